Source: an optimization exercise on an open RTL-to-GDS flow (aim: small area). Production flows keep margins and buffers that such runs may drop.
Where RTL was checked, it was by simulation tests only, not by an equivalence proof against the original.
Runs are listed by start time; runs that overlapped did not see each other's results, and the first one shown may already differ from the original design.
The series may have gaps, and a smaller design here may also do less where the tests do not look.
Function not checked in runs 14, 15, 17 and 19: the RTL went through the layout flow alone.

===== flow/config.mk =====
export PLATFORM = sky130hd
export DESIGN_NAME = ResonantLowPassFilter
export DESIGN_NICKNAME = ResonantLowPassFilter
export VERILOG_FILES = /design/flow/design.v
export SDC_FILE = /design/flow/constraint.sdc
export NUM_CORES = 4
export LEC_CHECK = 0
export CAP_MARGIN = 20
export CORE_MARGIN = 2
export CORE_UTILIZATION = 40
export SLEW_MARGIN = 20

===== flow/constraint.sdc =====
create_clock -name core_clock -period 7.0 [get_ports {clk}]
set_input_delay 1.4000 -clock core_clock [delete_from_list [all_inputs] [get_ports {clk}]]
set_output_delay 1.4000 -clock core_clock [all_outputs]
set_load 0.01 [all_outputs]

===== flow/design.v =====
module ResonantLowPassFilter(
    input clk,
    input signed [15:0] audio_in,
    input signed [15:0] cutoff,
    input signed [15:0] resonance,
    input signed [15:0] gain,
    input reset_n,
    output reg signed [15:0] filtered_audio
);
    parameter [15:0] MAX_POS_VALUE = 16'h7FFF;
    parameter [15:0] MIN_NEG_VALUE = -16'h8000;
    reg signed [15:0] state;
    reg signed [15:0] feedback;
    reg signed [15:0] output_reg;
    reg signed [15:0] alpha;
    reg signed [15:0] beta;
    reg signed [15:0] gamma;
    wire signed [31:0] fb_prod  = $signed(state) * $signed(beta);
    wire signed [31:0] out_prod = $signed(state) * $signed(alpha);
    wire signed [16:0] fb_full  = fb_prod >>> 15;
    wire signed [16:0] out_full = out_prod >>> 15;
    wire signed [16:0] st_full  = $signed(audio_in) - $signed(feedback);
    wire signed [16:0] fa_full  = $signed(output_reg) + ($signed(gamma) >>> 1);
    function signed [15:0] sat17;
        input signed [16:0] v;
        begin
            if (v > $signed({MAX_POS_VALUE[15], MAX_POS_VALUE}))
                sat17 = $signed(MAX_POS_VALUE);
            else if (v < $signed({MIN_NEG_VALUE[15], MIN_NEG_VALUE}))
                sat17 = $signed(MIN_NEG_VALUE);
            else
                sat17 = v[15:0];
        end
    endfunction
    always @(posedge clk or negedge reset_n) begin
        if (!reset_n) begin
            state <= $signed(16'h0000);
            feedback <= $signed(16'h0000);
            output_reg <= $signed(16'h0000);
            alpha <= $signed(16'h0000);
            beta <= $signed(16'h0000);
            gamma <= $signed(16'h0000);
            filtered_audio <= $signed(16'h0000);
        end else begin
            alpha <= $signed(cutoff);
            beta <= $signed(resonance);
            gamma <= $signed(gain);
            feedback <= sat17(fb_full);
            state <= sat17(st_full);
            output_reg <= sat17(out_full);
            filtered_audio <= sat17(fa_full);  
        end
    end
endmodule

===== flow/run.sh =====
#!/bin/bash
# synth_recipe.tcl (not shown) runs the flow's synth.tcl, then flattens the netlist and writes it again
# the make line also repeats each setting of config.mk as NAME=value (left out here)
make -C /OpenROAD-flow-scripts/flow DESIGN_CONFIG=/design/flow/config.mk WORK_HOME=/design/flow/orfs CLKGATE_MAP_FILE= SYNTH_SCRIPT=/design/flow/synth_recipe.tcl finish

==> key figures, run 1 <==
Run status
  • Status: complete, no violations

STA
  • PnR worst setup slack: 0.338 ns
  • Clock skew: 0.0138 ns
  • Setup TNS Final: 0 ns
  • Final Cycle Share: 0.952
  • RSZ-0062 raised after global routing: no
  • Fin. Hold Viols: 0
  • Fmax: 0.150 GHz
  • Tmin final: 6.66 ns
  • Setup violations, final: 0
  • Slew @ Worst Pin: 0.992 ns
  • Max-slew violations: 0
  • Slew headroom: 0.325

Die
  • Die Area: 0.0609 mm^2
  • Initial Util: 0.407
  • Die Span Y: 247 um
  • Die X: 247 um
  • Core Area: 0.0579 mm^2
  • Rows: 88
  • IO Pins: 82

Critical path
  • RR Startpoint: alpha[4]
  • Crit-path cells: and2_1, fa_1, inv_1, fa_1, fa_1, inv_1, fa_1, fa_1, inv_1, fa_1, inv_1, ha_1, a211oi_1, nand2_1, a311oi_1, buf_4, nand2_1, a31oi_4, o21ai_1, mux2i_1, buf_12, a31o_2
  • Critical path depth in cells: 22
  • Worst EP required: 7.29 ns
  • R2r setup slk: 0.34 ns
  • CP Data Arrival Time: 6.96 ns
  • Critical path class: register to register
  • CP max FO: 14
  • Worst setup EP type: register
  • R2R Path End: output_reg[3]
  • Slowest stage cell, crit path: dfrtp_1
  • Top delay family on crit path: adder cells
  • Worst reg2reg path depth: 22
  • Most used cell, CP: fa_1
  • Startpoint type of the worst setup path: register
  • Crit-path max cell delay: 0.57 ns
  • CP bufs+invs: 6

CTS
  • Clock latency on the worst-skew pair: 0.40 ns
  • TritonCTS clock tree: yes
  • Post-CTS setup repair buffer count: 0
  • CTS clk-pin slew, worst paths: 0.09 ns
  • CTS H-Tree Depth: 3
  • Root Buffer: clkbuf_16
  • CTS Buf Count: 9
  • Clk sink count: 111
  • CTS Hold Bufs: 0
  • Clk buf depth: 2

Place
  • Placed cell count: 3,285
  • Pre-CTS setup slack: 0.141 ns
  • DP HPWL: 45,500 um
  • RD Place Congestion: 0.833
  • PortBufs: 80

Global route
  • Gr usage total: 0.195
  • Largest net degree at the start of global routing: 58
  • First-pass GRT wire length: 93,400 um
  • Initial antenna violation count: 0
  • Vias in the first global route: 18,100
  • Total grt overflow: 0

Yosys
  • FF+latch count, synth: 111
  • Top cells by area, synth: fa_1 (45%), dfrtp_1 (12%), ha_1 (10%)
  • Fraction of registers with async set/reset: 1.00
  • Number of flops mapped to enable cells by yosys: 0
  • Area leader, netlist: fa_1
  • Main synth FF type: dfrtp_1
  • Netlist cell types: 63
  • Seq/Total Area, Yosys: 0.118
  • Top cell type's share of synthesized area: 0.445
  • Syn avg cell area: 9.64 um^2
  • Post-Syn Area: 0.0236 mm^2
  • Syn. warnings: 1
  • Synthesized netlist cell count: 2,444

Routing
  • Via count: 16,200
  • WL/cell: 16.5 um
  • Initial drt markers: 824
  • Via density per instance: 4.90
  • DR pass1 iterations: 7
  • # DRC: 0
  • Post-route ant nets: 0
  • Drt total wl: 54,600 um

Final layout
  • Most common cell after layout, fill and taps aside: inv_1
  • Ant diodes: 0
  • Area grow syn2layout: 10.5%
  • Nets: 3,311
  • Most frequent cells in the layout: inv_1 (607), fa_1 (523), nand2_1 (265)
  • Share of cells above drive strength 1: 0.0576
  • Final core occ: 0.449
  • Filler-free cell count of the finished design: 3,301

Min path
  • Hold path depth: 3
  • Hold Path Class: register to register
  • Hold endpoint: filtered_audio[0]
  • Beginning of the worst hold path: gamma[1]

Run
  • Max cap viols: 0
## worst reg2reg max path, cell delays in order (launching register included)
cell	delay, ns
dfrtp_1	0.57
and2_1	0.29
fa_1	0.54
inv_1	0.05
fa_1	0.47
fa_1	0.52
inv_1	0.06
fa_1	0.46
fa_1	0.51
inv_1	0.05
fa_1	0.47
inv_1	0.04
ha_1	0.29
a211oi_1	0.29
nand2_1	0.16
a311oi_1	0.39
buf_4	0.20
nand2_1	0.11
a31oi_4	0.31
o21ai_1	0.21
mux2i_1	0.20
buf_12	0.18
a31o_2	0.21
## logic make-up after synthesis
kind of cell / count (synthesis) / share of synthesized area
flops: 111 / 0.118
simple gates: 633 / 0.134
xor+xnor: 69 / 0.0257
fa+ha+maj: 730 / 0.553
mux: 7 / 0.00324
compound gates: 199 / 0.0542
buf+inv: 695 / 0.112
## what timing repair did
action / 4_1_cts / 5_1_grt
resized for setup: 0 / 20
endpoints found under the setup margin: 0 / 32
endpoints found under the hold margin: 0 / 0
## worst max path at each step
stage / startpoint / to / slack, ns
global placement: state[14] / output_reg[14] / 0.22
finish: alpha[4] / output_reg[3] / 0.34
CTS: state[12] / output_reg[14] / 0.08
floorplan: state[15] / feedback[13] / 0.62
global route: alpha[1] / output_reg[14] / 0.005
detailed placement: state[14] / output_reg[3] / 0.14
## through the flow
stage,cell area [um^2],hold WS [ns]
2_1_floorplan,23600,0.549
3_3_place_gp,25700,0.594
3_5_place_dp,25700,0.615
4_1_cts,26000,0.648
5_1_grt,26000,0.706
6_report,26000,0.636
## per-layer routing
metal  vias to the layer above  routed length [um]  track usage
li1                       7381                   -            -
met1                      8442               23700        0.258
met2                       271               27900        0.340
met3                        73                1870       0.0220
met4                         0                1170       0.0505
met5                         -                   0            0
## Yosys cell counts (4+ instances only)
library cell and instances:
inv_1 607, fa_1 524, nand2_1 265, and2_1 244, ha_1 190, dfrtp_1 111
clkbuf_1 80, a21oi_1 72, nor2_1 51, xnor2_1 51, o21ai_0 36, xor2_1 18
nand3_1 17, o21a_1 17, nand2b_1 15, a211oi_1 9, maj3_2 9, o21bai_1 9
or3_1 8, maj3_1 7, o211ai_1 7, a21o_1 6, buf_2 6, a21boi_0 5
and3_1 5, nand4_1 5, nor2b_1 5, mux2i_1 4, o22ai_1 4, o31ai_1 4
## final cells by class
class / count / area (um^2)
Clock buffer: 9 / 225
Clock inverter: 7 / 80.1
Fill cell: 5622 / 31900
Inverter: 607 / 2280
Multi-Input combinational cell: 1638 / 18200
Sequential cell: 111 / 2800
Tap cell: 765 / 957
Timing Repair Buffer: 164 / 1520
Power of run 1 is not shown: default switching activity piles up to over one toggle a cycle in this logic, so the estimate is an artifact.
## Run 2: large edit since run 1, in outline
flow/design.v: 54 -> 2381 lines; modules unchanged: 0
  ResonantLowPassFilter: edited, 54 -> 2373 lines, shown in part
  rlpf_fa: new, 4 lines
  rlpf_ha: new, 4 lines
==> module ResonantLowPassFilter, changes in run 2, first 40 of 2401 lines <==
@@ -8,46 +8,2365 @@
     output reg signed [15:0] filtered_audio
 );
-    parameter [15:0] MAX_POS_VALUE = 16'h7FFF;
-    parameter [15:0] MIN_NEG_VALUE = -16'h8000;
-    reg signed [15:0] state;
-    reg signed [15:0] feedback;
-    reg signed [15:0] output_reg;
-    reg signed [15:0] alpha;
-    reg signed [15:0] beta;
-    reg signed [15:0] gamma;
-    wire signed [31:0] fb_prod  = $signed(state) * $signed(beta);
-    wire signed [31:0] out_prod = $signed(state) * $signed(alpha);
-    wire signed [16:0] fb_full  = fb_prod >>> 15;
-    wire signed [16:0] out_full = out_prod >>> 15;
-    wire signed [16:0] st_full  = $signed(audio_in) - $signed(feedback);
-    wire signed [16:0] fa_full  = $signed(output_reg) + ($signed(gamma) >>> 1);
+    reg signed [15:0] state, feedback, sum_reg;
+    reg signed [15:0] alpha, beta;
+    wire [16:0] sx = {state, 1'b0};
+    wire [7:0] neg, one, two, nz;
+    genvar i;
+    generate for (i = 0; i < 8; i = i + 1) begin : enc
+        assign neg[i] = sx[2*i+2];
+        assign one[i] = sx[2*i+1] ^ sx[2*i];
+        assign two[i] = (sx[2*i+2] & ~sx[2*i+1] & ~sx[2*i]) | (~sx[2*i+2] & sx[2*i+1] & sx[2*i]);
+        assign nz[i]  = one[i] | two[i];
+    end endgenerate
+    wire s_min = state[15] & ~|state[14:0];
+    wire ca = s_min & alpha[15] & ~|alpha[14:0];
+    wire cb = s_min & beta[15] & ~|beta[14:0];
+    wire ppbeta_1;
+    assign ppbeta_1 = (one[0] & beta[0]) ^ neg[0];
+    wire ppbeta_2;
+    assign ppbeta_2 = ((one[0] & beta[1]) | (two[0] & beta[0])) ^ neg[0];
+    wire ppbeta_3;
+    assign ppbeta_3 = ((one[0] & beta[2]) | (two[0] & beta[1])) ^ neg[0];
+    wire ppbeta_4;
+    assign ppbeta_4 = ((one[0] & beta[3]) | (two[0] & beta[2])) ^ neg[0];
+    wire ppbeta_5;
==> module rlpf_fa as of run 2 <==
module rlpf_fa(input a, input b, input c, output s, output co);
    assign s = a ^ b ^ c;
    assign co = (a & b) | (a & c) | (b & c);
endmodule
==> module rlpf_ha as of run 2 <==
module rlpf_ha(input a, input b, output s, output co);
    assign s = a ^ b;
    assign co = a & b;
endmodule
--- a/flow/config.mk
+++ b/flow/config.mk
@@ -6,6 +6,8 @@
 export NUM_CORES = 4
 export LEC_CHECK = 0
+export ABC_AREA = 1
 export CAP_MARGIN = 20
 export CORE_MARGIN = 2
 export CORE_UTILIZATION = 40
 export SLEW_MARGIN = 20
+export SYNTH_HIERARCHICAL = 1
==> key figures, run 2 <==
Run status
  • Status: complete, no violations

Global route
  • First-pass GRT wire length: 63,800 um (-32%)
  • Total grt overflow: 0 (unchanged)
  • Largest net degree at the start of global routing: 65 (+12%)
  • Initial antenna violation count: 0 (unchanged)
  • Vias in the first global route: 11,800 (-35%)
  • Gr usage total: 0.212 (+0.0168)

Critical path
  • CP max FO: 8 (-6)
  • Crit-path max cell delay: 0.59 ns (+0.02 ns)
  • Most used cell, CP: nand2_1
  • Worst EP required: 7.25 ns (-0.04 ns)
  • Slowest stage cell, crit path: fa_1
  • Critical path class: register to register
  • Startpoint type of the worst setup path: register
  • Worst setup EP type: register
  • R2r setup slk: 0.49 ns (+0.16 ns)
  • CP Data Arrival Time: 6.76 ns (-0.20 ns)

Yosys
  • Synth top cells by count: xor2_1 (272), o22ai_1 (238), fa_1 (219)
  • Syn. warnings: 7 (+6)
  • Fraction of registers with async set/reset: 0.667 (-0.333)
  • FF+latch count, synth: 96 (-14%)
  • Main synth FF type: dfrtp_1
  • Number of flops mapped to enable cells by yosys: 0 (unchanged)
  • Top cells by area, synth: fa_1 (30%), xor2_1 (16%), dfrtp_1 (11%)
  • Syn avg cell area: 9.55 um^2 (-0.98%)
  • Top-count cell post-synth: xor2_1
  • Synthesized netlist cell count: 1,530 (-37%)
  • Post-Syn Area: 0.0146 mm^2 (-38%)
  • Top cell type's share of synthesized area: 0.300 (-0.145)
  • Area leader, netlist: fa_1
  • Netlist cell types: 43 (-32%)
  • Seq/Total Area, Yosys: 0.154 (+0.0356)

Routing
  • Via density per instance: 5.59 (+14%)
  • Drt total wl: 38,500 um (-30%)
  • DR pass1 iterations: 8 (+1)
  • Post-route ant nets: 0 (unchanged)
  • WL/cell: 19.1 um (+15%)
  • Initial drt markers: 861 (+4.5%)
  • Via count: 11,300 (-30%)
  • # DRC: 0 (unchanged)

Final layout
  • Area grow syn2layout: 10.8%
  • Most common cell after layout, fill and taps aside: xor2_1
  • Share of cells above drive strength 1: 0.0661 (+0.00850)
  • Nets: 1,951 (-41%)
  • Ant diodes: 0 (unchanged)
  • Most frequent cells in the layout: xor2_1 (272), o22ai_1 (238), fa_1 (219)

CTS
  • CTS H-Tree Depth: 3 (unchanged)
  • CTS Buf Count: 9 (unchanged)
  • Post_cts resized: 0 (unchanged)
  • TritonCTS clock tree: yes
  • Clk buf depth: 2 (unchanged)
  • Clk sink count: 96 (-14%)
  • Root Buffer: clkbuf_16
  • Clock latency on the worst-skew pair: 0.39 ns (about the same)
  • CTS clk-pin slew, worst paths: 0.07 ns (-0.02 ns)
  • CTS Hold Bufs: 0 (unchanged)
  • Post-CTS setup repair buffer count: 0 (unchanged)

STA
  • Clock skew: 0.0171 ns (+0.00329 ns)
  • Slew @ Worst Pin: 0.850 ns (-0.142 ns)
  • Slew headroom: 0.433 (+0.108)
  • RSZ-0062 raised after global routing: no
  • Max-slew violations: 0 (unchanged)
  • Setup violations, final: 0 (unchanged)
  • Fmax: 0.154 GHz (+2.4%)
  • Tmin final: 6.51 ns (-0.157 ns)
  • Setup TNS Final: 0 ns (unchanged)
  • Fin. Hold Viols: 0 (unchanged)
  • Final Cycle Share: 0.929 (-0.0224)

Die
  • Rows: 69 (-22%)
  • Die X: 195 um (-21%)
  • IO Pins: 82 (unchanged)
  • Initial Util: 0.409 (+0.00183)
  • Die Area: 0.0381 mm^2 (-37%)
  • Die Span Y: 195 um (-21%)
  • Core Area: 0.0357 mm^2 (-38%)

Place
  • PortBufs: 80 (unchanged)
  • DP HPWL: 30,100 um (-34%)
  • RD Place Congestion: 0.881 (+5.7%)

Run
  • Max cap viols: 0 (unchanged)

Min path
  • Hold Path Class: register to register
-- run 2: cell types whose count changed after synthesis, moves of 47 or more --
cell     change
and2_1     -244
dfrtp_1     -47
fa_1       -305
ha_1        -78
inv_1      -469
nand2_1    -132
o22ai_1    +234
xor2_1     +254
-- run 2: through the flow --
stage	std cells	setup slack (ns)	util	cell area [um^2]	hold WS (ns)
after floorplan	1530	1.18	-	14600	0.331
after global placement	2004	0.296	0.445	15900	0.332
final	2020	0.494	0.453	16200	0.348
after global routing	2020	0.0180	0.453	16200	0.354
after detailed placement	2004	0.280	0.445	15900	0.335
after CTS	2020	0.375	0.452	16200	0.350
-- run 2: layer usage --
| layer | share of wire | global-route usage | vias to the layer above |
|---|---|---|---|
| li1 | - | - | 5166 |
| met1 | 0.44 | 0.295 | 5635 |
| met2 | 0.46 | 0.340 | 447 |
| met3 | 0.076 | 0.0380 | 47 |
| met4 | 0.019 | 0.0551 | 0 |
| met5 | 0 | 0 | - |
-- run 2: Yosys stat by module, one instance, submodules excluded --
| module | flops+latches | times used | area [um^2] | cells |
|---|---|---|---|---|
| rlpf_fa | 0 | 196 | 20.0 | 1 |
| rlpf_ha | 0 | 41 | 12.5 | 1 |
| ResonantLowPassFilter | 96 | 1 | 10200 | 1293 |
-- run 2: cells by family after synthesis --
kind of cell	count (synthesis)	share of synthesized area
and+or+nand+nor	234	0.0699
DFF	96	0.154
AOI/OAI and AO/OA	321	0.135
adders and majority gates	331	0.396
buffers and inverters	258	0.0701
xor gates and xnor gates	290	0.176
-- run 2: path summary, 6_finish.rpt --
path / cells after the start / endpoint / from
setup / recovery: 26 / sum_reg[9] / state[11]
hold / removal: 0 / filtered_audio[3] / sum_reg[3]
setup reg to reg: 26 / sum_reg[9] / state[11]
hold reg to reg: 0 / filtered_audio[3] / sum_reg[3]
max in group asynchronous: 1 / state[3] / reset_n
min in group asynchronous: 1 / filtered_audio[1] / reset_n
-- run 2: critical path: cells and delay by family (launching register included) --
kind | cells | cell delay (ns)
XOR/XNOR | 2 | 0.40
AND/OR/NAND/NOR | 15 | 2.46
adder cells (fa/ha/maj) | 6 | 2.71
flip-flops | 1 | 0.44
AO/OA/AOI/OAI | 1 | 0.12
buffers and inverters | 2 | 0.24
-- run 2: layout make-up --
cell class                 count  area, um^2
inverter                     143         546
timing repair buffer         128        1160
multi-input combinational   1176       11400
clock inverter                 6        51.3
fill                        3455       19600
sequential                    96        2250
clock buffer                  10         229
tap                          461         577
Power of run 2 is left out for the same reason.
==> run 3, diff against run 2 <==
--- a/flow/config.mk
+++ b/flow/config.mk
@@ -7,7 +7,8 @@
 export LEC_CHECK = 0
 export ABC_AREA = 1
-export CAP_MARGIN = 20
+export CAP_MARGIN = 0
 export CORE_MARGIN = 2
-export CORE_UTILIZATION = 40
-export SLEW_MARGIN = 20
+export CORE_UTILIZATION = 60
+export CTS_BUF_LIST = sky130_fd_sc_hd__clkbuf_4 sky130_fd_sc_hd__clkbuf_8
+export SLEW_MARGIN = 0
 export SYNTH_HIERARCHICAL = 1
==> key figures, run 3 <==
CTS
  • TritonCTS clock tree: yes
  • Root Buffer: clkbuf_8
  • CTS H-Tree Depth: 3 (unchanged)
  • Clock latency on the worst-skew pair: 0.39 ns (about the same)
  • CTS Buf Count: 9 (unchanged)
  • Clk sink count: 96 (unchanged)
  • CTS clk-pin slew, worst paths: 0.10 ns (+0.03 ns)
  • Clk buf depth: 2 (unchanged)

Global route
  • Vias in the first global route: 11,800 (+0.47%)
  • Total grt overflow: 0 (unchanged)
  • Initial antenna violation count: 0 (unchanged)
  • Largest net degree at the start of global routing: 65 (unchanged)
  • Gr usage total: 0.306 (+0.0940)
  • First-pass GRT wire length: 62,100 um (-2.6%)

Yosys
  • Syn. warnings: 7 (unchanged)
  • Main synth FF type: dfrtp_1
  • Synthesized netlist cell count: 1,530 (unchanged)
  • Netlist cell types: 43 (unchanged)
  • Top cells by area, synth: fa_1 (30%), xor2_1 (16%), dfrtp_1 (11%)
  • Area leader, netlist: fa_1
  • Fraction of registers with async set/reset: 0.667 (unchanged)
  • FF+latch count, synth: 96 (unchanged)
  • Synth top cells by count: xor2_1 (272), o22ai_1 (238), fa_1 (219)
  • Top-count cell post-synth: xor2_1
  • Top cell type's share of synthesized area: 0.300 (unchanged)
  • Seq/Total Area, Yosys: 0.154 (unchanged)
  • Syn avg cell area: 9.55 um^2 (unchanged)
  • Number of flops mapped to enable cells by yosys: 0 (unchanged)
  • Post-Syn Area: 0.0146 mm^2 (unchanged)

STA
  • Setup TNS Final: 0 ns (unchanged)
  • Slew @ Worst Pin: 0.948 ns (+0.0984 ns)
  • Fin. Hold Viols: 0 (unchanged)
  • Tmin final: 6.61 ns (+0.104 ns)
  • Clock skew: 0.0156 ns (-0.00154 ns)
  • Fmax: 0.151 GHz (-1.6%)
  • Max-slew violations: 0 (unchanged)
  • Final Cycle Share: 0.944 (+0.0149)
  • Setup violations, final: 0 (unchanged)
  • RSZ-0062 raised after global routing: no
  • Slew headroom: 0.368 (-0.0656)
  • PnR worst setup slack: 0.390 ns (-0.104 ns)

Final layout
  • Finished Cell Area: 0.0159 mm^2 (-1.5%)
  • Most common cell after layout, fill and taps aside: xor2_1
  • # fillers: 2,044 (-41%)
  • Filler-free cell count of the finished design: 1,881 (-6.9%)
  • Most frequent cells in the layout: xor2_1 (272), o22ai_1 (238), fa_1 (219)
  • Ant diodes: 0 (unchanged)
  • Share of cells above drive strength 1: 0.0649 (-0.00120)
  • Nets: 1,949 (-0.10%)
  • Area grow syn2layout: 9.11%

Place
  • PortBufs: 80 (unchanged)
  • RD Place Congestion: 0.883 (+0.28%)
  • Pre-CTS setup slack: 0.273 ns (-0.00669 ns)
  • Placed cell count: 1,862 (-7.1%)
  • DP HPWL: 28,600 um (-5.2%)
  • Cell area after placement: 0.0157 mm^2 (-1.3%)

Routing
  • Via density per instance: 6.07 (+8.5%)
  • DR pass1 iterations: 5 (-3)
  • Drt total wl: 37,400 um (-3.0%)
  • Initial drt markers: 1,054 (+22%)
  • Post-route ant nets: 0 (unchanged)
  • # DRC: 0 (unchanged)
  • WL/cell: 19.9 um (+4.2%)
  • Via count: 11,400 (+1.1%)

Critical path
  • Top delay family on crit path: adder cells
  • Critical path class: register to register
  • CP Data Arrival Time: 6.94 ns (+0.18 ns)
  • Crit-path max cell delay: 0.67 ns (+0.08 ns)
  • Slowest stage cell, crit path: dfrtp_2
  • Worst setup EP type: register
  • Worst EP required: 7.33 ns (+0.08 ns)
  • CP max FO: 16 (+8)
  • Most used cell, CP: nand2_1
  • Startpoint type of the worst setup path: register
  • CP bufs+invs: 3 (+1)

Run status
  • Status: complete, no violations

Die
  • Initial Util: 0.606 (+0.197)
  • IO Pins: 82 (unchanged)
  • Rows: 57 (-17%)
  • Die Area: 0.0256 mm^2 (-33%)
  • Die X: 160 um (-18%)
  • Core Area: 0.0241 mm^2 (-33%)
  • Die Span Y: 160 um (-18%)

Min path
  • Hold Path Class: register to register

Run
  • Max cap viols: 0 (unchanged)
run 3: worst register-to-register path, cell delays in order, from the launching register on:
cell and delay (ns):
dfrtp_2 0.67, inv_1 0.25, o21ai_2 0.61, o22ai_1 0.17, xor2_1 0.18, ha_1 0.35
fa_1 0.40, fa_1 0.60, fa_1 0.43, ha_1 0.34, inv_1 0.07, nor3_1 0.24
nand3_1 0.11, nand2_1 0.17, nand2_1 0.12, nand2_1 0.16, nand2_1 0.08, nand2_1 0.09
a21boi_0 0.12, fa_1 0.40, xnor2_1 0.23, xor2_2 0.31, nor2_4 0.10, inv_2 0.17
nand3_1 0.09, nand2_1 0.07
run 3: final timing paths:
| path | startpoint | to | slack, ns | cells after the start |
|---|---|---|---|---|
| min in group asynchronous | reset_n | state[1] | 1.12 | 1 |
| worst min-delay path | sum_reg[2] | filtered_audio[2] | 0.36 | 0 |
| worst max register to register | state[11] | sum_reg[0] | 0.39 | 25 |
| worst min register to register | sum_reg[2] | filtered_audio[2] | 0.36 | 0 |
| worst max-delay path | state[11] | sum_reg[0] | 0.39 | 25 |
| max in group asynchronous | reset_n | state[7] | 5.20 | 1 |
run 3: per-module statistics from Yosys, one instance, submodules excluded:
module / flip-flops and latches / copies in the design
ResonantLowPassFilter: 96 / 1
rlpf_fa: 0 / 196
rlpf_ha: 0 / 41
run 3: stage by stage:
step                 util  hold WS (ns)
floorplan               -         0.331
global placement    0.650         0.335
detailed placement  0.650         0.335
CTS                 0.660         0.359
global route        0.661         0.370
finish              0.661         0.358
run 3: logic make-up (layout without fill, tap and decap cells):
logic type | count (synthesis) | after routing | synth area share
flops | 96 | 96 | 0.154
buf+inv | 258 | 285 | 0.0701
xor+xnor | 290 | 290 | 0.176
simple gates | 234 | 234 | 0.0699
compound gates | 321 | 321 | 0.135
fa+ha+maj | 331 | 331 | 0.396
run 3: routing by layer:
layer | vias up | track usage | routed length [um] | share of wire
met4 | 0 | 0.101 | 1220 | 0.033
li1 | 5157 | - | - | -
met2 | 500 | 0.480 | 17400 | 0.47
met3 | 93 | 0.0447 | 2600 | 0.070
met5 | - | 0 | 0 | 0
met1 | 5665 | 0.440 | 16200 | 0.43
run 3: cell type report:
type / instances / area, um^2 / area share
Clock buffer: 10 / 138 / 0.00864
Clock inverter: 6 / 85.1 / 0.00534
Inverter: 143 / 542 / 0.0340
Multi-Input combinational cell: 1176 / 11400 / 0.714
Sequential cell: 96 / 2250 / 0.141
Tap cell: 324 / 405 / 0.0254
Timing Repair Buffer: 126 / 1140 / 0.0718
run 3: what timing repair did:
| item | 4_1_cts | 5_1_grt |
|---|---|---|
| hold buffers | 0 | 0 |
| setup endpoints to repair | 0 | 12 |
| buffers inserted | 0 | 3 |
| resized for setup | 0 | 3 |
Power of run 3 is left out for the same reason.
==> run 4, diff against run 3 <==
--- a/flow/config.mk
+++ b/flow/config.mk
@@ -7,8 +7,8 @@
 export LEC_CHECK = 0
 export ABC_AREA = 1
-export CAP_MARGIN = 0
+export CAP_MARGIN = 20
 export CORE_MARGIN = 2
 export CORE_UTILIZATION = 60
 export CTS_BUF_LIST = sky130_fd_sc_hd__clkbuf_4 sky130_fd_sc_hd__clkbuf_8
-export SLEW_MARGIN = 0
+export SLEW_MARGIN = 20
 export SYNTH_HIERARCHICAL = 1
==> key figures, run 4 <==
Global route
  • Largest net degree at the start of global routing: 65 (unchanged)
  • First-pass GRT wire length: 62,100 um (unchanged)
  • Vias in the first global route: 11,800 (unchanged)
  • Gr usage total: 0.306 (unchanged)
  • Total grt overflow: 0 (unchanged)
  • Initial antenna violation count: 0 (unchanged)

CTS
  • Root Buffer: clkbuf_8
  • Clock latency on the worst-skew pair: 0.39 ns (about the same)
  • CTS clk-pin slew, worst paths: 0.10 ns (about the same)
  • CTS Buf Count: 9 (unchanged)
  • Clk sink count: 96 (unchanged)
  • TritonCTS clock tree: yes
  • Clk buf depth: 2 (unchanged)
  • CTS Hold Bufs: 0 (unchanged)
  • CTS H-Tree Depth: 3 (unchanged)

Critical path
  • R2r setup slk: 0.39 ns (about the same)
  • CP Data Arrival Time: 6.94 ns (about the same)
  • Worst reg2reg path depth: 25 (unchanged)
  • Slowest stage cell, crit path: dfrtp_2
  • Most used cell, CP: nand2_1
  • RR Startpoint: state[11]
  • CP max FO: 16 (unchanged)
  • Critical path class: register to register
  • Worst EP required: 7.33 ns (about the same)
  • R2R Path End: sum_reg[0]
  • Crit-path max cell delay: 0.67 ns (about the same)
  • CP bufs+invs: 3 (unchanged)
  • Startpoint type of the worst setup path: register
  • Worst setup EP type: register
  • Top delay family on crit path: adder cells

Min path
  • Hold Path Class: register to register
  • Beginning of the worst hold path: sum_reg[2]
  • Hold path depth: 0 (unchanged)
  • Hold endpoint: filtered_audio[2]

Yosys
  • Synth top cells by count: xor2_1 (272), o22ai_1 (238), fa_1 (219)
  • Fraction of registers with async set/reset: 0.667 (unchanged)
  • Syn. warnings: 7 (unchanged)
  • Mux contribution to synthesized area: 0 (unchanged)
  • Netlist cell types: 43 (unchanged)
  • Number of flops mapped to enable cells by yosys: 0 (unchanged)
  • Complex-gate fraction of the synthesized area: 0.135 (unchanged)
  • Post-Syn Area: 0.0146 mm^2 (unchanged)
  • Synthesized netlist cell count: 1,530 (unchanged)
  • FF+latch count, synth: 96 (unchanged)
  • Adder-Cell Fraction of Synth Area: 0.396 (unchanged)
  • Top cells by area, synth: fa_1 (30%), xor2_1 (16%), dfrtp_1 (11%)
  • Syn avg cell area: 9.55 um^2 (unchanged)
  • Top cell type's share of synthesized area: 0.300 (unchanged)
  • Seq/Total Area, Yosys: 0.154 (unchanged)
  • Post-Synth Simple-Gate Area: 0.0699 (unchanged)
  • Xor/xnor share of the synthesized area: 0.176 (unchanged)
  • Main synth FF type: dfrtp_1
  • Largest family of logic cells by synthesized area: adder cells
  • Area leader, netlist: fa_1
  • Top-count cell post-synth: xor2_1

Place
  • PortBufs: 80 (unchanged)
  • RD Place Congestion: 0.883 (unchanged)
  • DP HPWL: 28,600 um (unchanged)

STA
  • Max-slew violations: 0 (unchanged)
  • Slew @ Worst Pin: 0.948 ns (unchanged)
  • RSZ-0062 raised after global routing: no
  • Setup violations, final: 0 (unchanged)
  • Slew headroom: 0.368 (unchanged)
  • Clock skew: 0.0156 ns (unchanged)
  • Tmin final: 6.61 ns (unchanged)
  • Fmax: 0.151 GHz (unchanged)
  • Setup TNS Final: 0 ns (unchanged)
  • Final Cycle Share: 0.944 (unchanged)
  • Fin. Hold Viols: 0 (unchanged)

Routing
  • Via density per instance: 6.07 (unchanged)
  • # DRC: 0 (unchanged)
  • WL/cell: 19.9 um (unchanged)
  • DR pass1 iterations: 5 (unchanged)
  • Initial drt markers: 1,054 (unchanged)
  • Post-route ant nets: 0 (unchanged)
  • Drt total wl: 37,400 um (unchanged)
  • Via count: 11,400 (unchanged)

Run status
  • Status: complete, no violations

Final layout
  • Share of cells above drive strength 1: 0.0649 (unchanged)
  • # fillers: 2,044 (unchanged)
  • Most common cell after layout, fill and taps aside: xor2_1
  • Area grow syn2layout: 9.11% (unchanged)
  • Most frequent cells in the layout: xor2_1 (272), o22ai_1 (238), fa_1 (219)
  • Ant diodes: 0 (unchanged)
  • Nets: 1,949 (unchanged)

Die
  • Core Area: 0.0241 mm^2 (unchanged)
  • Die X: 160 um (unchanged)
  • Initial Util: 0.606 (unchanged)
  • IO Pins: 82 (unchanged)
  • Die Area: 0.0256 mm^2 (unchanged)
  • Die Span Y: 160 um (unchanged)
  • Rows: 57 (unchanged)

Run
  • Max cap viols: 0 (unchanged)
## run 4: cell counts after synthesis
No cell type changed its count.
## run 4: cells by family after synthesis
logic type,after synthesis
buffers and inverters,258
DFF,96
AOI/OAI and AO/OA,321
and+or+nand+nor,234
xor gates and xnor gates,290
adders and majority gates,331
## run 4: worst max path at each step
stage                         start           to  slack, ns  cells past startpoint
after floorplan            state[3]   sum_reg[0]       1.18                     27
after global placement      gain[3]  sum_reg[13]       0.33                     21
after detailed placement    gain[3]   sum_reg[0]       0.27                     21
after CTS                  state[9]   sum_reg[5]       0.34                     26
after global routing      state[11]   sum_reg[3]       0.02                     25
final                     state[11]   sum_reg[0]       0.39                     25
## run 4: per-layer routing
metal | GRT usage | wire length, um | up-vias
met5 | 0 | 0 | -
met4 | 0.101 | 1220 | 0
met3 | 0.0447 | 2600 | 93
met2 | 0.480 | 17400 | 500
met1 | 0.440 | 16200 | 5665
li1 | - | - | 5157
## run 4: worst reg2reg max path, delay by kind of cell, from the launching register on
family	cells	cell delay (ns)
adders and majority gates	6	2.52
xor gates and xnor gates	3	0.72
AOI/OAI and AO/OA	3	0.90
and+or+nand+nor	10	1.23
DFF	1	0.67
buffers and inverters	3	0.49
## run 4: metrics by stage
| stage | instance area (um^2) | util | setup slack [ns] | cells | hold WS (ns) |
|---|---|---|---|---|---|
| 2_1_floorplan | 14600 | - | 1.18 | 1530 | 0.331 |
| 3_3_place_gp | 15700 | 0.650 | 0.331 | 1862 | 0.335 |
| 3_5_place_dp | 15700 | 0.650 | 0.273 | 1862 | 0.335 |
| 4_1_cts | 15900 | 0.660 | 0.343 | 1878 | 0.359 |
| 5_1_grt | 15900 | 0.661 | 0.0192 | 1881 | 0.370 |
| 6_report | 15900 | 0.661 | 0.390 | 1881 | 0.358 |
## run 4: layout make-up
type                            instances  area, um^2  area share
Timing Repair Buffer                  126        1140      0.0718
Inverter                              143         542      0.0340
Clock buffer                           10         138     0.00864
Multi-Input combinational cell       1176       11400       0.714
Sequential cell                        96        2250       0.141
Clock inverter                          6        85.1     0.00534
Tap cell                              324         405      0.0254
## run 4: timing repair
item,CTS,global route
buffers inserted,0,3
endpoints found under the setup margin,0,12
resized for setup,0,3
endpoints found under the hold margin,0,0
## run 4: Yosys stat by module (local to each module, per instance)
module | cells inside | times used | flip-flops and latches
rlpf_ha | 1 | 41 | 0
rlpf_fa | 1 | 196 | 0
ResonantLowPassFilter | 1293 | 1 | 96
Power of run 4 is left out for the same reason.
## Run 5: large edit since run 4, in outline
flow/design.v: 2381 -> 2326 lines; modules unchanged: 2
  ResonantLowPassFilter: edited, 2373 -> 2312 lines, shown in part
  rlpf_xnor: new, 3 lines
  rlpf_or: new, 3 lines
==> module ResonantLowPassFilter, changes in run 5, first 51 of 3100 lines <==
@@ -8,5 +8,5 @@
     output reg signed [15:0] filtered_audio
 );
-    reg signed [15:0] state, feedback, sum_reg;
+    reg signed [15:0] state, nfeedback, sum_reg;    
     reg signed [15:0] alpha, beta;
     wire [16:0] sx = {state, 1'b0};
@@ -296,2057 +296,1996 @@
     wire ng137;
     assign ng137 = neg[7] & ~cb;
-    wire inv138;
-    assign inv138 = ~ppbeta_17;
-    wire inv139;
-    assign inv139 = ~ppbeta_33;
-    wire inv140;
-    assign inv140 = ~ppbeta_50;
-    wire inv141;
-    assign inv141 = ~ppbeta_67;
-    wire inv142;
-    assign inv142 = ~ppbeta_84;
-    wire inv143;
-    assign inv143 = ~ppbeta_101;
-    wire inv144;
-    assign inv144 = ~ppbeta_118;
-    wire inv145;
-    assign inv145 = ~ppbeta_135;
+    wire fs138;
+    wire fc139;
+    rlpf_ha u_fs138 (.a(neg[5]), .b(ppbeta_11), .s(fs138), .co(fc139));
+    wire fs140;
+    wire fc141;
+    rlpf_ha u_fs140 (.a(ppbeta_12), .b(ppbeta_27), .s(fs140), .co(fc141));
+    wire fs142;
+    wire fc143;
+    rlpf_fa u_fs142 (.a(neg[6]), .b(ppbeta_13), .c(ppbeta_28), .s(fs142), .co(fc143));
+    wire fs144;
+    wire fc145;
+    rlpf_ha u_fs144 (.a(ppbeta_43), .b(ppbeta_58), .s(fs144), .co(fc145));
     wire fs146;
     wire fc147;
-    rlpf_ha u_fs146 (.a(neg[5]), .b(ppbeta_11), .s(fs146), .co(fc147));
+    rlpf_fa u_fs146 (.a(ppbeta_14), .b(ppbeta_29), .c(ppbeta_44), .s(fs146), .co(fc147));
     wire fs148;
     wire fc149;
-    rlpf_ha u_fs148 (.a(ppbeta_12), .b(ppbeta_27), .s(fs148), .co(fc149));
+    rlpf_ha u_fs148 (.a(ppbeta_59), .b(ppbeta_74), .s(fs148), .co(fc149));
     wire fs150;
     wire fc151;
-    rlpf_fa u_fs150 (.a(neg[6]), .b(ppbeta_13), .c(ppbeta_28), .s(fs150), .co(fc151));
+    rlpf_fa u_fs150 (.a(ppbeta_15), .b(ppbeta_30), .c(ppbeta_45), .s(fs150), .co(fc151));
     wire fs152;
==> module rlpf_xnor as of run 5 <==
module rlpf_xnor(input a, input b, output y);
    assign y = ~(a ^ b);
endmodule
==> module rlpf_or as of run 5 <==
module rlpf_or(input a, input b, output y);
    assign y = a | b;
endmodule
==> key figures, run 5 <==
Run status
  • Status: complete, no violations

Routing
  • Drt total wl: 37,200 um (-0.44%)
  • Via density per instance: 6.13 (+1.0%)
  • Via count: 11,500 (+1.1%)
  • # DRC: 0 (unchanged)
  • Post-route ant nets: 0 (unchanged)
  • Initial drt markers: 1,201 (+14%)
  • DR pass1 iterations: 6 (+1)
  • WL/cell: 19.8 um (-0.54%)

STA
  • Slew headroom: 0.463 (+0.0954)
  • PnR worst setup slack: 0.557 ns (+0.167 ns)
  • Clock skew: 0.0190 ns (+0.00345 ns)
  • Final Cycle Share: 0.920 (-0.0238)
  • RSZ-0062 raised after global routing: no
  • Max-slew violations: 0 (unchanged)
  • Setup violations, final: 0 (unchanged)
  • Slew @ Worst Pin: 0.805 ns (-0.143 ns)
  • Hold slack: 0.357 ns (-0.000839 ns)
  • Fin. Hold Viols: 0 (unchanged)
  • Tmin final: 6.44 ns (-0.167 ns)
  • Setup TNS Final: 0 ns (unchanged)
  • Fmax: 0.155 GHz (+2.6%)

Die
  • Die X: 158 um (-1.4%)
  • Rows: 56 (-1.8%)
  • IO Pins: 82 (unchanged)
  • Initial Util: 0.609 (+0.00281)
  • Die Span Y: 158 um (-1.4%)
  • Core Area: 0.0233 mm^2 (-3.2%)
  • Die Area: 0.0249 mm^2 (-2.7%)

Min path
  • Hold endpoint: filtered_audio[8]
  • Hold Path Class: register to register
  • Hold path depth: 0 (unchanged)
  • Beginning of the worst hold path: sum_reg[8]

Global route
  • First-pass GRT wire length: 60,300 um (-2.9%)
  • Total grt overflow: 0 (unchanged)
  • Met2 usage: 0.498 (+0.0182)
  • Met1 GRT Util: 0.441 (+0.00113)
  • Gr usage total: 0.311 (+0.00587)
  • Met3 usage: 0.0402 (-0.00443)
  • GRT Max-Usage Layer: met2
  • Initial antenna violation count: 0 (unchanged)
  • Largest net degree at the start of global routing: 65 (unchanged)
  • Vias in the first global route: 11,200 (-5.1%)

Critical path
  • CP max FO: 9 (-7)
  • Critical path class: input pin to register
  • RR Startpoint: state[3]
  • Worst reg2reg path depth: 26 (+4.0%)
  • Startpoint type of the worst setup path: input pin
  • R2R Path End: sum_reg[3]
  • Worst setup EP type: register
  • Worst EP required: 7.26 ns (-0.07 ns)
  • R2r setup slk: 0.62 ns (+0.23 ns)
  • CP Data Arrival Time: 6.71 ns (-0.23 ns)

Final layout
  • Register area: 0.00227 mm^2 (+0.95%)
  • Most common cell after layout, fill and taps aside: xor2_1
  • Ant diodes: 0 (unchanged)
  • Area grow syn2layout: 8.96%
  • Most frequent cells in the layout: xor2_1 (287), o22ai_1 (239), fa_1 (190)
  • Area of the multi-input gates: 0.0110 mm^2 (-3.1%)
  • Final core occ: 0.663 (+0.00217)
  • # fillers: 1,993 (-2.5%)
  • Share of cells above drive strength 1: 0.0793 (+0.0144)
  • Nets: 1,928 (-1.1%)

Yosys
  • Post-Syn Area: 0.0142 mm^2 (-2.8%)
  • Top cell type's share of synthesized area: 0.268 (-0.0324)
  • Top-count cell post-synth: xor2_1
  • Seq/Total Area, Yosys: 0.159 (+0.00576)
  • Syn. warnings: 7 (unchanged)
  • Synth top cells by count: xor2_1 (287), o22ai_1 (239), fa_1 (190)
  • Number of flops mapped to enable cells by yosys: 0 (unchanged)
  • FF+latch count, synth: 96 (unchanged)
  • Syn avg cell area: 9.23 um^2 (-3.3%)
  • Synthesized netlist cell count: 1,539 (+0.59%)
  • Netlist cell types: 39 (-9.3%)
  • Main synth FF type: dfrtp_1
  • Fraction of registers with async set/reset: 0.667 (unchanged)
  • Top cells by area, synth: fa_1 (27%), xor2_1 (18%), o22ai_1 (11%)
  • Area leader, netlist: fa_1

Place
  • RD Place Congestion: 0.888 (+0.59%)
  • Pre-CTS setup slack: -0.0973 ns (-0.370 ns)
  • DP HPWL: 28,300 um (-0.75%)
  • PortBufs: 80 (unchanged)

CTS
  • CTS clk-pin slew, worst paths: 0.10 ns (about the same)
  • Clock latency on the worst-skew pair: 0.40 ns (about the same)
  • CTS Buf Count: 9 (unchanged)
  • Clk buf depth: 2 (unchanged)
  • Clk sink count: 96 (unchanged)
  • TritonCTS clock tree: yes
  • CTS H-Tree Depth: 3 (unchanged)
  • CTS Hold Bufs: 0 (unchanged)
  • Root Buffer: clkbuf_8

Run
  • Max cap viols: 0 (unchanged)
[run 5: worst max path at each step]
stage / start / to / slack [ns]
6_report: gain[2] / sum_reg[3] / 0.56
3_5_place_dp: gain[2] / sum_reg[3] / -0.1
5_1_grt: gain[2] / sum_reg[3] / 0.21
3_3_place_gp: gain[2] / sum_reg[3] / -0.01
2_1_floorplan: state[9] / sum_reg[11] / 1.34
4_1_cts: gain[2] / sum_reg[3] / 0.31
[run 5: cell type report]
type | count | share of cell area
Clock buffer | 10 | 0.00849
Clock inverter | 6 | 0.00348
Inverter | 130 | 0.0319
Multi-Input combinational cell | 1200 | 0.712
Sequential cell | 96 | 0.147
Tap cell | 319 | 0.0258
Timing Repair Buffer | 122 | 0.0718
[run 5: metal layers]
layer	up-vias	share of wire
met4	0	0.031
met5	-	0
met2	574	0.47
met1	5662	0.42
li1	5223	-
met3	84	0.078
[run 5: cells by family after synthesis]
kind of cell / Yosys count / share of synthesized area
xor gates and xnor gates: 287 / 0.177
adders and majority gates: 303 / 0.367
buffers and inverters: 243 / 0.0669
AOI/OAI and AO/OA: 331 / 0.143
and+or+nand+nor: 279 / 0.0869
DFF: 96 / 0.159
[run 5: per-module statistics from Yosys (local to each module, per instance)]
module	flip-flops and latches	cell area, um^2	copies in the design	cells
rlpf_fa	0	20.0	190	1
rlpf_ha	0	12.5	83	1
ResonantLowPassFilter	96	9360	1	1266
[run 5: worst max-delay path: stages]
cell and delay, ns:
clkdlybuf4s50_1 0.56, inv_1 0.10, fa_1 0.51, fa_1 0.46
fa_1 0.53, fa_1 0.41, ha_1 0.34, a21oi_1 0.20
nor2_1 0.06, a211oi_1 0.29, o221a_2 0.26, nand2_2 0.08
nand2_1 0.08, nand2_2 0.06, nand2_1 0.07, nand2_1 0.05
ha_1 0.17, nor2_1 0.13, xor2_1 0.12, nor2_2 0.37
inv_1 0.28, nand2_1 0.13, nand2_1 0.06
[run 5: timing repair]
item | in CTS | in global routing
resized for setup | 0 | 1
setup endpoints to repair | 0 | 7
setup buffers | 0 | 0
[run 5: metrics by stage]
stage                     instance area, um^2  cells
after CTS                               15500   1883
after floorplan                         14200   1539
after global routing                    15500   1883
after detailed placement                15300   1867
after global placement                  15300   1867
final                                   15500   1883
Power of run 5 is left out for the same reason.
==> run 6, diff against run 5 <==
==> flow/flow/run.sh (new file) <==
#!/bin/bash
# The standard layout, with the smallest buffer on the ports.
set -euo pipefail
bash standard.sh "BUFFER_PORTS_ARGS=-buffer_cell sky130_fd_sc_hd__buf_1" finish > standard_flow.log 2>&1
==> flow/standard.sh (new file) <==
#!/bin/bash
# synth_recipe.tcl (not shown) runs the flow's synth.tcl, then flattens the netlist and writes it again
# the make line also repeats each setting of config.mk as NAME=value (left out here)
make -C /OpenROAD-flow-scripts/flow DESIGN_CONFIG=/design/flow/config.mk WORK_HOME=/design/flow/orfs CLKGATE_MAP_FILE= SYNTH_SCRIPT=/design/flow/synth_recipe.tcl "${@:-finish}"
removed: flow/run.sh
==> key figures, run 6 <==
Yosys
  • Syn avg cell area: 9.23 um^2 (unchanged)
  • Synth top cells by count: xor2_1 (287), o22ai_1 (239), fa_1 (190)
  • Post-Syn Area: 0.0142 mm^2 (unchanged)
  • Synthesized netlist cell count: 1,539 (unchanged)
  • Top cells by area, synth: fa_1 (27%), xor2_1 (18%), o22ai_1 (11%)
  • Netlist cell types: 39 (unchanged)
  • Top cell type's share of synthesized area: 0.268 (unchanged)
  • Area leader, netlist: fa_1
  • FF+latch count, synth: 96 (unchanged)
  • Fraction of registers with async set/reset: 0.667 (unchanged)
  • Number of flops mapped to enable cells by yosys: 0 (unchanged)
  • Main synth FF type: dfrtp_1
  • Top-count cell post-synth: xor2_1
  • Syn. warnings: 7 (unchanged)
  • Seq/Total Area, Yosys: 0.159 (unchanged)

Global route
  • Largest net degree at the start of global routing: 65 (unchanged)
  • Total grt overflow: 0 (unchanged)
  • Vias in the first global route: 11,200 (-0.018%)
  • Initial antenna violation count: 0 (unchanged)
  • Gr usage total: 0.312 (about the same)
  • First-pass GRT wire length: 60,300 um (unchanged)

Die
  • Core Area: 0.0233 mm^2 (unchanged)
  • Rows: 56 (unchanged)
  • Die X: 158 um (unchanged)
  • Die Span Y: 158 um (unchanged)
  • IO Pins: 82 (unchanged)
  • Die Area: 0.0249 mm^2 (unchanged)
  • Initial Util: 0.609 (unchanged)

STA
  • Final Cycle Share: 0.924 (+0.00374)
  • RSZ-0062 raised after global routing: no
  • Tmin final: 6.47 ns (+0.0262 ns)
  • Max-slew violations: 0 (unchanged)
  • Fmax: 0.155 GHz (-0.41%)
  • Slew @ Worst Pin: 0.824 ns (+0.0185 ns)
  • Slew headroom: 0.451 (-0.0123)
  • Fin. Hold Viols: 0 (unchanged)
  • Clock skew: 0.0234 ns (+0.00439 ns)
  • Setup violations, final: 0 (unchanged)
  • Setup TNS Final: 0 ns (unchanged)

Critical path
  • Crit-path max cell delay: 0.74 ns (+0.18 ns)
  • R2r setup slk: 0.53 ns (-0.09 ns)
  • Startpoint type of the worst setup path: register
  • CP max FO: 32 (+23)
  • R2R Path End: sum_reg[14]
  • RR Startpoint: state[1]
  • Critical path class: register to register
  • Most used cell, CP: nand2_1
  • Critical path depth in cells: 24 (+4.3%)
  • Worst setup EP type: register
  • CP bufs+invs: 1 (-2)
  • Slowest stage cell, crit path: dfrtp_1
  • Top delay family on crit path: adder cells
  • Crit-path cells: nand2_2, nand2_4, inv_2, o21ai_0, xor2_1, fa_1, fa_1, fa_1, fa_1, ha_1, nand2_1, nor2_1, a211oi_1, o221a_2, nand2_2, nand2_1, nand2_2, nand2_1, nand2_1, ha_1, nor2_1, xor2_1, nand2_1, o21ai_0
  • Worst reg2reg path depth: 24 (-7.7%)
  • CP Data Arrival Time: 6.79 ns (+0.08 ns)
  • Worst EP required: 7.32 ns (+0.06 ns)

CTS
  • Clock latency on the worst-skew pair: 0.40 ns (about the same)
  • CTS Hold Bufs: 0 (unchanged)
  • Root Buffer: clkbuf_8
  • CTS Buf Count: 9 (unchanged)
  • TritonCTS clock tree: yes
  • Clk sink count: 96 (unchanged)
  • Post-CTS setup repair buffer count: 0 (unchanged)
  • Post_cts resized: 0 (unchanged)
  • CTS H-Tree Depth: 3 (unchanged)
  • Clk buf depth: 2 (unchanged)
  • CTS clk-pin slew, worst paths: 0.12 ns (+0.02 ns)

Final layout
  • Share of cells above drive strength 1: 0.0733 (-0.00597)
  • Nets: 1,919 (-0.47%)
  • Area grow syn2layout: 5.23%
  • Most frequent cells in the layout: xor2_1 (287), o22ai_1 (239), fa_1 (190)
  • Ant diodes: 0 (unchanged)
  • Most common cell after layout, fill and taps aside: xor2_1

Routing
  • DR pass1 iterations: 5 (-1)
  • Drt total wl: 36,900 um (-0.84%)
  • Via count: 11,200 (-2.5%)
  • WL/cell: 19.7 um (-0.37%)
  • Via density per instance: 6.00 (-2.1%)
  • Post-route ant nets: 0 (unchanged)
  • Initial drt markers: 945 (-21%)
  • # DRC: 0 (unchanged)

Min path
  • Hold Path Class: register to register
  • Hold path depth: 0 (unchanged)
  • Hold endpoint: filtered_audio[1]
  • Beginning of the worst hold path: sum_reg[1]

Place
  • PortBufs: 80 (unchanged)
  • DP HPWL: 28,300 um (-0.34%)
  • RD Place Congestion: 0.875 (-1.5%)

Run status
  • Status: complete, no violations

Run
  • Max cap viols: 0 (unchanged)
==> run 6: cell counts after synthesis <==
No cell type changed its count.
==> run 6: worst max-delay path by stage <==
| stage | from | endpoint | slack, ns |
|---|---|---|---|
| after floorplan | state[9] | sum_reg[11] | 1.34 |
| after global placement | state[1] | sum_reg[14] | 0.69 |
| after detailed placement | state[1] | sum_reg[2] | 0.61 |
| after CTS | state[1] | sum_reg[2] | 0.57 |
| after global routing | state[1] | sum_reg[2] | 0.05 |
| final | state[1] | sum_reg[14] | 0.53 |
==> run 6: per-stage QoR <==
stage                     utilization  hold WS [ns]  std cells  area, um^2  setup WS, ns
after global routing            0.641         0.368       1874       14900        0.0481
after CTS                       0.641         0.361       1874       14900         0.570
after global placement          0.631         0.331       1858       14700         0.687
final                           0.641         0.359       1874       14900         0.530
after floorplan                     -         0.331       1539       14200          1.34
after detailed placement        0.631         0.336       1858       14700         0.609
==> run 6: area by class of cell <==
type	instances	area (um^2)
clock buffer	9	124
tap	319	399
sequential	96	2270
clock inverter	7	96.3
fill	2016	8390
inverter	130	493
timing repair buffer	113	549
multi-input combinational	1200	11000
==> run 6: cell families (layout without fill, tap and decap cells) <==
logic type      count (synthesis)  in the layout  synth area share
compound gates                331            331             0.143
xor+xnor                      287            287             0.177
fa+ha+maj                     303            303             0.367
buf+inv                       243            259            0.0669
flops                          96             96             0.159
simple gates                  279            279            0.0869
==> run 6: routing by layer <==
| layer | up-vias | GRT usage | share of wire |
|---|---|---|---|
| met5 | - | 0 | 0 |
| met4 | 0 | 0.108 | 0.033 |
| met3 | 86 | 0.0506 | 0.067 |
| met2 | 459 | 0.479 | 0.46 |
| met1 | 5507 | 0.449 | 0.44 |
| li1 | 5197 | - | - |
==> run 6: modules after synthesis (local to each module, per instance) <==
module	area [um^2]	cells inside	flops+latches	times used
ResonantLowPassFilter	9360	1266	96	1
rlpf_fa	20.0	1	0	190
rlpf_ha	12.5	1	0	83
Power of run 6 is left out for the same reason.
==> run 7, diff against run 6 <==
==> flow/flow/run.sh (replaced) <==
#!/bin/bash
# The standard layout, with the smallest buffer on the ports and power (size) recovery after global routing.
set -euo pipefail
bash standard.sh "BUFFER_PORTS_ARGS=-buffer_cell sky130_fd_sc_hd__buf_1" RECOVER_POWER=100 finish > standard_flow.log 2>&1
--- a/flow/config.mk
+++ b/flow/config.mk
@@ -9,5 +9,5 @@
 export CAP_MARGIN = 20
 export CORE_MARGIN = 2
-export CORE_UTILIZATION = 60
+export CORE_UTILIZATION = 75
 export CTS_BUF_LIST = sky130_fd_sc_hd__clkbuf_4 sky130_fd_sc_hd__clkbuf_8
 export SLEW_MARGIN = 20
==> key figures, run 7 <==
Run status
  • Status: failed layout checks
  • SO Faults: capacitance limit, slew limit

Final layout
  • Ant diodes: 0 (unchanged)
  • Most frequent cells in the layout: xor2_1 (287), o22ai_1 (239), fa_1 (190)
  • Register area: 0.00227 mm^2 (unchanged)
  • Area of the multi-input gates: 0.0110 mm^2 (-0.41%)
  • Most common cell after layout, fill and taps aside: xor2_1
  • Area grow syn2layout: 4.00%
  • Share of cells above drive strength 1: 0.0649 (-0.00844)
  • Nets: 1,921 (+0.10%)
  • Filler-free cell count of the finished design: 1,791 (-4.4%)
  • # fillers: 1,309 (-35%)

Min path
  • Hold path depth: 0 (unchanged)
  • Hold Path Class: register to register

Global route
  • Initial antenna violation count: 0 (unchanged)
  • First-pass GRT wire length: 61,100 um (+1.2%)
  • Gr usage total: 0.388 (+0.0763)
  • Largest net degree at the start of global routing: 65 (unchanged)
  • Vias in the first global route: 12,000 (+7.0%)
  • Total grt overflow: 0 (unchanged)

STA
  • Slew headroom: -1.28 (-1.73)
  • Tmin final: 6.48 ns (+0.0107 ns)
  • Hold slack: 0.356 ns (-0.00277 ns)
  • Clock skew: 0.0145 ns (-0.00886 ns)
  • Max-slew violations: 65 (+65)
  • PnR worst setup slack: 0.520 ns (-0.0107 ns)
  • Slew @ Worst Pin: 3.41 ns (+2.59 ns)
  • Fmax: 0.154 GHz (-0.17%)
  • RSZ-0062 raised after global routing: no
  • Final Cycle Share: 0.926 (+0.00153)
  • Setup TNS Final: 0 ns (unchanged)
  • Fin. Hold Viols: 0 (unchanged)
  • Setup violations, final: 0 (unchanged)

Die
  • Initial Util: 0.762 (+0.153)
  • Die Span Y: 142 um (-10%)
  • IO Pins: 82 (unchanged)
  • Die X: 142 um (-10%)
  • Rows: 50 (-11%)
  • Core Area: 0.0186 mm^2 (-20%)
  • Die Area: 0.0201 mm^2 (-20%)

Routing
  • DR pass1 iterations: 6 (+1)
  • # DRC: 0 (unchanged)
  • Post-route ant nets: 0 (unchanged)
  • Via density per instance: 6.70 (+12%)
  • WL/cell: 20.9 um (+6.4%)
  • Via count: 12,000 (+6.7%)
  • Initial drt markers: 1,341 (+42%)
  • Drt total wl: 37,500 um (+1.7%)

Yosys
  • Top-count cell post-synth: xor2_1
  • Seq/Total Area, Yosys: 0.159 (unchanged)
  • Synthesized netlist cell count: 1,539 (unchanged)
  • Fraction of registers with async set/reset: 0.667 (unchanged)
  • Main synth FF type: dfrtp_1
  • Area leader, netlist: fa_1
  • Top cells by area, synth: fa_1 (27%), xor2_1 (18%), o22ai_1 (11%)
  • Post-Syn Area: 0.0142 mm^2 (unchanged)
  • Synth top cells by count: xor2_1 (287), o22ai_1 (239), fa_1 (190)
  • Netlist cell types: 39 (unchanged)
  • Syn avg cell area: 9.23 um^2 (unchanged)
  • Number of flops mapped to enable cells by yosys: 0 (unchanged)
  • FF+latch count, synth: 96 (unchanged)
  • Syn. warnings: 7 (unchanged)
  • Top cell type's share of synthesized area: 0.268 (unchanged)

Critical path
  • CP max FO: 17 (-47%)
  • Critical path class: register to register
  • Critical path depth in cells: 25 (+4.2%)
  • Worst setup EP type: register
  • Top delay family on crit path: adder cells
  • Slowest stage cell, crit path: dfrtp_2
  • Most used cell, CP: nand2_1
  • Startpoint type of the worst setup path: register
  • CP Data Arrival Time: 6.75 ns (-0.04 ns)
  • Crit-path max cell delay: 0.63 ns (-0.11 ns)
  • Worst reg2reg path depth: 25 (+4.2%)
  • CP bufs+invs: 2 (+1)
  • Worst EP required: 7.27 ns (-0.05 ns)

Place
  • DP HPWL: 27,500 um (-2.7%)
  • Placed cell count: 1,775 (-4.5%)
  • Pre-CTS setup slack: 0.164 ns (-0.445 ns)
  • PortBufs: 80 (unchanged)
  • RD Place Congestion: 0.941 (+7.6%)

CTS
  • Clk buf depth: 2 (unchanged)
  • Post_cts resized: 0 (unchanged)
  • Root Buffer: clkbuf_8
  • CTS H-Tree Depth: 3 (unchanged)
  • CTS Buf Count: 9 (unchanged)
  • Post-CTS setup repair buffer count: 0 (unchanged)
  • CTS Hold Bufs: 0 (unchanged)
  • CTS clk-pin slew, worst paths: 0.11 ns (about the same)
  • Clk sink count: 96 (unchanged)
  • Clock latency on the worst-skew pair: 0.40 ns (about the same)
  • TritonCTS clock tree: yes

Run
  • Max cap viols: 1 (+1)
[run 7: cell counts after synthesis]
Identical to the previous run, type by type.
[run 7: cells by family after synthesis]
kind of cell	share of synthesized area
flip-flops	0.159
XOR/XNOR	0.177
buffers and inverters	0.0669
AO/OA/AOI/OAI	0.143
adder cells (fa/ha/maj)	0.367
AND/OR/NAND/NOR	0.0869
[run 7: layout make-up]
cell class	instances	area share
Clock buffer	10	0.00889
Clock inverter	6	0.00364
Inverter	130	0.0334
Multi-Input combinational cell	1200	0.743
Sequential cell	96	0.154
Tap cell	234	0.0198
Timing Repair Buffer	115	0.0380
[run 7: Yosys stat by module, one instance, submodules excluded]
module / area, um^2 / flops+latches / copies in the design
rlpf_fa: 20.0 / 0 / 190
rlpf_ha: 12.5 / 0 / 83
ResonantLowPassFilter: 9360 / 96 / 1
[run 7: metal layers]
layer	track usage	vias up	routed length (um)
met1	0.528	5766	14300
met5	0	-	0
met3	0.0850	178	4140
met4	0.158	0	1730
li1	-	5215	-
met2	0.611	846	17400
[run 7: worst paths after layout]
check / to / slack (ns) / startpoint
max in group asynchronous: state[9] / 2.55 / reset_n
setup / recovery: sum_reg[13] / 0.52 / state[13]
hold / removal: filtered_audio[2] / 0.36 / sum_reg[2]
min in group asynchronous: filtered_audio[1] / 2.24 / reset_n
setup reg to reg: sum_reg[13] / 0.52 / state[13]
hold reg to reg: filtered_audio[2] / 0.36 / sum_reg[2]
[run 7: through the flow]
stage          utilization  area [um^2]
6_report             0.792        14800
5_1_grt              0.792        14800
3_3_place_gp         0.785        14600
2_1_floorplan            -        14200
4_1_cts              0.795        14800
3_5_place_dp         0.785        14600
Power of run 7 is left out for the same reason.
==> run 8, diff against run 7 <==
--- a/flow/config.mk
+++ b/flow/config.mk
@@ -9,5 +9,5 @@
 export CAP_MARGIN = 20
 export CORE_MARGIN = 2
-export CORE_UTILIZATION = 75
+export CORE_UTILIZATION = 60
 export CTS_BUF_LIST = sky130_fd_sc_hd__clkbuf_4 sky130_fd_sc_hd__clkbuf_8
 export SLEW_MARGIN = 20
==> key figures, run 8 <==
Run status
  • Status: failed layout checks
  • SO Faults: capacitance limit, slew limit

Global route
  • First-pass GRT wire length: 60,300 um (-1.2%)
  • Largest net degree at the start of global routing: 65 (unchanged)
  • Total grt overflow: 0 (unchanged)
  • Gr usage total: 0.312 (-0.0763)
  • Vias in the first global route: 11,200 (-6.5%)
  • Initial antenna violation count: 0 (unchanged)

CTS
  • Post_cts resized: 0 (unchanged)
  • Post-CTS setup repair buffer count: 0 (unchanged)
  • Root Buffer: clkbuf_8
  • TritonCTS clock tree: yes
  • CTS H-Tree Depth: 3 (unchanged)
  • Clk buf depth: 2 (unchanged)
  • Clock latency on the worst-skew pair: 0.40 ns (about the same)
  • CTS Buf Count: 9 (unchanged)
  • CTS clk-pin slew, worst paths: 0.12 ns (about the same)
  • CTS Hold Bufs: 0 (unchanged)
  • Clk sink count: 96 (unchanged)

Critical path
  • Crit-path cells: nand2_2, nand2_4, inv_2, o21ai_0, xor2_1, fa_1, fa_1, fa_1, fa_1, ha_1, nand2_1, nor2_1, a211oi_1, o221a_2, nand2_2, nand2_1, nand2_1, nand2_1, nand2_1, ha_1, nor2_1, xor2_1, nand2_1, o21ai_0
  • Crit-path max cell delay: 0.75 ns (+0.12 ns)
  • R2R Path End: sum_reg[2]
  • R2r setup slk: 0.51 ns (about the same)
  • CP Data Arrival Time: 6.81 ns (+0.06 ns)
  • Worst setup path endpoint: sum_reg[2]
  • Critical path class: register to register
  • Crit path from: state[1]
  • Worst setup EP type: register
  • Slowest stage cell, crit path: dfrtp_1
  • Worst EP required: 7.31 ns (+0.04 ns)
  • Top delay family on crit path: adder cells
  • Most used cell, CP: nand2_1
  • Startpoint type of the worst setup path: register
  • Worst reg2reg path depth: 24 (-4.0%)
  • Critical path depth in cells: 24 (-4.0%)
  • CP max FO: 32 (+15)
  • CP bufs+invs: 1 (-1)
  • RR Startpoint: state[1]

STA
  • Slew @ Worst Pin: 3.42 ns (+0.00357 ns)
  • Setup TNS Final: 0 ns (unchanged)
  • Fmax: 0.154 GHz (-0.22%)
  • Clock skew: 0.0224 ns (+0.00781 ns)
  • Tmin final: 6.49 ns (+0.0140 ns)
  • Hold slack: 0.357 ns (+0.00163 ns)
  • Fin. Hold Viols: 0 (unchanged)
  • Max-slew violations: 65 (unchanged)
  • RSZ-0062 raised after global routing: no
  • Setup violations, final: 0 (unchanged)
  • Final Cycle Share: 0.928 (+0.00201)
  • Slew headroom: -1.28 (-0.00238)

Routing
  • Via density per instance: 5.98 (-11%)
  • WL/cell: 19.7 um (-6.1%)
  • Initial drt markers: 863 (-36%)
  • Via count: 11,200 (-6.7%)
  • Drt total wl: 36,800 um (-1.8%)
  • Post-route ant nets: 0 (unchanged)
  • DR pass1 iterations: 5 (-1)
  • # DRC: 0 (unchanged)

Die
  • Rows: 56 (+12%)
  • Initial Util: 0.609 (-0.153)
  • Die Area: 0.0249 mm^2 (+24%)
  • Core Area: 0.0233 mm^2 (+25%)
  • Die Span Y: 158 um (+11%)
  • IO Pins: 82 (unchanged)
  • Die X: 158 um (+11%)

Final layout
  • Share of cells above drive strength 1: 0.0630 (-0.00185)
  • Final core occ: 0.638 (-0.155)
  • Filler-free cell count of the finished design: 1,874 (+4.6%)
  • Area grow syn2layout: 4.77%
  • Most frequent cells in the layout: xor2_1 (287), o22ai_1 (239), fa_1 (190)
  • Nets: 1,919 (-0.10%)
  • Most common cell after layout, fill and taps aside: xor2_1
  • Ant diodes: 0 (unchanged)

Yosys
  • Top cells by area, synth: fa_1 (27%), xor2_1 (18%), o22ai_1 (11%)
  • Syn. warnings: 7 (unchanged)
  • Number of flops mapped to enable cells by yosys: 0 (unchanged)
  • Post-Syn Area: 0.0142 mm^2 (unchanged)
  • Main synth FF type: dfrtp_1
  • Area leader, netlist: fa_1
  • Top-count cell post-synth: xor2_1
  • Synthesized netlist cell count: 1,539 (unchanged)
  • Syn avg cell area: 9.23 um^2 (unchanged)
  • Fraction of registers with async set/reset: 0.667 (unchanged)
  • Top cell type's share of synthesized area: 0.268 (unchanged)
  • Synth top cells by count: xor2_1 (287), o22ai_1 (239), fa_1 (190)
  • Netlist cell types: 39 (unchanged)
  • Seq/Total Area, Yosys: 0.159 (unchanged)
  • FF+latch count, synth: 96 (unchanged)

Place
  • Placed cell count: 1,858 (+4.7%)
  • DP HPWL: 28,300 um (+2.8%)
  • RD Place Congestion: 0.875 (-7.0%)
  • PortBufs: 80 (unchanged)

Min path
  • Hold Path Class: register to register

Run
  • Max cap viols: 1 (unchanged)
[run 8: per-layer routing]
layer | share of wire | vias up | global-route usage
met5 | 0 | - | 0
met4 | 0.033 | 0 | 0.108
met3 | 0.067 | 83 | 0.0506
met2 | 0.46 | 453 | 0.479
met1 | 0.44 | 5466 | 0.449
li1 | - | 5197 | -
[run 8: metrics by stage]
stage	worst slack [ns]	instance area, um^2
3_3_place_gp	0.687	14700
6_report	0.506	14900
3_5_place_dp	0.609	14700
5_1_grt	0.0345	14900
4_1_cts	0.570	14900
2_1_floorplan	1.34	14200
[run 8: cell type report]
| class | count | area (um^2) |
|---|---|---|
| inverter | 130 | 493 |
| sequential | 96 | 2270 |
| tap | 319 | 399 |
| fill | 2027 | 8450 |
| timing repair buffer | 113 | 542 |
| clock inverter | 7 | 96.3 |
| multi-input combinational | 1200 | 11000 |
| clock buffer | 9 | 124 |
[run 8: Yosys stat by module, one instance, submodules excluded]
module / area, um^2 / flip-flops and latches
rlpf_fa: 20.0 / 0
ResonantLowPassFilter: 9360 / 96
rlpf_ha: 12.5 / 0
[run 8: how the worst min path moves through the flow]
stage | from | depth (start not counted) | to | slack, ns
global placement | sum_reg[4] | 0 | filtered_audio[4] | 0.33
global route | sum_reg[5] | 0 | filtered_audio[5] | 0.37
CTS | sum_reg[1] | 0 | filtered_audio[1] | 0.36
detailed placement | sum_reg[2] | 0 | filtered_audio[2] | 0.34
floorplan | sum_reg[0] | 0 | filtered_audio[0] | 0.33
finish | sum_reg[1] | 0 | filtered_audio[1] | 0.36
[run 8: kinds of logic after synthesis]
family	count (synthesis)	share of synthesized area
AO/OA/AOI/OAI	331	0.143
buffers and inverters	243	0.0669
adder cells (fa/ha/maj)	303	0.367
AND/OR/NAND/NOR	279	0.0869
XOR/XNOR	287	0.177
flip-flops	96	0.159
[run 8: worst register-to-register path: stages, from the launching register on]
cell and delay, ns:
dfrtp_1 0.75, nand2_2 0.19, nand2_4 0.36, inv_2 0.10, o21ai_0 0.25, xor2_1 0.35
fa_1 0.51, fa_1 0.45, fa_1 0.53, fa_1 0.42, ha_1 0.35, nand2_1 0.08
nor2_1 0.04, a211oi_1 0.29, o221a_2 0.26, nand2_2 0.08, nand2_1 0.07, nand2_1 0.08
nand2_1 0.07, nand2_1 0.06, ha_1 0.18, nor2_1 0.13, xor2_1 0.24, nand2_1 0.36
o21ai_0 0.21
Power of run 8 is left out for the same reason.
==> run 9, diff against run 8 <==
==> flow/flow/run.sh (replaced) <==
#!/bin/bash
# The standard layout, with the smallest buffer on the ports.
set -euo pipefail
bash standard.sh "BUFFER_PORTS_ARGS=-buffer_cell sky130_fd_sc_hd__buf_1" finish > standard_flow.log 2>&1
--- a/flow/config.mk
+++ b/flow/config.mk
@@ -9,5 +9,5 @@
 export CAP_MARGIN = 20
 export CORE_MARGIN = 2
-export CORE_UTILIZATION = 60
+export CORE_UTILIZATION = 75
 export CTS_BUF_LIST = sky130_fd_sc_hd__clkbuf_4 sky130_fd_sc_hd__clkbuf_8
 export SLEW_MARGIN = 20
==> key figures, run 9 <==
Run status
  • Status: complete, no violations

STA
  • Slew headroom: 0.450 (+1.73)
  • Max-slew violations: 0 (-100%)
  • Clock skew: 0.0149 ns (-0.00747 ns)
  • Fmax: 0.155 GHz (+0.58%)
  • Setup TNS Final: 0 ns (unchanged)
  • Fin. Hold Viols: 0 (unchanged)
  • Slew @ Worst Pin: 0.825 ns (-2.59 ns)
  • Final Cycle Share: 0.922 (-0.00537)
  • RSZ-0062 raised after global routing: no
  • Setup violations, final: 0 (unchanged)
  • Tmin final: 6.46 ns (-0.0376 ns)

Critical path
  • RR Startpoint: state[13]
  • Critical path class: register to register
  • Worst EP required: 7.27 ns (-0.04 ns)
  • Worst setup EP type: register
  • R2R Path End: sum_reg[13]
  • CP Data Arrival Time: 6.73 ns (-0.08 ns)
  • Worst reg2reg path depth: 25 (+4.2%)
  • R2r setup slk: 0.54 ns (+0.04 ns)
  • CP max FO: 17 (-47%)
  • Startpoint type of the worst setup path: register

Global route
  • Initial antenna violation count: 0 (unchanged)
  • First-pass GRT wire length: 61,100 um (+1.2%)
  • Vias in the first global route: 12,000 (+7.0%)
  • Total grt overflow: 0 (unchanged)
  • Largest net degree at the start of global routing: 65 (unchanged)
  • Gr usage total: 0.388 (+0.0763)

Min path
  • Hold endpoint: filtered_audio[2]
  • Hold path depth: 0 (unchanged)
  • Hold Path Class: register to register
  • Beginning of the worst hold path: sum_reg[2]

Routing
  • Initial drt markers: 1,386 (+61%)
  • Via count: 12,000 (+6.9%)
  • Drt total wl: 37,500 um (+1.8%)
  • WL/cell: 20.9 um (+6.6%)
  • Via density per instance: 6.69 (+12%)
  • DR pass1 iterations: 6 (+1)
  • Post-route ant nets: 0 (unchanged)
  • # DRC: 0 (unchanged)

CTS
  • Root Buffer: clkbuf_8
  • CTS clk-pin slew, worst paths: 0.11 ns (about the same)
  • Clk sink count: 96 (unchanged)
  • TritonCTS clock tree: yes
  • Clock latency on the worst-skew pair: 0.40 ns (about the same)
  • Post-CTS setup repair buffer count: 0 (unchanged)
  • Clk buf depth: 2 (unchanged)
  • CTS Buf Count: 9 (unchanged)
  • CTS H-Tree Depth: 3 (unchanged)

Die
  • Initial Util: 0.762 (+0.153)
  • Die X: 142 um (-10%)
  • IO Pins: 82 (unchanged)
  • Die Span Y: 142 um (-10%)
  • Core Area: 0.0186 mm^2 (-20%)
  • Die Area: 0.0201 mm^2 (-20%)
  • Rows: 50 (-11%)

Yosys
  • Fraction of registers with async set/reset: 0.667 (unchanged)
  • Top cells by area, synth: fa_1 (27%), xor2_1 (18%), o22ai_1 (11%)
  • Mux contribution to synthesized area: 0 (unchanged)
  • Main synth FF type: dfrtp_1
  • Largest family of logic cells by synthesized area: adder cells
  • Post-Synth Simple-Gate Area: 0.0869 (unchanged)
  • Synthesized netlist cell count: 1,539 (unchanged)
  • Xor/xnor share of the synthesized area: 0.177 (unchanged)
  • Number of flops mapped to enable cells by yosys: 0 (unchanged)
  • Top-count cell post-synth: xor2_1
  • Seq/Total Area, Yosys: 0.159 (unchanged)
  • Adder-Cell Fraction of Synth Area: 0.367 (unchanged)
  • FF+latch count, synth: 96 (unchanged)
  • Synth top cells by count: xor2_1 (287), o22ai_1 (239), fa_1 (190)
  • Area leader, netlist: fa_1
  • Complex-gate fraction of the synthesized area: 0.143 (unchanged)
  • Post-Syn Area: 0.0142 mm^2 (unchanged)
  • Syn avg cell area: 9.23 um^2 (unchanged)
  • Netlist cell types: 39 (unchanged)
  • Top cell type's share of synthesized area: 0.268 (unchanged)
  • Syn. warnings: 7 (unchanged)

Final layout
  • Most common cell after layout, fill and taps aside: xor2_1
  • Nets: 1,921 (+0.10%)
  • Ant diodes: 0 (unchanged)
  • Most frequent cells in the layout: xor2_1 (287), o22ai_1 (239), fa_1 (190)
  • Area grow syn2layout: 4.41%
  • Share of cells above drive strength 1: 0.0751 (+0.0121)

Place
  • RD Place Congestion: 0.941 (+7.6%)
  • DP HPWL: 27,500 um (-2.7%)
  • PortBufs: 80 (unchanged)

Run
  • Max cap viols: 0 (-1)
==> run 9: cell counts after synthesis <==
Identical to the previous run, type by type.
==> run 9: kinds of logic (layout without fill, tap and decap cells) <==
kind of cell	count (synthesis)	after routing
XOR/XNOR	287	287
AND/OR/NAND/NOR	279	279
adder cells (fa/ha/maj)	303	303
AO/OA/AOI/OAI	331	331
buffers and inverters	243	261
flip-flops	96	96
==> run 9: worst max-delay path by stage <==
| stage | endpoint | from |
|---|---|---|
| 3_3_place_gp | sum_reg[13] | gain[2] |
| 3_5_place_dp | sum_reg[13] | state[13] |
| 5_1_grt | sum_reg[13] | state[13] |
| 6_report | sum_reg[13] | state[13] |
| 2_1_floorplan | sum_reg[11] | state[9] |
| 4_1_cts | sum_reg[13] | state[13] |
==> run 9: layout make-up <==
type / instances / area, um^2
inverters: 130 / 493
fillers: 1288 / 3810
clock inverters: 6 / 53.8
repair buffers: 115 / 564
well taps: 234 / 293
flip-flops and latches: 96 / 2270
clock buffers: 10 / 131
multi-input cells: 1200 / 11000
==> run 9: modules after synthesis, one instance, submodules excluded <==
module / cell area, um^2 / copies in the design
ResonantLowPassFilter: 9360 / 1
rlpf_fa: 20.0 / 190
rlpf_ha: 12.5 / 83
==> run 9: routing by layer <==
layer  vias up  track usage  part of all wire  routed length (um)
met1      5720        0.528              0.38               14200
met5         -            0                 0                   0
met3       159       0.0850              0.11                4140
met4         0        0.158             0.041                1560
li1       5211            -                 -                   -
met2       884        0.611              0.47               17600
==> run 9: metrics by stage <==
step	setup WS [ns]	utilization	hold slack [ns]	instance area, um^2	std cells
4_1_cts	0.132	0.795	0.359	14800	1791
3_5_place_dp	0.164	0.785	0.336	14600	1775
3_3_place_gp	0.360	0.785	0.331	14600	1775
6_report	0.543	0.795	0.356	14800	1791
5_1_grt	0.199	0.795	0.363	14800	1791
2_1_floorplan	1.34	-	0.331	14200	1539
==> run 9: critical path, stage by stage (launching register included) <==
cell and delay (ns):
dfrtp_2 0.63, inv_1 0.19, o21ai_4 0.49, o22ai_1 0.16
xor2_1 0.20, fa_1 0.49, fa_1 0.42, fa_1 0.54
fa_1 0.41, ha_1 0.34, a21oi_1 0.21, nor2_1 0.06
a211oi_1 0.33, o221a_2 0.27, nand2_2 0.08, nand2_1 0.08
nand2_2 0.06, nand2_1 0.06, nand2_1 0.05, ha_1 0.17
nor2_1 0.14, xor2_1 0.12, nor2_2 0.37, inv_1 0.27
nand2_1 0.11, nand2_1 0.07
==> run 9: timing repair <==
item / 4_1_cts / 5_1_grt
hold buffers: 0 / 0
gates resized for setup: 0 / 2
setup endpoints to repair: 0 / 7
Power of run 9 is left out for the same reason.
==> run 10, diff against run 9 <==
--- a/flow/config.mk
+++ b/flow/config.mk
@@ -9,6 +9,7 @@
 export CAP_MARGIN = 20
 export CORE_MARGIN = 2
-export CORE_UTILIZATION = 75
+export CORE_UTILIZATION = 60
 export CTS_BUF_LIST = sky130_fd_sc_hd__clkbuf_4 sky130_fd_sc_hd__clkbuf_8
+export CTS_CLUSTER_SIZE = 10
 export SLEW_MARGIN = 20
 export SYNTH_HIERARCHICAL = 1
==> key figures, run 10 <==
Run status
  • Status: complete, no violations

Critical path
  • Startpoint type of the worst setup path: register
  • CP Data Arrival Time: 6.79 ns (+0.06 ns)
  • Critical path class: register to register
  • RR Startpoint: state[1]
  • Worst EP required: 7.32 ns (+0.05 ns)
  • Crit path from: state[1]
  • Worst setup EP type: register
  • Worst setup path endpoint: sum_reg[14]
  • Worst reg2reg path depth: 24 (-4.0%)
  • CP max FO: 32 (+15)
  • R2r setup slk: 0.53 ns (about the same)
  • R2R Path End: sum_reg[14]

Die
  • Die Area: 0.0249 mm^2 (+24%)
  • Die Span Y: 158 um (+11%)
  • Rows: 56 (+12%)
  • IO Pins: 82 (unchanged)
  • Die X: 158 um (+11%)
  • Initial Util: 0.609 (-0.153)
  • Core Area: 0.0233 mm^2 (+25%)

Place
  • Placed cell count: 1,858 (+4.7%)
  • PortBufs: 80 (unchanged)
  • DP HPWL: 28,300 um (+2.8%)
  • RD Place Congestion: 0.875 (-7.0%)
  • Pre-CTS setup slack: 0.609 ns (+0.445 ns)

STA
  • Fin. Hold Viols: 0 (unchanged)
  • Tmin final: 6.47 ns (+0.0128 ns)
  • Max-slew violations: 0 (unchanged)
  • Fmax: 0.155 GHz (-0.20%)
  • Setup violations, final: 0 (unchanged)
  • RSZ-0062 raised after global routing: no
  • Hold slack: 0.359 ns (+0.00264 ns)
  • PnR worst setup slack: 0.530 ns (-0.0128 ns)
  • Slew headroom: 0.451 (+0.000965)
  • Slew @ Worst Pin: 0.824 ns (-0.00145 ns)
  • Setup TNS Final: 0 ns (unchanged)
  • Clock skew: 0.0234 ns (+0.00851 ns)
  • Final Cycle Share: 0.924 (+0.00183)

Final layout
  • Most frequent cells in the layout: xor2_1 (287), o22ai_1 (239), fa_1 (190)
  • Nets: 1,919 (-0.10%)
  • Filler-free cell count of the finished design: 1,874 (+4.6%)
  • Register area: 0.00227 mm^2 (unchanged)
  • # fillers: 2,016 (+57%)
  • Area grow syn2layout: 5.23%
  • Share of cells above drive strength 1: 0.0733 (-0.00183)
  • Ant diodes: 0 (unchanged)
  • Most common cell after layout, fill and taps aside: xor2_1
  • Area of the multi-input gates: 0.0110 mm^2 (about the same)

Global route
  • Total grt overflow: 0 (unchanged)
  • Initial antenna violation count: 0 (unchanged)
  • Gr usage total: 0.312 (-0.0763)
  • Vias in the first global route: 11,200 (-6.5%)
  • Largest net degree at the start of global routing: 65 (unchanged)
  • First-pass GRT wire length: 60,300 um (-1.2%)

Run
  • Max cap viols: 0 (unchanged)

Yosys
  • Top-count cell post-synth: xor2_1
  • Post-Syn Area: 0.0142 mm^2 (unchanged)
  • FF+latch count, synth: 96 (unchanged)
  • Top cell type's share of synthesized area: 0.268 (unchanged)
  • Main synth FF type: dfrtp_1
  • Netlist cell types: 39 (unchanged)
  • Top cells by area, synth: fa_1 (27%), xor2_1 (18%), o22ai_1 (11%)
  • Synth top cells by count: xor2_1 (287), o22ai_1 (239), fa_1 (190)
  • Synthesized netlist cell count: 1,539 (unchanged)
  • Number of flops mapped to enable cells by yosys: 0 (unchanged)
  • Area leader, netlist: fa_1
  • Syn. warnings: 7 (unchanged)
  • Syn avg cell area: 9.23 um^2 (unchanged)
  • Seq/Total Area, Yosys: 0.159 (unchanged)
  • Fraction of registers with async set/reset: 0.667 (unchanged)

CTS
  • CTS Buf Count: 9 (unchanged)
  • CTS H-Tree Depth: 3 (unchanged)
  • CTS clk-pin slew, worst paths: 0.12 ns (about the same)
  • CTS Hold Bufs: 0 (unchanged)
  • Clock latency on the worst-skew pair: 0.40 ns (about the same)
  • Post-CTS setup repair buffer count: 0 (unchanged)
  • Root Buffer: clkbuf_8
  • Clk buf depth: 2 (unchanged)
  • TritonCTS clock tree: yes
  • Post_cts resized: 0 (unchanged)
  • Clk sink count: 96 (unchanged)

Routing
  • Drt total wl: 36,900 um (-1.7%)
  • Via density per instance: 6.00 (-10%)
  • # DRC: 0 (unchanged)
  • Via count: 11,200 (-6.1%)
  • WL/cell: 19.7 um (-6.1%)
  • DR pass1 iterations: 5 (-1)
  • Initial drt markers: 945 (-32%)
  • Post-route ant nets: 0 (unchanged)

Min path
  • Hold Path Class: register to register
  • Hold path depth: 0 (unchanged)
==> run 10: cell counts after synthesis <==
Identical to the previous run, type by type.
==> run 10: area by class of cell <==
class / count / share of cell area
Clock buffer: 9 / 0.00829
Clock inverter: 7 / 0.00645
Inverter: 130 / 0.0330
Multi-Input combinational cell: 1200 / 0.737
Sequential cell: 96 / 0.152
Tap cell: 319 / 0.0267
Timing Repair Buffer: 113 / 0.0368
==> run 10: metal layers <==
metal | up-vias | GRT usage | part of all wire
met4 | 0 | 0.108 | 0.033
met3 | 86 | 0.0506 | 0.067
met1 | 5507 | 0.449 | 0.44
li1 | 5197 | - | -
met2 | 459 | 0.479 | 0.46
met5 | - | 0 | 0
==> run 10: kinds of logic (layout without fill, tap and decap cells) <==
logic type | after synthesis | count (layout) | synth area share
compound gates | 331 | 331 | 0.143
xor+xnor | 287 | 287 | 0.177
fa+ha+maj | 303 | 303 | 0.367
buf+inv | 243 | 259 | 0.0669
flops | 96 | 96 | 0.159
simple gates | 279 | 279 | 0.0869
==> run 10: worst max-delay path: stages (launching register included) <==
cell and delay [ns]:
dfrtp_1 0.74, nand2_2 0.18, nand2_4 0.36, inv_2 0.09, o21ai_0 0.25, xor2_1 0.36, fa_1 0.51, fa_1 0.45
fa_1 0.53, fa_1 0.42, ha_1 0.35, nand2_1 0.08, nor2_1 0.04, a211oi_1 0.29, o221a_2 0.26, nand2_2 0.08
nand2_1 0.08, nand2_2 0.06, nand2_1 0.06, nand2_1 0.06, ha_1 0.18, nor2_1 0.13, xor2_1 0.24, nand2_1 0.35
o21ai_0 0.21
==> run 10: how the worst min path moves through the flow <==
stage / from / endpoint / slack, ns
floorplan: sum_reg[0] / filtered_audio[0] / 0.33
CTS: sum_reg[1] / filtered_audio[1] / 0.36
finish: sum_reg[1] / filtered_audio[1] / 0.36
detailed placement: sum_reg[2] / filtered_audio[2] / 0.34
global route: sum_reg[5] / filtered_audio[5] / 0.37
global placement: sum_reg[4] / filtered_audio[4] / 0.33
==> run 10: per-stage QoR <==
stage	utilization	cell area [um^2]
floorplan	-	14200
global route	0.641	14900
finish	0.641	14900
detailed placement	0.631	14700
CTS	0.641	14900
global placement	0.631	14700
==> run 10: per-module statistics from Yosys, one instance, submodules excluded <==
module | cells | area [um^2]
ResonantLowPassFilter | 1266 | 9360
rlpf_fa | 1 | 20.0
rlpf_ha | 1 | 12.5
Power of run 10 is left out for the same reason.
==> run 11, diff against run 10 <==
==> flow/flow/run.sh (replaced) <==
#!/bin/bash
# The standard layout, with the smallest buffer on the ports and a clock
# tree without dummy loads.
set -euo pipefail
bash standard.sh \
  "BUFFER_PORTS_ARGS=-buffer_cell sky130_fd_sc_hd__buf_1" \
  "CTS_ARGS=-sink_clustering_enable -repair_clock_nets -dont_use_dummy_load -buf_list {sky130_fd_sc_hd__clkbuf_4 sky130_fd_sc_hd__clkbuf_8}" \
  finish > standard_flow.log 2>&1
--- a/flow/config.mk
+++ b/flow/config.mk
@@ -10,6 +10,6 @@
 export CORE_MARGIN = 2
 export CORE_UTILIZATION = 60
-export CTS_BUF_LIST = sky130_fd_sc_hd__clkbuf_4 sky130_fd_sc_hd__clkbuf_8
-export CTS_CLUSTER_SIZE = 10
+export GPL_ROUTABILITY_DRIVEN = 0
+export GPL_TIMING_DRIVEN = 0
 export SLEW_MARGIN = 20
 export SYNTH_HIERARCHICAL = 1
==> key figures, run 11 <==
Run status
  • Status: complete, no violations

Yosys
  • Seq/Total Area, Yosys: 0.159 (unchanged)
  • Top cell type's share of synthesized area: 0.268 (unchanged)
  • Synth top cells by count: xor2_1 (287), o22ai_1 (239), fa_1 (190)
  • Netlist cell types: 39 (unchanged)
  • Post-Syn Area: 0.0142 mm^2 (unchanged)
  • Fraction of registers with async set/reset: 0.667 (unchanged)
  • Main synth FF type: dfrtp_1
  • Area leader, netlist: fa_1
  • Number of flops mapped to enable cells by yosys: 0 (unchanged)
  • Top cells by area, synth: fa_1 (27%), xor2_1 (18%), o22ai_1 (11%)
  • FF+latch count, synth: 96 (unchanged)
  • Synthesized netlist cell count: 1,539 (unchanged)
  • Syn. warnings: 7 (unchanged)
  • Top-count cell post-synth: xor2_1
  • Syn avg cell area: 9.23 um^2 (unchanged)

Global route
  • Total grt overflow: 0 (unchanged)
  • Vias in the first global route: 11,800 (+5.1%)
  • Gr usage total: 0.341 (+0.0293)
  • Initial antenna violation count: 0 (unchanged)
  • First-pass GRT wire length: 64,400 um (+6.7%)
  • Largest net degree at the start of global routing: 32 (-51%)

STA
  • Tmin final: 6.53 ns (+0.0565 ns)
  • Fin. Hold Viols: 0 (unchanged)
  • Max-slew violations: 0 (unchanged)
  • Slew headroom: 0.401 (-0.0496)
  • Hold slack: 0.339 ns (-0.0194 ns)
  • Final Cycle Share: 0.932 (+0.00807)
  • Clock skew: 0.0354 ns (+0.0120 ns)
  • Fmax: 0.153 GHz (-0.86%)
  • RSZ-0062 raised after global routing: no
  • Setup violations, final: 0 (unchanged)
  • Slew @ Worst Pin: 0.898 ns (+0.0744 ns)

Place
  • Placed cell count: 1,940 (+4.4%)
  • DP HPWL: 33,400 um (+18%)
  • Cell area after placement: 0.0149 mm^2 (+1.5%)
  • PortBufs: 80 (unchanged)

Routing
  • Via density per instance: 6.01 (about the same)
  • Via count: 11,700 (+4.0%)
  • WL/cell: 20.6 um (+4.7%)
  • Initial drt markers: 1,158 (+23%)
  • DR pass1 iterations: 8 (+3)
  • # DRC: 0 (unchanged)
  • Post-route ant nets: 0 (unchanged)
  • Drt total wl: 40,100 um (+8.8%)

Critical path
  • Most used cell, CP: nand2_1
  • CP max FO: 10 (-69%)
  • Worst setup EP type: register
  • Startpoint type of the worst setup path: register
  • CP Data Arrival Time: 6.80 ns (about the same)
  • Critical path class: register to register
  • Crit-path max cell delay: 0.52 ns (-0.22 ns)
  • Slowest stage cell, crit path: fa_1
  • R2r setup slk: 0.47 ns (-0.06 ns)
  • Worst EP required: 7.27 ns (-0.05 ns)

Final layout
  • Ant diodes: 0 (unchanged)
  • Nets: 1,999 (+4.2%)
  • Most common cell after layout, fill and taps aside: xor2_1
  • Share of cells above drive strength 1: 0.0651 (-0.00820)
  • Area grow syn2layout: 6.55%
  • # fillers: 2,009 (-0.35%)
  • Finished Cell Area: 0.0151 mm^2 (+1.3%)
  • Final core occ: 0.649 (+0.00804)
  • Filler-free cell count of the finished design: 1,947 (+3.9%)
  • Most frequent cells in the layout: xor2_1 (284), o22ai_1 (239), fa_1 (190)

Die
  • Initial Util: 0.609 (unchanged)
  • Core Area: 0.0233 mm^2 (unchanged)
  • Die X: 158 um (unchanged)
  • IO Pins: 82 (unchanged)
  • Die Span Y: 158 um (unchanged)
  • Rows: 56 (unchanged)
  • Die Area: 0.0249 mm^2 (unchanged)

CTS
  • CTS Buf Count: 9 (unchanged)
  • Clock latency on the worst-skew pair: 0.39 ns (about the same)
  • CTS H-Tree Depth: 3 (unchanged)
  • TritonCTS clock tree: yes
  • CTS Hold Bufs: 0 (unchanged)
  • Clk buf depth: 2 (unchanged)
  • Clk sink count: 96 (unchanged)
  • Root Buffer: clkbuf_8
  • CTS clk-pin slew, worst paths: 0.12 ns (about the same)

Min path
  • Hold Path Class: register to register

Run
  • Max cap viols: 0 (unchanged)
[run 11: changes by cell type in the layout (fill, tap and decap cells not counted), moves of 3 or more]
cell      before  now
o21ai_1        4   10
clkbuf_1       0   65
o21ai_2       13    7
xor2_1       287  284
clkbuf_2       0    8
xor2_2         0    3
inv_8          3    0
buf_2          1   17
buf_4         33    1
buf_1         79   96
[run 11: cells by family after synthesis]
family          Yosys count  synth area share
compound gates          331             0.143
fa+ha+maj               303             0.367
xor+xnor                287             0.177
simple gates            279            0.0869
buf+inv                 243            0.0669
flops                    96             0.159
[run 11: per-stage QoR]
stage	worst slack, ns	setup TNS, ns
floorplan	1.34	0
global placement	-0.271	-1.68
detailed placement	-0.304	-2.05
CTS	0.0190	0
global route	0.0128	0
finish	0.474	0
[run 11: cell type report]
type / instances / area [um^2] / area share
Multi-Input combinational cell: 1200 / 11000 / 0.729
Sequential cell: 96 / 2270 / 0.150
Inverter: 130 / 493 / 0.0326
Buffer: 110 / 465 / 0.0308
Tap cell: 319 / 399 / 0.0264
Timing Repair Buffer: 83 / 349 / 0.0231
Clock buffer: 9 / 124 / 0.00819
[run 11: worst paths after layout]
check / startpoint / to / depth (start not counted)
worst min register to register: sum_reg[12] / filtered_audio[12] / 0
worst max-delay path: state[13] / sum_reg[11] / 31
min in group asynchronous: reset_n / filtered_audio[4] / 1
worst max register to register: state[13] / sum_reg[11] / 31
worst min-delay path: sum_reg[12] / filtered_audio[12] / 0
max in group asynchronous: reset_n / nfeedback[1] / 3
[run 11: modules after synthesis, one instance, submodules excluded]
module / flops+latches / cells inside / copies in the design / area, um^2
ResonantLowPassFilter: 96 / 1266 / 1 / 9360
rlpf_fa: 0 / 1 / 190 / 20.0
rlpf_ha: 0 / 1 / 83 / 12.5
[run 11: layer usage]
layer  part of all wire  global-route usage  wire (um)
met1               0.41               0.470      16600
met2               0.46               0.536      18300
met3              0.093              0.0704       3750
met4              0.037               0.121       1500
met5                  0                   0          0
[run 11: worst max-delay path: cells and delay by family (launching register included)]
kind,cells,cell delay (ns)
adder cells (fa/ha/maj),6,2.38
AND/OR/NAND/NOR,16,1.82
buffers and inverters,5,0.99
flip-flops,1,0.50
AO/OA/AOI/OAI,2,0.37
XOR/XNOR,2,0.36
[run 11: what timing repair did]
| item | CTS | global route |
|---|---|---|
| buffers inserted | 0 | 1 |
| endpoints found under the setup margin | 10 | 15 |
| pin swaps | 0 | 1 |
| hold endpoints to repair | 0 | 0 |
| resized for setup | 6 | 36 |
Power of run 11 is left out for the same reason.
==> run 12, diff against run 11 <==
--- a/flow/config.mk
+++ b/flow/config.mk
@@ -10,5 +10,4 @@
 export CORE_MARGIN = 2
 export CORE_UTILIZATION = 60
-export GPL_ROUTABILITY_DRIVEN = 0
 export GPL_TIMING_DRIVEN = 0
 export SLEW_MARGIN = 20
==> key figures, run 12 <==
Final layout
  • Ant diodes: 0 (unchanged)
  • Most common cell after layout, fill and taps aside: xor2_1
  • Area of the multi-input gates: 0.0110 mm^2 (about the same)
  • Share of cells above drive strength 1: 0.0633 (-0.00184)
  • # fillers: 2,061 (+2.6%)
  • Register area: 0.00227 mm^2 (about the same)
  • Nets: 1,999 (unchanged)
  • Most frequent cells in the layout: xor2_1 (285), o22ai_1 (239), fa_1 (190)
  • Area grow syn2layout: 6.45% (about the same)
  • Final core occ: 0.648 (about the same)

Yosys
  • FF+latch count, synth: 96 (unchanged)
  • Synth top cells by count: xor2_1 (287), o22ai_1 (239), fa_1 (190)
  • Number of flops mapped to enable cells by yosys: 0 (unchanged)
  • Main synth FF type: dfrtp_1
  • Synthesized netlist cell count: 1,539 (unchanged)
  • Top cells by area, synth: fa_1 (27%), xor2_1 (18%), o22ai_1 (11%)
  • Area leader, netlist: fa_1
  • Syn avg cell area: 9.23 um^2 (unchanged)
  • Netlist cell types: 39 (unchanged)
  • Post-Syn Area: 0.0142 mm^2 (unchanged)
  • Fraction of registers with async set/reset: 0.667 (unchanged)
  • Seq/Total Area, Yosys: 0.159 (unchanged)
  • Top cell type's share of synthesized area: 0.268 (unchanged)
  • Top-count cell post-synth: xor2_1
  • Syn. warnings: 7 (unchanged)

Die
  • Die Area: 0.0249 mm^2 (unchanged)
  • Initial Util: 0.609 (unchanged)
  • Core Area: 0.0233 mm^2 (unchanged)
  • Rows: 56 (unchanged)
  • Die X: 158 um (unchanged)
  • Die Span Y: 158 um (unchanged)
  • IO Pins: 82 (unchanged)

CTS
  • Clk buf depth: 2 (unchanged)
  • Clk sink count: 96 (unchanged)
  • Clock latency on the worst-skew pair: 0.41 ns (+0.02 ns)
  • CTS Buf Count: 9 (unchanged)
  • CTS H-Tree Depth: 3 (unchanged)
  • CTS Hold Bufs: 0 (unchanged)
  • Root Buffer: clkbuf_8
  • TritonCTS clock tree: yes
  • CTS clk-pin slew, worst paths: 0.12 ns (about the same)
  • Post-CTS setup repair buffer count: 0 (unchanged)

Global route
  • Initial antenna violation count: 0 (unchanged)
  • Gr usage total: 0.343 (+0.00260)
  • Vias in the first global route: 11,900 (+0.39%)
  • First-pass GRT wire length: 64,900 um (+0.73%)
  • Total grt overflow: 0 (unchanged)
  • Largest net degree at the start of global routing: 31 (-3.1%)

STA
  • Fin. Hold Viols: 0 (unchanged)
  • RSZ-0062 raised after global routing: no
  • Max-slew violations: 0 (unchanged)
  • Clock skew: 0.0470 ns (+0.0115 ns)
  • Fmax: 0.152 GHz (-1.1%)
  • PnR worst setup slack: 0.400 ns (-0.0738 ns)
  • Setup violations, final: 0 (unchanged)
  • Final Cycle Share: 0.943 (+0.0105)
  • Slew headroom: 0.383 (-0.0180)
  • Tmin final: 6.60 ns (+0.0738 ns)
  • Slew @ Worst Pin: 0.925 ns (+0.0270 ns)

Critical path
  • CP Data Arrival Time: 6.92 ns (+0.12 ns)
  • Slowest stage cell, crit path: clkbuf_1
  • Worst EP required: 7.32 ns (+0.05 ns)
  • Crit-path max cell delay: 0.57 ns (+0.05 ns)
  • Critical path class: register to register
  • Worst setup EP type: register
  • Most used cell, CP: nand2_1
  • CP max FO: 10 (unchanged)
  • Startpoint type of the worst setup path: register

Routing
  • Via count: 11,800 (+0.68%)
  • Via density per instance: 6.05 (+0.68%)
  • # DRC: 0 (unchanged)
  • WL/cell: 21.0 um (+2.0%)
  • Drt total wl: 40,900 um (+2.0%)
  • Post-route ant nets: 0 (unchanged)
  • Initial drt markers: 1,224 (+5.7%)
  • DR pass1 iterations: 6 (-2)

Place
  • PortBufs: 80 (unchanged)
  • Pre-CTS setup slack: -0.394 ns (-0.0901 ns)
  • DP HPWL: 34,100 um (+1.8%)
  • RD Place Congestion: 0.971

Min path
  • Hold Path Class: register to register

Run
  • Max cap viols: 0 (unchanged)

Run status
  • Status: complete, no violations
## run 12: cell types whose count changed in the layout (fill, tap and decap cells not counted), sizes merged
cell / change
clkbuf: +3
buf: -3
## run 12: final cells by class
| cell class | count | area share |
|---|---|---|
| tap | 319 | 0.0264 |
| clock buffer | 9 | 0.00819 |
| buffer | 111 | 0.0309 |
| timing repair buffer | 82 | 0.0226 |
| multi-input combinational | 1200 | 0.729 |
| inverter | 130 | 0.0326 |
| sequential | 96 | 0.150 |
## run 12: worst max-delay path, delay by kind of cell (launching register included)
kind	cells	cell delay (ns)
XOR/XNOR	2	0.45
adder cells (fa/ha/maj)	6	2.26
flip-flops	1	0.50
AO/OA/AOI/OAI	1	0.14
AND/OR/NAND/NOR	16	1.92
buffers and inverters	5	1.25
## run 12: cell families after synthesis
family                   after synthesis  share of synthesized area
AO/OA/AOI/OAI                        331                      0.143
XOR/XNOR                             287                      0.177
buffers and inverters                243                     0.0669
adder cells (fa/ha/maj)              303                      0.367
AND/OR/NAND/NOR                      279                     0.0869
flip-flops                            96                      0.159
## run 12: Yosys stat by module (local to each module, per instance)
module                 area (um^2)  copies in the design  flops+latches  cells inside
rlpf_fa                       20.0                   190              0             1
rlpf_ha                       12.5                    83              0             1
ResonantLowPassFilter         9360                     1             96          1266
## run 12: final timing paths
kind / start / slack (ns) / endpoint / cells after the start
max: state[13] / 0.40 / sum_reg[13] / 30
min: sum_reg[13] / 0.35 / filtered_audio[13] / 0
max reg2reg: state[13] / 0.40 / sum_reg[13] / 30
min reg2reg: sum_reg[13] / 0.35 / filtered_audio[13] / 0
max in group asynchronous: reset_n / 5.43 / nfeedback[2] / 3
min in group asynchronous: reset_n / 0.84 / filtered_audio[1] / 1
## run 12: timing repair
item	in CTS	in global routing
endpoints found under the hold margin	0	0
resized for setup	9	22
pin swaps	0	0
endpoints found under the setup margin	15	15
## run 12: per-stage QoR
stage	setup TNS (ns)	instances	hold WS, ns	cell area (um^2)
after floorplan	0	1539	0.331	14200
after global placement	-1.95	1938	0.332	14900
after detailed placement	-2.82	1940	0.336	14900
after CTS	0	1947	0.350	15100
after global routing	0	1947	0.353	15100
final	0	1947	0.352	15100
## run 12: per-layer routing
layer,up-vias,GRT usage,part of all wire
met5,-,0,0
met4,0,0.112,0.034
met3,94,0.0602,0.090
met2,595,0.548,0.47
met1,5719,0.477,0.41
li1,5367,-,-
Power of run 12 is left out for the same reason.
==> run 13, diff against run 12 <==
--- a/flow/config.mk
+++ b/flow/config.mk
@@ -10,5 +10,5 @@
 export CORE_MARGIN = 2
 export CORE_UTILIZATION = 60
-export GPL_TIMING_DRIVEN = 0
+export CTS_BUF_LIST = sky130_fd_sc_hd__clkbuf_4 sky130_fd_sc_hd__clkbuf_8
 export SLEW_MARGIN = 20
 export SYNTH_HIERARCHICAL = 1
==> key figures, run 13 <==
Routing
  • Initial drt markers: 934 (-24%)
  • Via density per instance: 6.00 (-0.86%)
  • Via count: 11,200 (-4.9%)
  • WL/cell: 19.7 um (-6.4%)
  • Post-route ant nets: 0 (unchanged)
  • # DRC: 0 (unchanged)
  • Drt total wl: 36,700 um (-10%)
  • DR pass1 iterations: 5 (-1)

Place
  • PortBufs: 80 (unchanged)
  • RD Place Congestion: 0.875 (-9.9%)
  • DP HPWL: 28,300 um (-17%)

Yosys
  • Adder-Cell Fraction of Synth Area: 0.367 (unchanged)
  • Synth top cells by count: xor2_1 (287), o22ai_1 (239), fa_1 (190)
  • Xor/xnor share of the synthesized area: 0.177 (unchanged)
  • Top cells by area, synth: fa_1 (27%), xor2_1 (18%), o22ai_1 (11%)
  • FF+latch count, synth: 96 (unchanged)
  • Syn avg cell area: 9.23 um^2 (unchanged)
  • Top-count cell post-synth: xor2_1
  • Seq/Total Area, Yosys: 0.159 (unchanged)
  • Complex-gate fraction of the synthesized area: 0.143 (unchanged)
  • Number of flops mapped to enable cells by yosys: 0 (unchanged)
  • Top cell type's share of synthesized area: 0.268 (unchanged)
  • Fraction of registers with async set/reset: 0.667 (unchanged)
  • Largest family of logic cells by synthesized area: adder cells
  • Main synth FF type: dfrtp_1
  • Synthesized netlist cell count: 1,539 (unchanged)
  • Syn. warnings: 7 (unchanged)
  • Area leader, netlist: fa_1
  • Post-Syn Area: 0.0142 mm^2 (unchanged)
  • Netlist cell types: 39 (unchanged)
  • Post-Synth Simple-Gate Area: 0.0869 (unchanged)
  • Mux contribution to synthesized area: 0 (unchanged)

Run
  • Max cap viols: 0 (unchanged)

Final layout
  • Share of cells above drive strength 1: 0.0691 (+0.00585)
  • Ant diodes: 0 (unchanged)
  • Most frequent cells in the layout: xor2_1 (287), o22ai_1 (239), fa_1 (190)
  • Nets: 1,919 (-4.0%)
  • Area grow syn2layout: 4.55%
  • # fillers: 2,032 (-1.4%)
  • Most common cell after layout, fill and taps aside: xor2_1

Critical path
  • Worst EP required: 7.29 ns (-0.03 ns)
  • Critical path class: register to register
  • Worst setup EP type: register
  • RR Startpoint: state[1]
  • Startpoint type of the worst setup path: register
  • CP max FO: 32 (+22)
  • CP Data Arrival Time: 6.76 ns (-0.16 ns)
  • Crit path from: state[1]

Global route
  • Gr usage total: 0.311 (-0.0321)
  • Vias in the first global route: 11,200 (-5.4%)
  • First-pass GRT wire length: 60,300 um (-7.1%)
  • Initial antenna violation count: 0 (unchanged)
  • Total grt overflow: 0 (unchanged)
  • Largest net degree at the start of global routing: 65 (+110%)

STA
  • Final Cycle Share: 0.924 (-0.0189)
  • Setup violations, final: 0 (unchanged)
  • Setup TNS Final: 0 ns (unchanged)
  • Clock skew: 0.0467 ns (-0.000294 ns)
  • Max-slew violations: 0 (unchanged)
  • Tmin final: 6.47 ns (-0.132 ns)
  • Slew @ Worst Pin: 0.829 ns (-0.0960 ns)
  • Slew headroom: 0.447 (+0.0640)
  • Fin. Hold Viols: 0 (unchanged)
  • RSZ-0062 raised after global routing: no
  • Fmax: 0.155 GHz (+2.0%)

CTS
  • Clk sink count: 96 (unchanged)
  • CTS Hold Bufs: 0 (unchanged)
  • Post-CTS setup repair buffer count: 0 (unchanged)
  • CTS H-Tree Depth: 3 (unchanged)
  • Clock latency on the worst-skew pair: 0.40 ns (about the same)
  • CTS Buf Count: 9 (unchanged)
  • Root Buffer: clkbuf_8
  • Post_cts resized: 0 (-9)
  • TritonCTS clock tree: yes
  • CTS clk-pin slew, worst paths: 0.11 ns (about the same)
  • Clk buf depth: 2 (unchanged)

Die
  • Die Span Y: 158 um (unchanged)
  • IO Pins: 82 (unchanged)
  • Initial Util: 0.609 (unchanged)
  • Core Area: 0.0233 mm^2 (unchanged)
  • Die Area: 0.0249 mm^2 (unchanged)
  • Rows: 56 (unchanged)
  • Die X: 158 um (unchanged)

Min path
  • Hold Path Class: register to register
  • Beginning of the worst hold path: sum_reg[1]

Run status
  • Status: complete, no violations
[run 13: cell types whose count changed in the layout (fill, tap and decap cells not counted), sizes merged]
| cell | before | now |
|---|---|---|
| clkbuf | 87 | 9 |
| buf | 115 | 113 |
[run 13: cell families (layout without fill, tap and decap cells)]
kind of cell,after synthesis,count (layout)
fa+ha+maj,303,303
xor+xnor,287,287
flops,96,96
buf+inv,243,252
simple gates,279,279
compound gates,331,331
[run 13: final timing paths]
kind	endpoint	slack [ns]	depth (start not counted)
setup / recovery	sum_reg[2]	0.53	24
hold / removal	filtered_audio[1]	0.35	0
setup reg to reg	sum_reg[2]	0.53	24
hold reg to reg	filtered_audio[1]	0.35	0
max in group asynchronous	state[3]	5.21	2
min in group asynchronous	sum_reg[11]	1.18	2
[run 13: through the flow]
stage                     hold slack [ns]   util  cells  setup slack, ns  cell area (um^2)
after floorplan                     0.331      -   1539             1.34             14200
after global placement              0.331  0.631   1858            0.687             14700
after detailed placement            0.336  0.631   1858            0.609             14700
after CTS                           0.357  0.636   1867            0.565             14800
after global routing                0.364  0.636   1867           0.0448             14800
final                               0.354  0.636   1867            0.532             14800
[run 13: critical path, cell delays in order (launching register included)]
cell and delay [ns]:
dfrtp_1 0.75, nand2_2 0.19, nand2_4 0.36, inv_2 0.09, o21ai_0 0.25, xor2_1 0.35
fa_1 0.51, fa_1 0.45, fa_1 0.53, fa_1 0.42, ha_1 0.35, nand2_1 0.08
nor2_1 0.04, a211oi_1 0.29, o221a_2 0.26, nand2_2 0.08, nand2_1 0.08, nand2_2 0.06
nand2_1 0.06, nand2_1 0.06, ha_1 0.18, nor2_1 0.13, xor2_1 0.24, nand2_1 0.35
o21ai_0 0.20
[run 13: final cells by class]
cell class / instances / area (um^2) / share of cell area
well taps: 319 / 399 / 0.0269
repair buffers: 113 / 549 / 0.0370
clock buffers: 9 / 124 / 0.00834
multi-input cells: 1200 / 11000 / 0.742
flip-flops and latches: 96 / 2270 / 0.153
inverters: 130 / 493 / 0.0332
[run 13: Yosys stat by module (local to each module, per instance)]
module / copies in the design / area, um^2 / cells
ResonantLowPassFilter: 1 / 9360 / 1266
rlpf_ha: 83 / 12.5 / 1
rlpf_fa: 190 / 20.0 / 1
[run 13: per-layer routing]
metal / wire length [um] / vias to the layer above / global-route usage
met4: 1320 / 0 / 0.113
li1: - / 5190 / -
met5: 0 / - / 0
met2: 16800 / 444 / 0.475
met3: 2600 / 81 / 0.0512
met1: 16000 / 5479 / 0.448
Power of run 13 is left out for the same reason.
==> run 14, diff against run 13 <==
--- a/flow/design.v
+++ b/flow/design.v
@@ -8,9 +8,10 @@
     output reg signed [15:0] filtered_audio
 );
-    reg signed [15:0] state, nfeedback, sum_reg;    
+    reg signed [15:0] state, nfeedback;    
+    reg signed [16:0] sum_reg;    
     reg signed [15:0] alpha, beta;
+    genvar i;
     wire [16:0] sx = {state, 1'b0};
     wire [7:0] neg, one, two, nz;
-    genvar i;
     generate for (i = 0; i < 8; i = i + 1) begin : enc
         assign neg[i] = sx[2*i+2];
@@ -2301,11 +2302,11 @@
             state <= 16'sd0;
             nfeedback <= 16'hffff;
-            sum_reg <= 16'sd0;
+            sum_reg <= 17'sd0;
             filtered_audio <= 16'sd0;
         end else begin
             nfeedback <= nfb_new;
             state <= sat17(st_full);
-            sum_reg <= sat17(fa_full);
-            filtered_audio <= sum_reg;
+            sum_reg <= fa_full;
+            filtered_audio <= sat17(sum_reg);
         end
     end
==> flow/flow/run.sh (replaced) <==
#!/bin/bash
# The standard layout, with the smallest buffer on the ports and a clock
# tree without dummy loads.
set -euo pipefail
bash standard.sh \
  "BUFFER_PORTS_ARGS=-buffer_cell sky130_fd_sc_hd__buf_1" \
  "CTS_ARGS=-sink_clustering_enable -repair_clock_nets -dont_use_dummy_load -buf_list {sky130_fd_sc_hd__clkbuf_8 sky130_fd_sc_hd__clkbuf_16}" \
  finish > standard_flow.log 2>&1
==> key figures, run 14 <==
STA
  • PnR worst setup slack: 1.16 ns (+0.626 ns)
  • RSZ-0062 raised after global routing: no
  • Fmax: 0.171 GHz (+11%)
  • Tmin final: 5.84 ns (-0.626 ns)
  • Fin. Hold Viols: 0 (unchanged)
  • Final Cycle Share: 0.835 (-0.0895)
  • Setup violations, final: 0 (unchanged)
  • Slew headroom: 0.421 (-0.0266)
  • Clock skew: 0.0275 ns (-0.0192 ns)
  • Setup TNS Final: 0 ns (unchanged)
  • Slew @ Worst Pin: 0.869 ns (+0.0398 ns)
  • Max-slew violations: 0 (unchanged)

Yosys
  • Netlist cell types: 42 (+7.7%)
  • Post-Syn Area: 0.0142 mm^2 (+0.28%)
  • Synth top cells by count: xor2_1 (281), o22ai_1 (240), fa_1 (190)
  • Seq/Total Area, Yosys: 0.161 (+0.00131)
  • Number of flops mapped to enable cells by yosys: 0 (unchanged)
  • Synthesized netlist cell count: 1,553 (+0.91%)
  • Top cell type's share of synthesized area: 0.267 (-0.000753)
  • Main synth FF type: dfrtp_1
  • FF+latch count, synth: 97 (+1.0%)
  • Top cells by area, synth: fa_1 (27%), xor2_1 (17%), o22ai_1 (11%)
  • Top-count cell post-synth: xor2_1
  • Fraction of registers with async set/reset: 0.670 (+0.00344)
  • Area leader, netlist: fa_1
  • Syn avg cell area: 9.17 um^2 (-0.62%)
  • Syn. warnings: 7 (unchanged)

Global route
  • Total grt overflow: 0 (unchanged)
  • First-pass GRT wire length: 60,100 um (-0.24%)
  • Largest net degree at the start of global routing: 66 (+1.5%)
  • Gr usage total: 0.312 (+0.000665)
  • Initial antenna violation count: 0 (unchanged)
  • Vias in the first global route: 11,300 (+0.58%)

Critical path
  • CP max FO: 18 (-44%)
  • Worst EP required: 7.29 ns (about the same)
  • Critical path class: register to register
  • CP Data Arrival Time: 6.14 ns (-0.62 ns)
  • Startpoint type of the worst setup path: register
  • Worst reg2reg path depth: 22 (-8.3%)
  • Worst setup EP type: register

Final layout
  • Nets: 1,934 (+0.78%)
  • Most common cell after layout, fill and taps aside: xor2_1
  • Share of cells above drive strength 1: 0.0653 (-0.00378)
  • Ant diodes: 0 (unchanged)
  • Most frequent cells in the layout: xor2_1 (281), o22ai_1 (240), fa_1 (190)
  • Max reg flops: 17
  • Area grow syn2layout: 5.39%

Place
  • RD Place Congestion: 0.913 (+4.4%)
  • Pre-CTS setup slack: 1.23 ns (+0.617 ns)
  • PortBufs: 80 (unchanged)
  • DP HPWL: 28,000 um (-0.91%)

Die
  • Initial Util: 0.609 (about the same)
  • Rows: 56 (unchanged)
  • Die Span Y: 158 um (+0.14%)
  • Die X: 158 um (+0.14%)
  • Die Area: 0.0250 mm^2 (+0.28%)
  • Core Area: 0.0234 mm^2 (+0.30%)
  • IO Pins: 82 (unchanged)

CTS
  • CTS clk-pin slew, worst paths: 0.09 ns (-0.02 ns)
  • TritonCTS clock tree: yes
  • Root Buffer: clkbuf_16
  • CTS H-Tree Depth: 3 (unchanged)
  • Post_cts resized: 0 (unchanged)
  • Post-CTS setup repair buffer count: 0 (unchanged)
  • Clock latency on the worst-skew pair: 0.37 ns (-0.03 ns)
  • Clk sink count: 97 (+1.0%)
  • CTS Hold Bufs: 0 (unchanged)
  • Clk buf depth: 2 (unchanged)
  • CTS Buf Count: 9 (unchanged)

Routing
  • Via count: 11,300 (+1.3%)
  • Via density per instance: 6.03 (+0.62%)
  • DR pass1 iterations: 6 (+1)
  • Initial drt markers: 986 (+5.6%)
  • Post-route ant nets: 0 (unchanged)
  • # DRC: 0 (unchanged)
  • WL/cell: 19.8 um (+0.54%)
  • Drt total wl: 37,200 um (+1.2%)

Run
  • Max cap viols: 0 (unchanged)

Min path
  • Hold path depth: 2 (+2)
  • Hold Path Class: register to register

Run status
  • Status: complete, no violations
[run 14: changes by cell type after synthesis, sizes merged, moves of 3 or more]
cell and delta:
o21ai -5, clkbuf +3, nand3 -3, inv -4, xor2 -6, xnor2 +7
nand2 +11, nor2 -4, clkinv +7
[run 14: cells by family after synthesis]
logic type,share of synthesized area
xor+xnor,0.177
buf+inv,0.0676
flops,0.161
simple gates,0.0864
fa+ha+maj,0.368
compound gates,0.140
[run 14: routing by layer]
metal  share of wire  global-route usage  wire length (um)
met5               0                   0                 0
met4           0.025               0.100               948
met1            0.42               0.426             15700
met3           0.084              0.0641              3110
met2            0.47               0.500             17400
[run 14: final cells by class]
cell class | count | area (um^2)
clock buffer | 9 | 225
fill | 2023 | 8390
multi-input combinational | 1208 | 11000
tap | 319 | 399
sequential | 97 | 2300
timing repair buffer | 114 | 572
inverter | 133 | 499
[run 14: path summary, 6_finish.rpt]
check / slack (ns) / start / to
worst min register to register: 0.44 / sum_reg[5] / filtered_audio[5]
worst max-delay path: 1.16 / state[7] / sum_reg[16]
worst min-delay path: 0.44 / sum_reg[5] / filtered_audio[5]
worst max register to register: 1.16 / state[7] / sum_reg[16]
max in group asynchronous: 5.09 / reset_n / state[5]
min in group asynchronous: 1.25 / reset_n / sum_reg[3]
[run 14: critical path: stages (launching register included)]
cell and delay [ns]:
dfrtp_2 0.61, nor2_1 0.13, inv_1 0.09, nand2_1 0.41
o22ai_1 0.37, xor2_1 0.26, fa_1 0.49, fa_1 0.43
fa_1 0.54, fa_1 0.42, ha_1 0.35, a21oi_1 0.24
nor2_1 0.06, a211oi_1 0.31, o221a_2 0.27, nand2_2 0.09
nand2_1 0.09, nand2_2 0.06, nand2_1 0.06, nand2_1 0.06
ha_1 0.17, nor2_1 0.12, xnor2_1 0.13
[run 14: per-module statistics from Yosys, one instance, submodules excluded]
module	area, um^2	flip-flops and latches	copies in the design	cells
rlpf_fa	20.0	0	190	1
ResonantLowPassFilter	9400	97	1	1280
rlpf_ha	12.5	0	83	1
[run 14: metrics by stage]
step / cells / cell area, um^2 / utilization / hold slack (ns)
finish: 1880 / 15000 / 0.641 / 0.441
detailed placement: 1871 / 14800 / 0.632 / 0.435
CTS: 1880 / 15000 / 0.641 / 0.438
global route: 1880 / 15000 / 0.641 / 0.454
global placement: 1871 / 14800 / 0.632 / 0.431
floorplan: 1553 / 14200 / - / 0.423
Power of run 14 is left out for the same reason.
==> run 15, diff against run 14 <==
==> flow/flow/run.sh (replaced) <==
#!/bin/bash
# The standard layout, with the smallest buffer on the ports and a clock
# tree without dummy loads.
set -euo pipefail
bash standard.sh \
  "BUFFER_PORTS_ARGS=-buffer_cell sky130_fd_sc_hd__buf_1" \
  "CTS_ARGS=-sink_clustering_enable -repair_clock_nets -dont_use_dummy_load -buf_list {sky130_fd_sc_hd__clkbuf_4 sky130_fd_sc_hd__clkbuf_8 sky130_fd_sc_hd__clkbuf_16}" \
  finish > standard_flow.log 2>&1
==> key figures, run 15 <==
Run status
  • Status: complete, no violations

Critical path
  • Slowest stage cell, crit path: dfrtp_2
  • Startpoint type of the worst setup path: register
  • Worst EP required: 7.29 ns (about the same)
  • Top delay family on crit path: adder cells
  • Critical path class: register to register
  • Worst setup EP type: register
  • CP Data Arrival Time: 6.14 ns (about the same)
  • Crit-path max cell delay: 0.61 ns (about the same)
  • CP max FO: 18 (unchanged)
  • Crit-path cells: nor2_1, inv_1, nand2_1, o22ai_1, xor2_1, fa_1, fa_1, fa_1, fa_1, ha_1, a21oi_1, nor2_1, a211oi_1, o221a_2, nand2_2, nand2_1, nand2_2, nand2_1, nand2_1, ha_1, nor2_1, xnor2_1
  • CP bufs+invs: 1 (unchanged)

CTS
  • CTS Hold Bufs: 0 (unchanged)
  • TritonCTS clock tree: yes
  • Post_cts resized: 0 (unchanged)
  • CTS clk-pin slew, worst paths: 0.09 ns (about the same)
  • Clk sink count: 97 (unchanged)
  • CTS H-Tree Depth: 3 (unchanged)
  • Clk buf depth: 2 (unchanged)
  • Clock latency on the worst-skew pair: 0.37 ns (about the same)
  • Root Buffer: clkbuf_16
  • Post-CTS setup repair buffer count: 0 (unchanged)
  • CTS Buf Count: 9 (unchanged)

Routing
  • Via density per instance: 6.03 (unchanged)
  • Post-route ant nets: 0 (unchanged)
  • WL/cell: 19.8 um (unchanged)
  • DR pass1 iterations: 6 (unchanged)
  • Initial drt markers: 986 (unchanged)
  • Drt total wl: 37,200 um (unchanged)
  • # DRC: 0 (unchanged)
  • Via count: 11,300 (unchanged)

STA
  • Clock skew: 0.0275 ns (unchanged)
  • Final Cycle Share: 0.835 (unchanged)
  • Slew @ Worst Pin: 0.869 ns (unchanged)
  • Setup violations, final: 0 (unchanged)
  • Slew headroom: 0.421 (unchanged)
  • RSZ-0062 raised after global routing: no
  • Fin. Hold Viols: 0 (unchanged)
  • Fmax: 0.171 GHz (unchanged)
  • Tmin final: 5.84 ns (unchanged)
  • Setup TNS Final: 0 ns (unchanged)
  • Max-slew violations: 0 (unchanged)

Yosys
  • Number of flops mapped to enable cells by yosys: 0 (unchanged)
  • Top cells by area, synth: fa_1 (27%), xor2_1 (17%), o22ai_1 (11%)
  • Post-Synth Simple-Gate Area: 0.0864 (unchanged)
  • Netlist cell types: 42 (unchanged)
  • Largest family of logic cells by synthesized area: adder cells
  • Post-Syn Area: 0.0142 mm^2 (unchanged)
  • Top-count cell post-synth: xor2_1
  • Xor/xnor share of the synthesized area: 0.177 (unchanged)
  • Syn. warnings: 7 (unchanged)
  • Mux contribution to synthesized area: 0 (unchanged)
  • Main synth FF type: dfrtp_1
  • Synthesized netlist cell count: 1,553 (unchanged)
  • Synth top cells by count: xor2_1 (281), o22ai_1 (240), fa_1 (190)
  • Complex-gate fraction of the synthesized area: 0.140 (unchanged)
  • Syn avg cell area: 9.17 um^2 (unchanged)
  • Adder-Cell Fraction of Synth Area: 0.368 (unchanged)
  • Seq/Total Area, Yosys: 0.161 (unchanged)
  • Area leader, netlist: fa_1
  • FF+latch count, synth: 97 (unchanged)
  • Fraction of registers with async set/reset: 0.670 (unchanged)
  • Top cell type's share of synthesized area: 0.267 (unchanged)

Final layout
  • Most frequent cells in the layout: xor2_1 (281), o22ai_1 (240), fa_1 (190)
  • Area grow syn2layout: 5.39% (unchanged)
  • Ant diodes: 0 (unchanged)
  • Share of cells above drive strength 1: 0.0653 (unchanged)
  • Finished Cell Area: 0.0150 mm^2 (unchanged)
  • Max reg flops: 17 (unchanged)
  • Most common cell after layout, fill and taps aside: xor2_1
  • Nets: 1,934 (unchanged)

Global route
  • First-pass GRT wire length: 60,100 um (unchanged)
  • Vias in the first global route: 11,300 (unchanged)
  • Initial antenna violation count: 0 (unchanged)
  • Largest net degree at the start of global routing: 66 (unchanged)
  • Total grt overflow: 0 (unchanged)
  • Gr usage total: 0.312 (unchanged)

Die
  • Die Area: 0.0250 mm^2 (unchanged)
  • Rows: 56 (unchanged)
  • Die Span Y: 158 um (unchanged)
  • Core Area: 0.0234 mm^2 (unchanged)
  • IO Pins: 82 (unchanged)
  • Initial Util: 0.609 (unchanged)
  • Die X: 158 um (unchanged)

Run
  • Max cap viols: 0 (unchanged)

Place
  • RD Place Congestion: 0.913 (unchanged)
  • DP HPWL: 28,000 um (unchanged)
  • PortBufs: 80 (unchanged)
  • Cell area after placement: 0.0148 mm^2 (unchanged)

Min path
  • Hold Path Class: register to register
run 15: cell counts in the layout (fill, tap and decap cells not counted):
Identical to the previous run, type by type.
run 15: area by class of cell:
cell class                 instances  area, um^2
fill                            2023        8390
clock buffer                       9         225
sequential                        97        2300
tap                              319         399
multi-input combinational       1208       11000
timing repair buffer             114         572
inverter                         133         499
run 15: cells by family (layout without fill, tap and decap cells):
kind of cell / count (synthesis) / after routing
buffers and inverters: 248 / 256
DFF: 97 / 97
and+or+nand+nor: 286 / 286
AOI/OAI and AO/OA: 329 / 329
adders and majority gates: 305 / 305
xor gates and xnor gates: 288 / 288
run 15: modules after synthesis (local to each module, per instance):
| module | copies in the design | cells | cell area, um^2 | flip-flops and latches |
|---|---|---|---|---|
| ResonantLowPassFilter | 1 | 1280 | 9400 | 97 |
| rlpf_fa | 190 | 1 | 20.0 | 0 |
| rlpf_ha | 83 | 1 | 12.5 | 0 |
run 15: layer usage:
metal | GRT usage | part of all wire | up-vias
met2 | 0.500 | 0.47 | 479
met5 | 0 | 0 | -
met1 | 0.426 | 0.42 | 5559
met3 | 0.0641 | 0.084 | 77
li1 | - | - | 5227
met4 | 0.100 | 0.025 | 0
run 15: metrics by stage:
step           utilization  cells  hold WS, ns  worst slack, ns
5_1_grt              0.641   1880        0.454            0.848
4_1_cts              0.641   1880        0.438             1.22
2_1_floorplan            -   1553        0.423             1.94
3_5_place_dp         0.632   1871        0.435             1.23
3_3_place_gp         0.632   1871        0.431             1.29
6_report             0.641   1880        0.441             1.16
run 15: tightest hold or removal path: stages, from the launching register on:
cell and delay [ns]:
dfrtp_1 0.32, nand2_1 0.05, nand2_1 0.05
run 15: worst paths after layout:
| path | cells past startpoint | endpoint | slack, ns | start |
|---|---|---|---|---|
| max | 22 | sum_reg[16] | 1.16 | state[7] |
| max reg2reg | 22 | sum_reg[16] | 1.16 | state[7] |
| min reg2reg | 2 | filtered_audio[5] | 0.44 | sum_reg[5] |
| min | 2 | filtered_audio[5] | 0.44 | sum_reg[5] |
| max in group asynchronous | 2 | state[5] | 5.09 | reset_n |
| min in group asynchronous | 2 | sum_reg[3] | 1.25 | reset_n |
Power of run 15 is left out for the same reason.
--- run 16: outline of the changes from run 15 ---
flow/design.v: 2327 -> 2316 lines; modules unchanged: 4
  ResonantLowPassFilter: edited, 2313 -> 2302 lines, shown in part
==> module ResonantLowPassFilter, changes in run 16, first 41 of 3481 lines <==
@@ -9,5 +9,5 @@
 );
     reg signed [15:0] state, nfeedback;    
-    reg signed [16:0] sum_reg;    
+    reg signed [15:0] sum_reg;
     reg signed [15:0] alpha, beta;
     genvar i;
@@ -24,5 +24,5 @@
     wire cb = s_min & beta[15] & ~|beta[14:0];
     wire ppbeta_1;
-    assign ppbeta_1 = (one[0] & beta[0]) ^ neg[0];
+    assign ppbeta_1 = one[0] & beta[0];
     wire ppbeta_2;
     assign ppbeta_2 = ((one[0] & beta[1]) | (two[0] & beta[0])) ^ neg[0];
@@ -57,829 +57,836 @@
     wire ppbeta_17;
     assign ppbeta_17 = ~((nz[0] & beta[15]) ^ neg[0]);
-    wire ppbeta_18;
-    assign ppbeta_18 = (one[1] & beta[0]) ^ neg[1];
+    wire nc18;
+    assign nc18 = neg[0] & ~(one[0] & beta[0]);
     wire ppbeta_19;
-    assign ppbeta_19 = ((one[1] & beta[1]) | (two[1] & beta[0])) ^ neg[1];
+    assign ppbeta_19 = one[1] & beta[0];
     wire ppbeta_20;
-    assign ppbeta_20 = ((one[1] & beta[2]) | (two[1] & beta[1])) ^ neg[1];
+    assign ppbeta_20 = ((one[1] & beta[1]) | (two[1] & beta[0])) ^ neg[1];
     wire ppbeta_21;
-    assign ppbeta_21 = ((one[1] & beta[3]) | (two[1] & beta[2])) ^ neg[1];
+    assign ppbeta_21 = ((one[1] & beta[2]) | (two[1] & beta[1])) ^ neg[1];
     wire ppbeta_22;
-    assign ppbeta_22 = ((one[1] & beta[4]) | (two[1] & beta[3])) ^ neg[1];
+    assign ppbeta_22 = ((one[1] & beta[3]) | (two[1] & beta[2])) ^ neg[1];
     wire ppbeta_23;
-    assign ppbeta_23 = ((one[1] & beta[5]) | (two[1] & beta[4])) ^ neg[1];
+    assign ppbeta_23 = ((one[1] & beta[4]) | (two[1] & beta[3])) ^ neg[1];
     wire ppbeta_24;
-    assign ppbeta_24 = ((one[1] & beta[6]) | (two[1] & beta[5])) ^ neg[1];
+    assign ppbeta_24 = ((one[1] & beta[5]) | (two[1] & beta[4])) ^ neg[1];
     wire ppbeta_25;
-    assign ppbeta_25 = ((one[1] & beta[7]) | (two[1] & beta[6])) ^ neg[1];
==> flow/flow/run.sh (replaced) <==
#!/bin/bash
# The standard layout, with the smallest buffer on the ports, upsized
# synthesis cells downsized after floorplan, and a clock tree without dummy
# loads.
set -euo pipefail
bash standard.sh \
  "BUFFER_PORTS_ARGS=-buffer_cell sky130_fd_sc_hd__buf_1" \
  "POST_FLOORPLAN_TCL=$PWD/flow/downsize.tcl" \
  "CTS_ARGS=-sink_clustering_enable -repair_clock_nets -dont_use_dummy_load -buf_list {sky130_fd_sc_hd__clkbuf_8 sky130_fd_sc_hd__clkbuf_16}" \
  finish > standard_flow.log 2>&1
==> flow/flow/downsize.tcl (new file) <==
# After floorplan: give every combinational cell that synthesis upsized the
# smallest drive strength of its kind; the later repair steps upsize again
# wherever slew, capacitance or timing needs it.
set db [ord::get_db]
set n 0
foreach inst [[ord::get_db_block] getInsts] {
  set name [[$inst getMaster] getName]
  if {![regexp {^(sky130_fd_sc_hd__[a-z0-9]+)_([0-9]+)$} $name -> base size]} { continue }
  if {$size <= 1} { continue }
  if {[regexp {__(df|dl|sdf|edf|clk|tap|fill|decap|conb|buf|lpflow|probe)} $base]} { continue }
  foreach s {0 1} {
    set m [$db findMaster ${base}_$s]
    if {$m != "NULL" && $m != ""} {
      $inst swapMaster $m
      incr n
      break
    }
  }
}
puts "downsize.tcl: downsized $n cells"
--- a/flow/config.mk
+++ b/flow/config.mk
@@ -10,5 +10,4 @@
 export CORE_MARGIN = 2
 export CORE_UTILIZATION = 60
-export CTS_BUF_LIST = sky130_fd_sc_hd__clkbuf_4 sky130_fd_sc_hd__clkbuf_8
 export SLEW_MARGIN = 20
 export SYNTH_HIERARCHICAL = 1
==> key figures, run 16 <==
Run status
  • Status: complete, no violations

Routing
  • # DRC: 0 (unchanged)
  • Via count: 11,300 (-0.78%)
  • Drt total wl: 36,400 um (-2.2%)
  • DR pass1 iterations: 5 (-1)
  • Via density per instance: 6.17 (+2.2%)
  • WL/cell: 19.9 um (+0.73%)
  • Initial drt markers: 1,230 (+25%)
  • Post-route ant nets: 0 (unchanged)

STA
  • Setup TNS Final: 0 ns (unchanged)
  • RSZ-0062 raised after global routing: no
  • Slew @ Worst Pin: 0.860 ns (-0.00931 ns)
  • Clock skew: 0.0255 ns (-0.00195 ns)
  • Setup violations, final: 0 (unchanged)
  • Max-slew violations: 0 (unchanged)
  • Fmax: 0.155 GHz (-9.6%)
  • Tmin final: 6.46 ns (+0.622 ns)
  • Fin. Hold Viols: 0 (unchanged)
  • Slew headroom: 0.427 (+0.00621)
  • Final Cycle Share: 0.923 (+0.0888)

Global route
  • Largest net degree at the start of global routing: 65 (-1.5%)
  • Total grt overflow: 0 (unchanged)
  • Gr usage total: 0.312 (-0.000345)
  • Initial antenna violation count: 0 (unchanged)
  • Vias in the first global route: 11,500 (+1.5%)
  • First-pass GRT wire length: 59,700 um (-0.74%)

Yosys
  • Number of flops mapped to enable cells by yosys: 0 (unchanged)
  • Synth top cells by count: xor2_1 (265), o22ai_1 (237), fa_1 (189)
  • Area leader, netlist: fa_1
  • Main synth FF type: dfrtp_1
  • Top cells by area, synth: fa_1 (27%), xor2_1 (17%), o22ai_1 (11%)
  • Top cell type's share of synthesized area: 0.272 (+0.00473)
  • Post-Syn Area: 0.0139 mm^2 (-2.3%)
  • Seq/Total Area, Yosys: 0.163 (+0.00191)
  • Netlist cell types: 47 (+12%)
  • Top-count cell post-synth: xor2_1
  • Fraction of registers with async set/reset: 0.667 (-0.00344)
  • FF+latch count, synth: 96 (-1.0%)
  • Syn. warnings: 7 (unchanged)
  • Syn avg cell area: 9.13 um^2 (-0.40%)
  • Synthesized netlist cell count: 1,524 (-1.9%)

Place
  • PortBufs: 80 (unchanged)
  • RD Place Congestion: 0.912 (-0.21%)
  • DP HPWL: 27,400 um (-2.3%)

Final layout
  • Most frequent cells in the layout: xor2_1 (266), o22ai_1 (237), fa_1 (189)
  • Most common cell after layout, fill and taps aside: xor2_1
  • Area grow syn2layout: 5.09%
  • Ant diodes: 0 (unchanged)
  • Share of cells above drive strength 1: 0.0500 (-0.0153)
  • # fillers: 1,988 (-1.7%)
  • Nets: 1,899 (-1.8%)

CTS
  • CTS clk-pin slew, worst paths: 0.08 ns (about the same)
  • Clk sink count: 96 (-1.0%)
  • CTS H-Tree Depth: 3 (unchanged)
  • TritonCTS clock tree: yes
  • Root Buffer: clkbuf_16
  • Clk buf depth: 2 (unchanged)
  • CTS Buf Count: 9 (unchanged)
  • Clock latency on the worst-skew pair: 0.36 ns (about the same)
  • Post-CTS setup repair buffer count: 0 (unchanged)

Critical path
  • Crit path from: state[7]
  • CP Data Arrival Time: 6.66 ns (+0.52 ns)
  • Critical path class: register to register
  • Worst EP required: 7.20 ns (-0.09 ns)
  • RR Startpoint: state[7]
  • Worst setup EP type: register
  • Startpoint type of the worst setup path: register
  • CP max FO: 22 (+4)

Die
  • Die Area: 0.0244 mm^2 (-2.2%)
  • Die Span Y: 156 um (-1.1%)
  • Die X: 156 um (-1.1%)
  • Core Area: 0.0227 mm^2 (-3.0%)
  • Initial Util: 0.613 (+0.00442)
  • Rows: 55 (-1.8%)
  • IO Pins: 82 (unchanged)

Min path
  • Beginning of the worst hold path: sum_reg[13]
  • Hold Path Class: register to register

Run
  • Max cap viols: 0 (unchanged)
run 16: layout make-up:
cell class / instances / area (um^2) / share of cell area
multi-input combinational: 1177 / 10700 / 0.728
sequential: 96 / 2260 / 0.155
tap: 285 / 357 / 0.0244
inverter: 136 / 510 / 0.0349
timing repair buffer: 122 / 617 / 0.0422
clock buffer: 9 / 225 / 0.0154
run 16: kinds of logic after synthesis:
group | after synthesis | synth area share
AO/OA/AOI/OAI | 339 | 0.148
flip-flops | 96 | 0.163
AND/OR/NAND/NOR | 275 | 0.0839
XOR/XNOR | 272 | 0.172
buffers and inverters | 251 | 0.0699
adder cells (fa/ha/maj) | 291 | 0.363
run 16: Yosys stat by module (local to each module, per instance):
module / area, um^2 / times used / flip-flops and latches
rlpf_ha: 12.5 / 71 / 0
ResonantLowPassFilter: 9250 / 1 / 96
rlpf_fa: 20.0 / 189 / 0
run 16: repair_timing:
action / CTS / global route
hold buffers: 0 / 0
gates resized for setup: 0 / 1
endpoints found under the setup margin: 0 / 7
run 16: stage by stage:
stage | setup slack (ns) | hold WS (ns) | cell area (um^2) | util | std cells
2_1_floorplan | 1.27 | 0.331 | 13900 | - | 1524
3_3_place_gp | 0.334 | 0.333 | 14400 | 0.634 | 1816
3_5_place_dp | 0.227 | 0.335 | 14400 | 0.634 | 1816
4_1_cts | 0.330 | 0.343 | 14600 | 0.644 | 1825
5_1_grt | 0.0770 | 0.349 | 14600 | 0.644 | 1825
6_report | 0.537 | 0.337 | 14600 | 0.644 | 1825
run 16: metal layers:
layer	GRT usage	routed length (um)	vias to the layer above
met1	0.443	16000	5551
met5	0	0	-
met2	0.497	17000	477
li1	-	-	5142
met3	0.0346	2220	84
met4	0.110	1100	0
run 16: worst paths after layout:
| path | endpoint | slack, ns | depth (start not counted) |
|---|---|---|---|
| max in group asynchronous | state[9] | 5.15 | 2 |
| setup reg to reg | sum_reg[1] | 0.54 | 26 |
| hold / removal | filtered_audio[13] | 0.34 | 0 |
| hold reg to reg | filtered_audio[13] | 0.34 | 0 |
| min in group asynchronous | sum_reg[14] | 1.23 | 2 |
| setup / recovery | sum_reg[1] | 0.54 | 26 |
run 16: worst max-delay path, stage by stage (launching register included):
cell      delay [ns]
dfrtp_1         0.39
buf_4           0.31
nand2_1         0.12
nand2_1         0.26
buf_4           0.38
o22ai_1         0.14
xor2_1          0.20
fa_1            0.51
fa_1            0.41
fa_1            0.51
fa_1            0.42
ha_1            0.35
a21oi_1         0.23
o21bai_1        0.08
a221oi_1        0.25
nand2_1         0.17
nand2_1         0.10
nand2_1         0.08
nand2_1         0.07
nand2_1         0.05
ha_1            0.17
nor2_1          0.12
xor2_1          0.12
nor2_2          0.38
inv_1           0.29
nand2_1         0.12
nand2_1         0.07
Power of run 16 is left out for the same reason.
==> run 17, diff against run 16 <==
--- a/flow/design.v
+++ b/flow/design.v
@@ -340,6 +340,5 @@
     wire fs163;
     wire fc164;
-    assign fs163 = ~(ppbeta_17 ^ ppbeta_33);
-    assign fc164 = ppbeta_17 | ppbeta_33;
+    rlpf_fa u_fs163 (.a(ppbeta_17), .b(ppbeta_33), .c(1'b1), .s(fs163), .co(fc164));
     wire fs165;
     wire fc166;
@@ -350,6 +349,5 @@
     wire fs169;
     wire fc170;
-    assign fs169 = ~(ppbeta_34 ^ ppbeta_50);
-    assign fc170 = ppbeta_34 | ppbeta_50;
+    rlpf_fa u_fs169 (.a(ppbeta_34), .b(ppbeta_50), .c(1'b1), .s(fs169), .co(fc170));
     wire fs171;
     wire fc172;
@@ -366,6 +364,5 @@
     wire fs179;
     wire fc180;
-    assign fs179 = ~(ppbeta_52 ^ ppbeta_68);
-    assign fc180 = ppbeta_52 | ppbeta_68;
+    rlpf_fa u_fs179 (.a(ppbeta_52), .b(ppbeta_68), .c(1'b1), .s(fs179), .co(fc180));
     wire fs181;
     wire fc182;
@@ -470,6 +467,5 @@
     wire fs247;
     wire fc248;
-    assign fs247 = ~(ppbeta_88 ^ ppbeta_104);
-    assign fc248 = ppbeta_88 | ppbeta_104;
+    rlpf_fa u_fs247 (.a(ppbeta_88), .b(ppbeta_104), .c(1'b1), .s(fs247), .co(fc248));
     wire fs249;
     wire fc250;
@@ -928,6 +924,5 @@
     wire os501;
     wire oc502;
-    assign os501 = ~(gain[2] ^ ppalpha_371);
-    assign oc502 = gain[2] | ppalpha_371;
+    rlpf_fa u_os501 (.a(gain[2]), .b(ppalpha_371), .c(1'b1), .s(os501), .co(oc502));
     wire os503;
     wire oc504;
@@ -990,6 +985,5 @@
     wire os541;
     wire oc542;
-    assign os541 = ~(gain[5] ^ ppalpha_406);
-    assign oc542 = gain[5] | ppalpha_406;
+    rlpf_fa u_os541 (.a(gain[5]), .b(ppalpha_406), .c(1'b1), .s(os541), .co(oc542));
     wire os543;
     wire oc544;
@@ -1006,6 +1000,5 @@
     wire os551;
     wire oc552;
-    assign os551 = ~(gain[7] ^ ppalpha_424);
-    assign oc552 = gain[7] | ppalpha_424;
+    rlpf_fa u_os551 (.a(gain[7]), .b(ppalpha_424), .c(1'b1), .s(os551), .co(oc552));
     wire os553;
     wire oc554;
@@ -1122,6 +1115,5 @@
     wire os627;
     wire oc628;
-    assign os627 = ~(gain[11] ^ ppalpha_460);
-    assign oc628 = gain[11] | ppalpha_460;
+    rlpf_fa u_os627 (.a(gain[11]), .b(ppalpha_460), .c(1'b1), .s(os627), .co(oc628));
     wire os629;
     wire oc630;
==> key figures, run 17 <==
CTS
  • CTS H-Tree Depth: 3 (unchanged)
  • CTS clk-pin slew, worst paths: 0.08 ns (about the same)
  • Clock latency on the worst-skew pair: 0.37 ns (about the same)
  • Root Buffer: clkbuf_16
  • TritonCTS clock tree: yes
  • Clk buf depth: 2 (unchanged)
  • CTS Buf Count: 9 (unchanged)
  • Clk sink count: 96 (unchanged)

Critical path
  • Startpoint type of the worst setup path: register
  • RR Startpoint: state[1]
  • Most used cell, CP: nand2_1
  • Worst EP required: 7.28 ns (+0.08 ns)
  • Worst setup EP type: register
  • CP Data Arrival Time: 6.77 ns (+0.11 ns)
  • R2r setup slk: 0.51 ns (-0.02 ns)
  • R2R Path End: sum_reg[1]
  • Critical path class: register to register
  • Worst reg2reg path depth: 26 (unchanged)
  • Crit-path max cell delay: 0.52 ns (about the same)
  • CP max FO: 17 (-23%)
  • Slowest stage cell, crit path: dfrtp_1

Final layout
  • Nets: 1,887 (-0.63%)
  • Most common cell after layout, fill and taps aside: xor2_1
  • Most frequent cells in the layout: xor2_1 (266), o22ai_1 (238), fa_1 (197)
  • Area grow syn2layout: 5.85%
  • Register area: 0.00227 mm^2 (+0.22%)
  • # fillers: 1,973 (-0.75%)
  • Area of the multi-input gates: 0.0107 mm^2 (+0.83%)
  • Share of cells above drive strength 1: 0.0596 (+0.00955)

Yosys
  • Seq/Total Area, Yosys: 0.163 (+0.000439)
  • Syn. warnings: 7 (unchanged)
  • Top cell type's share of synthesized area: 0.284 (+0.0123)
  • Netlist cell types: 46 (-2.1%)
  • Fraction of registers with async set/reset: 0.667 (unchanged)
  • Top-count cell post-synth: xor2_1
  • Synthesized netlist cell count: 1,497 (-1.8%)
  • FF+latch count, synth: 96 (unchanged)
  • Main synth FF type: dfrtp_1
  • Synth top cells by count: xor2_1 (265), o22ai_1 (238), fa_1 (197)
  • Area leader, netlist: fa_1
  • Syn avg cell area: 9.27 um^2 (+1.5%)
  • Number of flops mapped to enable cells by yosys: 0 (unchanged)
  • Post-Syn Area: 0.0139 mm^2 (-0.27%)
  • Top cells by area, synth: fa_1 (28%), xor2_1 (17%), o22ai_1 (11%)

Run status
  • Status: complete, no violations

Global route
  • Largest net degree at the start of global routing: 57 (-12%)
  • Total grt overflow: 0 (unchanged)
  • Gr usage total: 0.319 (+0.00746)
  • First-pass GRT wire length: 60,200 um (+0.88%)
  • Vias in the first global route: 11,200 (-2.2%)
  • Initial antenna violation count: 0 (unchanged)

Die
  • Core Area: 0.0227 mm^2 (unchanged)
  • Die Span Y: 156 um (-0.13%)
  • Initial Util: 0.611 (-0.00165)
  • Rows: 55 (unchanged)
  • Die X: 156 um (-0.13%)
  • Die Area: 0.0244 mm^2 (-0.26%)
  • IO Pins: 82 (unchanged)

Routing
  • Drt total wl: 37,000 um (+1.6%)
  • DR pass1 iterations: 6 (+1)
  • # DRC: 0 (unchanged)
  • Via count: 11,100 (-1.3%)
  • Post-route ant nets: 0 (unchanged)
  • Initial drt markers: 948 (-23%)
  • Via density per instance: 6.12 (-0.73%)
  • WL/cell: 20.4 um (+2.2%)

STA
  • Fin. Hold Viols: 0 (unchanged)
  • RSZ-0062 raised after global routing: no
  • Slew @ Worst Pin: 0.795 ns (-0.0645 ns)
  • Max-slew violations: 0 (unchanged)
  • Final Cycle Share: 0.927 (+0.00353)
  • Slew headroom: 0.470 (+0.0430)
  • Fmax: 0.154 GHz (-0.38%)
  • Clock skew: 0.0223 ns (-0.00325 ns)
  • Tmin final: 6.49 ns (+0.0247 ns)
  • Hold slack: 0.328 ns (-0.00966 ns)
  • Setup violations, final: 0 (unchanged)

Min path
  • Beginning of the worst hold path: sum_reg[13]
  • Hold Path Class: register to register
  • Hold endpoint: filtered_audio[13]
  • Hold path depth: 0 (unchanged)

Run
  • Max cap viols: 0 (unchanged)

Place
  • PortBufs: 80 (unchanged)
  • DP HPWL: 27,700 um (+1.4%)
  • RD Place Congestion: 0.894 (-1.9%)
## run 17: kinds of logic after synthesis
family,synth area share
xor+xnor,0.172
flops,0.163
compound gates,0.150
simple gates,0.0824
buf+inv,0.0638
other cells,0.000270
fa+ha+maj,0.369
## run 17: metal layers
| metal | track usage | up-vias | share of wire |
|---|---|---|---|
| met5 | 0 | - | 0 |
| met2 | 0.500 | 441 | 0.46 |
| met4 | 0.0970 | 0 | 0.028 |
| met3 | 0.0594 | 78 | 0.078 |
| li1 | - | 5119 | - |
| met1 | 0.454 | 5466 | 0.43 |
## run 17: how the worst max path moves through the flow
stage / startpoint / endpoint / cells after the start
6_report: state[1] / sum_reg[1] / 26
5_1_grt: state[1] / sum_reg[1] / 26
4_1_cts: state[7] / sum_reg[5] / 26
3_5_place_dp: gain[2] / sum_reg[1] / 23
3_3_place_gp: gain[2] / sum_reg[1] / 23
2_1_floorplan: gain[2] / sum_reg[11] / 22
## run 17: area by class of cell
type / instances / area share
Multi-Input combinational cell: 1181 / 0.731
Sequential cell: 96 / 0.154
Timing Repair Buffer: 130 / 0.0461
Inverter: 112 / 0.0286
Tap cell: 285 / 0.0243
Clock buffer: 9 / 0.0153
Antenna cell: 1 / 0.000170
## run 17: stage by stage
stage               setup TNS [ns]  cells  setup WS, ns  cell area (um^2)   util
floorplan                        0   1504          1.02             13900      -
global route                     0   1813        0.0254             14700  0.647
detailed placement           -1.43   1804        -0.218             14500  0.637
finish                           0   1814         0.512             14700  0.647
global placement            -0.583   1804       -0.0923             14500  0.637
CTS                              0   1813         0.283             14700  0.647
## run 17: Yosys stat by module (local to each module, per instance)
module                 cell area [um^2]  cells  flops+latches  times used
ResonantLowPassFilter              9050   1229             96           1
rlpf_fa                            20.0      1              0         197
rlpf_ha                            12.5      1              0          71
## run 17: worst max-delay path: cells and delay by family (launching register included)
kind	cells	cell delay [ns]
buf+inv	2	0.62
simple gates	11	1.17
fa+ha+maj	7	2.60
compound gates	4	1.02
xor+xnor	2	0.47
flops	1	0.52
## run 17: repair_timing
action	4_1_cts	5_1_grt
hold buffers	0	0
pin swaps	0	0
buffers inserted	0	0
gates resized for setup	1	3
setup endpoints to repair	2	15
Power of run 17 is left out for the same reason.
==> run 18, diff against run 17 <==
--- a/flow/design.v
+++ b/flow/design.v
@@ -340,5 +340,6 @@
     wire fs163;
     wire fc164;
-    rlpf_fa u_fs163 (.a(ppbeta_17), .b(ppbeta_33), .c(1'b1), .s(fs163), .co(fc164));
+    assign fs163 = ~(ppbeta_17 ^ ppbeta_33);
+    assign fc164 = ppbeta_17 | ppbeta_33;
     wire fs165;
     wire fc166;
@@ -349,5 +350,6 @@
     wire fs169;
     wire fc170;
-    rlpf_fa u_fs169 (.a(ppbeta_34), .b(ppbeta_50), .c(1'b1), .s(fs169), .co(fc170));
+    assign fs169 = ~(ppbeta_34 ^ ppbeta_50);
+    assign fc170 = ppbeta_34 | ppbeta_50;
     wire fs171;
     wire fc172;
@@ -364,5 +366,6 @@
     wire fs179;
     wire fc180;
-    rlpf_fa u_fs179 (.a(ppbeta_52), .b(ppbeta_68), .c(1'b1), .s(fs179), .co(fc180));
+    assign fs179 = ~(ppbeta_52 ^ ppbeta_68);
+    assign fc180 = ppbeta_52 | ppbeta_68;
     wire fs181;
     wire fc182;
@@ -467,5 +470,6 @@
     wire fs247;
     wire fc248;
-    rlpf_fa u_fs247 (.a(ppbeta_88), .b(ppbeta_104), .c(1'b1), .s(fs247), .co(fc248));
+    assign fs247 = ~(ppbeta_88 ^ ppbeta_104);
+    assign fc248 = ppbeta_88 | ppbeta_104;
     wire fs249;
     wire fc250;
@@ -924,5 +928,6 @@
     wire os501;
     wire oc502;
-    rlpf_fa u_os501 (.a(gain[2]), .b(ppalpha_371), .c(1'b1), .s(os501), .co(oc502));
+    assign os501 = ~(gain[2] ^ ppalpha_371);
+    assign oc502 = gain[2] | ppalpha_371;
     wire os503;
     wire oc504;
@@ -985,5 +990,6 @@
     wire os541;
     wire oc542;
-    rlpf_fa u_os541 (.a(gain[5]), .b(ppalpha_406), .c(1'b1), .s(os541), .co(oc542));
+    assign os541 = ~(gain[5] ^ ppalpha_406);
+    assign oc542 = gain[5] | ppalpha_406;
     wire os543;
     wire oc544;
@@ -1000,5 +1006,6 @@
     wire os551;
     wire oc552;
-    rlpf_fa u_os551 (.a(gain[7]), .b(ppalpha_424), .c(1'b1), .s(os551), .co(oc552));
+    assign os551 = ~(gain[7] ^ ppalpha_424);
+    assign oc552 = gain[7] | ppalpha_424;
     wire os553;
     wire oc554;
@@ -1115,5 +1122,6 @@
     wire os627;
     wire oc628;
-    rlpf_fa u_os627 (.a(gain[11]), .b(ppalpha_460), .c(1'b1), .s(os627), .co(oc628));
+    assign os627 = ~(gain[11] ^ ppalpha_460);
+    assign oc628 = gain[11] | ppalpha_460;
     wire os629;
     wire oc630;
==> flow/flow/run.sh (replaced) <==
#!/bin/bash
# The standard layout, with the smallest buffer on the ports, upsized
# synthesis cells downsized after floorplan, and a clock tree without dummy
# loads.
set -euo pipefail
bash standard.sh \
  "BUFFER_PORTS_ARGS=-buffer_cell sky130_fd_sc_hd__buf_1" \
  "POST_FLOORPLAN_TCL=$PWD/flow/downsize.tcl" \
  "CTS_ARGS=-sink_clustering_enable -repair_clock_nets -dont_use_dummy_load -buf_list {sky130_fd_sc_hd__clkbuf_4 sky130_fd_sc_hd__clkbuf_8}" \
  finish > standard_flow.log 2>&1
--- a/flow/config.mk
+++ b/flow/config.mk
@@ -9,5 +9,5 @@
 export CAP_MARGIN = 20
 export CORE_MARGIN = 2
-export CORE_UTILIZATION = 60
+export CORE_UTILIZATION = 70
 export SLEW_MARGIN = 20
 export SYNTH_HIERARCHICAL = 1
==> key figures, run 18 <==
STA
  • RSZ-0062 raised after global routing: no
  • Setup violations, final: 0 (unchanged)
  • Slew @ Worst Pin: 0.855 ns (+0.0596 ns)
  • Max-slew violations: 0 (unchanged)
  • Tmin final: 6.50 ns (+0.00958 ns)
  • Slew headroom: 0.430 (-0.0397)
  • Fin. Hold Viols: 0 (unchanged)
  • Final Cycle Share: 0.928 (+0.00137)
  • Setup TNS Final: 0 ns (unchanged)
  • Fmax: 0.154 GHz (-0.15%)
  • Clock skew: 0.0332 ns (+0.0109 ns)

Final layout
  • Register area: 0.00226 mm^2 (-0.28%)
  • Most frequent cells in the layout: xor2_1 (266), o22ai_1 (237), fa_1 (189)
  • Nets: 1,899 (+0.64%)
  • Most common cell after layout, fill and taps aside: xor2_1
  • Area of the multi-input gates: 0.0107 mm^2 (-0.83%)
  • Area grow syn2layout: 4.17%
  • Share of cells above drive strength 1: 0.0494 (-0.0102)
  • # fillers: 1,539 (-22%)
  • Ant diodes: 0 (-1)

Critical path
  • Worst EP required: 7.23 ns (-0.05 ns)
  • Most used cell, CP: nand2_1
  • Startpoint type of the worst setup path: register
  • R2r setup slk: 0.50 ns (about the same)
  • Critical path class: register to register
  • CP max FO: 18 (+1)
  • Top delay family on crit path: adder cells
  • CP bufs+invs: 3 (+1)
  • Worst setup EP type: register
  • Crit-path max cell delay: 0.53 ns (about the same)
  • CP Data Arrival Time: 6.73 ns (-0.04 ns)
  • Slowest stage cell, crit path: fa_1

Global route
  • Initial antenna violation count: 0 (unchanged)
  • First-pass GRT wire length: 58,900 um (-2.2%)
  • Gr usage total: 0.347 (+0.0282)
  • Total grt overflow: 0 (unchanged)
  • Largest net degree at the start of global routing: 65 (+14%)
  • Vias in the first global route: 11,600 (+3.3%)

Die
  • Die Area: 0.0210 mm^2 (-14%)
  • Die Span Y: 145 um (-7.1%)
  • Core Area: 0.0195 mm^2 (-14%)
  • Die X: 145 um (-7.1%)
  • IO Pins: 82 (unchanged)
  • Rows: 51 (-7.3%)
  • Initial Util: 0.715 (+0.104)

CTS
  • CTS clk-pin slew, worst paths: 0.10 ns (+0.02 ns)
  • CTS Hold Bufs: 0 (unchanged)
  • CTS Buf Count: 9 (unchanged)
  • CTS H-Tree Depth: 3 (unchanged)
  • TritonCTS clock tree: yes
  • Clk sink count: 96 (unchanged)
  • Clk buf depth: 2 (unchanged)
  • Clock latency on the worst-skew pair: 0.39 ns (+0.02 ns)
  • Root Buffer: clkbuf_8

Routing
  • WL/cell: 19.6 um (-3.5%)
  • # DRC: 0 (unchanged)
  • Via density per instance: 6.37 (+4.0%)
  • Post-route ant nets: 0 (unchanged)
  • Via count: 11,500 (+3.5%)
  • Initial drt markers: 1,088 (+15%)
  • Drt total wl: 35,500 um (-4.0%)
  • DR pass1 iterations: 7 (+1)

Yosys
  • Number of flops mapped to enable cells by yosys: 0 (unchanged)
  • Main synth FF type: dfrtp_1
  • Syn avg cell area: 9.13 um^2 (-1.5%)
  • Top-count cell post-synth: xor2_1
  • Top cells by area, synth: fa_1 (27%), xor2_1 (17%), o22ai_1 (11%)
  • Synth top cells by count: xor2_1 (265), o22ai_1 (237), fa_1 (189)
  • Synthesized netlist cell count: 1,524 (+1.8%)
  • Top cell type's share of synthesized area: 0.272 (-0.0123)
  • Syn. warnings: 7 (unchanged)
  • Fraction of registers with async set/reset: 0.667 (unchanged)
  • Area leader, netlist: fa_1
  • Post-Syn Area: 0.0139 mm^2 (+0.27%)
  • Netlist cell types: 47 (+2.2%)
  • FF+latch count, synth: 96 (unchanged)
  • Seq/Total Area, Yosys: 0.163 (-0.000439)

Run status
  • Status: complete, no violations

Place
  • PortBufs: 80 (unchanged)
  • RD Place Congestion: 0.915 (+2.3%)
  • DP HPWL: 27,100 um (-2.5%)

Min path
  • Hold Path Class: register to register

Run
  • Max cap viols: 0 (unchanged)
run 18: cell count changes after synthesis, sizes merged, moves of 2 or more:
cell,previous run,this run
buf,14,12
clkbuf,101,103
fa,197,189
ha,94,102
inv,110,134
nand2,149,154
nand3,26,28
nor2,69,66
nor3,5,7
o21bai,2,5
run 18: layout make-up:
cell class | count | share of cell area
inverter | 136 | 0.0352
timing repair buffer | 122 | 0.0425
clock buffer | 9 | 0.00854
multi-input combinational | 1177 | 0.735
sequential | 96 | 0.156
tap | 265 | 0.0229
run 18: logic make-up after synthesis:
| family | count (synthesis) | synth area share |
|---|---|---|
| DFF | 96 | 0.163 |
| xor gates and xnor gates | 272 | 0.172 |
| buffers and inverters | 251 | 0.0699 |
| adders and majority gates | 291 | 0.363 |
| AOI/OAI and AO/OA | 339 | 0.148 |
| and+or+nand+nor | 275 | 0.0839 |
run 18: per-layer routing:
layer,routed length [um],global-route usage
met5,0,0
met4,1260,0.116
met3,3080,0.0654
met2,16900,0.555
met1,14200,0.482
run 18: repair_timing:
item	4_1_cts	5_1_grt
resized for setup	0	1
setup endpoints to repair	0	7
buffers inserted	0	0
run 18: path summary, 6_finish.rpt:
| check | from | endpoint | depth (start not counted) |
|---|---|---|---|
| worst max-delay path | state[7] | sum_reg[5] | 26 |
| max in group asynchronous | reset_n | state[9] | 2 |
| min in group asynchronous | reset_n | filtered_audio[8] | 2 |
| worst min-delay path | sum_reg[12] | filtered_audio[12] | 0 |
| worst min register to register | sum_reg[12] | filtered_audio[12] | 0 |
| worst max register to register | state[7] | sum_reg[5] | 26 |
run 18: through the flow:
step                      worst slack, ns   util  instances  area [um^2]  hold slack, ns
after floorplan                      1.27      -       1524        13900           0.331
after global placement              0.393  0.739       1796        14400           0.331
after detailed placement            0.286  0.739       1796        14400           0.335
after CTS                           0.341  0.745       1805        14500           0.349
after global routing                0.144  0.745       1805        14500           0.358
final                               0.502  0.745       1805        14500           0.350
run 18: per-module statistics from Yosys (local to each module, per instance):
module / copies in the design / cells / cell area (um^2) / flip-flops and latches
rlpf_ha: 71 / 1 / 12.5 / 0
ResonantLowPassFilter: 1 / 1264 / 9250 / 96
rlpf_fa: 189 / 1 / 20.0 / 0
Power of run 18 is left out for the same reason.
==> run 19, diff against run 18 <==
--- a/flow/design.v
+++ b/flow/design.v
@@ -340,6 +340,5 @@
     wire fs163;
     wire fc164;
-    assign fs163 = ~(ppbeta_17 ^ ppbeta_33);
-    assign fc164 = ppbeta_17 | ppbeta_33;
+    rlpf_fa u_fs163 (.a(ppbeta_17), .b(ppbeta_33), .c(1'b1), .s(fs163), .co(fc164));
     wire fs165;
     wire fc166;
@@ -350,6 +349,5 @@
     wire fs169;
     wire fc170;
-    assign fs169 = ~(ppbeta_34 ^ ppbeta_50);
-    assign fc170 = ppbeta_34 | ppbeta_50;
+    rlpf_fa u_fs169 (.a(ppbeta_34), .b(ppbeta_50), .c(1'b1), .s(fs169), .co(fc170));
     wire fs171;
     wire fc172;
@@ -366,6 +364,5 @@
     wire fs179;
     wire fc180;
-    assign fs179 = ~(ppbeta_52 ^ ppbeta_68);
-    assign fc180 = ppbeta_52 | ppbeta_68;
+    rlpf_fa u_fs179 (.a(ppbeta_52), .b(ppbeta_68), .c(1'b1), .s(fs179), .co(fc180));
     wire fs181;
     wire fc182;
@@ -470,6 +467,5 @@
     wire fs247;
     wire fc248;
-    assign fs247 = ~(ppbeta_88 ^ ppbeta_104);
-    assign fc248 = ppbeta_88 | ppbeta_104;
+    rlpf_fa u_fs247 (.a(ppbeta_88), .b(ppbeta_104), .c(1'b1), .s(fs247), .co(fc248));
     wire fs249;
     wire fc250;
@@ -928,6 +924,5 @@
     wire os501;
     wire oc502;
-    assign os501 = ~(gain[2] ^ ppalpha_371);
-    assign oc502 = gain[2] | ppalpha_371;
+    rlpf_fa u_os501 (.a(gain[2]), .b(ppalpha_371), .c(1'b1), .s(os501), .co(oc502));
     wire os503;
     wire oc504;
@@ -990,6 +985,5 @@
     wire os541;
     wire oc542;
-    assign os541 = ~(gain[5] ^ ppalpha_406);
-    assign oc542 = gain[5] | ppalpha_406;
+    rlpf_fa u_os541 (.a(gain[5]), .b(ppalpha_406), .c(1'b1), .s(os541), .co(oc542));
     wire os543;
     wire oc544;
@@ -1006,6 +1000,5 @@
     wire os551;
     wire oc552;
-    assign os551 = ~(gain[7] ^ ppalpha_424);
-    assign oc552 = gain[7] | ppalpha_424;
+    rlpf_fa u_os551 (.a(gain[7]), .b(ppalpha_424), .c(1'b1), .s(os551), .co(oc552));
     wire os553;
     wire oc554;
@@ -1122,6 +1115,5 @@
     wire os627;
     wire oc628;
-    assign os627 = ~(gain[11] ^ ppalpha_460);
-    assign oc628 = gain[11] | ppalpha_460;
+    rlpf_fa u_os627 (.a(gain[11]), .b(ppalpha_460), .c(1'b1), .s(os627), .co(oc628));
     wire os629;
     wire oc630;
==> key figures, run 19 <==
Run status
  • Status: complete, no violations

Yosys
  • Synth top cells by count: xor2_1 (265), o22ai_1 (238), fa_1 (197)
  • Netlist cell types: 46 (-2.1%)
  • Number of flops mapped to enable cells by yosys: 0 (unchanged)
  • Fraction of registers with async set/reset: 0.667 (unchanged)
  • Main synth FF type: dfrtp_1
  • Area leader, netlist: fa_1
  • Top cell type's share of synthesized area: 0.284 (+0.0123)
  • Post-Syn Area: 0.0139 mm^2 (-0.27%)
  • Syn. warnings: 7 (unchanged)
  • Seq/Total Area, Yosys: 0.163 (+0.000439)
  • Synthesized netlist cell count: 1,497 (-1.8%)
  • Syn avg cell area: 9.27 um^2 (+1.5%)
  • Top cells by area, synth: fa_1 (28%), xor2_1 (17%), o22ai_1 (11%)
  • FF+latch count, synth: 96 (unchanged)
  • Top-count cell post-synth: xor2_1

Global route
  • Initial antenna violation count: 0 (unchanged)
  • Total grt overflow: 0 (unchanged)
  • Largest net degree at the start of global routing: 65 (unchanged)
  • Gr usage total: 0.363 (+0.0152)
  • First-pass GRT wire length: 58,200 um (-1.2%)
  • Vias in the first global route: 11,200 (-3.2%)

Place
  • RD Place Congestion: 0.946 (+3.4%)
  • PortBufs: 80 (unchanged)
  • DP HPWL: 26,900 um (-0.66%)
  • Placed cell count: 1,777 (-1.1%)

CTS
  • TritonCTS clock tree: yes
  • Clk buf depth: 2 (unchanged)
  • CTS clk-pin slew, worst paths: 0.07 ns (-0.03 ns)
  • Root Buffer: clkbuf_8
  • CTS Buf Count: 9 (unchanged)
  • Clk sink count: 96 (unchanged)
  • CTS H-Tree Depth: 3 (unchanged)
  • Clock latency on the worst-skew pair: 0.40 ns (about the same)

Routing
  • Drt total wl: 36,500 um (+2.9%)
  • Post-route ant nets: 0 (unchanged)
  • DR pass1 iterations: 5 (-2)
  • Via density per instance: 6.38 (+0.21%)
  • WL/cell: 20.4 um (+4.0%)
  • Via count: 11,400 (-0.84%)
  • # DRC: 0 (unchanged)
  • Initial drt markers: 1,175 (+8.0%)

Critical path
  • Critical path class: register to register
  • Slowest stage cell, crit path: dfrtp_2
  • Worst EP required: 7.30 ns (+0.07 ns)
  • Startpoint type of the worst setup path: register
  • Worst setup EP type: register
  • R2R Path End: sum_reg[3]
  • CP Data Arrival Time: 6.79 ns (+0.06 ns)
  • RR Startpoint: state[11]
  • R2r setup slk: 0.51 ns (about the same)
  • CP max FO: 16 (-2)
  • Worst reg2reg path depth: 26 (unchanged)
  • Crit-path max cell delay: 0.64 ns (+0.11 ns)
  • Most used cell, CP: nand2_1

STA
  • Setup violations, final: 0 (unchanged)
  • Fin. Hold Viols: 0 (unchanged)
  • Slew @ Worst Pin: 0.832 ns (-0.0225 ns)
  • Final Cycle Share: 0.928 (about the same)
  • Clock skew: 0.0337 ns (+0.000534 ns)
  • Fmax: 0.154 GHz (about the same)
  • Slew headroom: 0.445 (+0.0150)
  • RSZ-0062 raised after global routing: no
  • Tmin final: 6.49 ns (-0.00509 ns)
  • Max-slew violations: 0 (unchanged)

Die
  • IO Pins: 82 (unchanged)
  • Rows: 51 (unchanged)
  • Die X: 145 um (-0.13%)
  • Initial Util: 0.713 (-0.00193)
  • Die Area: 0.0210 mm^2 (-0.26%)
  • Die Span Y: 145 um (-0.13%)
  • Core Area: 0.0195 mm^2 (unchanged)

Final layout
  • Nets: 1,880 (-1.0%)
  • Most common cell after layout, fill and taps aside: xor2_1
  • Ant diodes: 0 (unchanged)
  • Filler-free cell count of the finished design: 1,786 (-1.1%)
  • Area grow syn2layout: 4.60%
  • Most frequent cells in the layout: xor2_1 (266), o22ai_1 (238), fa_1 (197)
  • Share of cells above drive strength 1: 0.0546 (+0.00522)

Min path
  • Hold Path Class: register to register
  • Hold path depth: 0 (unchanged)
  • Hold endpoint: filtered_audio[1]
  • Beginning of the worst hold path: sum_reg[1]

Run
  • Max cap viols: 0 (unchanged)
==> run 19: cell count changes in the layout (fill, tap and decap cells not counted), sizes merged, moves of 2 or more <==
cell / previous run / this run
nand2: 154 / 149
ha: 102 / 94
nor2: 66 / 69
fa: 189 / 197
nor3: 7 / 5
o21bai: 5 / 2
nand3: 28 / 26
conb: 0 / 8
inv: 134 / 110
==> run 19: worst max path at each step <==
stage               startpoint           to  slack, ns
finish               state[11]   sum_reg[3]       0.51
global route         state[11]   sum_reg[7]       0.03
CTS                  state[11]   sum_reg[3]       0.13
detailed placement     gain[2]   sum_reg[3]      -0.11
global placement       gain[2]  sum_reg[13]     -0.003
floorplan              gain[2]  sum_reg[11]       1.02
==> run 19: critical path, delay by kind of cell, from the launching register on <==
family / cells / cell delay, ns
AOI/OAI and AO/OA: 4 / 1.08
xor gates and xnor gates: 2 / 0.69
adders and majority gates: 6 / 2.35
buffers and inverters: 2 / 0.37
DFF: 1 / 0.64
and+or+nand+nor: 12 / 1.28
==> run 19: cell families after synthesis <==
| logic type | after synthesis | synth area share |
|---|---|---|
| other | 1 | 0.000270 |
| adder cells (fa/ha/maj) | 291 | 0.369 |
| buffers and inverters | 227 | 0.0638 |
| AND/OR/NAND/NOR | 270 | 0.0824 |
| AO/OA/AOI/OAI | 340 | 0.150 |
| XOR/XNOR | 272 | 0.172 |
| flip-flops | 96 | 0.163 |
==> run 19: through the flow <==
stage           TNS, ns  setup slack [ns]   util  area (um^2)  hold slack [ns]
2_1_floorplan         0              1.02      -        13900            0.331
3_3_place_gp   -0.00343          -0.00343  0.739        14400            0.332
3_5_place_dp     -0.635            -0.109  0.739        14400            0.335
4_1_cts               0             0.130  0.745        14500            0.353
5_1_grt               0            0.0332  0.746        14500            0.360
6_report              0             0.507  0.746        14500            0.350
==> run 19: layer usage <==
layer / part of all wire / wire length, um / global-route usage
met5: 0 / 0 / 0
met3: 0.094 / 3420 / 0.0724
met2: 0.46 / 16700 / 0.557
met1: 0.41 / 15000 / 0.508
met4: 0.037 / 1350 / 0.146
==> run 19: repair_timing <==
item                                    4_1_cts  5_1_grt
gates resized for setup                       0        5
hold buffers                                  0        0
endpoints found under the setup margin        0       15
setup buffers                                 0        0
==> run 19: per-module statistics from Yosys, one instance, submodules excluded <==
module / flip-flops and latches / times used
rlpf_ha: 0 / 71
ResonantLowPassFilter: 96 / 1
rlpf_fa: 0 / 197
==> run 19: final cells by class <==
class / instances / area, um^2
Clock buffer: 9 / 124
Fill cell: 1484 / 4940
Inverter: 112 / 420
Multi-Input combinational cell: 1181 / 10700
Sequential cell: 96 / 2270
Tap cell: 265 / 332
Timing Repair Buffer: 123 / 624
Power of run 19 is left out for the same reason.
==> run 20, diff against run 19 <==
--- a/flow/design.v
+++ b/flow/design.v
@@ -340,5 +340,6 @@
     wire fs163;
     wire fc164;
-    rlpf_fa u_fs163 (.a(ppbeta_17), .b(ppbeta_33), .c(1'b1), .s(fs163), .co(fc164));
+    assign fs163 = ~(ppbeta_17 ^ ppbeta_33);
+    assign fc164 = ppbeta_17 | ppbeta_33;
     wire fs165;
     wire fc166;
@@ -349,5 +350,6 @@
     wire fs169;
     wire fc170;
-    rlpf_fa u_fs169 (.a(ppbeta_34), .b(ppbeta_50), .c(1'b1), .s(fs169), .co(fc170));
+    assign fs169 = ~(ppbeta_34 ^ ppbeta_50);
+    assign fc170 = ppbeta_34 | ppbeta_50;
     wire fs171;
     wire fc172;
@@ -364,5 +366,6 @@
     wire fs179;
     wire fc180;
-    rlpf_fa u_fs179 (.a(ppbeta_52), .b(ppbeta_68), .c(1'b1), .s(fs179), .co(fc180));
+    assign fs179 = ~(ppbeta_52 ^ ppbeta_68);
+    assign fc180 = ppbeta_52 | ppbeta_68;
     wire fs181;
     wire fc182;
@@ -467,5 +470,6 @@
     wire fs247;
     wire fc248;
-    rlpf_fa u_fs247 (.a(ppbeta_88), .b(ppbeta_104), .c(1'b1), .s(fs247), .co(fc248));
+    assign fs247 = ~(ppbeta_88 ^ ppbeta_104);
+    assign fc248 = ppbeta_88 | ppbeta_104;
     wire fs249;
     wire fc250;
@@ -924,5 +928,6 @@
     wire os501;
     wire oc502;
-    rlpf_fa u_os501 (.a(gain[2]), .b(ppalpha_371), .c(1'b1), .s(os501), .co(oc502));
+    assign os501 = ~(gain[2] ^ ppalpha_371);
+    assign oc502 = gain[2] | ppalpha_371;
     wire os503;
     wire oc504;
@@ -985,5 +990,6 @@
     wire os541;
     wire oc542;
-    rlpf_fa u_os541 (.a(gain[5]), .b(ppalpha_406), .c(1'b1), .s(os541), .co(oc542));
+    assign os541 = ~(gain[5] ^ ppalpha_406);
+    assign oc542 = gain[5] | ppalpha_406;
     wire os543;
     wire oc544;
@@ -1000,5 +1006,6 @@
     wire os551;
     wire oc552;
-    rlpf_fa u_os551 (.a(gain[7]), .b(ppalpha_424), .c(1'b1), .s(os551), .co(oc552));
+    assign os551 = ~(gain[7] ^ ppalpha_424);
+    assign oc552 = gain[7] | ppalpha_424;
     wire os553;
     wire oc554;
@@ -1115,5 +1122,6 @@
     wire os627;
     wire oc628;
-    rlpf_fa u_os627 (.a(gain[11]), .b(ppalpha_460), .c(1'b1), .s(os627), .co(oc628));
+    assign os627 = ~(gain[11] ^ ppalpha_460);
+    assign oc628 = gain[11] | ppalpha_460;
     wire os629;
     wire oc630;
--- a/flow/flow/run.sh
+++ b/flow/flow/run.sh
@@ -7,4 +7,5 @@
   "BUFFER_PORTS_ARGS=-buffer_cell sky130_fd_sc_hd__buf_1" \
   "POST_FLOORPLAN_TCL=$PWD/flow/downsize.tcl" \
+  "POST_RESIZE_TCL=$PWD/flow/bufdown.tcl" \
   "CTS_ARGS=-sink_clustering_enable -repair_clock_nets -dont_use_dummy_load -buf_list {sky130_fd_sc_hd__clkbuf_4 sky130_fd_sc_hd__clkbuf_8}" \
   finish > standard_flow.log 2>&1
==> flow/flow/bufdown.tcl (new file) <==
# After the placement repair: try the smallest buffer in place of each
# buffer that repair inserted, then repair slew and capacitance again.
set db [ord::get_db]
set b1 [$db findMaster sky130_fd_sc_hd__buf_1]
set n 0
foreach inst [[ord::get_db_block] getInsts] {
  set name [[$inst getMaster] getName]
  if {[string match "place*" [$inst getName]] && [regexp {^sky130_fd_sc_hd__buf_[2-9]} $name]} {
    $inst swapMaster $b1
    incr n
  }
}
puts "bufdown.tcl: downsized $n buffers"
estimate_parasitics -placement
repair_design -slew_margin 20 -cap_margin 20
==> key figures, run 20 <==
Run status
  • Status: complete, no violations

STA
  • Final Cycle Share: 0.945 (+0.0179)
  • Setup violations, final: 0 (unchanged)
  • Fmax: 0.151 GHz (-1.9%)
  • RSZ-0062 raised after global routing: yes
  • Max-slew violations: 0 (unchanged)
  • Fin. Hold Viols: 0 (unchanged)
  • Slew headroom: 0.257 (-0.188)
  • Clock skew: 0.0224 ns (-0.0113 ns)
  • Tmin final: 6.62 ns (+0.125 ns)
  • Slew @ Worst Pin: 1.11 ns (+0.281 ns)

Yosys
  • Netlist cell types: 47 (+2.2%)
  • Top cell type's share of synthesized area: 0.272 (-0.0123)
  • Number of flops mapped to enable cells by yosys: 0 (unchanged)
  • Top cells by area, synth: fa_1 (27%), xor2_1 (17%), o22ai_1 (11%)
  • Synthesized netlist cell count: 1,524 (+1.8%)
  • Syn avg cell area: 9.13 um^2 (-1.5%)
  • Syn. warnings: 7 (unchanged)
  • Main synth FF type: dfrtp_1
  • Post-Syn Area: 0.0139 mm^2 (+0.27%)
  • Top-count cell post-synth: xor2_1
  • Synth top cells by count: xor2_1 (265), o22ai_1 (237), fa_1 (189)
  • Area leader, netlist: fa_1
  • Seq/Total Area, Yosys: 0.163 (-0.000439)
  • FF+latch count, synth: 96 (unchanged)
  • Fraction of registers with async set/reset: 0.667 (unchanged)

Critical path
  • R2r setup slk: 0.38 ns (-0.13 ns)
  • CP max FO: 17 (+1)
  • Critical path class: register to register
  • Crit-path max cell delay: 0.73 ns (+0.09 ns)
  • Worst EP required: 7.31 ns (about the same)
  • Startpoint type of the worst setup path: register
  • Crit-path cells: nor2_1, inv_1, nand2_1, buf_1, buf_1, o22ai_1, xor2_1, fa_1, fa_1, fa_1, fa_1, ha_1, a21oi_1, nor2_1, a211oi_1, o221a_1, nand2_1, nand2_1, nand2_1, ha_1, nor2_1, xor2_1
  • Slowest stage cell, crit path: buf_1
  • Worst setup EP type: register
  • CP Data Arrival Time: 6.93 ns (+0.14 ns)

Die
  • Die X: 145 um (+0.13%)
  • Rows: 51 (unchanged)
  • Core Area: 0.0195 mm^2 (unchanged)
  • Die Area: 0.0210 mm^2 (+0.26%)
  • Initial Util: 0.715 (+0.00193)
  • IO Pins: 82 (unchanged)
  • Die Span Y: 145 um (+0.13%)

CTS
  • Clk sink count: 96 (unchanged)
  • Clock latency on the worst-skew pair: 0.40 ns (about the same)
  • CTS H-Tree Depth: 3 (unchanged)
  • Clk buf depth: 2 (unchanged)
  • TritonCTS clock tree: yes
  • CTS clk-pin slew, worst paths: 0.10 ns (+0.03 ns)
  • CTS Buf Count: 9 (unchanged)
  • Root Buffer: clkbuf_8

Routing
  • Via count: 11,500 (+0.68%)
  • DR pass1 iterations: 5 (unchanged)
  • Drt total wl: 35,500 um (-2.7%)
  • WL/cell: 19.7 um (-3.8%)
  • # DRC: 0 (unchanged)
  • Post-route ant nets: 0 (unchanged)
  • Initial drt markers: 1,130 (-3.8%)
  • Via density per instance: 6.35 (-0.55%)

Global route
  • Largest net degree at the start of global routing: 52 (-20%)
  • First-pass GRT wire length: 58,300 um (+0.17%)
  • Total grt overflow: 0 (unchanged)
  • Gr usage total: 0.346 (-0.0166)
  • Initial antenna violation count: 0 (unchanged)
  • Vias in the first global route: 11,500 (+2.6%)

Final layout
  • Nets: 1,902 (+1.2%)
  • Ant diodes: 0 (unchanged)
  • Share of cells above drive strength 1: 0.0376 (-0.0170)
  • Most common cell after layout, fill and taps aside: xor2_1
  • Most frequent cells in the layout: xor2_1 (266), o22ai_1 (237), fa_1 (189)
  • Final core occ: 0.744 (-0.00244)
  • Area grow syn2layout: 3.97%

Place
  • RD Place Congestion: 0.915 (-3.3%)
  • DP HPWL: 27,200 um (+1.1%)
  • PortBufs: 80 (unchanged)

Run
  • Max cap viols: 0 (unchanged)

Min path
  • Hold Path Class: register to register
[run 20: cell types whose count changed in the layout (fill, tap and decap cells not counted), moves of 8 or more]
cell / delta
inv_1: +24
buf_4: -43
clkbuf_2: +15
buf_1: +23
fa_1: -8
conb_1: -8
ha_1: +8
[run 20: per-stage QoR]
stage	hold WS [ns]	instances	instance area (um^2)	TNS, ns	worst slack (ns)
3_3_place_gp	0.331	1796	14400	0	0.393
2_1_floorplan	0.331	1524	13900	0	1.27
4_1_cts	0.350	1808	14500	0	0.0680
6_report	0.345	1808	14500	0	0.382
5_1_grt	0.355	1808	14500	-0.0202	-0.0202
3_5_place_dp	0.337	1799	14300	-5.29	-0.538
[run 20: Yosys stat by module, one instance, submodules excluded]
module,cells inside,flip-flops and latches
rlpf_ha,1,0
rlpf_fa,1,0
ResonantLowPassFilter,1264,96
[run 20: layout make-up]
cell class	count	area, um^2
Multi-Input combinational cell	1177	10700
Fill cell	1513	4990
Sequential cell	96	2260
Timing Repair Buffer	125	579
Inverter	136	510
Tap cell	265	332
Clock buffer	9	124
[run 20: what timing repair did]
item | 4_1_cts | 5_1_grt
hold buffers | 0 | 0
setup buffers | 0 | 0
endpoints found under the setup margin | 15 | 22
gates resized for setup | 7 | 18
[run 20: path summary, 6_finish.rpt]
check	start	to	cells past startpoint
hold / removal	sum_reg[9]	filtered_audio[9]	0
setup / recovery	state[9]	nfeedback[14]	22
max in group asynchronous	reset_n	nfeedback[0]	3
setup reg to reg	state[9]	nfeedback[14]	22
hold reg to reg	sum_reg[9]	filtered_audio[9]	0
min in group asynchronous	reset_n	filtered_audio[8]	2
[run 20: routing by layer]
layer,routed length (um),global-route usage
met5,0,0
met4,1390,0.133
met3,3020,0.0635
met2,16800,0.549
met1,14300,0.477
[run 20: logic make-up (layout without fill, tap and decap cells)]
group,count (synthesis),after routing,synth area share
and+or+nand+nor,275,275,0.0839
xor gates and xnor gates,272,272,0.172
DFF,96,96,0.163
buffers and inverters,251,270,0.0699
AOI/OAI and AO/OA,339,339,0.148
adders and majority gates,291,291,0.363
[run 20: worst max-delay path, delay by kind of cell, from the launching register on]
| kind | cells | cell delay (ns) |
|---|---|---|
| buf+inv | 3 | 1.19 |
| flops | 1 | 0.46 |
| xor+xnor | 2 | 0.42 |
| compound gates | 4 | 0.98 |
| simple gates | 7 | 1.06 |
| fa+ha+maj | 6 | 2.44 |
Power of run 20 is left out for the same reason.
==> run 21, diff against run 20 <==
--- a/flow/design.v
+++ b/flow/design.v
@@ -2130,151 +2130,148 @@
     rlpf_ha u_skp1181 (.a(audio_in[15]), .b(nfeedback[15]), .s(skp1181), .co(skg1180));
     wire skg1182;
-    wire skp1183;
-    rlpf_ha u_skp1183 (.a(audio_in[15]), .b(nfeedback[15]), .s(skp1183), .co(skg1182));
-    wire skg1184;
-    assign skg1184 = skg1150 | (skp1151 & 1'b1);
+    assign skg1182 = skg1150 | (skp1151 & 1'b1);
+    wire skG1183;
+    wire skP1184;
+    assign skG1183 = skg1152 | (skp1153 & skg1182);
+    assign skP1184 = skp1153 & skp1151;
     wire skG1185;
     wire skP1186;
-    assign skG1185 = skg1152 | (skp1153 & skg1184);
-    assign skP1186 = skp1153 & skp1151;
+    assign skG1185 = skg1156 | (skp1157 & skg1154);
+    assign skP1186 = skp1157 & skp1155;
     wire skG1187;
     wire skP1188;
-    assign skG1187 = skg1156 | (skp1157 & skg1154);
-    assign skP1188 = skp1157 & skp1155;
+    assign skG1187 = skg1160 | (skp1161 & skg1158);
+    assign skP1188 = skp1161 & skp1159;
     wire skG1189;
     wire skP1190;
-    assign skG1189 = skg1160 | (skp1161 & skg1158);
-    assign skP1190 = skp1161 & skp1159;
+    assign skG1189 = skg1164 | (skp1165 & skg1162);
+    assign skP1190 = skp1165 & skp1163;
     wire skG1191;
     wire skP1192;
-    assign skG1191 = skg1164 | (skp1165 & skg1162);
-    assign skP1192 = skp1165 & skp1163;
+    assign skG1191 = skg1168 | (skp1169 & skg1166);
+    assign skP1192 = skp1169 & skp1167;
     wire skG1193;
     wire skP1194;
-    assign skG1193 = skg1168 | (skp1169 & skg1166);
-    assign skP1194 = skp1169 & skp1167;
+    assign skG1193 = skg1172 | (skp1173 & skg1170);
+    assign skP1194 = skp1173 & skp1171;
     wire skG1195;
     wire skP1196;
-    assign skG1195 = skg1172 | (skp1173 & skg1170);
-    assign skP1196 = skp1173 & skp1171;
+    assign skG1195 = skg1176 | (skp1177 & skg1174);
+    assign skP1196 = skp1177 & skp1175;
     wire skG1197;
     wire skP1198;
-    assign skG1197 = skg1176 | (skp1177 & skg1174);
-    assign skP1198 = skp1177 & skp1175;
+    assign skG1197 = skg1180 | (skp1181 & skg1178);
+    assign skP1198 = skp1181 & skp1179;
     wire skG1199;
     wire skP1200;
-    assign skG1199 = skg1180 | (skp1181 & skg1178);
-    assign skP1200 = skp1181 & skp1179;
+    assign skG1199 = skG1185 | (skP1186 & skG1183);
+    assign skP1200 = skP1186 & skP1184;
     wire skG1201;
     wire skP1202;
-    assign skG1201 = skG1187 | (skP1188 & skG1185);
-    assign skP1202 = skP1188 & skP1186;
+    assign skG1201 = skG1189 | (skP1190 & skG1187);
+    assign skP1202 = skP1190 & skP1188;
     wire skG1203;
     wire skP1204;
-    assign skG1203 = skG1191 | (skP1192 & skG1189);
-    assign skP1204 = skP1192 & skP1190;
+    assign skG1203 = skG1193 | (skP1194 & skG1191);
+    assign skP1204 = skP1194 & skP1192;
     wire skG1205;
     wire skP1206;
-    assign skG1205 = skG1195 | (skP1196 & skG1193);
-    assign skP1206 = skP1196 & skP1194;
+    assign skG1205 = skG1197 | (skP1198 & skG1195);
+    assign skP1206 = skP1198 & skP1196;
     wire skG1207;
     wire skP1208;
-    assign skG1207 = skG1199 | (skP1200 & skG1197);
-    assign skP1208 = skP1200 & skP1198;
+    assign skG1207 = skG1201 | (skP1202 & skG1199);
+    assign skP1208 = skP1202 & skP1200;
     wire skG1209;
     wire skP1210;
-    assign skG1209 = skG1203 | (skP1204 & skG1201);
-    assign skP1210 = skP1204 & skP1202;
+    assign skG1209 = skG1205 | (skP1206 & skG1203);
+    assign skP1210 = skP1206 & skP1204;
     wire skG1211;
     wire skP1212;
-    assign skG1211 = skG1207 | (skP1208 & skG1205);
-    assign skP1212 = skP1208 & skP1206;
+    assign skG1211 = skG1209 | (skP1210 & skG1207);
+    assign skP1212 = skP1210 & skP1208;
     wire skG1213;
     wire skP1214;
-    assign skG1213 = skG1211 | (skP1212 & skG1209);
-    assign skP1214 = skP1212 & skP1210;
+    assign skG1213 = skG1203 | (skP1204 & skG1207);
+    assign skP1214 = skP1204 & skP1208;
     wire skG1215;
     wire skP1216;
-    assign skG1215 = skG1205 | (skP1206 & skG1209);
-    assign skP1216 = skP1206 & skP1210;
+    assign skG1215 = skG1187 | (skP1188 & skG1199);
+    assign skP1216 = skP1188 & skP1200;
     wire skG1217;
     wire skP1218;
-    assign skG1217 = skG1189 | (skP1190 & skG1201);
-    assign skP1218 = skP1190 & skP1202;
+    assign skG1217 = skG1191 | (skP1192 & skG1207);
+    assign skP1218 = skP1192 & skP1208;
     wire skG1219;
     wire skP1220;
-    assign skG1219 = skG1193 | (skP1194 & skG1209);
-    assign skP1220 = skP1194 & skP1210;
+    assign skG1219 = skG1195 | (skP1196 & skG1213);
+    assign skP1220 = skP1196 & skP1214;
     wire skG1221;
     wire skP1222;
-    assign skG1221 = skG1197 | (skP1198 & skG1215);
-    assign skP1222 = skP1198 & skP1216;
+    assign skG1221 = skg1154 | (skp1155 & skG1183);
+    assign skP1222 = skp1155 & skP1184;
     wire skG1223;
     wire skP1224;
-    assign skG1223 = skg1154 | (skp1155 & skG1185);
-    assign skP1224 = skp1155 & skP1186;
+    assign skG1223 = skg1158 | (skp1159 & skG1199);
+    assign skP1224 = skp1159 & skP1200;
     wire skG1225;
     wire skP1226;
-    assign skG1225 = skg1158 | (skp1159 & skG1201);
-    assign skP1226 = skp1159 & skP1202;
+    assign skG1225 = skg1162 | (skp1163 & skG1215);
+    assign skP1226 = skp1163 & skP1216;
     wire skG1227;
     wire skP1228;
-    assign skG1227 = skg1162 | (skp1163 & skG1217);
-    assign skP1228 = skp1163 & skP1218;
+    assign skG1227 = skg1166 | (skp1167 & skG1207);
+    assign skP1228 = skp1167 & skP1208;
     wire skG1229;
     wire skP1230;
-    assign skG1229 = skg1166 | (skp1167 & skG1209);
-    assign skP1230 = skp1167 & skP1210;
+    assign skG1229 = skg1170 | (skp1171 & skG1217);
+    assign skP1230 = skp1171 & skP1218;
     wire skG1231;
     wire skP1232;
-    assign skG1231 = skg1170 | (skp1171 & skG1219);
-    assign skP1232 = skp1171 & skP1220;
+    assign skG1231 = skg1174 | (skp1175 & skG1213);
+    assign skP1232 = skp1175 & skP1214;
     wire skG1233;
     wire skP1234;
-    assign skG1233 = skg1174 | (skp1175 & skG1215);
-    assign skP1234 = skp1175 & skP1216;
+    assign skG1233 = skg1178 | (skp1179 & skG1219);
+    assign skP1234 = skp1179 & skP1220;
     wire skG1235;
     wire skP1236;
-    assign skG1235 = skg1178 | (skp1179 & skG1221);
-    assign skP1236 = skp1179 & skP1222;
-    wire skG1237;
-    wire skP1238;
-    assign skG1237 = skg1182 | (skp1183 & skG1213);
-    assign skP1238 = skp1183 & skP1214;
+    assign skG1235 = skg1180 | (skp1181 & skG1211);
+    assign skP1236 = skp1181 & skP1212;
+    wire sks1237;
+    assign sks1237 = skp1151 ^ 1'b1;
+    wire sks1238;
+    assign sks1238 = skp1153 ^ skg1182;
     wire sks1239;
-    assign sks1239 = skp1151 ^ 1'b1;
+    assign sks1239 = skp1155 ^ skG1183;
     wire sks1240;
-    assign sks1240 = skp1153 ^ skg1184;
+    assign sks1240 = skp1157 ^ skG1221;
     wire sks1241;
-    assign sks1241 = skp1155 ^ skG1185;
+    assign sks1241 = skp1159 ^ skG1199;
     wire sks1242;
-    assign sks1242 = skp1157 ^ skG1223;
+    assign sks1242 = skp1161 ^ skG1223;
     wire sks1243;
-    assign sks1243 = skp1159 ^ skG1201;
+    assign sks1243 = skp1163 ^ skG1215;
     wire sks1244;
-    assign sks1244 = skp1161 ^ skG1225;
+    assign sks1244 = skp1165 ^ skG1225;
     wire sks1245;
-    assign sks1245 = skp1163 ^ skG1217;
+    assign sks1245 = skp1167 ^ skG1207;
     wire sks1246;
-    assign sks1246 = skp1165 ^ skG1227;
+    assign sks1246 = skp1169 ^ skG1227;
     wire sks1247;
-    assign sks1247 = skp1167 ^ skG1209;
+    assign sks1247 = skp1171 ^ skG1217;
     wire sks1248;
-    assign sks1248 = skp1169 ^ skG1229;
+    assign sks1248 = skp1173 ^ skG1229;
     wire sks1249;
-    assign sks1249 = skp1171 ^ skG1219;
+    assign sks1249 = skp1175 ^ skG1213;
     wire sks1250;
-    assign sks1250 = skp1173 ^ skG1231;
+    assign sks1250 = skp1177 ^ skG1231;
     wire sks1251;
-    assign sks1251 = skp1175 ^ skG1215;
+    assign sks1251 = skp1179 ^ skG1219;
     wire sks1252;
-    assign sks1252 = skp1177 ^ skG1233;
+    assign sks1252 = skp1181 ^ skG1233;
     wire sks1253;
-    assign sks1253 = skp1179 ^ skG1221;
-    wire sks1254;
-    assign sks1254 = skp1181 ^ skG1235;
-    wire sks1255;
-    assign sks1255 = skp1183 ^ skG1213;
-    wire signed [16:0] st_full = {sks1255, sks1254, sks1253, sks1252, sks1251, sks1250, sks1249, sks1248, sks1247, sks1246, sks1245, sks1244, sks1243, sks1242, sks1241, sks1240, sks1239};
+    assign sks1253 = skp1181 ^ skG1211;
+    wire signed [16:0] st_full = {sks1253, sks1252, sks1251, sks1250, sks1249, sks1248, sks1247, sks1246, sks1245, sks1244, sks1243, sks1242, sks1241, sks1240, sks1239, sks1238, sks1237};
     wire signed [15:0] nfb_new = ~fsum[30:15];
     wire [16:0] fa_full = osum[31:15];
--- a/flow/flow/run.sh
+++ b/flow/flow/run.sh
@@ -2,5 +2,6 @@
 # The standard layout, with the smallest buffer on the ports, upsized
 # synthesis cells downsized after floorplan, and a clock tree without dummy
-# loads.
+# loads; buffers that placement repair inserted are retried at the
+# smallest size before slew and capacitance are repaired again.
 set -euo pipefail
 bash standard.sh \
==> key figures, run 21 <==
Run status
  • Status: complete, no violations

Yosys
  • Synth top cells by count: xor2_1 (270), o22ai_1 (234), fa_1 (189)
  • Syn avg cell area: 9.08 um^2 (-0.63%)
  • Synthesized netlist cell count: 1,537 (+0.85%)
  • Area leader, netlist: fa_1
  • Top cell type's share of synthesized area: 0.271 (-0.000585)
  • Syn. warnings: 7 (unchanged)
  • Fraction of registers with async set/reset: 0.667 (unchanged)
  • Post-Syn Area: 0.0140 mm^2 (+0.22%)
  • Top-count cell post-synth: xor2_1
  • Netlist cell types: 40 (-15%)
  • Number of flops mapped to enable cells by yosys: 0 (unchanged)
  • Seq/Total Area, Yosys: 0.162 (-0.000350)
  • Top cells by area, synth: fa_1 (27%), xor2_1 (17%), o22ai_1 (10%)
  • Main synth FF type: dfrtp_1
  • FF+latch count, synth: 96 (unchanged)

Run
  • Max cap viols: 0 (unchanged)

Critical path
  • RR Startpoint: alpha[15]
  • R2r setup slk: 0.48 ns (+0.09 ns)
  • Startpoint type of the worst setup path: register
  • Worst reg2reg path depth: 28 (+27%)
  • CP bufs+invs: 6 (+3)
  • Worst setup EP type: register
  • Top delay family on crit path: adder cells
  • CP max FO: 15 (-2)
  • Crit-path max cell delay: 0.57 ns (-0.16 ns)
  • Worst EP required: 7.23 ns (-0.08 ns)
  • Crit path from: alpha[15]
  • CP Data Arrival Time: 6.75 ns (-0.18 ns)
  • R2R Path End: sum_reg[8]
  • Critical path class: register to register
  • Most used cell, CP: nand2_1
  • Slowest stage cell, crit path: dfxtp_1

Routing
  • Initial drt markers: 1,216 (+7.6%)
  • # DRC: 0 (unchanged)
  • Drt total wl: 36,300 um (+2.3%)
  • WL/cell: 19.9 um (+1.2%)
  • DR pass1 iterations: 8 (+3)
  • Via density per instance: 6.37 (+0.35%)
  • Via count: 11,600 (+1.4%)
  • Post-route ant nets: 0 (unchanged)

Die
  • Die Span Y: 145 um (+0.11%)
  • IO Pins: 82 (unchanged)
  • Core Area: 0.0195 mm^2 (+0.33%)
  • Die X: 145 um (+0.11%)
  • Initial Util: 0.714 (-0.000800)
  • Rows: 51 (unchanged)
  • Die Area: 0.0211 mm^2 (+0.21%)

Global route
  • Total grt overflow: 0 (unchanged)
  • Initial antenna violation count: 0 (unchanged)
  • Vias in the first global route: 11,700 (+1.8%)
  • Largest net degree at the start of global routing: 38 (-27%)
  • First-pass GRT wire length: 59,600 um (+2.2%)
  • Gr usage total: 0.353 (+0.00703)

Min path
  • Hold Path Class: register to register
  • Hold path depth: 0 (unchanged)
  • Beginning of the worst hold path: sum_reg[11]
  • Hold endpoint: filtered_audio[11]

CTS
  • Clk sink count: 96 (unchanged)
  • Root Buffer: clkbuf_8
  • Clk buf depth: 2 (unchanged)
  • CTS Buf Count: 9 (unchanged)
  • CTS clk-pin slew, worst paths: 0.11 ns (about the same)
  • Clock latency on the worst-skew pair: 0.39 ns (about the same)
  • CTS Hold Bufs: 0 (unchanged)
  • CTS H-Tree Depth: 3 (unchanged)
  • TritonCTS clock tree: yes

Final layout
  • Most common cell after layout, fill and taps aside: xor2_1
  • # fillers: 1,484 (-1.9%)
  • Most frequent cells in the layout: xor2_1 (270), o22ai_1 (234), fa_1 (189)
  • Share of cells above drive strength 1: 0.0384 (+0.000848)
  • Area grow syn2layout: 4.39%
  • Ant diodes: 0 (unchanged)
  • Nets: 1,919 (+0.89%)

STA
  • Slew @ Worst Pin: 1.14 ns (+0.0261 ns)
  • Tmin final: 6.52 ns (-0.0932 ns)
  • Final Cycle Share: 0.932 (-0.0133)
  • Slew headroom: 0.240 (-0.0174)
  • Clock skew: 0.0389 ns (+0.0165 ns)
  • Fin. Hold Viols: 0 (unchanged)
  • Max-slew violations: 0 (unchanged)
  • Hold slack: 0.348 ns (+0.00335 ns)
  • Fmax: 0.153 GHz (+1.4%)
  • Setup violations, final: 0 (unchanged)
  • RSZ-0062 raised after global routing: no

Place
  • DP HPWL: 27,400 um (+0.84%)
  • RD Place Congestion: 0.923 (+0.87%)
  • PortBufs: 80 (unchanged)
[run 21: changes by cell type after synthesis, sizes merged, moves of 4 or more]
cell and change:
buf +7, clkbuf -10, inv +5, nor2 +6
o21ai +14, xnor2 -5, xor2 +4
[run 21: per-module statistics from Yosys (local to each module, per instance)]
| module | cells inside | cell area (um^2) | flip-flops and latches | times used |
|---|---|---|---|---|
| rlpf_ha | 1 | 12.5 | 0 | 70 |
| ResonantLowPassFilter | 1278 | 9290 | 96 | 1 |
| rlpf_fa | 1 | 20.0 | 0 | 189 |
[run 21: cell type report]
type | instances | area [um^2] | share of cell area
clock buffers | 9 | 124 | 0.00851
inverters | 142 | 533 | 0.0366
well taps | 265 | 332 | 0.0228
flip-flops and latches | 96 | 2260 | 0.155
repair buffers | 127 | 638 | 0.0438
multi-input cells | 1187 | 10700 | 0.733
[run 21: worst max path at each step]
stage	endpoint	slack (ns)	cells past startpoint
after floorplan	sum_reg[10]	1.18	25
after global placement	sum_reg[2]	0.42	26
after detailed placement	sum_reg[2]	-0.22	27
after CTS	sum_reg[8]	0.02	28
after global routing	sum_reg[2]	0.009	27
final	sum_reg[8]	0.48	28
[run 21: metrics by stage]
step	instances	util	area [um^2]	setup TNS, ns	setup slack, ns
after floorplan	1537	-	14000	0	1.18
after global placement	1812	0.738	14400	0	0.419
after detailed placement	1817	0.737	14400	-1.48	-0.217
after CTS	1826	0.744	14500	0	0.0175
after global routing	1826	0.746	14600	0	0.00899
final	1826	0.746	14600	0	0.475
[run 21: cells by family after synthesis]
| kind of cell | share of synthesized area |
|---|---|
| fa+ha+maj | 0.362 |
| xor+xnor | 0.170 |
| flops | 0.162 |
| compound gates | 0.149 |
| simple gates | 0.0869 |
| buf+inv | 0.0701 |
[run 21: metal layers]
| layer | up-vias | track usage | share of wire |
|---|---|---|---|
| met3 | 112 | 0.0487 | 0.087 |
| met4 | 0 | 0.149 | 0.037 |
| met1 | 5629 | 0.494 | 0.41 |
| met2 | 684 | 0.558 | 0.47 |
| met5 | - | 0 | 0 |
| li1 | 5206 | - | - |
[run 21: what timing repair did]
action,4_1_cts,5_1_grt
gates resized for setup,7,22
setup endpoints to repair,13,15
setup buffers,0,0
Power of run 21 is left out for the same reason.
==> run 22, diff against run 21 <==
==> flow/design.v: back to that of run 16 <==
==> flow/flow/run.sh (replaced) <==
#!/bin/bash
# The standard layout, with the smallest buffer on the ports, upsized
# synthesis cells downsized after floorplan, and a clock tree without dummy
# loads.
set -euo pipefail
bash standard.sh \
  "BUFFER_PORTS_ARGS=-buffer_cell sky130_fd_sc_hd__buf_1" \
  "POST_FLOORPLAN_TCL=$PWD/flow/downsize.tcl" \
  "CTS_ARGS=-sink_clustering_enable -repair_clock_nets -dont_use_dummy_load -buf_list {sky130_fd_sc_hd__clkbuf_4 sky130_fd_sc_hd__clkbuf_8}" \
  finish > standard_flow.log 2>&1
--- a/flow/config.mk
+++ b/flow/config.mk
@@ -10,4 +10,5 @@
 export CORE_MARGIN = 2
 export CORE_UTILIZATION = 70
+export PLACE_DENSITY_LB_ADDON = 0.2
 export SLEW_MARGIN = 20
 export SYNTH_HIERARCHICAL = 1
removed: flow/flow/bufdown.tcl
==> key figures, run 22 <==
Final layout
  • Nets: 1,898 (-1.1%)
  • Finished Cell Area: 0.0145 mm^2 (-0.36%)
  • Ant diodes: 0 (unchanged)
  • Area of the multi-input gates: 0.0107 mm^2 (about the same)
  • # fillers: 1,439 (-3.0%)
  • Register area: 0.00226 mm^2 (unchanged)
  • Area grow syn2layout: 4.24%
  • Most common cell after layout, fill and taps aside: xor2_1
  • Filler-free cell count of the finished design: 1,804 (-1.2%)
  • Share of cells above drive strength 1: 0.0500 (+0.0116)
  • Most frequent cells in the layout: xor2_1 (266), o22ai_1 (237), fa_1 (189)

STA
  • Tmin final: 6.49 ns (-0.0387 ns)
  • Max-slew violations: 0 (unchanged)
  • Fmax: 0.154 GHz (+0.60%)
  • RSZ-0062 raised after global routing: no
  • Fin. Hold Viols: 0 (unchanged)
  • Final Cycle Share: 0.927 (-0.00552)
  • PnR worst setup slack: 0.514 ns (+0.0387 ns)
  • Slew @ Worst Pin: 0.823 ns (-0.317 ns)
  • Setup TNS Final: 0 ns (unchanged)
  • Clock skew: 0.0360 ns (-0.00293 ns)
  • Slew headroom: 0.451 (+0.211)
  • Setup violations, final: 0 (unchanged)

Routing
  • Drt total wl: 35,900 um (-1.2%)
  • WL/cell: 19.9 um (about the same)
  • Post-route ant nets: 0 (unchanged)
  • DR pass1 iterations: 8 (unchanged)
  • Via density per instance: 6.52 (+2.3%)
  • Initial drt markers: 1,420 (+17%)
  • # DRC: 0 (unchanged)
  • Via count: 11,800 (+1.1%)

Min path
  • Hold path depth: 0 (unchanged)
  • Hold endpoint: filtered_audio[6]
  • Hold Path Class: register to register
  • Beginning of the worst hold path: sum_reg[6]

Yosys
  • Top-count cell post-synth: xor2_1
  • Synthesized netlist cell count: 1,524 (-0.85%)
  • Netlist cell types: 47 (+18%)
  • Syn avg cell area: 9.13 um^2 (+0.64%)
  • Number of flops mapped to enable cells by yosys: 0 (unchanged)
  • Synth top cells by count: xor2_1 (265), o22ai_1 (237), fa_1 (189)
  • Area leader, netlist: fa_1
  • Top cells by area, synth: fa_1 (27%), xor2_1 (17%), o22ai_1 (11%)
  • Fraction of registers with async set/reset: 0.667 (unchanged)
  • Syn. warnings: 7 (unchanged)
  • FF+latch count, synth: 96 (unchanged)
  • Top cell type's share of synthesized area: 0.272 (+0.000585)
  • Main synth FF type: dfrtp_1
  • Seq/Total Area, Yosys: 0.163 (+0.000350)
  • Post-Syn Area: 0.0139 mm^2 (-0.22%)

Critical path
  • R2r setup slk: 0.51 ns (+0.04 ns)
  • Startpoint type of the worst setup path: register
  • RR Startpoint: state[9]
  • CP Data Arrival Time: 6.76 ns (about the same)
  • Worst reg2reg path depth: 24 (-14%)
  • Worst EP required: 7.28 ns (+0.05 ns)
  • CP max FO: 20 (+5)
  • Critical path class: register to register
  • Worst setup EP type: register
  • R2R Path End: sum_reg[6]

CTS
  • CTS Buf Count: 9 (unchanged)
  • Root Buffer: clkbuf_8
  • Clk buf depth: 2 (unchanged)
  • CTS clk-pin slew, worst paths: 0.10 ns (about the same)
  • CTS H-Tree Depth: 3 (unchanged)
  • Post-CTS setup repair buffer count: 0 (unchanged)
  • Clk sink count: 96 (unchanged)
  • CTS Hold Bufs: 0 (unchanged)
  • Clock latency on the worst-skew pair: 0.39 ns (about the same)
  • TritonCTS clock tree: yes

Die
  • Core Area: 0.0195 mm^2 (-0.33%)
  • Die Span Y: 145 um (-0.11%)
  • IO Pins: 82 (unchanged)
  • Die Area: 0.0210 mm^2 (-0.21%)
  • Rows: 51 (unchanged)
  • Initial Util: 0.715 (+0.000800)
  • Die X: 145 um (-0.11%)

Global route
  • Total grt overflow: 0 (unchanged)
  • Largest net degree at the start of global routing: 65 (+71%)
  • First-pass GRT wire length: 59,900 um (+0.65%)
  • Initial antenna violation count: 0 (unchanged)
  • Vias in the first global route: 12,100 (+2.9%)
  • Gr usage total: 0.353 (about the same)

Place
  • Pre-CTS setup slack: 0.165 ns (+0.381 ns)
  • Placed cell count: 1,795 (-1.2%)
  • PortBufs: 80 (unchanged)
  • RD Place Congestion: 0.939 (+1.8%)
  • DP HPWL: 26,800 um (-2.4%)
  • Cell area after placement: 0.0144 mm^2 (-0.14%)

Run status
  • Status: complete, no violations

Run
  • Max cap viols: 0 (unchanged)
[run 22: cell types whose count changed after synthesis, moves of 4 or more]
cell      previous run  this run
xnor2_1              1         6
nand2_1            137       149
nand2_2             18         5
clkbuf_1            93       103
xor2_1             270       265
nor2_1              70        64
nand3_1             29        25
buf_2               12         4
o21ai_0             67        54
[run 22: worst max path at each step]
stage                  start          end  slack [ns]  depth (start not counted)
finish              state[9]   sum_reg[6]        0.51                         24
global route        state[9]   sum_reg[2]        0.05                         26
CTS                 state[9]   sum_reg[5]        0.15                         25
detailed placement  state[9]   sum_reg[7]        0.16                         25
global placement     gain[2]   sum_reg[1]        0.42                         24
floorplan           state[9]  sum_reg[11]        1.27                         26
[run 22: metrics by stage]
stage | hold WS (ns) | util
3_5_place_dp | 0.336 | 0.738
5_1_grt | 0.331 | 0.746
4_1_cts | 0.323 | 0.745
6_report | 0.325 | 0.746
3_3_place_gp | 0.334 | 0.738
2_1_floorplan | 0.331 | -
[run 22: cell families after synthesis]
group           count (synthesis)  synth area share
simple gates                  275            0.0839
flops                          96             0.163
xor+xnor                      272             0.172
buf+inv                       251            0.0699
fa+ha+maj                     291             0.363
compound gates                339             0.148
[run 22: area by class of cell]
cell class / count / share of cell area
Multi-Input combinational cell: 1177 / 0.735
Timing Repair Buffer: 121 / 0.0420
Sequential cell: 96 / 0.156
Clock buffer: 9 / 0.00854
Inverter: 136 / 0.0352
Tap cell: 265 / 0.0228
[run 22: repair_timing]
action / CTS / global route
endpoints found under the setup margin: 0 / 11
gates resized for setup: 0 / 6
hold endpoints to repair: 0 / 0
[run 22: critical path: stages (launching register included)]
cell      delay (ns)
dfrtp_1         0.38
buf_4           0.30
inv_1           0.15
o21ai_2         0.41
buf_4           0.37
o22ai_1         0.13
xor2_1          0.20
fa_1            0.51
fa_1            0.40
fa_1            0.51
fa_1            0.42
ha_1            0.35
a21oi_1         0.21
o21bai_1        0.08
a221oi_1        0.28
nand2_1         0.17
nand2_1         0.10
nand2_1         0.07
nand2_1         0.07
nand2_1         0.05
ha_1            0.17
nor2_1          0.14
xor2_1          0.33
nand2_1         0.40
o21ai_0         0.19
[run 22: modules after synthesis (local to each module, per instance)]
module                 area [um^2]  times used  cells
ResonantLowPassFilter         9250           1   1264
rlpf_ha                       12.5          71      1
rlpf_fa                       20.0         189      1
[run 22: routing by layer]
layer,vias to the layer above,GRT usage,wire length (um)
li1,5146,-,-
met1,5698,0.479,14200
met2,742,0.568,16900
met3,172,0.0607,3270
met4,0,0.141,1570
met5,-,0,0
Power of run 22 is left out for the same reason.
==> run 23, diff against run 22 <==
--- a/flow/config.mk
+++ b/flow/config.mk
@@ -9,6 +9,5 @@
 export CAP_MARGIN = 20
 export CORE_MARGIN = 2
-export CORE_UTILIZATION = 70
-export PLACE_DENSITY_LB_ADDON = 0.2
+export CORE_UTILIZATION = 80
 export SLEW_MARGIN = 20
 export SYNTH_HIERARCHICAL = 1
==> key figures, run 23 <==
STA
  • Setup TNS Final: 0 ns (unchanged)
  • Fmax: 0.153 GHz (-0.97%)
  • Slew @ Worst Pin: 0.868 ns (+0.0451 ns)
  • Setup violations, final: 0 (unchanged)
  • RSZ-0062 raised after global routing: yes
  • Tmin final: 6.55 ns (+0.0634 ns)
  • Final Cycle Share: 0.936 (+0.00905)
  • Max-slew violations: 0 (unchanged)
  • Clock skew: 0.0427 ns (+0.00671 ns)
  • Slew headroom: 0.421 (-0.0301)
  • Fin. Hold Viols: 0 (unchanged)

Final layout
  • Most frequent cells in the layout: xor2_1 (266), o22ai_1 (237), fa_1 (189)
  • Share of cells above drive strength 1: 0.0481 (-0.00192)
  • Ant diodes: 0 (unchanged)
  • Most common cell after layout, fill and taps aside: xor2_1
  • Finished Cell Area: 0.0144 mm^2 (-0.46%)
  • Area grow syn2layout: 3.77%
  • Nets: 1,897 (-0.053%)

CTS
  • Clk buf depth: 2 (unchanged)
  • CTS H-Tree Depth: 3 (unchanged)
  • Clock latency on the worst-skew pair: 0.41 ns (+0.02 ns)
  • CTS clk-pin slew, worst paths: 0.11 ns (about the same)
  • Clk sink count: 96 (unchanged)
  • CTS Hold Bufs: 0 (unchanged)
  • CTS Buf Count: 9 (unchanged)
  • TritonCTS clock tree: yes
  • Root Buffer: clkbuf_8

Yosys
  • Syn avg cell area: 9.13 um^2 (unchanged)
  • Syn. warnings: 7 (unchanged)
  • Synth top cells by count: xor2_1 (265), o22ai_1 (237), fa_1 (189)
  • Number of flops mapped to enable cells by yosys: 0 (unchanged)
  • Top-count cell post-synth: xor2_1
  • Fraction of registers with async set/reset: 0.667 (unchanged)
  • Top cell type's share of synthesized area: 0.272 (unchanged)
  • Post-Syn Area: 0.0139 mm^2 (unchanged)
  • Main synth FF type: dfrtp_1
  • Netlist cell types: 47 (unchanged)
  • Area leader, netlist: fa_1
  • Seq/Total Area, Yosys: 0.163 (unchanged)
  • Top cells by area, synth: fa_1 (27%), xor2_1 (17%), o22ai_1 (11%)
  • FF+latch count, synth: 96 (unchanged)
  • Synthesized netlist cell count: 1,524 (unchanged)

Critical path
  • R2R Path End: sum_reg[7]
  • Worst setup EP type: register
  • CP bufs+invs: 3 (unchanged)
  • Crit-path max cell delay: 0.57 ns (+0.06 ns)
  • Top delay family on crit path: adder cells
  • Critical path depth in cells: 26 (+8.3%)
  • Worst EP required: 7.24 ns (-0.04 ns)
  • Most used cell, CP: nand2_1
  • Crit path from: state[13]
  • CP Data Arrival Time: 6.79 ns (+0.03 ns)
  • Startpoint type of the worst setup path: register
  • Worst reg2reg path depth: 26 (+8.3%)
  • Slowest stage cell, crit path: fa_1
  • Critical path class: register to register
  • CP max FO: 17 (-15%)
  • RR Startpoint: state[13]
  • Worst setup path endpoint: sum_reg[7]
  • R2r setup slk: 0.45 ns (-0.06 ns)

Min path
  • Hold Path Class: register to register
  • Beginning of the worst hold path: sum_reg[11]

Routing
  • WL/cell: 21.1 um (+5.9%)
  • Initial drt markers: 1,488 (+4.8%)
  • Via density per instance: 6.77 (+3.8%)
  • Via count: 11,900 (+1.5%)
  • Drt total wl: 37,100 um (+3.5%)
  • DR pass1 iterations: 6 (-2)
  • # DRC: 0 (unchanged)
  • Post-route ant nets: 0 (unchanged)

Die
  • IO Pins: 82 (unchanged)
  • Die Span Y: 136 um (-6.3%)
  • Die X: 136 um (-6.3%)
  • Initial Util: 0.810 (+0.0952)
  • Core Area: 0.0172 mm^2 (-12%)
  • Die Area: 0.0185 mm^2 (-12%)
  • Rows: 48 (-5.9%)

Global route
  • First-pass GRT wire length: 59,300 um (-1.1%)
  • Largest net degree at the start of global routing: 65 (unchanged)
  • Initial antenna violation count: 0 (unchanged)
  • Total grt overflow: 0 (unchanged)
  • Vias in the first global route: 12,200 (+1.6%)
  • Gr usage total: 0.412 (+0.0593)

Place
  • RD Place Congestion: 0.959 (+2.1%)
  • Cell area after placement: 0.0143 mm^2 (-0.40%)
  • DP HPWL: 27,700 um (+3.7%)
  • PortBufs: 80 (unchanged)

Run status
  • Status: complete, no violations

Run
  • Max cap viols: 0 (unchanged)
-- run 23: cell counts after synthesis --
No cell type changed its count.
-- run 23: layer usage --
layer,wire (um),track usage,vias up
met5,0,0,-
met4,1550,0.194,0
met3,3480,0.0776,166
met2,17900,0.672,819
met1,14200,0.535,5798
li1,-,-,5148
-- run 23: final cells by class --
class / count / area, um^2
repair buffers: 120 / 602
fillers: 1058 / 2730
inverters: 136 / 510
well taps: 225 / 282
clock buffers: 9 / 124
flip-flops and latches: 96 / 2260
multi-input cells: 1177 / 10700
-- run 23: worst reg2reg max path: stages, from the launching register on --
cell      delay (ns)
dfrtp_1         0.36
buf_4           0.19
nor2_1          0.18
inv_1           0.08
nand2_1         0.54
o22ai_1         0.20
xor2_1          0.20
fa_1            0.57
fa_1            0.44
fa_1            0.51
fa_1            0.41
ha_1            0.34
a21oi_1         0.21
o21ai_0         0.19
a221oi_1        0.28
nand2_1         0.17
nand2_1         0.09
nand2_1         0.07
nand2_1         0.07
nand2_1         0.05
ha_1            0.17
nor2_1          0.13
xor2_1          0.13
nor2_2          0.38
inv_1           0.28
nand2_1         0.12
nand2_1         0.06
-- run 23: through the flow --
step	setup WS (ns)	util	hold WS [ns]	std cells
finish	0.451	0.841	0.340	1763
global route	-0.0117	0.841	0.345	1763
CTS	0.116	0.840	0.344	1763
detailed placement	0.169	0.833	0.335	1754
global placement	0.366	0.833	0.332	1754
floorplan	1.27	-	0.331	1524
-- run 23: modules after synthesis, one instance, submodules excluded --
module	cell area (um^2)	cells inside
ResonantLowPassFilter	9250	1264
rlpf_fa	20.0	1
rlpf_ha	12.5	1
-- run 23: timing repair --
action	4_1_cts	5_1_grt
gates resized for setup	0	3
setup buffers	0	0
endpoints found under the setup margin	0	13
-- run 23: kinds of logic after synthesis --
logic type | after synthesis | share of synthesized area
flops | 96 | 0.163
compound gates | 339 | 0.148
buf+inv | 251 | 0.0699
xor+xnor | 272 | 0.172
fa+ha+maj | 291 | 0.363
simple gates | 275 | 0.0839
-- run 23: worst min path at each step --
stage               cells after the start                  to  slack, ns
floorplan                               0   filtered_audio[0]       0.33
global placement                        0   filtered_audio[5]       0.33
detailed placement                      0   filtered_audio[2]       0.33
CTS                                     0   filtered_audio[3]       0.34
global route                            0   filtered_audio[3]       0.34
finish                                  0  filtered_audio[11]       0.34
Power of run 23 is left out for the same reason.
==> run 24, diff against run 23 <==
==> flow/flow/run.sh (replaced) <==
#!/bin/bash
# The standard layout, with: the standard flow's synthesis but a stronger ABC area
# script; the smallest buffer on the ports; upsized synthesis cells
# downsized after floorplan; a clock tree without dummy loads.
set -euo pipefail
export FLOW_WORK=$PWD
export FLOW_ABC_SCRIPT=$PWD/flow/abc_area2.script
bash standard.sh \
  "SYNTH_SCRIPT=$PWD/flow/synth.tcl" \
  "BUFFER_PORTS_ARGS=-buffer_cell sky130_fd_sc_hd__buf_1" \
  "POST_FLOORPLAN_TCL=$PWD/flow/downsize.tcl" \
  "CTS_ARGS=-sink_clustering_enable -repair_clock_nets -dont_use_dummy_load -buf_list {sky130_fd_sc_hd__clkbuf_4 sky130_fd_sc_hd__clkbuf_8}" \
  finish > standard_flow.log 2>&1
==> flow/flow/abc_area2.script (new file) <==
strash
&get -n
&st
&dch
&nf -R 1000
&put
strash
dch -f
map -a
topo
==> flow/flow/synth.tcl (new file) <==
# The standard flow's own synthesis script (synth_recipe.tcl, sourced unchanged), with
# Yosys's abc call given a stronger area script (abc_area2.script).
proc abc {args} {
  set i [lsearch -exact $args -script]
  if {$i >= 0} { set args [lreplace $args [expr {$i + 1}] [expr {$i + 1}] $::env(FLOW_ABC_SCRIPT)] }
  yosys abc {*}$args
}
source $::env(FLOW_WORK)/synth_recipe.tcl
--- a/flow/config.mk
+++ b/flow/config.mk
@@ -9,5 +9,5 @@
 export CAP_MARGIN = 20
 export CORE_MARGIN = 2
-export CORE_UTILIZATION = 80
+export CORE_UTILIZATION = 70
 export SLEW_MARGIN = 20
 export SYNTH_HIERARCHICAL = 1
==> key figures, run 24 <==
Critical path
  • Worst setup EP type: register
  • Slowest stage cell, crit path: fa_1
  • Worst reg2reg path depth: 27 (+3.8%)
  • Critical path class: register to register
  • RR Startpoint: state[7]
  • Crit path from: state[7]
  • Startpoint type of the worst setup path: register
  • CP Data Arrival Time: 6.83 ns (+0.04 ns)
  • Most used cell, CP: fa_1
  • Crit-path max cell delay: 0.55 ns (-0.02 ns)
  • Worst EP required: 7.29 ns (+0.05 ns)
  • CP max FO: 21 (+4)

Global route
  • Initial antenna violation count: 0 (unchanged)
  • Total grt overflow: 0 (unchanged)
  • Largest net degree at the start of global routing: 65 (unchanged)
  • First-pass GRT wire length: 59,100 um (-0.36%)
  • Vias in the first global route: 11,900 (-2.9%)
  • Gr usage total: 0.380 (-0.0316)

Routing
  • WL/cell: 21.4 um (+1.5%)
  • Initial drt markers: 1,276 (-14%)
  • Drt total wl: 36,600 um (-1.6%)
  • Via count: 11,500 (-4.0%)
  • Via density per instance: 6.70 (-0.93%)
  • Post-route ant nets: 0 (unchanged)
  • DR pass1 iterations: 7 (+1)
  • # DRC: 0 (unchanged)

Run status
  • Status: complete, no violations

Final layout
  • Ant diodes: 0 (unchanged)
  • Most frequent cells in the layout: xor2_1 (270), o22ai_1 (235), fa_1 (189)
  • Area grow syn2layout: 9.64%
  • Share of cells above drive strength 1: 0.0766 (+0.0285)
  • Filler-free cell count of the finished design: 1,709 (-3.1%)
  • Most common cell after layout, fill and taps aside: xor2_1
  • Register area: 0.00227 mm^2 (+0.44%)
  • Area of the multi-input gates: 0.0105 mm^2 (-1.8%)
  • # fillers: 1,312 (+24%)
  • Nets: 1,834 (-3.3%)

STA
  • Clock skew: 0.0371 ns (-0.00554 ns)
  • Tmin final: 6.54 ns (-0.0108 ns)
  • Slew @ Worst Pin: 0.841 ns (-0.0271 ns)
  • Fmax: 0.153 GHz (+0.17%)
  • Fin. Hold Viols: 0 (unchanged)
  • Setup violations, final: 0 (unchanged)
  • Hold slack: 0.351 ns (+0.0105 ns)
  • Final Cycle Share: 0.934 (-0.00155)
  • Max-slew violations: 0 (unchanged)
  • Slew headroom: 0.439 (+0.0181)

CTS
  • CTS Buf Count: 9 (unchanged)
  • CTS clk-pin slew, worst paths: 0.08 ns (-0.03 ns)
  • Clk buf depth: 2 (unchanged)
  • Root Buffer: clkbuf_8
  • Clock latency on the worst-skew pair: 0.41 ns (about the same)
  • TritonCTS clock tree: yes
  • CTS H-Tree Depth: 3 (unchanged)
  • Clk sink count: 96 (unchanged)

Place
  • PortBufs: 80 (unchanged)
  • RD Place Congestion: 0.957 (-0.26%)
  • Placed cell count: 1,696 (-3.3%)
  • DP HPWL: 27,100 um (-2.3%)

Yosys
  • Top-count cell post-synth: xor2_1
  • Synthesized netlist cell count: 1,325 (-13%)
  • Top cell type's share of synthesized area: 0.289 (+0.0167)
  • Area leader, netlist: fa_1
  • Main synth FF type: dfrtp_1
  • Fraction of registers with async set/reset: 0.667 (unchanged)
  • FF+latch count, synth: 96 (unchanged)
  • Top cells by area, synth: fa_1 (29%), xor2_1 (18%), o22ai_1 (11%)
  • Syn avg cell area: 9.90 um^2 (+8.4%)
  • Seq/Total Area, Yosys: 0.173 (+0.0100)
  • Syn. warnings: 7 (unchanged)
  • Synth top cells by count: xor2_1 (270), o22ai_1 (236), fa_1 (189)
  • Number of flops mapped to enable cells by yosys: 0 (unchanged)
  • Post-Syn Area: 0.0131 mm^2 (-5.8%)
  • Netlist cell types: 34 (-28%)

Run
  • Max cap viols: 0 (unchanged)

Die
  • Die Span Y: 141 um (+3.6%)
  • Rows: 50 (+4.2%)
  • Die Area: 0.0198 mm^2 (+7.4%)
  • IO Pins: 82 (unchanged)
  • Die X: 141 um (+3.6%)
  • Initial Util: 0.708 (-0.102)
  • Core Area: 0.0185 mm^2 (+7.8%)

Min path
  • Beginning of the worst hold path: sum_reg[4]
  • Hold Path Class: register to register
  • Hold path depth: 0 (unchanged)
## run 24: per-stage QoR
step                instance area, um^2  setup WS (ns)  TNS [ns]   util
floorplan                         13200        0.00149         0      -
global placement                  14200          0.368         0  0.765
detailed placement                14200         0.0236         0  0.765
CTS                               14300         0.0295         0  0.772
global route                      14400        -0.0172   -0.0539  0.776
finish                            14400          0.461         0  0.776
## run 24: cells by family after synthesis
| group | after synthesis | share of synthesized area |
|---|---|---|
| flops | 96 | 0.173 |
| compound gates | 339 | 0.160 |
| buf+inv | 121 | 0.0346 |
| xor+xnor | 273 | 0.182 |
| simple gates | 203 | 0.0636 |
| fa+ha+maj | 293 | 0.387 |
## run 24: modules after synthesis (local to each module, per instance)
module / copies in the design / cells inside
ResonantLowPassFilter: 1 / 1065
rlpf_ha: 71 / 1
rlpf_fa: 189 / 1
## run 24: final timing paths
path                                 endpoint  slack (ns)
min reg2reg                 filtered_audio[4]        0.35
max in group asynchronous            state[1]        5.21
min in group asynchronous  filtered_audio[15]        1.17
max reg2reg                        sum_reg[0]        0.46
max                                sum_reg[0]        0.46
min                         filtered_audio[4]        0.35
## run 24: final cells by class
class,instances,share of cell area
Inverter,121,0.0316
Clock buffer,9,0.00862
Multi-Input combinational cell,1108,0.729
Timing Repair Buffer,141,0.0528
Sequential cell,96,0.158
Tap cell,234,0.0204
## run 24: timing repair
item	CTS	global route
hold buffers	0	0
pin swaps	0	1
gates resized for setup	1	14
setup buffers	0	4
setup endpoints to repair	1	15
## run 24: critical path, delay by kind of cell (launching register included)
family,cells,cell delay (ns)
fa+ha+maj,6,2.41
compound gates,5,1.15
simple gates,9,1.07
buf+inv,5,0.91
flops,1,0.47
xor+xnor,2,0.42
## run 24: layer usage
layer,vias up,part of all wire,GRT usage,routed length [um]
met5,-,0,0,0
met4,0,0.056,0.196,2030
met3,181,0.088,0.0764,3230
met2,691,0.47,0.609,17200
met1,5615,0.38,0.496,14000
li1,4971,-,-,-
Power of run 24 is left out for the same reason.
==> run 25, diff against run 24 <==
==> flow/flow/abc_area2.script (replaced) <==
strash
&get -n
&st
&dch
&nf -R 1000
&put
==> key figures, run 25 <==
Yosys
  • Main synth FF type: dfrtp_1
  • Seq/Total Area, Yosys: 0.170 (-0.00263)
  • Number of flops mapped to enable cells by yosys: 0 (unchanged)
  • Top-count cell post-synth: a22oi_1
  • Fraction of registers with async set/reset: 0.667 (unchanged)
  • Synthesized netlist cell count: 1,258 (-5.1%)
  • Syn. warnings: 7 (unchanged)
  • Top cell type's share of synthesized area: 0.284 (-0.00439)
  • FF+latch count, synth: 96 (unchanged)
  • Synth top cells by count: a22oi_1 (239), xnor2_1 (228), fa_1 (189)
  • Top cells by area, synth: fa_1 (28%), xnor2_1 (15%), a22oi_1 (13%)
  • Area leader, netlist: fa_1
  • Netlist cell types: 39 (+15%)
  • Post-Syn Area: 0.0133 mm^2 (+1.5%)
  • Syn avg cell area: 10.6 um^2 (+7.0%)

Global route
  • Largest net degree at the start of global routing: 65 (unchanged)
  • Gr usage total: 0.364 (-0.0161)
  • Initial antenna violation count: 0 (unchanged)
  • Vias in the first global route: 11,400 (-4.5%)
  • Total grt overflow: 0 (unchanged)
  • First-pass GRT wire length: 57,500 um (-2.7%)

STA
  • Slew @ Worst Pin: 0.872 ns (+0.0308 ns)
  • Clock skew: 0.0295 ns (-0.00768 ns)
  • RSZ-0062 raised after global routing: no
  • Tmin final: 6.53 ns (-0.0130 ns)
  • Slew headroom: 0.418 (-0.0213)
  • Final Cycle Share: 0.932 (-0.00186)
  • Setup violations, final: 0 (unchanged)
  • Fin. Hold Viols: 0 (unchanged)
  • Setup TNS Final: 0 ns (unchanged)
  • Fmax: 0.153 GHz (+0.20%)
  • Max-slew violations: 0 (unchanged)

Min path
  • Hold path depth: 0 (unchanged)
  • Hold Path Class: register to register
  • Beginning of the worst hold path: sum_reg[13]
  • Hold endpoint: filtered_audio[13]

CTS
  • Clk sink count: 96 (unchanged)
  • Root Buffer: clkbuf_8
  • Clock latency on the worst-skew pair: 0.39 ns (-0.02 ns)
  • CTS Buf Count: 9 (unchanged)
  • Clk buf depth: 2 (unchanged)
  • CTS clk-pin slew, worst paths: 0.10 ns (+0.02 ns)
  • CTS H-Tree Depth: 3 (unchanged)
  • TritonCTS clock tree: yes
  • Post-CTS setup repair buffer count: 0 (unchanged)

Run
  • Max cap viols: 0 (unchanged)

Die
  • Die X: 142 um (+0.75%)
  • Die Area: 0.0201 mm^2 (+1.5%)
  • Core Area: 0.0187 mm^2 (+1.0%)
  • IO Pins: 82 (unchanged)
  • Die Span Y: 142 um (+0.75%)
  • Initial Util: 0.712 (+0.00373)
  • Rows: 50 (unchanged)

Routing
  • DR pass1 iterations: 6 (-1)
  • WL/cell: 21.5 um (+0.29%)
  • Initial drt markers: 1,203 (-5.7%)
  • Drt total wl: 35,100 um (-4.0%)
  • # DRC: 0 (unchanged)
  • Via density per instance: 6.74 (+0.54%)
  • Via count: 11,000 (-3.8%)
  • Post-route ant nets: 0 (unchanged)

Run status
  • Status: complete, no violations

Critical path
  • CP max FO: 19 (-9.5%)
  • Startpoint type of the worst setup path: register
  • Most used cell, CP: nand2_1
  • Worst EP required: 7.32 ns (+0.03 ns)
  • Worst setup EP type: register
  • CP Data Arrival Time: 6.84 ns (about the same)
  • R2r setup slk: 0.47 ns (about the same)
  • Crit-path max cell delay: 0.53 ns (-0.02 ns)
  • Slowest stage cell, crit path: fa_1
  • Worst reg2reg path depth: 25 (-7.4%)
  • RR Startpoint: state[5]
  • R2R Path End: sum_reg[9]
  • Critical path class: register to register

Final layout
  • Area of the multi-input gates: 0.0110 mm^2 (+5.2%)
  • Share of cells above drive strength 1: 0.0756 (-0.00100)
  • Area grow syn2layout: 9.49%
  • Most common cell after layout, fill and taps aside: a22oi_1
  • Ant diodes: 0 (unchanged)
  • Register area: 0.00227 mm^2 (unchanged)
  • # fillers: 1,338 (+2.0%)
  • Nets: 1,761 (-4.0%)
  • Most frequent cells in the layout: a22oi_1 (239), xnor2_1 (228), fa_1 (189)

Place
  • DP HPWL: 26,300 um (-3.1%)
  • RD Place Congestion: 0.942 (-1.6%)
  • PortBufs: 80 (unchanged)
[run 25: changes by cell type after synthesis, moves of 5 or more]
cell	before	now
a22oi_1	5	239
o22ai_1	236	8
xnor2_1	3	228
xor2_1	270	55
clkinv_1	121	43
nor2_1	78	48
o21ai_0	30	51
a21oi_1	40	27
and2_0	0	11
nor2b_1	0	11
nand2_1	85	75
nand3_1	14	9
o211ai_1	4	9
[run 25: how the worst max path moves through the flow]
| stage | slack [ns] | start | to | cells past startpoint |
|---|---|---|---|---|
| final | 0.47 | state[5] | sum_reg[9] | 25 |
| after global routing | 0.06 | state[5] | sum_reg[13] | 25 |
| after CTS | 0.28 | state[5] | sum_reg[9] | 25 |
| after detailed placement | 0.28 | gain[2] | sum_reg[9] | 24 |
| after global placement | 0.45 | state[5] | sum_reg[1] | 25 |
| after floorplan | 0.02 | state[7] | sum_reg[11] | 23 |
[run 25: cells by family after synthesis]
logic type      count (synthesis)  synth area share
flops                          96             0.170
mux                             2           0.00169
fa+ha+maj                     293             0.381
compound gates                357             0.186
buf+inv                        43            0.0121
simple gates                  184            0.0623
xor+xnor                      283             0.186
[run 25: repair_timing]
| item | CTS | global route |
|---|---|---|
| hold buffers | 0 | 0 |
| endpoints found under the setup margin | 0 | 15 |
| gates resized for setup | 0 | 6 |
[run 25: per-module statistics from Yosys, one instance, submodules excluded]
module / copies in the design / cell area [um^2]
ResonantLowPassFilter: 1 / 8640
rlpf_fa: 189 / 20.0
rlpf_ha: 71 / 12.5
[run 25: cell type report]
class | instances | area share
Multi-Input combinational cell | 1119 | 0.756
Sequential cell | 96 | 0.156
Timing Repair Buffer | 135 | 0.0490
Tap cell | 234 | 0.0201
Inverter | 43 | 0.0111
Clock buffer | 9 | 0.00850
[run 25: critical path: cells and delay by family, from the launching register on]
family | cells | cell delay, ns
buffers and inverters | 2 | 0.51
and+or+nand+nor | 8 | 1.23
DFF | 1 | 0.40
xor gates and xnor gates | 3 | 0.90
adders and majority gates | 6 | 2.38
AOI/OAI and AO/OA | 6 | 1.02
[run 25: per-stage QoR]
stage               cells  utilization  worst slack, ns  area, um^2  hold WS (ns)
floorplan            1258            -           0.0170       13400         0.331
global placement     1627        0.771            0.452       14400         0.333
detailed placement   1627        0.771            0.283       14400         0.337
CTS                  1636        0.777            0.282       14500         0.357
global route         1636        0.779           0.0625       14600         0.363
finish               1636        0.779            0.474       14600         0.346
[run 25: per-layer routing]
metal  GRT usage  vias to the layer above  wire (um)
met3      0.0699                       98       3140
met2       0.609                      626      17300
li1            -                     4830          -
met5           0                        -          0
met1       0.485                     5474      13700
met4       0.115                        0        941
Power of run 25 is left out for the same reason.
==> run 26, diff against run 25 <==
==> flow/flow/run.sh (replaced) <==
#!/bin/bash
# The standard layout, with: the standard flow's synthesis but a stronger ABC area
# script; the smallest buffer on the ports; upsized synthesis cells
# downsized after floorplan; buffers from placement repair retried at the
# smallest size; a clock tree without dummy loads.
set -euo pipefail
export FLOW_WORK=$PWD
export FLOW_ABC_SCRIPT=$PWD/flow/abc_area2.script
bash standard.sh \
  "SYNTH_SCRIPT=$PWD/flow/synth.tcl" \
  "BUFFER_PORTS_ARGS=-buffer_cell sky130_fd_sc_hd__buf_1" \
  "POST_FLOORPLAN_TCL=$PWD/flow/downsize.tcl" \
  "POST_RESIZE_TCL=$PWD/flow/bufdown.tcl" \
  "CTS_ARGS=-sink_clustering_enable -repair_clock_nets -dont_use_dummy_load -buf_list {sky130_fd_sc_hd__clkbuf_4 sky130_fd_sc_hd__clkbuf_8}" \
  finish > standard_flow.log 2>&1
==> flow/flow/abc_area2.script (replaced) <==
strash
&get -n
&st
&dch
&nf -R 1000
&put
strash
dch -f
map -a
topo
==> flow/flow/bufdown.tcl (new file) <==
# After the placement repair: try the smallest buffer in place of each
# buffer that repair inserted, then repair slew and capacitance again.
set db [ord::get_db]
set b1 [$db findMaster sky130_fd_sc_hd__buf_1]
set n 0
foreach inst [[ord::get_db_block] getInsts] {
  set name [[$inst getMaster] getName]
  if {[string match "place*" [$inst getName]] && [regexp {^sky130_fd_sc_hd__buf_[2-9]} $name]} {
    $inst swapMaster $b1
    incr n
  }
}
puts "bufdown.tcl: downsized $n buffers"
estimate_parasitics -placement
repair_design -slew_margin 20 -cap_margin 20
==> key figures, run 26 <==
Critical path
  • Startpoint type of the worst setup path: register
  • Most used cell, CP: fa_1
  • Worst setup EP type: register
  • CP Data Arrival Time: 7.07 ns (+0.23 ns)
  • Worst EP required: 7.33 ns (about the same)
  • RR Startpoint: state[15]
  • Slowest stage cell, crit path: clkbuf_2
  • Crit-path cells: clkinv_1, o21ai_2, clkbuf_2, o22ai_1, xor2_1, fa_1, fa_1, fa_1, fa_1, ha_1, a21oi_1, nor3_1, a211oi_1, nor2_1, a2111o_1, a31oi_1, o21ai_0, nand3_1, nand2_1, ha_1, nor2_1, xor2_1
  • CP max FO: 27 (+8)
  • Critical path class: register to register
  • Crit-path max cell delay: 0.63 ns (+0.10 ns)
  • Worst reg2reg path depth: 22 (-12%)
  • R2R Path End: nfeedback[14]
  • R2r setup slk: 0.26 ns (-0.21 ns)

Die
  • Die X: 141 um (-0.74%)
  • IO Pins: 82 (unchanged)
  • Die Area: 0.0198 mm^2 (-1.5%)
  • Core Area: 0.0185 mm^2 (-1.0%)
  • Rows: 50 (unchanged)
  • Initial Util: 0.708 (-0.00373)
  • Die Span Y: 141 um (-0.74%)

Min path
  • Beginning of the worst hold path: sum_reg[2]
  • Hold endpoint: filtered_audio[2]
  • Hold path depth: 0 (unchanged)
  • Hold Path Class: register to register

Final layout
  • # fillers: 1,350 (+0.90%)
  • Filler-free cell count of the finished design: 1,712 (+4.6%)
  • Area grow syn2layout: 9.54% (about the same)
  • Final core occ: 0.776 (-0.00372)
  • Share of cells above drive strength 1: 0.0616 (-0.0140)
  • Area of the multi-input gates: 0.0105 mm^2 (-4.7%)
  • Ant diodes: 0 (unchanged)
  • Register area: 0.00227 mm^2 (unchanged)
  • Nets: 1,837 (+4.3%)
  • Most common cell after layout, fill and taps aside: xor2_1
  • Most frequent cells in the layout: xor2_1 (270), o22ai_1 (236), fa_1 (189)

Yosys
  • Main synth FF type: dfrtp_1
  • Post-Syn Area: 0.0131 mm^2 (-1.5%)
  • FF+latch count, synth: 96 (unchanged)
  • Netlist cell types: 34 (-13%)
  • Number of flops mapped to enable cells by yosys: 0 (unchanged)
  • Seq/Total Area, Yosys: 0.173 (+0.00263)
  • Syn. warnings: 7 (unchanged)
  • Area leader, netlist: fa_1
  • Top-count cell post-synth: xor2_1
  • Fraction of registers with async set/reset: 0.667 (unchanged)
  • Syn avg cell area: 9.90 um^2 (-6.5%)
  • Top cells by area, synth: fa_1 (29%), xor2_1 (18%), o22ai_1 (11%)
  • Top cell type's share of synthesized area: 0.289 (+0.00439)
  • Synthesized netlist cell count: 1,325 (+5.3%)
  • Synth top cells by count: xor2_1 (270), o22ai_1 (236), fa_1 (189)

STA
  • Setup violations, final: 0 (unchanged)
  • Final Cycle Share: 0.962 (+0.0302)
  • Fmax: 0.148 GHz (-3.1%)
  • Tmin final: 6.74 ns (+0.211 ns)
  • Slew @ Worst Pin: 1.17 ns (+0.294 ns)
  • Clock skew: 0.0409 ns (+0.0114 ns)
  • Fin. Hold Viols: 0 (unchanged)
  • Setup TNS Final: 0 ns (unchanged)
  • Max-slew violations: 0 (unchanged)
  • Slew headroom: 0.222 (-0.196)
  • PnR worst setup slack: 0.263 ns (-0.211 ns)

CTS
  • CTS H-Tree Depth: 3 (unchanged)
  • TritonCTS clock tree: yes
  • CTS clk-pin slew, worst paths: 0.12 ns (+0.02 ns)
  • Clock latency on the worst-skew pair: 0.40 ns (about the same)
  • Clk buf depth: 2 (unchanged)
  • CTS Buf Count: 9 (unchanged)
  • Clk sink count: 96 (unchanged)
  • Root Buffer: clkbuf_8
  • CTS Hold Bufs: 0 (unchanged)

Place
  • Pre-CTS setup slack: -1.12 ns (-1.40 ns)
  • DP HPWL: 27,300 um (+4.0%)
  • Placed cell count: 1,702 (+4.6%)
  • PortBufs: 80 (unchanged)
  • RD Place Congestion: 0.957 (+1.6%)

Global route
  • Initial antenna violation count: 0 (unchanged)
  • Total grt overflow: 0 (unchanged)
  • Gr usage total: 0.377 (+0.0130)
  • Largest net degree at the start of global routing: 36 (-45%)
  • First-pass GRT wire length: 58,800 um (+2.2%)
  • Vias in the first global route: 11,700 (+3.4%)

Routing
  • Via count: 11,400 (+3.3%)
  • WL/cell: 21.0 um (-2.0%)
  • # DRC: 0 (unchanged)
  • Post-route ant nets: 0 (unchanged)
  • Via density per instance: 6.65 (-1.3%)
  • DR pass1 iterations: 6 (unchanged)
  • Initial drt markers: 1,290 (+7.2%)
  • Drt total wl: 36,000 um (+2.6%)

Run
  • Max cap viols: 0 (unchanged)

Run status
  • Status: complete, no violations
## run 26: timing repair
| item | in CTS | in global routing |
|---|---|---|
| pin swaps | 0 | 2 |
| buffers inserted | 0 | 3 |
| cloned | 0 | 0 |
| setup endpoints to repair | 20 | 21 |
| resized for setup | 21 | 41 |
## run 26: cell families after synthesis
family / after synthesis / share of synthesized area
AOI/OAI and AO/OA: 339 / 0.160
adders and majority gates: 293 / 0.387
xor gates and xnor gates: 273 / 0.182
and+or+nand+nor: 203 / 0.0636
buffers and inverters: 121 / 0.0346
DFF: 96 / 0.173
## run 26: worst max-delay path by stage
stage                   start            end  slack [ns]
floorplan            state[5]     sum_reg[0]       0.001
global placement     state[1]     sum_reg[0]        0.37
detailed placement   state[7]     sum_reg[2]       -1.12
CTS                  state[7]     sum_reg[2]        0.10
global route         state[7]     sum_reg[0]       -0.03
finish              state[15]  nfeedback[14]        0.26
## run 26: critical path: cells and delay by family (launching register included)
kind	cells	cell delay [ns]
buf+inv	2	1.00
flops	1	0.38
fa+ha+maj	6	2.42
compound gates	7	1.94
xor+xnor	2	0.47
simple gates	5	0.46
## run 26: metal layers
| layer | vias to the layer above | share of wire | GRT usage |
|---|---|---|---|
| met4 | 0 | 0.052 | 0.182 |
| met3 | 158 | 0.086 | 0.0628 |
| met2 | 679 | 0.48 | 0.605 |
| met5 | - | 0 | 0 |
| li1 | 4989 | - | - |
| met1 | 5562 | 0.38 | 0.505 |
## run 26: layout make-up
type                       instances  share of cell area
multi-input combinational       1108               0.731
sequential                        96               0.158
timing repair buffer             144              0.0502
inverter                         121              0.0319
tap                              234              0.0204
clock buffer                       9             0.00862
## run 26: modules after synthesis, one instance, submodules excluded
module / cell area [um^2] / times used / flip-flops and latches / cells
ResonantLowPassFilter: 8440 / 1 / 96 / 1065
rlpf_ha: 12.5 / 71 / 0 / 1
rlpf_fa: 20.0 / 189 / 0 / 1
## run 26: metrics by stage
| stage | hold slack (ns) | cell area, um^2 |
|---|---|---|
| after floorplan | 0.331 | 13200 |
| after global placement | 0.333 | 14200 |
| after detailed placement | 0.335 | 14100 |
| after CTS | 0.355 | 14200 |
| after global routing | 0.357 | 14400 |
| final | 0.352 | 14400 |
Power of run 26 is left out for the same reason.
==> run 27, diff against run 26 <==
==> flow/flow/run.sh (replaced) <==
#!/bin/bash
# The standard layout, with: the standard flow's synthesis but a stronger ABC area
# script; the smallest buffer on the ports; upsized synthesis cells
# downsized after floorplan; a clock tree without dummy loads.
set -euo pipefail
export FLOW_WORK=$PWD
export FLOW_ABC_SCRIPT=$PWD/flow/abc_area2.script
bash standard.sh \
  "SYNTH_SCRIPT=$PWD/flow/synth.tcl" \
  "BUFFER_PORTS_ARGS=-buffer_cell sky130_fd_sc_hd__buf_1" \
  "POST_FLOORPLAN_TCL=$PWD/flow/downsize.tcl" \
  "CTS_ARGS=-sink_clustering_enable -repair_clock_nets -dont_use_dummy_load -buf_list {sky130_fd_sc_hd__clkbuf_4 sky130_fd_sc_hd__clkbuf_8}" \
  finish > standard_flow.log 2>&1
--- a/flow/config.mk
+++ b/flow/config.mk
@@ -9,5 +9,5 @@
 export CAP_MARGIN = 20
 export CORE_MARGIN = 2
-export CORE_UTILIZATION = 70
+export CORE_UTILIZATION = 80
 export SLEW_MARGIN = 20
 export SYNTH_HIERARCHICAL = 1
removed: flow/flow/bufdown.tcl
==> key figures, run 27 <==
CTS
  • TritonCTS clock tree: yes
  • CTS Buf Count: 9 (unchanged)
  • Clk sink count: 96 (unchanged)
  • Clock latency on the worst-skew pair: 0.42 ns (+0.02 ns)
  • Clk buf depth: 2 (unchanged)
  • CTS H-Tree Depth: 3 (unchanged)
  • Root Buffer: clkbuf_8
  • CTS clk-pin slew, worst paths: 0.12 ns (about the same)

Final layout
  • Share of cells above drive strength 1: 0.0716 (+0.0101)
  • Area grow syn2layout: 9.34%
  • Register area: 0.00228 mm^2 (+0.22%)
  • Most common cell after layout, fill and taps aside: xor2_1
  • Nets: 1,825 (-0.65%)
  • # fillers: 732 (-46%)
  • Most frequent cells in the layout: xor2_1 (270), o22ai_1 (236), fa_1 (189)
  • Ant diodes: 0 (unchanged)
  • Area of the multi-input gates: 0.0105 mm^2 (unchanged)

STA
  • Slew @ Worst Pin: 0.860 ns (-0.306 ns)
  • Setup violations, final: 0 (unchanged)
  • Fin. Hold Viols: 0 (unchanged)
  • Fmax: 0.148 GHz (-0.14%)
  • Hold slack: 0.356 ns (+0.00448 ns)
  • Max-slew violations: 0 (unchanged)
  • Slew headroom: 0.426 (+0.204)
  • Final Cycle Share: 0.964 (+0.00135)
  • Clock skew: 0.0318 ns (-0.00901 ns)
  • Tmin final: 6.75 ns (+0.00942 ns)
  • Setup TNS Final: 0 ns (unchanged)

Yosys
  • Top cells by area, synth: fa_1 (29%), xor2_1 (18%), o22ai_1 (11%)
  • Top cell type's share of synthesized area: 0.289 (unchanged)
  • Synth top cells by count: xor2_1 (270), o22ai_1 (236), fa_1 (189)
  • Xor/xnor share of the synthesized area: 0.182 (unchanged)
  • Number of flops mapped to enable cells by yosys: 0 (unchanged)
  • Syn avg cell area: 9.90 um^2 (unchanged)
  • Post-Synth Simple-Gate Area: 0.0636 (unchanged)
  • Adder-Cell Fraction of Synth Area: 0.387 (unchanged)
  • Netlist cell types: 34 (unchanged)
  • Synthesized netlist cell count: 1,325 (unchanged)
  • FF+latch count, synth: 96 (unchanged)
  • Fraction of registers with async set/reset: 0.667 (unchanged)
  • Syn. warnings: 7 (unchanged)
  • Main synth FF type: dfrtp_1
  • Top-count cell post-synth: xor2_1
  • Complex-gate fraction of the synthesized area: 0.160 (unchanged)
  • Seq/Total Area, Yosys: 0.173 (unchanged)
  • Largest family of logic cells by synthesized area: adder cells
  • Post-Syn Area: 0.0131 mm^2 (unchanged)
  • Area leader, netlist: fa_1
  • Mux contribution to synthesized area: 0 (unchanged)

Place
  • DP HPWL: 28,100 um (+2.9%)
  • PortBufs: 80 (unchanged)
  • RD Place Congestion: 0.962 (+0.60%)

Global route
  • First-pass GRT wire length: 62,700 um (+6.6%)
  • Initial antenna violation count: 0 (unchanged)
  • Largest net degree at the start of global routing: 65 (+81%)
  • Total grt overflow: 0 (unchanged)
  • Gr usage total: 0.458 (+0.0808)
  • Vias in the first global route: 12,400 (+5.9%)

Routing
  • DR pass1 iterations: 9 (+3)
  • Post-route ant nets: 0 (unchanged)
  • Initial drt markers: 2,328 (+80%)
  • Via density per instance: 7.28 (+9.4%)
  • Wire length on met3: 5000 um (+62%)
  • Top Metal Used: met4
  • # DRC: 0 (unchanged)
  • Drt total wl: 39,400 um (+9.4%)
  • Met1 WL: 13,200 um (-4.6%)
  • Via count: 12,200 (+7.5%)
  • Metal2 WL: 18,100 um (+5.0%)
  • WL/cell: 23.4 um (+11%)

Die
  • Initial Util: 0.823 (+0.114)
  • IO Pins: 82 (unchanged)
  • Die Area: 0.0174 mm^2 (-12%)
  • Die X: 132 um (-6.3%)
  • Core Area: 0.0159 mm^2 (-14%)
  • Die Span Y: 132 um (-6.3%)
  • Rows: 46 (-8.0%)

Critical path
  • CP max FO: 25 (-7.4%)
  • CP Data Arrival Time: 7.09 ns (+0.02 ns)
  • Worst reg2reg path depth: 24 (+9.1%)
  • Worst setup EP type: register
  • Critical path class: register to register
  • Startpoint type of the worst setup path: register
  • Worst EP required: 7.34 ns (about the same)

Run
  • Max cap viols: 0 (unchanged)

Min path
  • Hold path depth: 0 (unchanged)
  • Hold Path Class: register to register

Run status
  • Status: complete, no violations
-- run 27: modules after synthesis, one instance, submodules excluded --
module                 cells  times used  cell area, um^2
rlpf_fa                    1         189             20.0
ResonantLowPassFilter   1065           1             8440
rlpf_ha                    1          71             12.5
-- run 27: repair_timing --
item                                   in CTS  in global routing
setup endpoints to repair                   8                 16
gates resized for setup                     4                 21
setup buffers                               0                  1
hold buffers                                0                  0
pin swaps                                   0                  1
endpoints found under the hold margin       0                  0
-- run 27: worst paths after layout --
kind / from / end / slack (ns)
setup / recovery: state[13] / nfeedback[14] / 0.25
hold / removal: sum_reg[5] / filtered_audio[5] / 0.36
setup reg to reg: state[13] / nfeedback[14] / 0.25
hold reg to reg: sum_reg[5] / filtered_audio[5] / 0.36
max in group asynchronous: reset_n / state[11] / 5.19
min in group asynchronous: reset_n / filtered_audio[13] / 1.17
-- run 27: worst max-delay path: stages (launching register included) --
cell	delay, ns
dfrtp_4	0.62
clkinv_1	0.12
buf_4	0.24
nand2_1	0.10
o21ai_2	0.21
buf_4	0.43
o22ai_1	0.16
xor2_1	0.23
fa_1	0.48
fa_1	0.46
fa_1	0.58
fa_1	0.44
ha_1	0.36
a21oi_1	0.30
nor3_1	0.09
a211oi_1	0.33
nor2_1	0.08
a2111o_1	0.30
a31oi_1	0.28
o21ai_0	0.18
nand3_1	0.09
nand2_1	0.09
ha_1	0.19
nor2_1	0.12
xor2_1	0.19
-- run 27: kinds of logic (layout without fill, tap and decap cells) --
| group | Yosys count | in the layout |
|---|---|---|
| xor+xnor | 273 | 273 |
| fa+ha+maj | 293 | 293 |
| compound gates | 339 | 339 |
| simple gates | 203 | 203 |
| flops | 96 | 96 |
| buf+inv | 121 | 262 |
-- run 27: per-stage QoR --
| step | area (um^2) | setup slack [ns] | std cells | utilization |
|---|---|---|---|---|
| after CTS | 14200 | 0.0857 | 1681 | 0.893 |
| after detailed placement | 14100 | 0.0192 | 1672 | 0.884 |
| after global placement | 14100 | 0.391 | 1672 | 0.884 |
| final | 14300 | 0.254 | 1682 | 0.899 |
| after floorplan | 13200 | 0.00149 | 1325 | - |
| after global routing | 14300 | -0.0726 | 1682 | 0.899 |
-- run 27: metal layers --
metal	GRT usage	vias to the layer above
li1	-	4961
met1	0.579	5777
met2	0.728	1156
met3	0.106	345
met4	0.268	0
met5	0	-
-- run 27: cell type report --
cell class                 instances  share of cell area
inverter                         121              0.0317
timing repair buffer             132              0.0499
tap                              216              0.0188
multi-input combinational       1108               0.732
clock buffer                       9             0.00864
sequential                        96               0.159
Power of run 27 is left out for the same reason.

afterwards: timing with drivers on the ports:
Ports are ideal in the flow. The routed layouts listed here were re-timed in OpenROAD.
Step 1: set_driving_cell puts a clkbuf_16 on clk and a buf_2 on each other input, an assumption about the parent block.
Step 2 adds t to the input delays and takes it off the output delays; t is the mean of the earliest and latest rising clock arrival at the registers after step 1. Input paths then give back, and output paths get back, about the clock's delay inside the block.
Slacks: no drivers / after step 1 / after step 2; pairs: no drivers / after step 1.
run | t, ns | setup slack, ns | clock arrival spread, ns
run 1 | 0.448 | 0.338 / 0.338 / 0.338 | 0.013 / 0.014
run 2 | 0.433 | 0.494 / 0.494 / 0.322 | 0.017 / 0.017
run 3 | 0.434 | 0.390 / 0.390 / 0.356 | 0.016 / 0.016
run 4 | 0.434 | 0.390 / 0.390 / 0.356 | 0.016 / 0.016
run 5 | 0.434 | 0.557 / 0.579 / 0.144 | 0.020 / 0.019
run 6 | 0.434 | 0.530 / 0.530 / 0.530 | 0.023 / 0.023
run 7 | 0.434 | 0.520 / 0.520 / 0.409 | 0.017 / 0.017
run 8 | 0.434 | 0.506 / 0.506 / 0.506 | 0.022 / 0.022
run 9 | 0.435 | 0.543 / 0.543 / 0.451 | 0.015 / 0.015
run 10 | 0.434 | 0.530 / 0.530 / 0.530 | 0.023 / 0.023
run 11 | 0.421 | 0.474 / 0.474 / 0.474 | 0.035 / 0.035
run 12 | 0.428 | 0.400 / 0.400 / 0.400 | 0.047 / 0.047
run 13 | 0.422 | 0.532 / 0.532 / 0.532 | 0.047 / 0.047
run 14 | 0.404 | 1.158 / 1.158 / 1.158 | 0.028 / 0.028
run 15 | 0.404 | 1.158 / 1.158 / 1.158 | 0.028 / 0.028
run 16 | 0.401 | 0.537 / 0.537 / 0.439 | 0.026 / 0.026
run 17 | 0.404 | 0.512 / 0.512 / 0.169 | 0.023 / 0.023
run 18 | 0.419 | 0.502 / 0.502 / 0.485 | 0.034 / 0.034
run 19 | 0.428 | 0.507 / 0.507 / 0.228 | 0.035 / 0.034
run 20 | 0.430 | 0.382 / 0.382 / 0.382 | 0.024 / 0.023
run 21 | 0.423 | 0.475 / 0.475 / 0.466 | 0.040 / 0.039
run 22 | 0.417 | 0.514 / 0.514 / 0.514 | 0.036 / 0.036
run 23 | 0.427 | 0.451 / 0.451 / 0.440 | 0.043 / 0.043
run 24 | 0.430 | 0.461 / 0.461 / 0.461 | 0.037 / 0.037
run 25 | 0.418 | 0.474 / 0.474 / 0.474 | 0.030 / 0.029
run 26 | 0.421 | 0.263 / 0.263 / 0.263 | 0.042 / 0.041
run 27 | 0.435 | 0.254 / 0.254 / 0.254 | 0.043 / 0.044
For run 5, which loses most, drivers alone change the setup slack by +0.022 ns; drivers and shift together by -0.413 ns.
